What follows belongs to an exercise in optimizing a design on an open flow for small area; a production flow would make more cautious choices.
The RTL was checked by simulation tests, not by an equivalence proof against the original design.
Runs are listed by start time; runs that overlapped did not see each other's results, and the first one shown may already differ from the original design.
The series may have gaps, and a smaller design here may also do less where the tests do not look.
Power is estimated from default activity; no workload was simulated.

==> flow/design.v <==
module debounce #(parameter SIZE = 1) (
				       input 		 clk,
				       input 		 rst,
				       input [SIZE-1:0]  in,
				       output [SIZE-1:0] out
				       );
   reg [SIZE-1:0] 					 q1,q2;
   always @(posedge clk or posedge rst) begin
      if(rst) begin
	 q1 <= 'b0;
	 q2 <= 'b0;
      end
      else begin
	 q1 <= in;
	 q2 <= q1;
      end
   end
   assign out = q2;
endmodule  
module chronometer_control #( parameter SIZE = 32, parameter VALUE = 5000000, 
parameter ADDR_SIZE = 10, parameter DATA_SIZE = 16) (
									       input 	     rst,
									       input 	     clk,
									       input 	     start_d,
									       input 	     stop_d,
									       input 	     restart_d,
											 input blink,
									       output [15:0] value,
											 output [ADDR_SIZE-1 : 0]  rd_addr,
											 input  [DATA_SIZE-1 : 0] rd_data,
											 output [ADDR_SIZE-1 : 0]  wr_addr,
											 output [DATA_SIZE-1 : 0]      wr_data,
											 output 			      wr_en,
											 output rd_en,
											 output cs,
											 input rd_done
									       );
   localparam IDLE = 3'b000;
   localparam RUN = 3'b001;
   localparam STOP = 3'b010;
   localparam START = 3'b011;
	localparam PRE_START = 3'b100;
   reg [2:0] 										     state_nxt, state_reg;
   reg [15:0] 										     value_nxt, value_reg;
   reg [SIZE-1:0] 									     cnt_nxt,cnt_reg;
   wire 										     start,stop,restart;
   reg [DATA_SIZE-1:0] 											     wr_data_nxt,wr_data_reg;
   reg [ADDR_SIZE-1:0] 											     wr_addr_reg,wr_addr_nxt,rd_addr_reg,rd_addr_nxt;
   reg 													     wr_en_reg,wr_en_nxt,rd_en_nxt,rd_en_reg;
   reg cs_nxt,cs_reg;
	assign wr_en = wr_en_reg;
	assign wr_data = wr_data_reg;
	assign rd_addr = rd_addr_reg;
	assign wr_addr = wr_addr_reg;
   assign rd_en = rd_en_reg;
   assign start = start_d & ~restart_d & ~stop_d;
   assign stop = ~start_d & ~restart_d & stop_d;
   assign restart = ~start_d & restart_d & ~stop_d;
	assign cs = cs_reg;
   assign value = value_reg;
   always @(*) begin
      value_nxt = value_reg;
      state_nxt = state_reg;
      cnt_nxt = cnt_reg;
      rd_addr_nxt = rd_addr_reg;
      wr_en_nxt = wr_en_reg;
      wr_addr_nxt = wr_addr_reg;
		wr_data_nxt = wr_data_reg;
		rd_en_nxt = rd_en_reg;
		cs_nxt = cs_reg;
      case(state_nxt)
	IDLE : begin
		value_nxt = 'b0;
		cnt_nxt = 'b0;
		wr_en_nxt = 1'b1;
		cs_nxt = 1'b1;
		wr_data_nxt = value_nxt;
	   if(start == 1'b1) begin
			wr_en_nxt = 1'b0;
		 state_nxt = RUN;		 
	   end
	end
	START: begin
		rd_en_nxt = 1'b0;
		if(rd_done) begin
			state_nxt = RUN;
			value_nxt = rd_data;
		end
	end
	RUN : begin
	   if(stop) begin
	      state_nxt = STOP;
	      wr_en_nxt = 1'b1;
	      wr_data_nxt = value_reg;
	      cs_nxt = 1'b0;
	      rd_addr_nxt = wr_addr_reg;  
	   end
	   else if(restart) begin
	      state_nxt = IDLE;	      
	   end
	   else begin
			state_nxt = RUN;
			cnt_nxt = cnt_reg+1;
			wr_en_nxt = 1'b0;
	      if(cnt_reg == VALUE) begin
				 value_nxt = value_reg + 1;
				 cnt_nxt = 'b1;
				 wr_en_nxt = 1'b1;
				 wr_data_nxt = value_nxt;
				 cs_nxt = 1'b1;
	      end
	   end
	end  
	STOP: begin
		wr_en_nxt = 1'b0;
		if(start) begin
			state_nxt = START;
			wr_addr_nxt = wr_addr_reg + 1;
			rd_en_nxt = 1'b1;
			cs_nxt = 1'b0;
		end
		else if(restart) begin
			state_nxt = IDLE;
			wr_addr_nxt = wr_addr_reg + 1;
		end
	end	
      endcase  
   end  
   always @(posedge clk or posedge rst) begin
      if(rst) begin
	 state_reg <= IDLE;
	 value_reg <= 'b0;
	 cnt_reg <= 'b0;
	 wr_en_reg <= 1'b0;
	 rd_en_reg <= 1'b0;
	 rd_addr_reg <= 'b0;
	 wr_addr_reg <= 'b0;
	 wr_data_reg <= 'b0;
	 cs_reg <= 1'b0;
      end
      else begin
		wr_data_reg <= wr_data_nxt;
	 state_reg <= state_nxt;
	 value_reg <= value_nxt;
	 wr_en_reg <= wr_en_nxt;
	 wr_addr_reg <= wr_addr_nxt;
	 rd_addr_reg <= rd_addr_nxt;
	 rd_en_reg <= rd_en_nxt;
	 cnt_reg <= cnt_nxt;
	 cs_reg <= cs_nxt;
      end
   end
endmodule  
module led_chronometer #( parameter CLK_FPGA = 100000000, parameter CLK_DIV = 5000000, parameter ADDR_SIZE = 4, parameter DATA_SIZE = 16) (
											  input 	rst,
											  input 	clk,
											  input 	start,
											  input 	stop,
											  input 	restart,
											  output [ADDR_SIZE-1 : 0]  rd_addr,
											 input  [DATA_SIZE-1 : 0] rd_data,
											 output [ADDR_SIZE-1 : 0]  wr_addr,
											 output [DATA_SIZE-1 : 0]      wr_data,
											 output 			      wr_en,
											 output rd_en,
											 output cs,
											 input rd_done,
											 output [15:0] value
											  );
   wire 			     blink;
   wire 			     clk_out,clk_int;
   chronometer_control #( .SIZE(32), .VALUE(CLK_DIV), .DATA_SIZE(DATA_SIZE), .ADDR_SIZE(ADDR_SIZE)) control (
				.clk(clk),
				.rst(rst),
				.start_d(start),
				.stop_d(stop),
				.restart_d(restart),
				.wr_data(wr_data),
			  .rd_data(rd_data),
			  .rd_addr(rd_addr),
			  .wr_addr(wr_addr),
			  .wr_en(wr_en),
			  .rd_en(rd_en),
			  .cs(cs),
			  .rd_done(rd_done),
			  .value(value)
				);
endmodule  
`timescale 1ns / 1ps
module master_interface #(parameter WB_DATA_WIDTH=32, parameter WB_ADDR_WIDTH=11,parameter GRANULARITY = 8,
	parameter CLK_FPGA=100000000, parameter CLK_DIV = 5000000,parameter DATA_SIZE=16,parameter ADDR_SIZE= 10) (
	input clk_i,
	input rst_i,
	output [WB_ADDR_WIDTH-1:0] addr_o,
	input [WB_DATA_WIDTH-1:0] data_i,
	output [WB_DATA_WIDTH-1:0] data_o,
	output stb_o,
	output [WB_DATA_WIDTH/GRANULARITY-1:0] sel_o,
	input ack_i,
	output cyc_o,
	output we_o,
	input start,
	input restart,
	input stop,
	output [15:0] value
    );
localparam IDLE = 2'b00;
localparam ACK_PHASE = 2'b01;
localparam DATA_PHASE = 2'b10;
reg [1:0] state_nxt ,state_reg;
wire rd_en,wr_en;
wire [ADDR_SIZE-1:0] rd_addr,wr_addr;
wire [DATA_SIZE-1:0] wr_data;
reg [DATA_SIZE-1:0] rd_data_reg,rd_data_nxt;
reg stb_reg,stb_nxt;
reg cyc_reg, cyc_nxt;
reg we_reg,we_nxt;
reg [WB_ADDR_WIDTH-1:0] addr_reg,addr_nxt;
reg [WB_DATA_WIDTH-1:0] data_reg,data_nxt;
reg [WB_DATA_WIDTH/GRANULARITY-1:0] sel_nxt,sel_reg;
wire en;
led_chronometer #( .CLK_FPGA(CLK_FPGA), .CLK_DIV(CLK_DIV), .DATA_SIZE(DATA_SIZE), .ADDR_SIZE(ADDR_SIZE)) led (
			  .clk(clk_i),
			  .rst(rst_i),
			  .start(start),
			  .stop(stop),
			  .restart(restart),
			  .wr_data(wr_data),
			  .rd_data(rd_data_reg),
			  .rd_addr(rd_addr),
			  .wr_addr(wr_addr),
			  .wr_en(wr_en),
			  .rd_en(rd_en),
			  .cs(en),
			  .rd_done(ack_i),
			  .value(value)
			  );
assign addr_o = addr_reg;
assign data_o = data_reg;
assign we_o = we_reg;
assign cyc_o = cyc_reg;
assign stb_o = stb_reg;
assign sel_o = sel_reg;
always @(*) begin
	state_nxt = state_reg;
	cyc_nxt = cyc_reg;
	sel_nxt = sel_reg;
	addr_nxt = addr_reg;
	data_nxt = data_reg;
	stb_nxt = stb_reg;
	we_nxt = we_reg;
	rd_data_nxt = rd_data_reg;
	case(state_nxt)
	IDLE:begin
		if(wr_en) begin
			state_nxt = ACK_PHASE;
			addr_nxt = {en,{(WB_ADDR_WIDTH-1-ADDR_SIZE){1'b0}},wr_addr};
			data_nxt = wr_data;
			cyc_nxt = 1'b1;
			stb_nxt = 1'b1;
			we_nxt = 1'b1;
			sel_nxt = 4'b0011;
		end
		else if(rd_en) begin
			state_nxt = ACK_PHASE;
			addr_nxt = {en,{(WB_ADDR_WIDTH-1-ADDR_SIZE){1'b0}},rd_addr};
			cyc_nxt = 1'b1;
			stb_nxt = 1'b1;
			we_nxt = 1'b0;
			sel_nxt = 4'b0011;
		end
	end
	ACK_PHASE: begin
		if(ack_i) begin
			state_nxt = IDLE;
			cyc_nxt = 1'b0;
			stb_nxt = 1'b0;
			rd_data_nxt = data_i;
		end
	end
	endcase
end
always @(posedge clk_i or posedge rst_i) begin
	if(rst_i) begin
		stb_reg <= 1'b0;
		cyc_reg <= 1'b0;
		addr_reg <= 'b0;
		data_reg <= 'b0;
		sel_reg <= 'b0;
		we_reg <= 1'b0;
		state_reg <= IDLE;
		rd_data_reg <= 'b0;
	end
	else begin
		rd_data_reg <= rd_data_nxt;
		stb_reg <= stb_nxt;
		cyc_reg <=cyc_nxt;
		addr_reg <= addr_nxt;
		data_reg <= data_nxt;
		sel_reg <= sel_nxt;
		state_reg <= state_nxt;
		we_reg <= we_nxt;
	end
end
endmodule
`timescale 1ns / 1ps
module wb_conbus_top(
	clk_i, rst_i,
	m0_dat_i, m0_dat_o, m0_adr_i, m0_sel_i, m0_we_i, m0_cyc_i,
	m0_stb_i, m0_ack_o, m0_err_o, m0_rty_o, m0_cab_i,
	s0_dat_i, s0_dat_o, s0_adr_o, s0_sel_o, s0_we_o, s0_cyc_o,
	s0_stb_o, s0_ack_i, s0_err_i, s0_rty_i, s0_cab_o,
	s1_dat_i, s1_dat_o, s1_adr_o, s1_sel_o, s1_we_o, s1_cyc_o,
	s1_stb_o, s1_ack_i, s1_err_i, s1_rty_i, s1_cab_o,
	value
    );
parameter		s0_addr_w = 1 ;			 
parameter		s0_addr = 1'b0;			 
parameter		s1_addr_w = 1 ;			 
parameter		s1_addr = 1'b1;			 
input		clk_i, rst_i;
input		[32-1 : 0]		m0_dat_i;
output	[32-1:0]		m0_dat_o;
input		[11-1 : 0]		m0_adr_i; 
input		[32 / 8-1 : 0]		m0_sel_i; 
input							m0_we_i; 
input							m0_cyc_i;
input							m0_stb_i;
input							m0_cab_i;
output						m0_ack_o;
output						m0_err_o;
output						m0_rty_o;
input [15:0] value;
input		[32-1:0]		s0_dat_i;
output	[32-1:0]		s0_dat_o;
output	[11-1:0]		s0_adr_o;
output	[32 / 8-1:0]		s0_sel_o;
output						s0_we_o;
output						s0_cyc_o;
output						s0_stb_o;
output						s0_cab_o;
input							s0_ack_i;
input							s0_err_i;
input							s0_rty_i;
input		[32-1:0]		s1_dat_i;
output	[32-1:0]		s1_dat_o;
output	[11-1:0]		s1_adr_o;
output	[32 / 8-1:0]		s1_sel_o;
output						s1_we_o;
output						s1_cyc_o;
output						s1_stb_o;
output						s1_cab_o;
input							s1_ack_i;
input							s1_err_i;
input							s1_rty_i;
wire	[2 -1:0]	i_ssel_dec;
		wire		[11 + 32 / 8 + 32 +4 -1:0]	i_bus_m;		 
wire	[32 -1:0]		i_dat_s;	 
wire	[3 -1:0]	i_bus_s;	 
assign	m0_dat_o = i_dat_s;
assign  {m0_ack_o, m0_err_o, m0_rty_o} = i_bus_s;  
assign  i_bus_s = {s0_ack_i | s1_ack_i, s0_err_i | s1_err_i, s0_rty_i | s1_rty_i};
assign  {s0_adr_o, s0_sel_o, s0_dat_o, s0_we_o, s0_cab_o,s0_cyc_o} = i_bus_m[11 + 32 / 8 + 32 +4 -1:1];
assign	 s0_stb_o = i_bus_m[0] & i_ssel_dec[0];     
assign  {s1_adr_o, s1_sel_o, s1_dat_o, s1_we_o, s1_cab_o, s1_cyc_o} = i_bus_m[11 + 32 / 8 + 32 +4 -1:1];
assign	s1_stb_o = i_bus_m[0] & i_ssel_dec[1];
	assign i_bus_m = {m0_adr_i, m0_sel_i, m0_dat_i, m0_we_i, m0_cab_i, m0_cyc_i,m0_stb_i};
	assign	i_dat_s = i_ssel_dec[0] ? s0_dat_i :
				  i_ssel_dec[1] ? s1_dat_i : 0; 
wire [1:0]	m0_ssel_dec;
assign i_ssel_dec = m0_ssel_dec;
assign m0_ssel_dec[0] = (m0_adr_i[11 -1 : 11 - s0_addr_w ] == s0_addr);
assign m0_ssel_dec[1] = (m0_adr_i[11 -1 : 11 - s1_addr_w ] == s1_addr);
endmodule
module bram_inf  #(parameter RAM_WIDTH = 16,    parameter RAM_ADDR_BITS = 9)   (
											       input 			      clk,
											       input 			      rst,
											       input [RAM_ADDR_BITS-1 : 0]  rd_addr,
											       output reg [RAM_WIDTH-1 : 0] rd_data,
											       input [RAM_ADDR_BITS-1 : 0]  wr_addr,
											       input [RAM_WIDTH-1 : 0]      wr_data,
											       input 			      wr_en
											       );
   reg [RAM_WIDTH- 1 : 0] 												      ram [2**RAM_ADDR_BITS-1:0];
   integer i;
				       											      always @(posedge clk or posedge rst)
																begin
																   if(rst) begin
																      for(i = 0; i < 2**RAM_ADDR_BITS; i = i + 1)
																	ram[i] <= 'b0;
																      rd_data <= 'b0;
																   end
																   else begin
																      if(wr_en)
																	ram[wr_addr] <= wr_data;
																      rd_data<= ram[rd_addr];
																   end
																end
endmodule
`timescale 1ns / 1ps
module wb_slave #(parameter WB_DATA_WIDTH=32, parameter WB_ADDR_WIDTH=11,parameter GRANULARITY = 8,
parameter SLAVE_ADDR_WIDTH = 1, parameter SLAVE_ADDR = 0) (
	input clk_i,
	input rst_i,
	input [WB_ADDR_WIDTH-1:0] addr_i,
	input [WB_DATA_WIDTH-1:0] data_i,
	output [WB_DATA_WIDTH-1:0] data_o,
	input stb_i,
	input [WB_DATA_WIDTH/GRANULARITY-1:0] sel_i,
	output ack_o,
	input cyc_i,
	input we_i,
	output start,
	output wr_rd,
	output [WB_DATA_WIDTH-1:0] interface_data_o,
	input [WB_DATA_WIDTH-1:0] interface_data_i,
	input [15:0] value
    );
localparam IDLE = 2'b00;
localparam RUN = 2'b01;
reg state_nxt,state_reg;
reg [WB_DATA_WIDTH-1:0] data_reg,data_nxt;
reg ack_reg,ack_nxt;
reg start_nxt,start_reg;
reg [WB_DATA_WIDTH-1:0] tmp_data;
assign ack_o = ack_reg;
assign data_o = data_reg;
assign start = start_reg;
assign wr_rd = we_i;
assign interface_data_o = data_i;
always @(*) begin
	state_nxt= state_reg;
	start_nxt = start_reg;
	data_nxt = data_reg;
	ack_nxt = ack_reg;
	case(state_nxt)
	IDLE:begin
		ack_nxt = 1'b0;
		if(cyc_i & stb_i & (addr_i[WB_ADDR_WIDTH-1:WB_ADDR_WIDTH-SLAVE_ADDR_WIDTH] == SLAVE_ADDR)) begin
			state_nxt = RUN;
			start_nxt = 1'b1;
		end
	end
	RUN:begin
		start_nxt = 1'b0;
		if(cyc_i & stb_i & (addr_i[WB_ADDR_WIDTH-1:WB_ADDR_WIDTH-SLAVE_ADDR_WIDTH] == SLAVE_ADDR)) begin
			state_nxt = IDLE;
			ack_nxt = 1'b1;
			if(we_i) begin
				data_nxt = data_i;
			end
			else begin
				data_nxt = interface_data_i;
			end
		end
	end	
	endcase
end
always @(posedge clk_i or posedge rst_i) begin
	if(rst_i) begin
		state_reg <= IDLE;
		start_reg <= 'b0;
		data_reg <= 'b0;
		ack_reg <= 'b0;
	end
	else begin
		state_reg <= state_nxt;
		start_reg <= start_nxt;
		data_reg <= data_nxt;
		ack_reg <= ack_nxt;
	end
end
endmodule
`timescale 1ns / 1ps
module slave_interface #(parameter WB_DATA_WIDTH=32, parameter WB_ADDR_WIDTH=11,parameter GRANULARITY = 8,
	parameter CLK_FPGA=100000000, parameter CLK_DIV = 5000000,parameter DATA_SIZE=16,parameter ADDR_SIZE= 10,
	parameter SLAVE_ADDR_WIDTH = 1) (
	input clk_i,
	input rst_i,
	input [WB_ADDR_WIDTH-1:0] addr_i,
	input [WB_DATA_WIDTH-1:0] data_i,
	output [WB_DATA_WIDTH-1:0] data_o,
	input stb_i,
	input [WB_DATA_WIDTH/GRANULARITY-1:0] sel_i,
	output ack_o,
	input cyc_i,
	input we_i,
	input [15:0] value
    );
wire start, wr_rd;
wire [WB_DATA_WIDTH-1:0] interface_data_o,interface_data_i;
wire [DATA_SIZE-1:0] ram_rd_data;
assign interface_data_i = {{(WB_DATA_WIDTH-DATA_SIZE){1'b0}},ram_rd_data};
wire wr_en;
wire [WB_DATA_WIDTH-1:0] tmp_data;
assign wr_en = (start == 1'b1 && wr_rd == 1'b1);
wb_slave slave (
	.clk_i(clk_i),
	.rst_i(rst_i),
	.addr_i(addr_i),
	.data_i(data_i),
	.data_o(data_o),
	.stb_i(stb_i),
	.sel_i(sel_i),
	.ack_o(ack_o),
	.cyc_i(cyc_i),
	.we_i(we_i),
	.start(start),
	.interface_data_o(interface_data_o),
	.interface_data_i(interface_data_i),
	.wr_rd(wr_rd),
	.value(value)
);
bram_inf #( .RAM_WIDTH(DATA_SIZE), .RAM_ADDR_BITS(ADDR_SIZE)) ram (
								     .clk(clk_i),
								     .rst(rst_i),
								     .wr_data(interface_data_o[DATA_SIZE-1:0]),
									  .rd_data(ram_rd_data),
									  .rd_addr(addr_i[ADDR_SIZE-1:0]),
									  .wr_addr(addr_i[ADDR_SIZE-1:0]),
									  .wr_en(wr_en)
								     );
endmodule
module display_7_seg (
		      input 	   clk,
		      input 	   rst,
		      input [15:0] data,
		      output [7:0] hex_display,
		      output [3:0] an
		      );
   localparam N = 18;
   reg [N-1:0] 		     count;  
   always @ (posedge clk or posedge rst)
     begin
	if (rst)
	  count <= 0;
	else
	  count <= count + 1;
     end
   reg [6:0]sseg;  
   reg [3:0] an_temp;  
   always @ (*)
     begin
	case(count[N-6:N-7])  
	  2'b00 :   
	    begin
	       sseg = data[3:0];
	       an_temp = 4'b1110;
	    end
	  2'b01:   
	    begin
	       sseg = data[7:4];
	       an_temp = 4'b1101;
	    end
	  2'b10:   
	    begin
	       sseg = data[11:8];
	       an_temp = 4'b1011;
	    end
	  2'b11:   
	    begin
	       sseg = data[15:12];
	       an_temp = 4'b0111;
	    end
	endcase
     end
   assign an = an_temp;
   reg [6:0] sseg_temp;  
   always @ (*)
		      begin
			 case(sseg)
			   4'd0 : sseg_temp = 7'b1000000;  
			   4'd1 : sseg_temp = 7'b1111001;  
			   4'd2 : sseg_temp = 7'b0100100;  
			   4'd3 : sseg_temp = 7'b0110000;  
			   4'd4 : sseg_temp = 7'b0011001;  
			   4'd5 : sseg_temp = 7'b0010010;  
			   4'd6 : sseg_temp = 7'b0000010;  
			   4'd7 : sseg_temp = 7'b1111000;  
			   4'd8 : sseg_temp = 7'b0000000;  
			   4'd9 : sseg_temp = 7'b0010000;  
			   4'ha: sseg_temp = 7'b0001000; 
			   4'hb: sseg_temp = 7'b0000011; 
			   4'hc: sseg_temp = 7'b1000110; 
			   4'hd: sseg_temp = 7'b0100001; 
			   4'he: sseg_temp = 7'b0000110; 
			   4'hf: sseg_temp = 7'b0001110; 
			   default : sseg_temp = 7'b0111111;  
			 endcase
		      end
   assign hex_display = {1'b1,sseg_temp};  
endmodule
`timescale 1ns / 1ps
module display_slave #(parameter WB_DATA_WIDTH=32, parameter WB_ADDR_WIDTH=11,parameter GRANULARITY = 8,
	parameter CLK_FPGA=100000000, parameter CLK_DIV = 5000000,parameter DATA_SIZE=16,parameter ADDR_SIZE= 10,
	parameter SLAVE_ADDR_WIDTH = 1) (
	input clk_i,
	input rst_i,
	input [WB_ADDR_WIDTH-1:0] addr_i,
	input [WB_DATA_WIDTH-1:0] data_i,
	output [WB_DATA_WIDTH-1:0] data_o,
	input stb_i,
	input [WB_DATA_WIDTH/GRANULARITY-1:0] sel_i,
	output ack_o,
	input cyc_i,
	input we_i,
	output [3:0] an,
	output [7:0] hex_display
    );
	wire [15:0] value;
	wire [WB_DATA_WIDTH-1:0] interface_data_o;
	wire start,wr_rd;
	assign value = interface_data_o;
	display_7_seg display (
			  .clk(clk_i),
			  .rst(rst_i),
			  .data(value),
			  .hex_display(hex_display),
			  .an(an)
			  );
	wb_slave #( .SLAVE_ADDR(1'b1)) slave (
	.clk_i(clk_i),
	.rst_i(rst_i),
	.addr_i(addr_i),
	.data_i(data_i),
	.data_o(data_o),
	.stb_i(stb_i),
	.sel_i(sel_i),
	.ack_o(ack_o),
	.cyc_i(cyc_i),
	.we_i(we_i),
	.start(start),
	.interface_data_o(interface_data_o),
	.interface_data_i({WB_DATA_WIDTH{1'b0}}),
	.wr_rd(wr_rd)
);
endmodule
module display_chronometer #( parameter WB_DATA_WIDTH=32, parameter WB_ADDR_WIDTH=11,parameter GRANULARITY = 8,
parameter CLK_FPGA = 100000000, 
parameter CLK_DIV=100, parameter CLK_DISPLAY = 1000, 
parameter ADDR_SIZE = 4, parameter DATA_SIZE = 16) (
			    input clk,
			    input rst,
			    input start,
			    input stop,
			    input restart,
			    output [7:0] hex_display,
			    output [3:0] an
			    );
   wire 				 start_d; 
   wire [WB_ADDR_WIDTH-1:0] m_addr,s1_addr,s0_addr;
	wire [WB_DATA_WIDTH-1:0] m_data_o,m_data_i,s0_data_o,s0_data_i,s1_data_i,s1_data_o;
	wire m_ack,m_cyc,m_stb,m_we,s0_ack,s0_cyc,s0_stb,s0_we,s1_we,s1_cyc,s1_stb,s1_ack;
	wire [WB_DATA_WIDTH/GRANULARITY-1:0] m_sel,s0_sel,s1_sel;
	wire clk_int, clk_i;
	wire [15:0] value;  
   debounce sta (
		 .clk(clk_i),
		 .rst(rst),
		 .in(start),
		 .out(start_d)
		 );
	assign clk_i = clk;
   master_interface #( .CLK_DIV(CLK_DIV), .DATA_SIZE(DATA_SIZE), .ADDR_SIZE(ADDR_SIZE)) m (
		.clk_i(clk_i),
		.rst_i(rst),
		.addr_o(m_addr),
		.data_i(m_data_i),
		.data_o(m_data_o),
		.sel_o(m_sel),
		.stb_o(m_stb),
		.cyc_o(m_cyc),
		.we_o(m_we),
		.ack_i(m_ack),
		.start(start_d),
		.restart(restart),
		.stop(stop),
		.value(value)  
		);
	wb_conbus_top w(
		.clk_i(clk_i),
		.rst_i(rst),
		.m0_dat_i(m_data_o),
		.m0_dat_o(m_data_i),
		.m0_adr_i(m_addr), 
		.m0_sel_i(m_sel), 
		.m0_we_i(m_we), 
		.m0_cyc_i(m_cyc),
		.m0_stb_i(m_stb), 
		.m0_ack_o(m_ack), 
		.m0_err_o(),
		.m0_rty_o(),
		.m0_cab_i(1'b0),
		.value(value),  
		.s0_dat_i(s0_data_o),
		.s0_dat_o(s0_data_i),
		.s0_adr_o(s0_addr),
		.s0_sel_o(s0_sel),
		.s0_we_o(s0_we),
		.s0_cyc_o(s0_cyc),
		.s0_stb_o(s0_stb),
		.s0_ack_i(s0_ack),
		.s0_err_i(1'b0),
		.s0_rty_i(1'b0), 
		.s0_cab_o(),
		.s1_dat_i(s1_data_o),
		.s1_dat_o(s1_data_i),
		.s1_adr_o(s1_addr),
		.s1_sel_o(s1_sel),
		.s1_we_o(s1_we),
		.s1_cyc_o(s1_cyc),
		.s1_stb_o(s1_stb),
		.s1_ack_i(s1_ack),
		.s1_err_i(1'b0),
		.s1_rty_i(1'b0), 
		.s1_cab_o()
		);
	slave_interface #( .DATA_SIZE(DATA_SIZE), .ADDR_SIZE(ADDR_SIZE)) s0(
		.clk_i(clk_i),
		.rst_i(rst),
		.addr_i(s0_addr),
		.data_i(s0_data_i),
		.data_o(s0_data_o),
		.sel_i(s0_sel),
		.stb_i(s0_stb),
		.cyc_i(s0_cyc),
		.ack_o(s0_ack),
		.we_i(s0_we),
		.value(value)  
		);
		display_slave s1(
		.clk_i(clk_i),
		.rst_i(rst),
		.addr_i(s1_addr),
		.data_i(s1_data_i),
		.data_o(s1_data_o),
		.sel_i(s1_sel),
		.stb_i(s1_stb),
		.cyc_i(s1_cyc),
		.ack_o(s1_ack),
		.we_i(s1_we),
		.an(an),
		.hex_display(hex_display)
		);
endmodule  
==> flow/run.sh <==
#!/bin/bash
# synth_recipe.tcl (not shown) runs the flow's synth.tcl, then flattens the netlist and writes it again
# the make line also repeats each setting of config.mk as NAME=value (left out here)
make -C /OpenROAD-flow-scripts/flow DESIGN_CONFIG=/design/flow/config.mk WORK_HOME=/design/flow/orfs CLKGATE_MAP_FILE= SYNTH_SCRIPT=/design/flow/synth_recipe.tcl finish
==> flow/config.mk <==
export PLATFORM = sky130hd
export DESIGN_NAME = display_chronometer
export DESIGN_NICKNAME = display_chronometer
export VERILOG_FILES = /design/flow/design.v
export SDC_FILE = /design/flow/constraint.sdc
export NUM_CORES = 4
export LEC_CHECK = 0
export CAP_MARGIN = 20
export CORE_MARGIN = 2
export CORE_UTILIZATION = 40
export SLEW_MARGIN = 20
==> flow/constraint.sdc <==
create_clock -name core_clock -period 10.0 [get_ports {clk}]
set_input_delay 2.0000 -clock core_clock [delete_from_list [all_inputs] [get_ports {clk}]]
set_output_delay 2.0000 -clock core_clock [all_outputs]
set_load 0.01 [all_outputs]
==> results.cfg, run 1 <==
[run_status]
outcome = complete, no violations

[global_routing]
grt.overflow.total = 0
groute.layer.met2.usage_pct = 32.4
total_routing_resource_utilization_after_global_routing_pct = 21.0
use_met1_pct = 30.4
grt_start_max_net_pins = 187
global_route.usage.met3_pct = 3.68
grt_first_pass_wirelength_um = 85700
gr-max-usage-layer = met2
grt_pass1_vias = 14100
grt_antenna_before_repair = 0

[sta]
max_slew.worst_pin.slew_ns = 1.15
timing.slew.headroom_pct = 23.0
hold_ws_ns = 0.347
maxSlewViolCount = 0
clock-skew-final_ns = 0.0366
setup-tns-final_ns = 0
min_period_over_period_pct = 53.6
final.min_clock_period_ns = 5.36
max_freq_mhz = 187
finalSetupViolations = 0
unrepaired_setup_endpoints_after_global_routing = false
final-hold-violation-count = 0

[placed_design]
count_of_buffers_from_port_buffering = 15
dpl_hpwl_um = 34600
routabilityCongestion = 0.846
place_area_mm2 = 0.0213

[layout]
largest_register_ff_count = 256
mostFrequentLayoutCell = sky130_fd_sc_hd__dfrtp_1
fraction_of_final_layout_cells_sized_beyond_drive_strength_1_pct = 25.6
nFillCells = 4578
flow.area_growth_from_synthesis_pct = 12.3
num-nets-final = 1752
sequential_cell_area_mm2 = 0.0110
final_cell_area_mm2 = 0.0230
antenna_cells = 0
postLayoutCoreUtil_pct = 45.7
layout.cells.most_common_list = sky130_fd_sc_hd__dfrtp_1, sky130_fd_sc_hd__mux2_2, sky130_fd_sc_hd__nor2_1
multi_input_gate_area_in_the_final_layout_mm2 = 0.00870

[synthesis]
synth_nets = 1773
synth.cell_area_mm2 = 0.0205
synth-main-ff-cell = sky130_fd_sc_hd__dfrtp_1
synth_area_per_inst_um2 = 11.7
async_reset_ff_share_pct = 100
synth.yosys.seq_area_share_pct = 53.8
synth_edf_count = 0
syn_inst = 1748
unique_cell_type_count_in_the_yosys_netlist = 65
yosys_register_bits = 440
yosysWarningCount = 8

[floorplanning]
initial_utilization_pct = 40.7
dieHeight_um = 230
die_area_mm2 = 0.0530
coreArea_mm2 = 0.0503
placementRows = 82
design.portCount = 17
die_w_um = 230

[critical_path]
criticalPathCategory = flop to primary output
cp.arrival_ns = 3.36
worst_path_max_delay_cell = sky130_fd_sc_hd__dfrtp_1
cp-end-kind = primary output
path_max_fanout = 20
cp_slowest_stage_delay_ns = 0.84
critical_path.cell_chain = mux4_2, inv_1, ha_1, inv_1, mux4_2, clkdlybuf4s50_1
critical_path.startpoint_type = flop
cp_data_required_time_ns = 8.00

[routing]
drt_antenna_net_count = 0
pre_antenna_drt_iters = 5
via_count = 13900
remaining_drc_errors = 0
drt_first_iter_violations = 1246
detail_route.wl_per_cell_um = 22.5
vias_per_cell = 5.71
totalWireLength_um = 54700

[clocking]
cts_buffer_depth = 3
htree_levels = 2
tritoncts.num_buffers = 47
worst_setup_hold_path_clk_slew_ns = 0.07
cts-resized-gates = 0
tritoncts = built
cts.sinks = 440
cts.repair_timing.setup_buffer_count = 0
ctsHoldBuffers = 0
clk_latency_ns = 0.60
clock-root-buffer = sky130_fd_sc_hd__clkbuf_16

[pwr]
p_per_area_mw_per_mm2 = 236
peakVddDrop_mv = 0.117
clkPwrFrac_pct = 33.0
p_sw_uw = 1820
power_leakage_uw = 0.0104
switching_portion_of_total_power_pct = 33.6
power.share.combinational_pct = 23.4
power.sequential.fraction_pct = 43.6
p_int_uw = 3590

[worst_hold_path]
hold_path.class = flop to flop

[flow_run]
maxCapViolations = 0
cell type report:
cell class / instances / area share (%)
well taps: 672 / 3.66
clock inverters: 25 / 1.24
multi-input cells: 1112 / 37.9
repair buffers: 61 / 2.50
inverters: 65 / 1.08
flip-flops and latches: 440 / 48.0
clock buffers: 61 / 5.66
stage by stage:
step / instances / worst slack, ns / power [uW]
final: 2436 / 4.64 / 5410
after global placement: 2346 / 5.22 / 3610
after detailed placement: 2347 / 5.12 / 3650
after CTS: 2433 / 4.64 / 5450
after global routing: 2436 / 4.52 / 5690
after floorplan: 1748 / 2.05 / 3200
cell families (layout without fill, tap and decap cells):
logic type / count (synthesis) / after routing / synth area share, %
flip-flops: 440 / 440 / 53.8
AND/OR/NAND/NOR: 387 / 387 / 9.70
AO/OA/AOI/OAI: 310 / 310 / 10.2
other: 1 / 1 / 0.0183
XOR/XNOR: 55 / 55 / 2.36
buffers and inverters: 196 / 212 / 3.96
multiplexers: 339 / 339 / 18.7
adder cells (fa/ha/maj): 20 / 20 / 1.22
Yosys cell counts (all sizes together) (15+ instances only):
cell / instances / share of area, %
nand2: 90 / 1.7
nor3: 22 / 0.76
inv: 65 / 1.2
and3: 16 / 0.49
dfrtp: 440 / 54
clkbuf: 83 / 1.5
a22oi: 59 / 2.2
xor2: 27 / 1.2
buf: 48 / 1.2
nand2b: 16 / 0.49
xnor2: 28 / 1.2
mux2: 287 / 16
nand4: 17 / 0.52
nor2: 102 / 1.9
nand3: 74 / 1.8
mux2i: 47 / 2.3
o22ai: 15 / 0.46
o21ai: 74 / 1.8
ha: 20 / 1.2
a21oi: 60 / 1.5
power groups by stage:
stage,Combinational [uW],Clock [uW],Sequential [uW]
final,1270,1790,2360
after global routing,1400,1890,2400
after CTS,1270,1820,2350
after detailed placement,1260,0,2390
after global placement,1240,0,2370
after floorplan,994,0,2200
worst paths after layout:
| kind | startpoint | endpoint | slack, ns | cells after the start |
|---|---|---|---|---|
| worst max-delay path | m.data_reg[1] | hex_display[3] | 4.64 | 6 |
| worst min-delay path | sta.q1 | sta.q2 | 0.35 | 0 |
| worst max register to register | m.we_reg | s0.ram.ram[10][4] | 6.59 | 5 |
| worst min register to register | sta.q1 | sta.q2 | 0.35 | 0 |
| max in group asynchronous | rst | s0.ram.ram[3][13] | 6.59 | 4 |
| min in group asynchronous | rst | sta.q2 | 1.97 | 2 |
worst max-delay path, delay by kind of cell, from the launching register on:
family | cells | cell delay (ns)
buf+inv | 3 | 0.65
fa+ha+maj | 1 | 0.31
mux | 2 | 0.95
flops | 1 | 0.84
routing by layer:
layer  vias to the layer above  part of all wire, %
met3                        94                  6.0
met2                       379                   45
met4                         0                  2.5
met1                      7206                   46
li1                       6222                    -
met5                         -                    0
==> run 2, diff against run 1 <==
==> flow/design.v (replaced) <==
module display_chronometer #(parameter CLK_DIV = 100) (
    input            clk,
    input            rst,
    input            start,
    input            stop,
    input            restart,
    output [7:0]     hex_display,
    output [3:0]     an
);
   localparam IDLE = 2'd0, RUN = 2'd1, STOP = 2'd2, START = 2'd3;
   reg q1, q2;
   always @(posedge clk or posedge rst)
     if (rst) begin q1 <= 1'b0; q2 <= 1'b0; end
     else begin q1 <= start; q2 <= q1; end
   wire b_start   =  q2 & ~restart & ~stop;
   wire b_stop    = ~q2 & ~restart &  stop;
   wire b_restart = ~q2 &  restart & ~stop;
   reg [1:0]  st;
   reg [15:0] value;
   reg [6:0]  cnt;
   reg        wen, ren;
   reg [3:0]  wa;
   reg        busy, a10, we, ack;
   reg [3:0]  a;
   reg [15:0] data;
   reg [15:0] rdata;
   reg        warm0, warm1, pulse0;
   reg [15:0] mem [0:15];
   wire [15:0] mem_rd = mem[a];
   wire warm_sel = a10 ? warm1 : warm0;
   wire take_wr  = ~busy & wen;
   wire take_rd  = ~busy & ~wen & ren;
   wire ack_now  = busy & ack;
   wire rd_load  = (take_rd & warm0) | (busy & ~ack & ~we & ~a10 & ~warm0);
   wire [15:0] rdata_nxt = (ack_now & we) ? data : rd_load ? mem_rd : rdata;
   integer i;
   always @(posedge clk or posedge rst) begin
      if (rst) begin
         st <= IDLE; value <= 16'd0; cnt <= 7'd0; wen <= 1'b0; ren <= 1'b0; wa <= 4'd0;
         busy <= 1'b0; a10 <= 1'b0; we <= 1'b0; ack <= 1'b0; a <= 4'd0; data <= 16'd0;
         rdata <= 16'd0; warm0 <= 1'b0; warm1 <= 1'b0; pulse0 <= 1'b0;
         for (i = 0; i < 16; i = i + 1) mem[i] <= 16'd0;
      end else begin
         case (st)
           IDLE: begin
              value <= 16'd0;
              cnt <= 7'd0;
              wen <= ~b_start;
              if (b_start) st <= RUN;
           end
           RUN: begin
              if (b_stop) begin
                 st <= STOP;
                 wen <= 1'b1;
              end else if (b_restart) begin
                 st <= IDLE;
              end else begin
                 if (cnt == CLK_DIV) begin
                    value <= value + 16'd1;
                    cnt <= 7'd1;
                    wen <= 1'b1;
                 end else begin
                    cnt <= cnt + 7'd1;
                    wen <= 1'b0;
                 end
              end
           end
           STOP: begin
              wen <= 1'b0;
              if (b_start) begin
                 st <= START;
                 wa <= wa + 4'd1;
                 ren <= 1'b1;
                 value <= rdata_nxt;
              end else if (b_restart) begin
                 st <= IDLE;
                 wa <= wa + 4'd1;
              end
           end
           START: begin
              ren <= 1'b0;
              if (ack_now) st <= RUN;
           end
         endcase
         if (take_wr) begin
            busy <= 1'b1;
            a10 <= (st != STOP);
            a <= wa;
            data <= value;
            we <= 1'b1;
         end else if (take_rd) begin
            busy <= 1'b1;
            a10 <= 1'b0;
            a <= wa - 4'd1;
            we <= 1'b0;
         end else if (ack_now) begin
            busy <= 1'b0;
         end
         rdata <= rdata_nxt;
         if (busy & ~ack) begin
            if (warm_sel) ack <= 1'b1;
            else if (a10) warm1 <= 1'b1;
            else warm0 <= 1'b1;
         end else begin
            ack <= 1'b0;
         end
         pulse0 <= busy & ~a10 & (ack | ~warm0);
         if (pulse0 & we) mem[a] <= data;
      end
   end
   reg [12:0] dcnt;
   always @(posedge clk or posedge rst)
     if (rst) dcnt <= 13'd0;
     else dcnt <= dcnt + 13'd1;
   reg [3:0] digit;
   reg [3:0] an_r;
   always @(*) begin
      case (dcnt[12:11])
        2'b00: begin digit = data[3:0];   an_r = 4'b1110; end
        2'b01: begin digit = data[7:4];   an_r = 4'b1101; end
        2'b10: begin digit = data[11:8];  an_r = 4'b1011; end
        default: begin digit = data[15:12]; an_r = 4'b0111; end
      endcase
   end
   assign an = an_r;
   reg [6:0] seg;
   always @(*) begin
      case (digit)
        4'h0: seg = 7'b1000000;
        4'h1: seg = 7'b1111001;
        4'h2: seg = 7'b0100100;
        4'h3: seg = 7'b0110000;
        4'h4: seg = 7'b0011001;
        4'h5: seg = 7'b0010010;
        4'h6: seg = 7'b0000010;
        4'h7: seg = 7'b1111000;
        4'h8: seg = 7'b0000000;
        4'h9: seg = 7'b0010000;
        4'ha: seg = 7'b0001000;
        4'hb: seg = 7'b0000011;
        4'hc: seg = 7'b1000110;
        4'hd: seg = 7'b0100001;
        4'he: seg = 7'b0000110;
        default: seg = 7'b0001110;
      endcase
   end
   assign hex_display = {1'b1, seg};
endmodule
--- a/flow/config.mk
+++ b/flow/config.mk
@@ -5,7 +5,9 @@
 export SDC_FILE = /design/flow/constraint.sdc
 export NUM_CORES = 4
 export LEC_CHECK = 0
+export ABC_AREA = 1
 export CAP_MARGIN = 20
 export CORE_MARGIN = 2
 export CORE_UTILIZATION = 40
+export CTS_BUF_LIST = sky130_fd_sc_hd__clkbuf_4 sky130_fd_sc_hd__clkbuf_8
 export SLEW_MARGIN = 20
==> run 2 against run 1 <==
  * Global-route usage is 2.7 points higher
  * Design area fell by 22%
  * Cell count rose by 6.4%
  * Largest cell class unchanged
  * Clock power shrank 25%
  * Synthesized cell count up 17%
  * Via count is 1.3% lower
  * Combinational power shrank 16%
  * Still clean
==> results.cfg, run 2 <==
[run_status]
outcome = complete, no violations

[global_routing]
total_routing_resource_utilization_after_global_routing_pct = 23.8
grt_antenna_before_repair = 1
grt_first_pass_wirelength_um = 77000
grt_pass1_vias = 13300
grt_start_max_net_pins = 185
grt.overflow.total = 0

[pwr]
p_per_area_mw_per_mm2 = 222
power.sequential.fraction_pct = 39.4
power_leakage_uw = 0.00871
switching_portion_of_total_power_pct = 36.5
clkPwrFrac_pct = 33.7
power.share.combinational_pct = 26.9
p_int_uw = 2530
p_sw_uw = 1460
peakVddDrop_mv = 0.193

[routing]
totalWireLength_um = 48200
remaining_drc_errors = 0
via_count = 13700
detail_route.wl_per_cell_um = 18.6
vias_per_cell = 5.29
drt_antenna_net_count = 0
pre_antenna_drt_iters = 5
drt_first_iter_violations = 1209

[layout]
layout.cells.most_common_list = sky130_fd_sc_hd__nand2_1, sky130_fd_sc_hd__dfrtp_1, sky130_fd_sc_hd__o21ai_0
antenna_cells = 0
flow.area_growth_from_synthesis_pct = 11.3
num-nets-final = 2050
fraction_of_final_layout_cells_sized_beyond_drive_strength_1_pct = 7.64
nFillCells = 4102
postLayoutCoreUtil_pct = 45.2
sequential_cell_area_mm2 = 0.00863
largest_register_ff_count = 256
multi_input_gate_area_in_the_final_layout_mm2 = 0.00677
top_register = mem
mostFrequentLayoutCell = sky130_fd_sc_hd__nand2_1

[critical_path]
cp-end-kind = primary output
worst_path_max_delay_cell = sky130_fd_sc_hd__clkdlybuf4s50_1
path_max_fanout = 19
cp_data_required_time_ns = 8.00
criticalPathCategory = flop to primary output
critical_path.startpoint_type = flop
cp.arrival_ns = 3.24
most_frequent_cell_on_the_critical_path = sky130_fd_sc_hd__o21ai_0
cp_slowest_stage_delay_ns = 0.56
critical_path.cell_chain = inv_1, o221ai_1, o21ai_0, clkinv_1, o21ai_0, nand2_1, o21ai_0, clkdlybuf4s50_1

[synthesis]
syn_inst = 2038
synth.cell_area_mm2 = 0.0162
yosysWarningCount = 2
synth_simple_gate_area_share_pct = 28.0
main_combinational_cell_family_by_area_after_synthesis = simple AND/OR/NAND/NOR gates
yosys-mux-area-fraction_pct = 0
unique_cell_type_count_in_the_yosys_netlist = 44
synth-adder-area-share_pct = 1.31
yosys_register_bits = 345
yosys.area.top_type = sky130_fd_sc_hd__dfrtp_1
synth.yosys.seq_area_share_pct = 53.3
synth_top_cell_area_share_pct = 53.3
synthTopCellsByArea = sky130_fd_sc_hd__dfrtp_1, sky130_fd_sc_hd__nand2_1, sky130_fd_sc_hd__o21ai_0
synth_compound_gate_area_share_pct = 11.3
synth_area_per_inst_um2 = 7.94
synth_nets = 2060
synth_edf_count = 0
synthMostInstantiatedCell = sky130_fd_sc_hd__nand2_1
synth-main-ff-cell = sky130_fd_sc_hd__dfrtp_1
synth_commonest_cells = sky130_fd_sc_hd__nand2_1, sky130_fd_sc_hd__dfrtp_1, sky130_fd_sc_hd__o21ai_0
async_reset_ff_share_pct = 100
yosys.area_share.xor_xnor_pct = 0.920

[clocking]
clk_latency_ns = 0.64
tritoncts = built
cts.repair_timing.setup_buffer_count = 0
cts_buffer_depth = 3
cts-resized-gates = 0
ctsHoldBuffers = 0
tritoncts.num_buffers = 59
clock-root-buffer = sky130_fd_sc_hd__clkbuf_8
worst_setup_hold_path_clk_slew_ns = 0.06
htree_levels = 2
cts.sinks = 345

[placed_design]
routabilityCongestion = 0.857
placement.setup.worst_slack_ns = 5.20
count_of_buffers_from_port_buffering = 15
dpl_hpwl_um = 28700

[floorplanning]
dieHeight_um = 205
die_area_mm2 = 0.0421
placementRows = 73
coreArea_mm2 = 0.0398
initial_utilization_pct = 40.7
design.portCount = 17
die_w_um = 205

[sta]
postLayoutSetupSlackWorst_ns = 4.76
setup-tns-final_ns = 0
finalSetupViolations = 0
maxSlewViolCount = 0
max_freq_mhz = 191
timing.slew.headroom_pct = 24.2
clock-skew-final_ns = 0.0199
final-hold-violation-count = 0
min_period_over_period_pct = 52.4
final.min_clock_period_ns = 5.24
max_slew.worst_pin.slew_ns = 1.13
unrepaired_setup_endpoints_after_global_routing = false

[flow_run]
maxCapViolations = 0

[worst_hold_path]
hold_path.class = flop to flop
## run 2: changes by cell type in the layout (fill, tap and decap cells not counted), sizes merged, moves of 25 or more
cell	before	now
nand3	74	200
dfrtp	440	345
nor2	102	144
mux2	287	0
a21oi	60	6
clkbuf	62	91
o21ai	74	315
inv	65	90
a22oi	59	1
nand2	90	717
mux2i	47	0
## run 2: worst max-delay path: cells and delay by family, from the launching register on
family	cells	cell delay (ns)
AOI/OAI and AO/OA	4	0.86
buffers and inverters	3	1.32
and+or+nand+nor	1	0.06
DFF	1	0.35
## run 2: kinds of logic after synthesis
family | after synthesis
AND/OR/NAND/NOR | 1103
buffers and inverters | 205
other | 1
adder cells (fa/ha/maj) | 17
XOR/XNOR | 17
AO/OA/AOI/OAI | 350
flip-flops | 345
## run 2: layout make-up
cell class | count | share of cell area (%)
timing repair buffer | 43 | 2.07
multi-input combinational | 1488 | 37.5
tap | 525 | 3.65
clock buffer | 91 | 6.47
inverter | 91 | 1.92
sequential | 345 | 47.9
clock inverter | 9 | 0.437
## run 2: routing by layer
metal | up-vias | track usage [%] | part of all wire, %
li1 | 6589 | - | -
met1 | 6595 | 31.7 | 44
met2 | 453 | 39.1 | 47
met3 | 85 | 4.17 | 6.9
met4 | 0 | 8.30 | 2.4
met5 | - | 0 | 0
## run 2: final timing paths
check                        start              to  slack [ns]  depth (start not counted)
max                        data[2]  hex_display[6]        4.76                          8
min                             q1              q2        0.36                          0
max reg2reg                  st[1]       value[13]        6.89                          9
min reg2reg                     q1              q2        0.36                          0
max in group asynchronous      rst       mem[4][3]        6.71                          3
min in group asynchronous      rst      mem[8][14]        1.84                          2
## run 2: metrics by stage
step                hold WS [ns]  instance area [um^2]  std cells  total power [uW]
finish                     0.362                 18000       2592              3990
CTS                        0.361                 18000       2592              4020
floorplan                  0.331                 16200       2038              2290
global route               0.375                 18000       2592              4210
detailed placement         0.336                 16800       2492              2660
global placement           0.343                 16800       2492              2650
## run 2: power groups by stage
stage	clock network (uW)	registers [uW]	logic (uW)
2_1_floorplan	0	1570	719
3_3_place_gp	0	1600	1060
3_5_place_dp	0	1600	1060
4_1_cts	1370	1570	1070
5_1_grt	1430	1590	1190
6_report	1340	1570	1070
==> run 3, diff against run 2 <==
--- a/flow/design.v
+++ b/flow/design.v
@@ -21,30 +21,78 @@
    reg        wen, ren;
    reg [3:0]  wa;
    reg        busy, a10, we, ack;
-   reg [3:0]  a;
    reg [15:0] data;
    reg [15:0] rdata;
-   reg        warm0, warm1, pulse0;
-   reg [15:0] mem [0:15];
-   wire [15:0] mem_rd = mem[a];
-   wire warm_sel = a10 ? warm1 : warm0;
+   reg        warm0, warm1;
+   reg [12:0] dcnt;
+   wire [1:0] ph = dcnt[1:0];
+   reg        init;                
+   reg        cv, cpt, csr;         
+   reg [1:0]  cage;
+   reg [3:0]  ca;
+   reg        ov;                  
+   reg [3:0]  oa;
+   reg        rp;                  
+   reg [15:0] ring0 [0:3];
+   reg [15:0] ring1 [0:3];
+   reg [15:0] ring2 [0:3];
+   reg [15:0] ring3 [0:3];
    wire take_wr  = ~busy & wen;
    wire take_rd  = ~busy & ~wen & ren;
+   wire take_wr0 = take_wr & (st == STOP);
    wire ack_now  = busy & ack;
-   wire rd_load  = (take_rd & warm0) | (busy & ~ack & ~we & ~a10 & ~warm0);
-   wire [15:0] rdata_nxt = (ack_now & we) ? data : rd_load ? mem_rd : rdata;
-   integer i;
+   wire busy_nxt = take_wr | take_rd | (busy & ~ack);
+   wire warm_sel = a10 ? warm1 : warm0;
+   wire [3:0] ta = wa - 4'd1;      
+   wire [1:0] ev_c = ca[1:0] + ph;
+   wire [1:0] ev_o = oa[1:0] + ph;
+   wire [1:0] ev_t = ta[1:0] + ph;
+   wire stay_stop = (st == STOP) & ~b_start & ~b_restart;
+   wire tp        = (st == STOP) & b_start & ~busy_nxt;
+   wire c_elig    = (cage == 2'd1) ? ~stay_stop : (cage == 2'd2) ? ~tp : 1'b1;
+   wire commit_c  = cv & (ev_c == 2'd3) & c_elig;
+   wire commit_o  = ov & (ev_o == 2'd3);
+   wire [15:0] wsrc = (commit_o | csr) ? rdata : data;
+   wire [3:0] wp;
+   assign wp[0] = ~init | (commit_c & (ca[3:2] == 2'd0)) | (commit_o & (oa[3:2] == 2'd0));
+   assign wp[1] = ~init | (commit_c & (ca[3:2] == 2'd1)) | (commit_o & (oa[3:2] == 2'd1));
+   assign wp[2] = ~init | (commit_c & (ca[3:2] == 2'd2)) | (commit_o & (oa[3:2] == 2'd2));
+   assign wp[3] = ~init | (commit_c & (ca[3:2] == 2'd3)) | (commit_o & (oa[3:2] == 2'd3));
+   reg [15:0] tail;
+   always @(*) begin
+      case (ta[3:2])
+        2'd0: tail = ring0[3];
+        2'd1: tail = ring1[3];
+        2'd2: tail = ring2[3];
+        default: tail = ring3[3];
+      endcase
+   end
+   wire rd_take_w = take_rd & warm0;
+   wire rd_now    = (rd_take_w | rp) & (ev_t == 2'd3);
+   wire byp       = (commit_c & ~cpt & (ca == ta)) | (commit_o & (oa == ta));
+   wire [15:0] sample = byp ? wsrc : tail;
+   integer k;
+   always @(posedge clk) begin
+      ring0[0] <= wp[0] ? wsrc : ring0[3];
+      ring1[0] <= wp[1] ? wsrc : ring1[3];
+      ring2[0] <= wp[2] ? wsrc : ring2[3];
+      ring3[0] <= wp[3] ? wsrc : ring3[3];
+      for (k = 1; k < 4; k = k + 1) begin
+         ring0[k] <= ring0[k-1];
+         ring1[k] <= ring1[k-1];
+         ring2[k] <= ring2[k-1];
+         ring3[k] <= ring3[k-1];
+      end
+   end
    always @(posedge clk or posedge rst) begin
       if (rst) begin
-         st <= IDLE; value <= 16'd0; cnt <= 7'd0; wen <= 1'b0; ren <= 1'b0; wa <= 4'd0;
-         busy <= 1'b0; a10 <= 1'b0; we <= 1'b0; ack <= 1'b0; a <= 4'd0; data <= 16'd0;
-         rdata <= 16'd0; warm0 <= 1'b0; warm1 <= 1'b0; pulse0 <= 1'b0;
-         for (i = 0; i < 16; i = i + 1) mem[i] <= 16'd0;
+         st <= IDLE; wen <= 1'b0; ren <= 1'b0;
+         busy <= 1'b0; ack <= 1'b0; data <= 16'd0;
+         warm0 <= 1'b0; warm1 <= 1'b0;
+         init <= 1'b0; cv <= 1'b0; csr <= 1'b0; ov <= 1'b0; rp <= 1'b0;
       end else begin
          case (st)
            IDLE: begin
-              value <= 16'd0;
-              cnt <= 7'd0;
               wen <= ~b_start;
               if (b_start) st <= RUN;
            end
@@ -55,26 +103,16 @@
               end else if (b_restart) begin
                  st <= IDLE;
               end else begin
-                 if (cnt == CLK_DIV) begin
-                    value <= value + 16'd1;
-                    cnt <= 7'd1;
-                    wen <= 1'b1;
-                 end else begin
-                    cnt <= cnt + 7'd1;
-                    wen <= 1'b0;
-                 end
+                 wen <= (cnt == CLK_DIV);
               end
            end
            STOP: begin
               wen <= 1'b0;
               if (b_start) begin
                  st <= START;
-                 wa <= wa + 4'd1;
                  ren <= 1'b1;
-                 value <= rdata_nxt;
               end else if (b_restart) begin
                  st <= IDLE;
-                 wa <= wa + 4'd1;
               end
            end
            START: begin
@@ -84,19 +122,12 @@
          endcase
          if (take_wr) begin
             busy <= 1'b1;
-            a10 <= (st != STOP);
-            a <= wa;
             data <= value;
-            we <= 1'b1;
          end else if (take_rd) begin
             busy <= 1'b1;
-            a10 <= 1'b0;
-            a <= wa - 4'd1;
-            we <= 1'b0;
          end else if (ack_now) begin
             busy <= 1'b0;
          end
-         rdata <= rdata_nxt;
          if (busy & ~ack) begin
             if (warm_sel) ack <= 1'b1;
             else if (a10) warm1 <= 1'b1;
@@ -104,11 +135,62 @@
          end else begin
             ack <= 1'b0;
          end
-         pulse0 <= busy & ~a10 & (ack | ~warm0);
-         if (pulse0 & we) mem[a] <= data;
-      end
-   end
-   reg [12:0] dcnt;
+         if (ph == 2'd3) init <= 1'b1;
+         if (rd_now) rp <= 1'b0;
+         else if (rd_take_w) rp <= 1'b1;
+         if (commit_o) ov <= 1'b0;
+         if (take_wr0) begin
+            if (cv & ~commit_c) ov <= 1'b1;
+            cv <= 1'b1;
+            csr <= 1'b0;
+         end else if (cv) begin
+            if (commit_c) cv <= 1'b0;
+            if (take_wr) csr <= 1'b1;
+         end
+      end
+   end
+   always @(posedge clk) begin
+      case (st)
+        IDLE: begin
+           value <= 16'd0;
+           cnt <= 7'd0;
+        end
+        RUN: begin
+           if (~b_stop & ~b_restart) begin
+              if (cnt == CLK_DIV) begin
+                 value <= value + 16'd1;
+                 cnt <= 7'd1;
+              end else begin
+                 cnt <= cnt + 7'd1;
+              end
+           end
+        end
+        STOP: begin
+           if (b_start | b_restart) wa <= wa + 4'd1;
+           if (b_start) value <= (ack_now & we) ? data : rdata;
+        end
+        default: ;
+      endcase
+      if (take_wr) begin
+         a10 <= (st != STOP);
+         we <= 1'b1;
+      end else if (take_rd) begin
+         a10 <= 1'b0;
+         we <= 1'b0;
+      end
+      if (ack_now & we) rdata <= data;
+      else if (take_rd & ~warm0) rdata <= 16'd0;    
+      else if (rd_now) rdata <= sample;
+      if (take_wr0) begin
+         if (cv & ~commit_c) oa <= ca;
+         ca <= wa;
+         cage <= 2'd1;
+         cpt <= 1'b0;
+      end else if (cv) begin
+         if (cage != 2'd3) cage <= cage + 2'd1;
+         if (cage == 2'd2 && tp) cpt <= 1'b1;
+      end
+   end
    always @(posedge clk or posedge rst)
      if (rst) dcnt <= 13'd0;
      else dcnt <= dcnt + 13'd1;
--- a/flow/config.mk
+++ b/flow/config.mk
@@ -5,7 +5,6 @@
 export SDC_FILE = /design/flow/constraint.sdc
 export NUM_CORES = 4
 export LEC_CHECK = 0
-export ABC_AREA = 1
 export CAP_MARGIN = 20
 export CORE_MARGIN = 2
 export CORE_UTILIZATION = 40
==> run 3 against run 2 <==
  * Synthesized cell count is 56% lower
  * Wire length decreased by 54%
  * Global-route usage down 9.5 points
  * Critical endpoint is now hex_display[3]
  * Sequential power increased by 34%
  * First-iteration DRC count is 67% lower
  * Largest cell class unchanged
==> results.cfg, run 3 <==
[run_status]
outcome = complete, no violations

[routing]
pre_antenna_drt_iters = 5
detail_route.wl_per_cell_um = 16.1
remaining_drc_errors = 0
vias_per_cell = 4.85
via_count = 6677
drt_antenna_net_count = 0
drt_first_iter_violations = 401
totalWireLength_um = 22100

[clocking]
cts_buffer_depth = 3
worst_setup_hold_path_clk_slew_ns = 0.06
cts-resized-gates = 0
htree_levels = 2
clock-root-buffer = sky130_fd_sc_hd__clkbuf_8
tritoncts = built
cts.sinks = 356
clk_latency_ns = 0.61
ctsHoldBuffers = 0
tritoncts.num_buffers = 54
cts.repair_timing.setup_buffer_count = 0

[sta]
hold_ws_ns = 0.303
min_period_over_period_pct = 50.7
maxSlewViolCount = 0
finalSetupViolations = 0
unrepaired_setup_endpoints_after_global_routing = false
clock-skew-final_ns = 0.0356
max_freq_mhz = 197
max_slew.worst_pin.slew_ns = 1.05
final-hold-violation-count = 0
setup-tns-final_ns = 0
timing.slew.headroom_pct = 29.7
final.min_clock_period_ns = 5.07

[layout]
nFillCells = 2674
mostFrequentLayoutCell = sky130_fd_sc_hd__dfxtp_1
postLayoutCoreUtil_pct = 46.1
multi_input_gate_area_in_the_final_layout_mm2 = 0.00413
flow.area_growth_from_synthesis_pct = 14.3
layout.cells.most_common_list = sky130_fd_sc_hd__dfxtp_1, sky130_fd_sc_hd__nand2_1, sky130_fd_sc_hd__mux2_2
sequential_cell_area_mm2 = 0.00787
fraction_of_final_layout_cells_sized_beyond_drive_strength_1_pct = 22.8
num-nets-final = 967
antenna_cells = 0

[pwr]
peakVddDrop_mv = 0.116
p_int_uw = 3010
power.sequential.fraction_pct = 49.2
p_per_area_mw_per_mm2 = 305
power_leakage_uw = 0.00573
p_sw_uw = 1250
clkPwrFrac_pct = 30.3
power.share.combinational_pct = 20.6
switching_portion_of_total_power_pct = 29.3

[global_routing]
grt_start_max_net_pins = 45
grt_pass1_vias = 6619
grt_first_pass_wirelength_um = 35900
grt.overflow.total = 0
grt_antenna_before_repair = 0
total_routing_resource_utilization_after_global_routing_pct = 14.3

[synthesis]
synth.yosys.seq_area_share_pct = 64.2
synthTopCellsByArea = sky130_fd_sc_hd__dfxtp_1, sky130_fd_sc_hd__edfxtp_1, sky130_fd_sc_hd__dfrtp_1
synth.cell_area_mm2 = 0.0123
synth_edf_count = 52
yosysWarningCount = 5
yosys.area.top_type = sky130_fd_sc_hd__dfxtp_1
yosys_register_bits = 356
synth_nets = 921
synthMostInstantiatedCell = sky130_fd_sc_hd__dfxtp_1
async_reset_ff_share_pct = 12.4
synth_area_per_inst_um2 = 13.7
synth-main-ff-cell = sky130_fd_sc_hd__dfxtp_1
unique_cell_type_count_in_the_yosys_netlist = 65
syn_inst = 894
synth_commonest_cells = sky130_fd_sc_hd__dfxtp_1, sky130_fd_sc_hd__nand2_1, sky130_fd_sc_hd__mux2_2
synth_top_cell_area_share_pct = 42.5

[critical_path]
cp_slowest_stage_delay_ns = 0.64
cp_data_required_time_ns = 8.00
critical_path_buf_inv_count = 3
most_frequent_cell_on_the_critical_path = sky130_fd_sc_hd__inv_1
path_max_fanout = 10
worst_path_max_delay_cell = sky130_fd_sc_hd__mux4_2
critical_path.startpoint_type = flop
gate_family_responsible_for_the_most_delay_along_the_worst_path = buffers and inverters
criticalPathCategory = flop to primary output
cp.arrival_ns = 3.07
critical_path.cell_chain = mux4_2, inv_1, ha_1, inv_1, nor2_1, a211oi_1, a31oi_1, clkdlybuf4s50_1
cp-end-kind = primary output

[flow_run]
maxCapViolations = 0

[floorplanning]
dieHeight_um = 179
die_w_um = 179
placementRows = 64
design.portCount = 17
initial_utilization_pct = 40.4
die_area_mm2 = 0.0321
coreArea_mm2 = 0.0303

[placed_design]
routabilityCongestion = 0.765
count_of_buffers_from_port_buffering = 15
dpl_hpwl_um = 14000

[worst_hold_path]
hold_path.class = flop to flop
==> run 3: power groups by stage <==
stage	Sequential, uW	Clock [uW]	Combinational (uW)
finish	2100	1290	877
global route	2150	1390	978
CTS	2100	1330	879
detailed placement	2120	0	874
global placement	2120	0	865
floorplan	2040	0	666
==> run 3: path summary, 6_finish.rpt <==
path / from / endpoint / slack [ns] / cells past startpoint
setup / recovery: dcnt[11] / hex_display[3] / 4.93 / 8
hold / removal: ring0[0][15] / ring0[1][15] / 0.30 / 0
max in group asynchronous: rst / data[13] / 7.66 / 2
hold reg to reg: ring0[0][15] / ring0[1][15] / 0.30 / 0
setup reg to reg: st[0] / ring2[0][12] / 6.71 / 7
min in group asynchronous: rst / q2 / 1.85 / 2
==> run 3: metrics by stage <==
stage	setup slack, ns	cells	total power (uW)	instance area, um^2
2_1_floorplan	6.18	894	2700	12300
3_3_place_gp	5.21	1279	2980	12700
3_5_place_dp	5.15	1279	3000	12700
4_1_cts	4.87	1377	4310	14000
5_1_grt	4.69	1378	4520	14000
6_report	4.93	1378	4270	14000
==> run 3: logic make-up after synthesis <==
family	count (synthesis)	share of synthesized area, %
other	1	0.0306
buffers and inverters	51	2.15
DFF	356	64.2
xor gates and xnor gates	49	3.96
muxes	134	14.1
AOI/OAI and AO/OA	101	6.31
and+or+nand+nor	180	6.95
adders and majority gates	22	2.25
==> run 3: per-layer routing <==
| layer | global-route usage, % | vias up | part of all wire (%) | wire length (um) |
|---|---|---|---|---|
| met3 | 2.91 | 34 | 4.1 | 905 |
| met4 | 4.44 | 0 | 1.7 | 380 |
| met1 | 20.2 | 3273 | 49 | 10900 |
| li1 | - | 3262 | - | - |
| met5 | 0 | - | 0 | 0 |
| met2 | 22.1 | 108 | 45 | 9930 |
==> run 3: area by class of cell <==
type / count / share of cell area, %
Sequential cell: 356 / 56.2
Multi-Input combinational cell: 487 / 29.5
Clock buffer: 84 / 7.59
Tap cell: 396 / 3.54
Timing Repair Buffer: 21 / 1.54
Clock inverter: 14 / 1.13
Inverter: 20 / 0.545
==> run 4, diff against run 3 <==
==> flow/flow/run.sh (new file) <==
#!/bin/bash
# Standard ORFS layout (standard.sh, unchanged synthesis), with a
# lighter clock tree: clkbuf_4 leaf buffers, clusters of at most 10 sinks and
# no dummy loads.  Tool output goes to flow_make.log in the work folder; ORFS
# keeps each step's own log under orfs/logs/.
set -euo pipefail
export CTS_ARGS="-sink_clustering_enable -repair_clock_nets -dont_use_dummy_load -buf_list sky130_fd_sc_hd__clkbuf_4 -sink_clustering_size 10 -sink_clustering_max_diameter 35"
bash standard.sh > flow_make.log 2>&1
==> flow/standard.sh (new file) <==
#!/bin/bash
# synth_recipe.tcl (not shown) runs the flow's synth.tcl, then flattens the netlist and writes it again
# the make line also repeats each setting of config.mk as NAME=value (left out here)
make -C /OpenROAD-flow-scripts/flow DESIGN_CONFIG=/design/flow/config.mk WORK_HOME=/design/flow/orfs CLKGATE_MAP_FILE= SYNTH_SCRIPT=/design/flow/synth_recipe.tcl "${@:-finish}"
--- a/flow/config.mk
+++ b/flow/config.mk
@@ -8,5 +8,4 @@
 export CAP_MARGIN = 20
 export CORE_MARGIN = 2
 export CORE_UTILIZATION = 40
-export CTS_BUF_LIST = sky130_fd_sc_hd__clkbuf_4 sky130_fd_sc_hd__clkbuf_8
 export SLEW_MARGIN = 20
removed: flow/run.sh
==> run 4 against run 3 <==
  * Clock power decreased by about 50%
  * Setup slack worse by 0.061 ns
  * Via count decreased by 1.4%
  * Critical path type unchanged
  * Critical endpoint unchanged
  * Highest routed layer unchanged
==> results.cfg, run 4 <==
[global_routing]
grt_first_pass_wirelength_um = 35000
grt_antenna_before_repair = 1
grt.overflow.total = 0
total_routing_resource_utilization_after_global_routing_pct = 14.0
grt_pass1_vias = 6478
grt_start_max_net_pins = 45

[routing]
via_count = 6585
drt_first_iter_violations = 361
totalWireLength_um = 21500
drt_antenna_net_count = 0
vias_per_cell = 4.95
detail_route.wl_per_cell_um = 16.2
pre_antenna_drt_iters = 4
remaining_drc_errors = 0

[synthesis]
async_reset_ff_share_pct = 12.4
syn_inst = 894
synth_top_cell_area_share_pct = 42.5
synth_area_per_inst_um2 = 13.7
synth_edf_count = 52
yosysWarningCount = 5
synth-main-ff-cell = sky130_fd_sc_hd__dfxtp_1
unique_cell_type_count_in_the_yosys_netlist = 65
yosys.area.top_type = sky130_fd_sc_hd__dfxtp_1
yosys_register_bits = 356
synthTopCellsByArea = sky130_fd_sc_hd__dfxtp_1, sky130_fd_sc_hd__edfxtp_1, sky130_fd_sc_hd__dfrtp_1
synthMostInstantiatedCell = sky130_fd_sc_hd__dfxtp_1
synth_commonest_cells = sky130_fd_sc_hd__dfxtp_1, sky130_fd_sc_hd__nand2_1, sky130_fd_sc_hd__mux2_2
synth_nets = 921
synth.yosys.seq_area_share_pct = 64.2
synth.cell_area_mm2 = 0.0123

[sta]
min_period_over_period_pct = 51.3
unrepaired_setup_endpoints_after_global_routing = false
finalSetupViolations = 0
max_slew.worst_pin.slew_ns = 1.04
setup-tns-final_ns = 0
max_freq_mhz = 195
postLayoutSetupSlackWorst_ns = 4.87
final.min_clock_period_ns = 5.13
clock-skew-final_ns = 0.0900
maxSlewViolCount = 0
final-hold-violation-count = 0
timing.slew.headroom_pct = 30.3
hold_ws_ns = 0.271

[critical_path]
critical_path.reg2reg.endpoint = ring2[0][6]
critical_path.startpoint_type = flop
setup.reg_to_reg.worst_slack_ns = 6.76
r2r_start = st[0]
cp_data_required_time_ns = 8.00
r2r.worst_path.cells = 7
path_max_fanout = 10
most_frequent_cell_on_the_critical_path = sky130_fd_sc_hd__inv_1
critical_path.cell_chain = mux4_2, inv_1, ha_1, inv_1, nor2_1, a211oi_1, a31oi_1, clkdlybuf4s50_1
cp.arrival_ns = 3.13
criticalPathCategory = flop to primary output
cp_slowest_stage_delay_ns = 0.64
worst_path_max_delay_cell = sky130_fd_sc_hd__mux4_2
cp-end-kind = primary output

[placed_design]
dpl_hpwl_um = 14000
count_of_buffers_from_port_buffering = 15
place_area_mm2 = 0.0127
placement.setup.worst_slack_ns = 5.15
routabilityCongestion = 0.765

[worst_hold_path]
worst_hold_startpoint = ring1[1][12]
min_delay_path_depth = 0
hold_path.class = flop to flop
worst_hold_path.endpoint = ring1[2][12]

[floorplanning]
die_w_um = 179
initial_utilization_pct = 40.4
design.portCount = 17
dieHeight_um = 179
die_area_mm2 = 0.0321
placementRows = 64
coreArea_mm2 = 0.0303

[pwr]
peakVddDrop_mv = 0.0743
p_per_area_mw_per_mm2 = 275
power_leakage_uw = 0.00530

[clocking]
cts.repair_timing.setup_buffer_count = 0
tritoncts = built
cts_buffer_depth = 3
tritoncts.num_buffers = 48
ctsHoldBuffers = 0
clk_latency_ns = 0.70
clock-root-buffer = sky130_fd_sc_hd__clkbuf_4
cts-resized-gates = 0
cts.sinks = 356
htree_levels = 2
worst_setup_hold_path_clk_slew_ns = 0.09

[layout]
fraction_of_final_layout_cells_sized_beyond_drive_strength_1_pct = 18.7
final_cell_area_mm2 = 0.0131
flow.area_growth_from_synthesis_pct = 7.28
mostFrequentLayoutCell = sky130_fd_sc_hd__dfxtp_1
num-nets-final = 961
layout.cells.most_common_list = sky130_fd_sc_hd__dfxtp_1, sky130_fd_sc_hd__nand2_1, sky130_fd_sc_hd__mux2_2

[run_status]
outcome = complete, no violations

[flow_run]
maxCapViolations = 0
==> run 4: cell counts after synthesis <==
No cell type changed its count.
==> run 4: power breakdown <==
group / internal [uW] / switching (uW)
sequential: 1870 / 220
clock: 221 / 422
combinational: 401 / 475
==> run 4: layout make-up <==
| type | count | area (um^2) |
|---|---|---|
| Tap cell | 396 | 495 |
| Fill cell | 2748 | 17200 |
| Multi-Input combinational cell | 487 | 4130 |
| Inverter | 20 | 76.3 |
| Timing Repair Buffer | 21 | 215 |
| Antenna cell | 1 | 2.50 |
| Clock buffer | 48 | 360 |
| Sequential cell | 356 | 7870 |
==> run 4: cell families after synthesis <==
group | synth area share, %
compound gates | 6.31
xor+xnor | 3.96
fa+ha+maj | 2.25
buf+inv | 2.15
flops | 64.2
mux | 14.1
other cells | 0.0306
simple gates | 6.95
==> run 4: how the worst max path moves through the flow <==
stage / from / to / slack [ns] / depth (start not counted)
after floorplan: dcnt[11] / hex_display[3] / 6.18 / 8
after global placement: stop / ring2[0][5] / 5.21 / 6
after detailed placement: stop / ring2[0][12] / 5.15 / 6
after CTS: dcnt[11] / hex_display[3] / 4.79 / 8
after global routing: dcnt[11] / hex_display[3] / 4.61 / 8
final: dcnt[11] / hex_display[3] / 4.87 / 8
==> run 4: critical path: cells and delay by family (launching register included) <==
kind | cells | cell delay [ns]
buffers and inverters | 3 | 0.76
AND/OR/NAND/NOR | 1 | 0.11
adder cells (fa/ha/maj) | 1 | 0.17
multiplexers | 1 | 0.64
AO/OA/AOI/OAI | 2 | 0.20
flip-flops | 1 | 0.62
==> run 4: layer usage <==
metal | wire length, um | vias to the layer above | track usage (%)
met2 | 9450 | 117 | 21.5
li1 | - | 3229 | -
met5 | 0 | - | 0
met1 | 10700 | 3211 | 19.8
met3 | 965 | 28 | 2.86
met4 | 359 | 0 | 4.23
==> run 4: stage by stage <==
stage	total power [uW]	util (%)	instances
after CTS	3650	43.2	1327
after global routing	3850	43.3	1329
after floorplan	2700	-	894
after detailed placement	3000	42.0	1279
final	3610	43.3	1329
after global placement	2980	42.0	1279
==> run 5, diff against run 4 <==
--- a/flow/design.v
+++ b/flow/design.v
@@ -8,6 +8,7 @@
     output [3:0]     an
 );
    localparam IDLE = 2'd0, RUN = 2'd1, STOP = 2'd2, START = 2'd3;
+   localparam [6:0] CNT_0 = 7'b0000001, CNT_1 = 7'b0000010, CNT_TICK = 7'b0111011;
    reg q1, q2;
    always @(posedge clk or posedge rst)
      if (rst) begin q1 <= 1'b0; q2 <= 1'b0; end
@@ -103,7 +104,7 @@
               end else if (b_restart) begin
                  st <= IDLE;
               end else begin
-                 wen <= (cnt == CLK_DIV);
+                 wen <= (cnt == CNT_TICK);
               end
            end
            STOP: begin
@@ -153,15 +154,15 @@
       case (st)
         IDLE: begin
            value <= 16'd0;
-           cnt <= 7'd0;
+           cnt <= CNT_0;
         end
         RUN: begin
            if (~b_stop & ~b_restart) begin
-              if (cnt == CLK_DIV) begin
+              if (cnt == CNT_TICK) begin
                  value <= value + 16'd1;
-                 cnt <= 7'd1;
+                 cnt <= CNT_1;
               end else begin
-                 cnt <= cnt + 7'd1;
+                 cnt <= {cnt[5:0], cnt[6] ^ cnt[5]};
               end
            end
         end
==> flow/flow/run.sh (replaced) <==
#!/bin/bash
# Layout flow: the standard layout (standard.sh) with two changes:
#  * synthesis runs synth_recipe.tcl with an area-oriented abc mapping script
#    (flow/synth.tcl, flow/area.abc); everything else in it is unchanged;
#  * clock tree: clkbuf_4 buffers, clusters of at most 10 sinks, no dummy
#    loads.
# Each tool's output: flow_synth.log and flow_make.log here, and ORFS's own
# per-step logs under orfs/logs/.
set -euo pipefail
W=$(pwd)
export FLOW_WORK=$W
export FLOW_ABC_SCRIPT=$W/flow/area.abc
# synthesis only, with our script; standard.sh then finds it done
make -C "$FLOW_HOME" DESIGN_CONFIG="$FLOW_CONFIG" WORK_HOME="$W/orfs" CLKGATE_MAP_FILE= \
  SYNTH_SCRIPT="$W/flow/synth.tcl" synth > flow_synth.log 2>&1
export CTS_ARGS="-sink_clustering_enable -repair_clock_nets -dont_use_dummy_load -buf_list sky130_fd_sc_hd__clkbuf_4 -sink_clustering_size 10 -sink_clustering_max_diameter 35"
bash standard.sh > flow_make.log 2>&1
==> flow/flow/area.abc (new file) <==
&get -n
&st
&dch
&nf -C 32 -p -R 100 -F 10 -A 10 -a
&put
==> flow/flow/synth.tcl (new file) <==
# The standard synthesis (synth_recipe.tcl, unchanged), with only the abc
# technology-mapping script swapped for an area-oriented one (flow/area.abc).
# Registers are mapped before abc runs, so they come out as in the standard
# synthesis.
proc abc {args} {
  set i [lsearch -exact $args -script]
  if {$i >= 0} { lset args [expr {$i + 1}] $::env(FLOW_ABC_SCRIPT) }
  yosys abc {*}$args
}
source $::env(FLOW_WORK)/synth_recipe.tcl
==> run 5 against run 4 <==
  * Non-clock buffer count is 6 higher
  * First-iteration DRC count up 32%
  * Largest power group unchanged
  * Maximum frequency fell by 7.9%
  * Total power is 2.0% lower
  * Sequential share of layout area rose by 3.6 points
  * Sequential cell count did not move
  * Clock power rose by 1%
  * Core utilization rose by 1.3 points
  * Synthesized area is 7.9% lower
==> results.cfg, run 5 <==
[synthesis]
async_reset_ff_share_pct = 12.4
synth_commonest_cells = sky130_fd_sc_hd__dfxtp_1, sky130_fd_sc_hd__nand2_1, sky130_fd_sc_hd__a21oi_1
yosysWarningCount = 5
yosys.area.top_type = sky130_fd_sc_hd__dfxtp_1
yosys_register_bits = 356
synthMostInstantiatedCell = sky130_fd_sc_hd__dfxtp_1
unique_cell_type_count_in_the_yosys_netlist = 49
synth_area_per_inst_um2 = 12.2
synth_edf_count = 52
synth-main-ff-cell = sky130_fd_sc_hd__dfxtp_1
syn_inst = 924
synthTopCellsByArea = sky130_fd_sc_hd__dfxtp_1, sky130_fd_sc_hd__edfxtp_1, sky130_fd_sc_hd__dfrtp_1
synth.cell_area_mm2 = 0.0113
synth_nets = 949
synth_top_cell_area_share_pct = 46.1
synth.yosys.seq_area_share_pct = 69.7

[global_routing]
total_routing_resource_utilization_after_global_routing_pct = 16.0
grt_first_pass_wirelength_um = 36800
grt_start_max_net_pins = 45
grt.overflow.total = 0
grt_pass1_vias = 6711
grt_antenna_before_repair = 1

[critical_path]
path_max_fanout = 10
r2r_start = busy
cp-end-kind = primary output
cp.arrival_ns = 3.57
critical_path.startpoint_type = flop
criticalPathCategory = flop to primary output
critical_path.reg2reg.endpoint = rdata[12]
cp_data_required_time_ns = 8.00
r2r.worst_path.cells = 10
setup.reg_to_reg.worst_slack_ns = 6.55
worstSetupStartpoint = dcnt[11]

[clocking]
cts_buffer_depth = 3
cts-resized-gates = 0
worst_setup_hold_path_clk_slew_ns = 0.10
tritoncts.num_buffers = 48
cts.repair_timing.setup_buffer_count = 0
clock-root-buffer = sky130_fd_sc_hd__clkbuf_4
ctsHoldBuffers = 0
cts.sinks = 356
clk_latency_ns = 0.68
tritoncts = built
htree_levels = 2

[pwr]
p_int_uw = 2390
power.share.combinational_pct = 23.8
power_leakage_uw = 0.00505
power.total_uw = 3540
p_sw_uw = 1150
p_per_area_mw_per_mm2 = 285
peakVddDrop_mv = 0.0983
clkPwrFrac_pct = 18.4
power.sequential.fraction_pct = 57.8
switching_portion_of_total_power_pct = 32.4

[routing]
via_count = 6921
drt_antenna_net_count = 0
totalWireLength_um = 22900
vias_per_cell = 5.03
remaining_drc_errors = 0
drt_first_iter_violations = 476
pre_antenna_drt_iters = 6
detail_route.wl_per_cell_um = 16.6

[worst_hold_path]
min_delay_path_depth = 0
hold_path.class = flop to flop
worst_hold_path.endpoint = ring0[3][7]
worst_hold_startpoint = ring0[2][7]

[layout]
fraction_of_final_layout_cells_sized_beyond_drive_strength_1_pct = 7.41
mostFrequentLayoutCell = sky130_fd_sc_hd__dfxtp_1
layout.cells.most_common_list = sky130_fd_sc_hd__dfxtp_1, sky130_fd_sc_hd__nand2_1, sky130_fd_sc_hd__a21oi_1
num-nets-final = 1025
flow.area_growth_from_synthesis_pct = 9.96
nFillCells = 2599
postLayoutCoreUtil_pct = 44.7

[placed_design]
count_of_buffers_from_port_buffering = 15
routabilityCongestion = 0.828
dpl_hpwl_um = 14400

[sta]
clock-skew-final_ns = 0.0693
maxSlewViolCount = 0
max_slew.worst_pin.slew_ns = 1.06
min_period_over_period_pct = 55.7
timing.slew.headroom_pct = 29.4
finalSetupViolations = 0
final-hold-violation-count = 0
max_freq_mhz = 180
setup-tns-final_ns = 0
unrepaired_setup_endpoints_after_global_routing = false
final.min_clock_period_ns = 5.57

[run_status]
outcome = complete, no violations

[floorplanning]
coreArea_mm2 = 0.0278
initial_utilization_pct = 40.6
design.portCount = 17
die_w_um = 172
dieHeight_um = 172
placementRows = 61
die_area_mm2 = 0.0296

[flow_run]
maxCapViolations = 0
run 5: cell types whose count changed after synthesis, sizes merged, moves of 20 or more:
cell   change
nand2     +25
inv       -20
mux2      -83
nor2      +56
a21oi     +87
o21ai     +24
a22oi     -31
run 5: critical path, cell delays in order, from the launching register on:
cell and delay (ns):
sky130_fd_sc_hd__dfrtp_1 0.70, sky130_fd_sc_hd__mux4_2 0.65, sky130_fd_sc_hd__clkinv_1 0.14, sky130_fd_sc_hd__ha_1 0.26
sky130_fd_sc_hd__o32ai_1 0.51, sky130_fd_sc_hd__clkdlybuf4s50_1 0.64
run 5: worst max-delay path by stage:
stage | depth (start not counted) | slack, ns | endpoint
finish | 5 | 4.43 | hex_display[1]
detailed placement | 10 | 4.76 | rdata[3]
global route | 5 | 4.28 | hex_display[1]
global placement | 10 | 4.87 | rdata[9]
floorplan | 6 | 3.86 | ring0[0][0]
CTS | 5 | 4.36 | hex_display[1]
run 5: routing by layer:
layer / global-route usage (%) / part of all wire, %
met3: 3.09 / 4.2
met5: 0 / 0
met1: 23.0 / 49
met4: 6.21 / 2.7
met2: 23.9 / 44
run 5: layout make-up:
cell class              count  area [um^2]  area share, %
flip-flops and latches    356         7870           63.4
clock buffers              48          360           2.90
inverters                  15         57.6          0.464
repair buffers             27          240           1.94
diodes                      1         2.50         0.0202
multi-input cells         552         3410           27.5
well taps                 378          473           3.81
run 5: cell families (layout without fill, tap and decap cells):
| group | count (synthesis) | after routing | share of synthesized area (%) |
|---|---|---|---|
| AOI/OAI and AO/OA | 213 | 213 | 12.0 |
| xor gates and xnor gates | 30 | 30 | 2.33 |
| adders and majority gates | 20 | 20 | 2.22 |
| buffers and inverters | 16 | 90 | 0.566 |
| DFF | 356 | 356 | 69.7 |
| muxes | 28 | 28 | 3.04 |
| other | 1 | 2 | 0.0332 |
| and+or+nand+nor | 260 | 260 | 10.1 |
run 5: power by group through the flow:
stage          Combinational, uW  Clock [uW]  Sequential [uW]
2_1_floorplan                578           0             2000
3_5_place_dp                 842           0             2070
4_1_cts                      846         679             2050
5_1_grt                      930         742             2090
6_report                     842         650             2050
3_3_place_gp                 828           0             2060
run 5: stage by stage:
stage	hold WS, ns	setup slack (ns)	area [um^2]	cells
floorplan	0.310	3.86	11300	924
global placement	0.310	4.87	12000	1328
detailed placement	0.312	4.76	12000	1328
CTS	0.268	4.36	12400	1376
global route	0.254	4.28	12400	1377
finish	0.262	4.43	12400	1377
==> run 6, diff against run 5 <==
--- a/flow/design.v
+++ b/flow/design.v
@@ -32,7 +32,7 @@
    reg [1:0]  cage;
    reg [3:0]  ca;
    reg        ov;                  
-   reg [3:0]  oa;
+   wire [3:0] oa = ca - 4'd1;
    reg        rp;                  
    reg [15:0] ring0 [0:3];
    reg [15:0] ring1 [0:3];
@@ -183,7 +183,6 @@
       else if (take_rd & ~warm0) rdata <= 16'd0;    
       else if (rd_now) rdata <= sample;
       if (take_wr0) begin
-         if (cv & ~commit_c) oa <= ca;
          ca <= wa;
          cage <= 2'd1;
          cpt <= 1'b0;
==> run 6 against run 5 <==
  * Via count decreased by 2.4%
  * Largest cell class unchanged
  * Critical path type unchanged
  * Sequential cell count decreased by 4
  * Core utilization decreased by 0.17 points
  * Clock power about the same
  * Die area decreased by 0.82%
  * Cell count decreased by 2.3%
==> results.cfg, run 6 <==
[run_status]
outcome = complete, no violations

[critical_path]
critical_path.startpoint_type = flop
cp_slowest_stage_delay_ns = 0.66
critical_path.cell_chain = mux4_2, clkinv_1, ha_1, mux4_2, clkdlybuf4s50_1
critical_path_buf_inv_count = 2
criticalPathCategory = flop to primary output
setup.reg_to_reg.worst_slack_ns = 6.42
gate_family_responsible_for_the_most_delay_along_the_worst_path = multiplexers
worst_path_max_delay_cell = sky130_fd_sc_hd__mux4_2
cp.arrival_ns = 3.31
cp-end-kind = primary output
cp_data_required_time_ns = 8.00
path_max_fanout = 10
worstSetupPathDepth = 5
r2r.worst_path.cells = 10
most_frequent_cell_on_the_critical_path = sky130_fd_sc_hd__mux4_2

[floorplanning]
die_area_mm2 = 0.0293
coreArea_mm2 = 0.0276
dieHeight_um = 171
design.portCount = 17
die_w_um = 171
initial_utilization_pct = 40.5
placementRows = 61

[synthesis]
synth-main-ff-cell = sky130_fd_sc_hd__dfxtp_1
synth.cell_area_mm2 = 0.0112
synth.yosys.seq_area_share_pct = 69.2
synthTopCellsByArea = sky130_fd_sc_hd__dfxtp_1, sky130_fd_sc_hd__edfxtp_1, sky130_fd_sc_hd__dfrtp_1
synth_top_cell_area_share_pct = 46.5
yosysWarningCount = 5
yosys_register_bits = 352
synth_edf_count = 48
yosys.area_share.xor_xnor_pct = 2.43
yosys-mux-area-fraction_pct = 4.76
synth_area_per_inst_um2 = 12.5
synth_simple_gate_area_share_pct = 8.81
synth_nets = 918
yosys.area.top_type = sky130_fd_sc_hd__dfxtp_1
synth_compound_gate_area_share_pct = 11.8
unique_cell_type_count_in_the_yosys_netlist = 47
main_combinational_cell_family_by_area_after_synthesis = compound AO/OA/AOI/OAI gates
synth_commonest_cells = sky130_fd_sc_hd__dfxtp_1, sky130_fd_sc_hd__nand2_1, sky130_fd_sc_hd__o21ai_0
synthMostInstantiatedCell = sky130_fd_sc_hd__dfxtp_1
syn_inst = 892
async_reset_ff_share_pct = 12.5
synth-adder-area-share_pct = 2.35

[sta]
min_period_over_period_pct = 53.1
maxSlewViolCount = 0
clock-skew-final_ns = 0.0689
max_slew.worst_pin.slew_ns = 1.08
final.min_clock_period_ns = 5.31
unrepaired_setup_endpoints_after_global_routing = false
max_freq_mhz = 188
finalSetupViolations = 0
timing.slew.headroom_pct = 27.3
hold_ws_ns = 0.294
setup-tns-final_ns = 0
final-hold-violation-count = 0

[global_routing]
grt_antenna_before_repair = 1
total_routing_resource_utilization_after_global_routing_pct = 15.1
grt_pass1_vias = 6519
grt.overflow.total = 0
grt_start_max_net_pins = 45
grt_first_pass_wirelength_um = 34600

[routing]
drt_antenna_net_count = 0
drt_first_iter_violations = 567
vias_per_cell = 5.02
pre_antenna_drt_iters = 7
detail_route.wl_per_cell_um = 16.2
remaining_drc_errors = 0
via_count = 6757
totalWireLength_um = 21800

[clocking]
cts_buffer_depth = 3
tritoncts.num_buffers = 49
worst_setup_hold_path_clk_slew_ns = 0.10
clk_latency_ns = 0.67
ctsHoldBuffers = 0
clock-root-buffer = sky130_fd_sc_hd__clkbuf_4
tritoncts = built
cts-resized-gates = 0
cts.repair_timing.setup_buffer_count = 0
htree_levels = 2
cts.sinks = 352

[layout]
fraction_of_final_layout_cells_sized_beyond_drive_strength_1_pct = 7.65
num-nets-final = 995
postLayoutCoreUtil_pct = 44.5
nFillCells = 2578
flow.area_growth_from_synthesis_pct = 9.86
layout.cells.most_common_list = sky130_fd_sc_hd__dfxtp_1, sky130_fd_sc_hd__nand2_1, sky130_fd_sc_hd__o21ai_0
mostFrequentLayoutCell = sky130_fd_sc_hd__dfxtp_1

[placed_design]
dpl_hpwl_um = 13600
count_of_buffers_from_port_buffering = 15
routabilityCongestion = 0.788

[pwr]
power_leakage_uw = 0.00515
p_per_area_mw_per_mm2 = 294
peakVddDrop_mv = 0.0880

[worst_hold_path]
hold_path.class = flop to flop
min_delay_path_depth = 0

[flow_run]
maxCapViolations = 0
run 6: changes by cell type after synthesis, sizes merged, moves of 5 or more:
cell / change
nor2: -55
o21ai: +50
a221o: -5
mux2: +16
nand2b: +5
a21oi: -51
run 6: per-layer routing:
layer / up-vias / wire length (um) / GRT usage [%]
met5: - / 0 / 0
met4: 0 / 597 / 5.90
met3: 58 / 1100 / 3.11
met2: 134 / 9420 / 23.0
met1: 3221 / 10700 / 21.3
li1: 3344 / - / -
run 6: area by class of cell:
class,instances,area [um^2],area share [%]
inverter,16,60.1,0.489
tap,378,473,3.85
antenna,1,2.50,0.0204
clock buffer,49,368,2.99
timing repair buffer,27,240,1.95
multi-input combinational,523,3400,27.7
sequential,352,7750,63.0
run 6: report_power, final:
group          internal [uW]  switching (uW)
sequential              1910             218
clock                    225             423
combinational            344             494
run 6: path summary, 6_finish.rpt:
kind	from	to
worst max-delay path	dcnt[11]	hex_display[3]
worst min-delay path	ring3[2][12]	ring3[3][12]
worst max register to register	st[0]	rdata[2]
worst min register to register	ring3[2][12]	ring3[3][12]
max in group asynchronous	rst	data[4]
min in group asynchronous	rst	data[9]
run 6: cells by family (layout without fill, tap and decap cells):
kind of cell               count (synthesis)  in the layout
muxes                                     45             45
and+or+nand+nor                          215            215
other                                      1              2
DFF                                      352            352
AOI/OAI and AO/OA                        210            210
xor gates and xnor gates                  31             31
buffers and inverters                     17             92
adders and majority gates                 21             21
run 6: worst register-to-register path, stage by stage, from the launching register on:
cell                       delay, ns
sky130_fd_sc_hd__dfrtp_1        0.41
sky130_fd_sc_hd__clkinv_1       0.13
sky130_fd_sc_hd__ha_1           0.44
sky130_fd_sc_hd__nand4b_1       0.23
sky130_fd_sc_hd__o32ai_1        0.10
sky130_fd_sc_hd__nor4b_1        0.91
sky130_fd_sc_hd__a32o_1         0.28
sky130_fd_sc_hd__buf_4          0.34
sky130_fd_sc_hd__a21oi_1        0.09
sky130_fd_sc_hd__a221o_1        0.37
sky130_fd_sc_hd__a21oi_1        0.13
run 6: through the flow:
step           setup slack (ns)  total power [uW]  instance area, um^2  std cells
2_1_floorplan              5.21              2660                11200        892
3_3_place_gp               4.44              2970                11900       1296
3_5_place_dp               4.36              2990                11900       1296
4_1_cts                    4.59              3650                12300       1345
5_1_grt                    4.53              3840                12300       1346
6_report                   4.69              3610                12300       1346
==> run 7, diff against run 6 <==
--- a/flow/flow/run.sh
+++ b/flow/flow/run.sh
@@ -3,7 +3,9 @@
 #  * synthesis runs synth_recipe.tcl with an area-oriented abc mapping script
 #    (flow/synth.tcl, flow/area.abc); everything else in it is unchanged;
 #  * clock tree: clkbuf_4 buffers, clusters of at most 10 sinks, no dummy
-#    loads.
+#    loads;
+#  * port buffers (every input and output still gets one) are buf_1 cells
+#    instead of the default clkdlybuf4s50_1.
 # Each tool's output: flow_synth.log and flow_make.log here, and ORFS's own
 # per-step logs under orfs/logs/.
 set -euo pipefail
@@ -14,4 +16,5 @@
 make -C "$FLOW_HOME" DESIGN_CONFIG="$FLOW_CONFIG" WORK_HOME="$W/orfs" CLKGATE_MAP_FILE= \
   SYNTH_SCRIPT="$W/flow/synth.tcl" synth > flow_synth.log 2>&1
 export CTS_ARGS="-sink_clustering_enable -repair_clock_nets -dont_use_dummy_load -buf_list sky130_fd_sc_hd__clkbuf_4 -sink_clustering_size 10 -sink_clustering_max_diameter 35"
+export BUFFER_PORTS_ARGS="-buffer_cell sky130_fd_sc_hd__buf_1"
 bash standard.sh > flow_make.log 2>&1
--- a/flow/config.mk
+++ b/flow/config.mk
@@ -5,7 +5,7 @@
 export SDC_FILE = /design/flow/constraint.sdc
 export NUM_CORES = 4
 export LEC_CHECK = 0
-export CAP_MARGIN = 20
+export CAP_MARGIN = 0
 export CORE_MARGIN = 2
 export CORE_UTILIZATION = 40
-export SLEW_MARGIN = 20
+export SLEW_MARGIN = 0
==> run 7 against run 6 <==
  * Still clean
  * Non-clock buffer count stayed put
  * Sequential cell count is the same
  * Maximum frequency rose by 7.0%
  * Combinational power shrank 3.8%
  * Clock-buffer cell count rose by 1
  * Total power shrank 0.66%
  * Clock power is essentially flat
  * Via count is 0.64% lower
  * Sequential share of layout area rose by 0.45 points
  * Sequential power about the same
  * Cell count is essentially flat
  * Critical endpoint unchanged
  * Largest cell class unchanged
  * Largest power group unchanged
==> results.cfg, run 7 <==
[synthesis]
main_combinational_cell_family_by_area_after_synthesis = compound AO/OA/AOI/OAI gates
synth_nets = 918
synthMostInstantiatedCell = sky130_fd_sc_hd__dfxtp_1
synth_simple_gate_area_share_pct = 8.81
yosys_register_bits = 352
async_reset_ff_share_pct = 12.5
synth_compound_gate_area_share_pct = 11.8
synth_area_per_inst_um2 = 12.5
yosysWarningCount = 5
synth_edf_count = 48
synth_top_cell_area_share_pct = 46.5
synth-main-ff-cell = sky130_fd_sc_hd__dfxtp_1
synth-adder-area-share_pct = 2.35
unique_cell_type_count_in_the_yosys_netlist = 47
yosys.area.top_type = sky130_fd_sc_hd__dfxtp_1
synth_commonest_cells = sky130_fd_sc_hd__dfxtp_1, sky130_fd_sc_hd__nand2_1, sky130_fd_sc_hd__o21ai_0
yosys.area_share.xor_xnor_pct = 2.43
yosys-mux-area-fraction_pct = 4.76
synth.cell_area_mm2 = 0.0112
synthTopCellsByArea = sky130_fd_sc_hd__dfxtp_1, sky130_fd_sc_hd__edfxtp_1, sky130_fd_sc_hd__dfrtp_1
syn_inst = 892
synth.yosys.seq_area_share_pct = 69.2

[floorplanning]
die_area_mm2 = 0.0293
dieHeight_um = 171
design.portCount = 17
placementRows = 61
die_w_um = 171
initial_utilization_pct = 40.5
coreArea_mm2 = 0.0276

[sta]
max_freq_mhz = 201
min_period_over_period_pct = 49.7
max_slew.worst_pin.slew_ns = 1.10
unrepaired_setup_endpoints_after_global_routing = false
clock-skew-final_ns = 0.0738
final.min_clock_period_ns = 4.97
timing.slew.headroom_pct = 25.7
setup-tns-final_ns = 0
finalSetupViolations = 0
maxSlewViolCount = 0
final-hold-violation-count = 0

[clocking]
cts_buffer_depth = 3
clk_latency_ns = 0.68
cts.sinks = 352
ctsHoldBuffers = 0
worst_setup_hold_path_clk_slew_ns = 0.10
tritoncts = built
cts-resized-gates = 0
tritoncts.num_buffers = 50
cts.repair_timing.setup_buffer_count = 0
clock-root-buffer = sky130_fd_sc_hd__clkbuf_4
htree_levels = 2

[routing]
drt_antenna_net_count = 0
vias_per_cell = 4.98
pre_antenna_drt_iters = 6
remaining_drc_errors = 0
drt_first_iter_violations = 498
detail_route.wl_per_cell_um = 16.3
via_count = 6714
totalWireLength_um = 21900

[global_routing]
grt.overflow.total = 0
total_routing_resource_utilization_after_global_routing_pct = 15.3
grt_pass1_vias = 6519
grt_first_pass_wirelength_um = 35100
grt_antenna_before_repair = 1
grt_start_max_net_pins = 45

[layout]
nFillCells = 2592
mostFrequentLayoutCell = sky130_fd_sc_hd__dfxtp_1
num-nets-final = 996
fraction_of_final_layout_cells_sized_beyond_drive_strength_1_pct = 7.75
postLayoutCoreUtil_pct = 44.2
layout.cells.most_common_list = sky130_fd_sc_hd__dfxtp_1, sky130_fd_sc_hd__nand2_1, sky130_fd_sc_hd__o21ai_0
flow.area_growth_from_synthesis_pct = 9.09

[placed_design]
routabilityCongestion = 0.802
dpl_hpwl_um = 14000
count_of_buffers_from_port_buffering = 15

[critical_path]
criticalPathCategory = flop to primary output
path_max_fanout = 10
critical_path.startpoint_type = flop
cp-end-kind = primary output
most_frequent_cell_on_the_critical_path = sky130_fd_sc_hd__mux4_2
cp.arrival_ns = 2.97
cp_slowest_stage_delay_ns = 0.66
cp_data_required_time_ns = 8.00
worst_path_max_delay_cell = sky130_fd_sc_hd__dfrtp_1
critical_path.cell_chain = mux4_2, clkinv_1, ha_1, mux4_2, buf_1

[pwr]
p_per_area_mw_per_mm2 = 294
power_leakage_uw = 0.00511
peakVddDrop_mv = 0.0870

[run_status]
outcome = complete, no violations

[worst_hold_path]
hold_path.class = flop to flop

[flow_run]
maxCapViolations = 0
[run 7: cell types whose count changed in the layout (fill, tap and decap cells not counted)]
cell                              previous run  this run
sky130_fd_sc_hd__buf_1                       0        15
sky130_fd_sc_hd__clkbuf_4                   49        50
sky130_fd_sc_hd__clkdlybuf4s50_1            15         0
[run 7: area by class of cell]
type	count	area, um^2	area share [%]
Antenna cell	1	2.50	0.0205
Tap cell	378	473	3.87
Multi-Input combinational cell	523	3400	27.9
Timing Repair Buffer	27	146	1.20
Sequential cell	352	7750	63.5
Inverter	16	60.1	0.492
Clock buffer	50	375	3.08
[run 7: where the power goes]
group | switching [uW] | internal [uW]
Clock | 421 | 229
Combinational | 494 | 312
Sequential | 223 | 1910
Total | 1140 | 2450
[run 7: final timing paths]
kind	endpoint	slack (ns)	start	cells after the start
max in group asynchronous	dcnt[10]	7.78	rst	2
worst max register to register	rdata[10]	6.39	q2	8
worst min-delay path	ring0[1][6]	0.28	ring0[0][6]	0
min in group asynchronous	data[14]	1.56	rst	2
worst min register to register	ring0[1][6]	0.28	ring0[0][6]	0
worst max-delay path	hex_display[3]	5.03	dcnt[11]	5
[run 7: critical path: cells and delay by family (launching register included)]
family	cells	cell delay, ns
mux	2	1.10
flops	1	0.66
buf+inv	2	0.29
fa+ha+maj	1	0.25
[run 7: kinds of logic (layout without fill, tap and decap cells)]
group / after synthesis / count (layout)
DFF: 352 / 352
AOI/OAI and AO/OA: 210 / 210
adders and majority gates: 21 / 21
xor gates and xnor gates: 31 / 31
other: 1 / 2
buffers and inverters: 17 / 93
and+or+nand+nor: 215 / 215
muxes: 45 / 45
[run 7: routing by layer]
metal	track usage [%]	part of all wire, %	vias to the layer above
li1	-	-	3347
met1	21.0	48	3178
met2	24.0	45	145
met3	3.77	5.7	44
met4	4.97	2.2	0
met5	0	0	-
[run 7: per-stage QoR]
stage / instance area, um^2 / hold WS [ns] / instances / setup slack, ns / power [uW]
4_1_cts: 12200 / 0.277 / 1346 / 4.93 / 3630
6_report: 12200 / 0.278 / 1347 / 5.03 / 3590
3_3_place_gp: 11800 / 0.310 / 1296 / 4.82 / 2950
5_1_grt: 12200 / 0.272 / 1347 / 4.86 / 3830
3_5_place_dp: 11800 / 0.312 / 1296 / 4.69 / 2970
2_1_floorplan: 11200 / 0.310 / 892 / 5.21 / 2660
==> run 8, diff against run 7 <==
--- a/flow/design.v
+++ b/flow/design.v
@@ -87,7 +87,7 @@
    end
    always @(posedge clk or posedge rst) begin
       if (rst) begin
-         st <= IDLE; wen <= 1'b0; ren <= 1'b0;
+         st <= IDLE; wen <= 1'b0; ren <= 1'b0; wa <= 4'd0;
          busy <= 1'b0; ack <= 1'b0; data <= 16'd0;
          warm0 <= 1'b0; warm1 <= 1'b0;
          init <= 1'b0; cv <= 1'b0; csr <= 1'b0; ov <= 1'b0; rp <= 1'b0;
@@ -109,6 +109,7 @@
            end
            STOP: begin
               wen <= 1'b0;
+              if (b_start | b_restart) wa <= wa + 4'd1;
               if (b_start) begin
                  st <= START;
                  ren <= 1'b1;
@@ -167,7 +168,6 @@
            end
         end
         STOP: begin
-           if (b_start | b_restart) wa <= wa + 4'd1;
            if (b_start) value <= (ack_now & we) ? data : rdata;
         end
         default: ;
--- a/flow/flow/run.sh
+++ b/flow/flow/run.sh
@@ -1,5 +1,5 @@
 #!/bin/bash
-# Layout flow: the standard layout (standard.sh) with two changes:
+# Layout flow: the standard layout (standard.sh) with these changes:
 #  * synthesis runs synth_recipe.tcl with an area-oriented abc mapping script
 #    (flow/synth.tcl, flow/area.abc); everything else in it is unchanged;
 #  * clock tree: clkbuf_4 buffers, clusters of at most 10 sinks, no dummy
==> run 8 against run 7 <==
  * Still clean
  * Non-clock buffer count up 2
  * Wire length down 0.52%
  * Setup slack worse by 0.048 ns
  * Critical path type unchanged
  * Largest power group unchanged
==> results.cfg, run 8 <==
[synthesis]
yosysWarningCount = 5
yosys.area.top_type = sky130_fd_sc_hd__dfxtp_1
synth_commonest_cells = sky130_fd_sc_hd__dfxtp_1, sky130_fd_sc_hd__nand2_1, sky130_fd_sc_hd__a21oi_1
synth.cell_area_mm2 = 0.0112
synth_top_cell_area_share_pct = 46.4
async_reset_ff_share_pct = 13.6
synthTopCellsByArea = sky130_fd_sc_hd__dfxtp_1, sky130_fd_sc_hd__edfxtp_1, sky130_fd_sc_hd__dfrtp_1
yosys_register_bits = 352
synth_nets = 958
synth.yosys.seq_area_share_pct = 68.9
synth_edf_count = 44
unique_cell_type_count_in_the_yosys_netlist = 50
syn_inst = 932
synthMostInstantiatedCell = sky130_fd_sc_hd__dfxtp_1
synth_area_per_inst_um2 = 12.0
synth-main-ff-cell = sky130_fd_sc_hd__dfxtp_1

[pwr]
peakVddDrop_mv = 0.102
p_per_area_mw_per_mm2 = 311
power_leakage_uw = 0.00505
power.total_uw = 3800

[routing]
drt_first_iter_violations = 590
vias_per_cell = 4.95
remaining_drc_errors = 0
detail_route.wl_per_cell_um = 15.7
drt_antenna_net_count = 0
via_count = 6869
pre_antenna_drt_iters = 5
totalWireLength_um = 21800

[floorplanning]
placementRows = 61
initial_utilization_pct = 40.5
design.portCount = 17
die_area_mm2 = 0.0294
dieHeight_um = 172
coreArea_mm2 = 0.0277
die_w_um = 172

[sta]
max_freq_mhz = 199
min_period_over_period_pct = 50.1
max_slew.worst_pin.slew_ns = 1.01
final.min_clock_period_ns = 5.01
finalSetupViolations = 0
maxSlewViolCount = 0
setup-tns-final_ns = 0
clock-skew-final_ns = 0.0485
unrepaired_setup_endpoints_after_global_routing = false
timing.slew.headroom_pct = 32.3
final-hold-violation-count = 0

[clocking]
cts.sinks = 352
ctsHoldBuffers = 0
tritoncts = built
htree_levels = 2
worst_setup_hold_path_clk_slew_ns = 0.09
cts_buffer_depth = 3
clk_latency_ns = 0.67
tritoncts.num_buffers = 48
cts.repair_timing.setup_buffer_count = 0
clock-root-buffer = sky130_fd_sc_hd__clkbuf_4
cts-resized-gates = 0

[critical_path]
worstSetupPathDepth = 5
r2r_start = busy
cp_slowest_stage_delay_ns = 0.70
critical_path.reg2reg.endpoint = rdata[12]
setup.reg_to_reg.worst_slack_ns = 6.44
critical_path.cell_chain = mux4_2, clkinv_1, ha_1, mux4_2, buf_1
cp.arrival_ns = 3.01
critical_path_buf_inv_count = 2
worst_path_max_delay_cell = sky130_fd_sc_hd__dfrtp_1
most_frequent_cell_on_the_critical_path = sky130_fd_sc_hd__mux4_2
path_max_fanout = 10
criticalPathCategory = flop to primary output
cp_data_required_time_ns = 8.00
cp-end-kind = primary output
r2r.worst_path.cells = 9
critical_path.startpoint_type = flop
gate_family_responsible_for_the_most_delay_along_the_worst_path = multiplexers

[worst_hold_path]
min_delay_path_depth = 0
worst_hold_startpoint = ring0[2][8]
worst_hold_path.endpoint = ring0[3][8]
hold_path.class = flop to flop

[global_routing]
total_routing_resource_utilization_after_global_routing_pct = 15.3
grt.overflow.total = 0
grt_pass1_vias = 6774
grt_start_max_net_pins = 49
grt_first_pass_wirelength_um = 35400
grt_antenna_before_repair = 1

[layout]
num-nets-final = 1036
final_cell_area_mm2 = 0.0122
fraction_of_final_layout_cells_sized_beyond_drive_strength_1_pct = 7.54
flow.area_growth_from_synthesis_pct = 9.12
layout.cells.most_common_list = sky130_fd_sc_hd__dfxtp_1, sky130_fd_sc_hd__nand2_1, sky130_fd_sc_hd__a21oi_1
mostFrequentLayoutCell = sky130_fd_sc_hd__dfxtp_1

[placed_design]
routabilityCongestion = 0.828
place_area_mm2 = 0.0119
dpl_hpwl_um = 13900
count_of_buffers_from_port_buffering = 15

[flow_run]
maxCapViolations = 0

[run_status]
outcome = complete, no violations
## run 8: power by group
group          total [uW]  internal (uW)  switching, uW  leakage (uW)
sequential           2110           1890            216       0.00318
combinational        1060            397            663       0.00165
clock                 638            221            418      0.000221
total                3800           2510           1300       0.00505
## run 8: cells by family after synthesis
family / after synthesis / synth area share (%)
flops: 352 / 68.9
simple gates: 257 / 10.1
compound gates: 216 / 11.8
mux: 37 / 3.90
xor+xnor: 30 / 2.34
fa+ha+maj: 21 / 2.34
buf+inv: 18 / 0.635
other cells: 1 / 0.0334
## run 8: layout make-up
type | count | area [um^2]
Antenna cell | 1 | 2.50
Clock buffer | 48 | 360
Fill cell | 2568 | 15500
Inverter | 17 | 63.8
Multi-Input combinational cell | 562 | 3460
Sequential cell | 352 | 7730
Tap cell | 378 | 473
Timing Repair Buffer | 29 | 161
## run 8: metrics by stage
stage,util [%],worst slack [ns],hold slack [ns],cells
after floorplan,-,4.02,0.310,932
after global placement,42.9,5.23,0.310,1338
after detailed placement,42.9,5.04,0.312,1338
after CTS,44.2,4.90,0.283,1386
after global routing,44.2,4.82,0.277,1387
final,44.2,4.99,0.280,1387
## run 8: routing by layer
metal / up-vias / part of all wire (%) / track usage [%]
li1: 3449 / - / -
met1: 3238 / 49 / 21.5
met2: 135 / 44 / 23.4
met3: 47 / 4.6 / 2.95
met4: 0 / 2.4 / 6.15
met5: - / 0 / 0
## run 8: how the worst max path moves through the flow
stage	startpoint	end	slack (ns)
after floorplan	restart	ring0[0][0]	4.02
after global placement	stop	rdata[12]	5.23
after detailed placement	stop	rdata[12]	5.04
after CTS	dcnt[11]	hex_display[3]	4.90
after global routing	dcnt[11]	hex_display[3]	4.82
final	dcnt[11]	hex_display[3]	4.99
==> run 9, diff against run 8 <==
--- a/flow/design.v
+++ b/flow/design.v
@@ -29,7 +29,7 @@
    wire [1:0] ph = dcnt[1:0];
    reg        init;                
    reg        cv, cpt, csr;         
-   reg [1:0]  cage;
+   reg        cage1, cage2;        
    reg [3:0]  ca;
    reg        ov;                  
    wire [3:0] oa = ca - 4'd1;
@@ -50,7 +50,7 @@
    wire [1:0] ev_t = ta[1:0] + ph;
    wire stay_stop = (st == STOP) & ~b_start & ~b_restart;
    wire tp        = (st == STOP) & b_start & ~busy_nxt;
-   wire c_elig    = (cage == 2'd1) ? ~stay_stop : (cage == 2'd2) ? ~tp : 1'b1;
+   wire c_elig    = cage1 ? ~stay_stop : cage2 ? ~tp : 1'b1;
    wire commit_c  = cv & (ev_c == 2'd3) & c_elig;
    wire commit_o  = ov & (ev_o == 2'd3);
    wire [15:0] wsrc = (commit_o | csr) ? rdata : data;
@@ -70,7 +70,7 @@
    end
    wire rd_take_w = take_rd & warm0;
    wire rd_now    = (rd_take_w | rp) & (ev_t == 2'd3);
-   wire byp       = (commit_c & ~cpt & (ca == ta)) | (commit_o & (oa == ta));
+   wire byp       = (commit_c & ~cpt & (ca[3:2] == ta[3:2])) | (commit_o & (oa[3:2] == ta[3:2]));
    wire [15:0] sample = byp ? wsrc : tail;
    integer k;
    always @(posedge clk) begin
@@ -184,11 +184,13 @@
       else if (rd_now) rdata <= sample;
       if (take_wr0) begin
          ca <= wa;
-         cage <= 2'd1;
+         cage1 <= 1'b1;
+         cage2 <= 1'b0;
          cpt <= 1'b0;
       end else if (cv) begin
-         if (cage != 2'd3) cage <= cage + 2'd1;
-         if (cage == 2'd2 && tp) cpt <= 1'b1;
+         cage1 <= 1'b0;
+         cage2 <= cage1;
+         if (cage2 && tp) cpt <= 1'b1;
       end
    end
    always @(posedge clk or posedge rst)
==> run 9 against run 8 <==
  * Sequential power about the same
  * Synthesized area down 0.86%
  * Setup slack got worse by 0.012 ns
  * Critical path depth unchanged
  * Sequential share of layout area increased by 0.65 points
  * Register-to-register slack lost 0.03 ns
  * First-iteration DRC count shrank 22%
  * Wire length rose by 2.2%
  * Total power decreased by 2.2%
  * Maximum frequency down 0.24%
  * Largest cell class unchanged
  * Highest routed layer unchanged
==> results.cfg, run 9 <==
[layout]
mostFrequentLayoutCell = sky130_fd_sc_hd__dfxtp_1
num-nets-final = 1019
postLayoutCoreUtil_pct = 44.0
finalNonFillerCells = 1373
fraction_of_final_layout_cells_sized_beyond_drive_strength_1_pct = 7.04
flow.area_growth_from_synthesis_pct = 8.94
layout.cells.most_common_list = sky130_fd_sc_hd__dfxtp_1, sky130_fd_sc_hd__nand2_1, sky130_fd_sc_hd__o21ai_0

[global_routing]
grt_first_pass_wirelength_um = 36500
grt.overflow.total = 0
grt_pass1_vias = 6816
grt_start_max_net_pins = 49
grt_antenna_before_repair = 1
total_routing_resource_utilization_after_global_routing_pct = 15.9

[floorplanning]
initial_utilization_pct = 40.4
die_area_mm2 = 0.0292
coreArea_mm2 = 0.0276
placementRows = 61
design.portCount = 17
die_w_um = 171
dieHeight_um = 171

[clocking]
htree_levels = 2
cts_buffer_depth = 3
clock-root-buffer = sky130_fd_sc_hd__clkbuf_4
cts-resized-gates = 0
tritoncts.num_buffers = 46
cts.repair_timing.setup_buffer_count = 0
worst_setup_hold_path_clk_slew_ns = 0.10
clk_latency_ns = 0.66
tritoncts = built
ctsHoldBuffers = 0
cts.sinks = 352

[critical_path]
gate_family_responsible_for_the_most_delay_along_the_worst_path = multiplexers
cp.arrival_ns = 3.03
critical_path.startpoint_type = flop
criticalPathCategory = flop to primary output
r2r_start = st[0]
cp_data_required_time_ns = 8.00
cp-end-kind = primary output
path_max_fanout = 10
critical_path.cell_chain = mux4_2, clkinv_1, ha_1, mux4_2, buf_1
worst_path_max_delay_cell = sky130_fd_sc_hd__dfrtp_1
most_frequent_cell_on_the_critical_path = sky130_fd_sc_hd__mux4_2
worstSetupStartpoint = dcnt[11]
cp_slowest_stage_delay_ns = 0.69
critical_path_buf_inv_count = 2

[routing]
drt_first_iter_violations = 461
totalWireLength_um = 22300
remaining_drc_errors = 0
drt_antenna_net_count = 0
detail_route.wl_per_cell_um = 16.2
vias_per_cell = 4.98
pre_antenna_drt_iters = 5
via_count = 6836

[flow_run]
maxCapViolations = 0

[placed_design]
place_inst = 1326
routabilityCongestion = 0.774
dpl_hpwl_um = 14200
count_of_buffers_from_port_buffering = 15

[pwr]
p_per_area_mw_per_mm2 = 307
power_leakage_uw = 0.00487
peakVddDrop_mv = 0.108

[synthesis]
syn_inst = 921
synth.cell_area_mm2 = 0.0111
synth.yosys.seq_area_share_pct = 69.4
yosys.area.top_type = sky130_fd_sc_hd__dfxtp_1
synthTopCellsByArea = sky130_fd_sc_hd__dfxtp_1, sky130_fd_sc_hd__edfxtp_1, sky130_fd_sc_hd__dfrtp_1
synth_top_cell_area_share_pct = 46.8
synth_commonest_cells = sky130_fd_sc_hd__dfxtp_1, sky130_fd_sc_hd__nand2_1, sky130_fd_sc_hd__o21ai_0
synth_nets = 944
yosysWarningCount = 5
synth-main-ff-cell = sky130_fd_sc_hd__dfxtp_1
synth_area_per_inst_um2 = 12.1
yosys_register_bits = 352
unique_cell_type_count_in_the_yosys_netlist = 44
synth_edf_count = 44
synthMostInstantiatedCell = sky130_fd_sc_hd__dfxtp_1
async_reset_ff_share_pct = 13.6

[sta]
timing.slew.headroom_pct = 7.55
setup-tns-final_ns = 0
min_period_over_period_pct = 50.3
final-hold-violation-count = 0
final.min_clock_period_ns = 5.03
unrepaired_setup_endpoints_after_global_routing = false
hold_ws_ns = 0.280
maxSlewViolCount = 0
max_slew.worst_pin.slew_ns = 1.39
finalSetupViolations = 0
max_freq_mhz = 199
clock-skew-final_ns = 0.0665

[run_status]
outcome = complete, no violations

[worst_hold_path]
hold_path.class = flop to flop
worst_hold_startpoint = ring1[2][7]
-- run 9: cell types whose count changed after synthesis, sizes merged, moves of 6 or more --
| cell | change |
|---|---|
| nand2 | -10 |
| a31oi | +11 |
| a21oi | -31 |
| nand3 | +7 |
| mux2 | +11 |
| o21ai | +15 |
| nor2 | +11 |
| a21boi | +6 |
| mux2i | -10 |
| a221oi | -9 |
| a21o | -8 |
-- run 9: final timing paths --
kind	to	slack, ns	cells after the start
setup / recovery	hex_display[3]	4.97	5
hold / removal	ring1[3][7]	0.28	0
setup reg to reg	rdata[12]	6.41	12
hold reg to reg	ring1[3][7]	0.28	0
max in group asynchronous	csr	8.03	3
min in group asynchronous	dcnt[5]	1.49	3
-- run 9: worst register-to-register path: stages, from the launching register on --
cell and delay, ns:
sky130_fd_sc_hd__dfrtp_1 0.42, sky130_fd_sc_hd__clkinv_1 0.10, sky130_fd_sc_hd__ha_1 0.46, sky130_fd_sc_hd__nand2_1 0.20
sky130_fd_sc_hd__nor2_1 0.19, sky130_fd_sc_hd__nand2_1 0.07, sky130_fd_sc_hd__o21ai_0 0.60, sky130_fd_sc_hd__nor4_1 0.15
sky130_fd_sc_hd__a31oi_2 0.46, sky130_fd_sc_hd__buf_4 0.36, sky130_fd_sc_hd__nand3_1 0.12, sky130_fd_sc_hd__a31oi_1 0.18
sky130_fd_sc_hd__nor2_1 0.05
-- run 9: layout make-up --
class | instances | area [um^2]
clock buffer | 46 | 345
tap | 378 | 473
antenna | 1 | 2.50
timing repair buffer | 28 | 154
sequential | 352 | 7730
fill | 2574 | 15400
multi-input combinational | 550 | 3350
inverter | 18 | 67.6
-- run 9: routing by layer --
layer	GRT usage (%)	vias up	part of all wire, %
met5	0	-	0
met2	24.7	135	44
met1	22.4	3265	49
met4	5.20	0	2.3
met3	3.17	45	4.7
li1	-	3391	-
-- run 9: where the power goes --
part	switching [uW]	leakage, uW	internal, uW
logic	656	0.00150	362
clock network	412	0.000212	212
registers	207	0.00316	1870
total	1270	0.00487	2450
-- run 9: logic make-up (layout without fill, tap and decap cells) --
| family | after synthesis | count (layout) | synth area share (%) |
|---|---|---|---|
| DFF | 352 | 352 | 69.4 |
| other | 1 | 2 | 0.0337 |
| AOI/OAI and AO/OA | 199 | 199 | 10.8 |
| muxes | 38 | 38 | 4.15 |
| and+or+nand+nor | 264 | 264 | 10.5 |
| xor gates and xnor gates | 30 | 30 | 2.36 |
| adders and majority gates | 18 | 18 | 2.02 |
| buffers and inverters | 19 | 92 | 0.675 |
-- run 9: through the flow --
stage,setup slack [ns],instance area (um^2),total power (uW)
after floorplan,3.91,11100,2730
after global placement,4.95,11800,3110
after detailed placement,4.82,11800,3130
after CTS,4.87,12100,3760
after global routing,4.81,12100,3980
final,4.97,12100,3720
==> run 10, diff against run 9 <==
--- a/flow/design.v
+++ b/flow/design.v
@@ -68,7 +68,7 @@
         default: tail = ring3[3];
       endcase
    end
-   wire rd_take_w = take_rd & warm0;
+   wire rd_take_w = take_rd;
    wire rd_now    = (rd_take_w | rp) & (ev_t == 2'd3);
    wire byp       = (commit_c & ~cpt & (ca[3:2] == ta[3:2])) | (commit_o & (oa[3:2] == ta[3:2]));
    wire [15:0] sample = byp ? wsrc : tail;
@@ -167,8 +167,8 @@
               end
            end
         end
-        STOP: begin
-           if (b_start) value <= (ack_now & we) ? data : rdata;
+        START: begin
+           if (ren) value <= rdata;
         end
         default: ;
       endcase
@@ -180,7 +180,6 @@
          we <= 1'b0;
       end
       if (ack_now & we) rdata <= data;
-      else if (take_rd & ~warm0) rdata <= 16'd0;    
       else if (rd_now) rdata <= sample;
       if (take_wr0) begin
          ca <= wa;
==> run 10 against run 9 <==
  * Cell count down 4.2%
  * Sequential cell count did not move
  * Clock-buffer cell count is 4 higher
  * Still clean on timing, DRC and antenna
  * Wire length is 4.7% lower
  * Combinational power is essentially flat
==> results.cfg, run 10 <==
[clocking]
tritoncts = built
cts.repair_timing.setup_buffer_count = 0
ctsHoldBuffers = 0
cts_buffer_depth = 3
clk_latency_ns = 0.71
cts-resized-gates = 0
cts.sinks = 352
clock-root-buffer = sky130_fd_sc_hd__clkbuf_4
tritoncts.num_buffers = 50
worst_setup_hold_path_clk_slew_ns = 0.10
htree_levels = 2

[run_status]
outcome = complete, no violations

[synthesis]
synth_nets = 919
yosys_register_bits = 352
yosys.area.top_type = sky130_fd_sc_hd__dfxtp_1
synth_commonest_cells = sky130_fd_sc_hd__dfxtp_1, sky130_fd_sc_hd__nand2_1, sky130_fd_sc_hd__o21ai_0
syn_inst = 895
synth.yosys.seq_area_share_pct = 70.5
unique_cell_type_count_in_the_yosys_netlist = 45
synth_area_per_inst_um2 = 12.2
yosysWarningCount = 5
async_reset_ff_share_pct = 13.6
synthMostInstantiatedCell = sky130_fd_sc_hd__dfxtp_1
synthTopCellsByArea = sky130_fd_sc_hd__dfxtp_1, sky130_fd_sc_hd__edfxtp_1, sky130_fd_sc_hd__dfrtp_1
synth-main-ff-cell = sky130_fd_sc_hd__dfxtp_1
synth_edf_count = 44
synth_top_cell_area_share_pct = 47.5
synth.cell_area_mm2 = 0.0110

[worst_hold_path]
hold_path.class = flop to flop
min_delay_path_depth = 0
worst_hold_startpoint = ring2[2][12]

[routing]
vias_per_cell = 5.03
pre_antenna_drt_iters = 6
drt_antenna_net_count = 0
remaining_drc_errors = 0
via_count = 6619
totalWireLength_um = 21300
detail_route.wl_per_cell_um = 16.2
drt_first_iter_violations = 583

[sta]
unrepaired_setup_endpoints_after_global_routing = false
finalSetupViolations = 0
setup-tns-final_ns = 0
min_period_over_period_pct = 49.4
max_slew.worst_pin.slew_ns = 0.983
clock-skew-final_ns = 0.117
max_freq_mhz = 203
final-hold-violation-count = 0
final.min_clock_period_ns = 4.94
timing.slew.headroom_pct = 34.5
maxSlewViolCount = 0

[critical_path]
critical_path.startpoint_type = flop
criticalPathCategory = flop to primary output
cp-end-kind = primary output
worst_path_max_delay_cell = sky130_fd_sc_hd__mux4_2
cp.arrival_ns = 2.94
worstSetupStartpoint = dcnt[11]
worstSetupPathDepth = 6
r2r_start = busy
gate_family_responsible_for_the_most_delay_along_the_worst_path = multiplexers
cp_slowest_stage_delay_ns = 0.70
path_max_fanout = 10
r2r.worst_path.cells = 8
critical_path.cell_chain = mux4_2, ha_1, nand2_1, o21ai_0, o21ai_0, buf_1
most_frequent_cell_on_the_critical_path = sky130_fd_sc_hd__o21ai_0
critical_path_buf_inv_count = 1
cp_data_required_time_ns = 8.00

[pwr]
power_leakage_uw = 0.00501
p_per_area_mw_per_mm2 = 317
peakVddDrop_mv = 0.0907

[layout]
layout.cells.most_common_list = sky130_fd_sc_hd__dfxtp_1, sky130_fd_sc_hd__nand2_1, sky130_fd_sc_hd__o21ai_0
fraction_of_final_layout_cells_sized_beyond_drive_strength_1_pct = 7.81
postLayoutCoreUtil_pct = 44.3
flow.area_growth_from_synthesis_pct = 9.05
num-nets-final = 999
final_cell_area_mm2 = 0.0119
mostFrequentLayoutCell = sky130_fd_sc_hd__dfxtp_1

[global_routing]
grt_first_pass_wirelength_um = 34500
use_met1_pct = 21.0
total_routing_resource_utilization_after_global_routing_pct = 15.2
groute.layer.met2.usage_pct = 24.0
gr-max-usage-layer = met2
global_route.usage.met3_pct = 3.03
grt_antenna_before_repair = 1
grt_pass1_vias = 6513
grt_start_max_net_pins = 49
grt.overflow.total = 0

[floorplanning]
design.portCount = 17
initial_utilization_pct = 40.6
die_w_um = 169
placementRows = 60
coreArea_mm2 = 0.0270
die_area_mm2 = 0.0287
dieHeight_um = 169

[flow_run]
maxCapViolations = 0

[placed_design]
place_area_mm2 = 0.0116
count_of_buffers_from_port_buffering = 15
routabilityCongestion = 0.829
dpl_hpwl_um = 13400
-- run 10: final cells by class --
type	instances	area (um^2)
repair buffers	29	161
diodes	1	2.50
flip-flops and latches	352	7730
multi-input cells	525	3190
clock buffers	50	375
fillers	2500	15000
inverters	17	63.8
well taps	341	427
-- run 10: per-stage QoR --
step	instances	total power [uW]	setup WS, ns	hold slack, ns
global route	1315	4040	4.83	0.300
detailed placement	1264	3170	5.02	0.312
global placement	1264	3140	5.14	0.310
CTS	1314	3820	4.92	0.290
finish	1315	3790	5.06	0.289
floorplan	895	2780	3.86	0.310
-- run 10: cells by family after synthesis --
| logic type | count (synthesis) | share of synthesized area, % |
|---|---|---|
| AOI/OAI and AO/OA | 201 | 11.3 |
| adders and majority gates | 19 | 2.17 |
| xor gates and xnor gates | 36 | 2.88 |
| buffers and inverters | 18 | 0.651 |
| DFF | 352 | 70.5 |
| and+or+nand+nor | 243 | 9.70 |
| muxes | 25 | 2.74 |
| other | 1 | 0.0342 |
-- run 10: path summary, 6_finish.rpt --
path                             endpoint  slack, ns
setup / recovery           hex_display[4]       5.06
hold / removal               ring2[3][12]       0.29
setup reg to reg             ring1[0][11]       6.43
hold reg to reg              ring2[3][12]       0.29
max in group asynchronous           st[0]       8.01
min in group asynchronous         dcnt[6]       1.46
-- run 10: power breakdown --
| part | internal (uW) | leakage [uW] | switching (uW) |
|---|---|---|---|
| logic | 387 | 0.00159 | 625 |
| registers | 1900 | 0.00319 | 220 |
| clock network | 229 | 0.000230 | 421 |
| total | 2520 | 0.00501 | 1270 |
-- run 10: per-layer routing --
layer,vias to the layer above,part of all wire (%)
met5,-,0
met4,0,2.3
met3,41,4.5
met2,152,44
met1,3137,49
li1,3289,-
==> run 11, diff against run 10 <==
--- a/flow/design.v
+++ b/flow/design.v
@@ -73,7 +73,15 @@
    wire byp       = (commit_c & ~cpt & (ca[3:2] == ta[3:2])) | (commit_o & (oa[3:2] == ta[3:2]));
    wire [15:0] sample = byp ? wsrc : tail;
    integer k;
-   always @(posedge clk) begin
+   always @(posedge clk or posedge rst) begin
+     if (rst) begin
+      for (k = 0; k < 4; k = k + 1) begin
+         ring0[k] <= 16'd0;
+         ring1[k] <= 16'd0;
+         ring2[k] <= 16'd0;
+         ring3[k] <= 16'd0;
+      end
+     end else begin
       ring0[0] <= wp[0] ? wsrc : ring0[3];
       ring1[0] <= wp[1] ? wsrc : ring1[3];
       ring2[0] <= wp[2] ? wsrc : ring2[3];
@@ -84,6 +92,7 @@
          ring2[k] <= ring2[k-1];
          ring3[k] <= ring3[k-1];
       end
+     end
    end
    always @(posedge clk or posedge rst) begin
       if (rst) begin
@@ -151,7 +160,11 @@
          end
       end
    end
-   always @(posedge clk) begin
+   always @(posedge clk or posedge rst) begin
+     if (rst) begin
+      value <= 16'd0; cnt <= CNT_0; a10 <= 1'b0; we <= 1'b0; rdata <= 16'd0;
+      ca <= 4'd0; cage1 <= 1'b0; cage2 <= 1'b0; cpt <= 1'b0;
+     end else begin
       case (st)
         IDLE: begin
            value <= 16'd0;
@@ -191,6 +204,7 @@
          cage2 <= cage1;
          if (cage2 && tp) cpt <= 1'b1;
       end
+     end
    end
    always @(posedge clk or posedge rst)
      if (rst) dcnt <= 13'd0;
==> run 11 against run 10 <==
  * Still clean
  * Die area is 13% higher
  * Sequential power is 13% lower
  * Design area is 13% higher
  * Clock-buffer cell count stayed put
  * Combinational power is 7% higher
  * Clock skew is 0.038 ns lower
  * Cell count is 9.0% higher
  * Clock power is 2% higher
  * Setup slack better by 0.087 ns
  * Sequential share of layout area is 0.66 points higher
  * Sequential cell count stayed put
  * Critical path type unchanged
  * Highest routed layer unchanged
==> results.cfg, run 11 <==
[run_status]
outcome = complete, no violations

[sta]
clock-skew-final_ns = 0.0795
min_period_over_period_pct = 48.5
timing.slew.headroom_pct = 28.7
finalSetupViolations = 0
maxSlewViolCount = 0
postLayoutSetupSlackWorst_ns = 5.15
unrepaired_setup_endpoints_after_global_routing = false
final.min_clock_period_ns = 4.85
max_slew.worst_pin.slew_ns = 1.07
max_freq_mhz = 206
final-hold-violation-count = 0
setup-tns-final_ns = 0

[clocking]
clock-root-buffer = sky130_fd_sc_hd__clkbuf_4
cts_buffer_depth = 3
worst_setup_hold_path_clk_slew_ns = 0.10
htree_levels = 2
cts.repair_timing.setup_buffer_count = 0
tritoncts = built
clk_latency_ns = 0.71
cts.sinks = 352
cts-resized-gates = 0
ctsHoldBuffers = 0
tritoncts.num_buffers = 50

[worst_hold_path]
min_delay_path_depth = 0
hold_path.class = flop to flop

[global_routing]
grt_first_pass_wirelength_um = 40800
grt_antenna_before_repair = 1
total_routing_resource_utilization_after_global_routing_pct = 15.6
grt.overflow.total = 0
grt_start_max_net_pins = 178
grt_pass1_vias = 7539

[critical_path]
cp.arrival_ns = 2.85
setup.reg_to_reg.worst_slack_ns = 6.49
path_max_fanout = 10
r2r.worst_path.cells = 9
cp-end-kind = primary output
cp_data_required_time_ns = 8.00
criticalPathCategory = flop to primary output
critical_path.startpoint_type = flop

[layout]
mostFrequentLayoutCell = sky130_fd_sc_hd__dfrtp_1
final_cell_area_mm2 = 0.0135
flow.area_growth_from_synthesis_pct = 8.92
finalNonFillerCells = 1434
sequential_cell_area_mm2 = 0.00881
num-nets-final = 1063
fraction_of_final_layout_cells_sized_beyond_drive_strength_1_pct = 7.81
postLayoutCoreUtil_pct = 44.2
nFillCells = 2769
multi_input_gate_area_in_the_final_layout_mm2 = 0.00354
layout.cells.most_common_list = sky130_fd_sc_hd__dfrtp_1, sky130_fd_sc_hd__nand2_1, sky130_fd_sc_hd__o21ai_0

[synthesis]
synth-main-ff-cell = sky130_fd_sc_hd__dfrtp_1
synth_nets = 982
synth.cell_area_mm2 = 0.0124
synthMostInstantiatedCell = sky130_fd_sc_hd__dfrtp_1
synthTopCellsByArea = sky130_fd_sc_hd__dfrtp_1, sky130_fd_sc_hd__nand2_1, sky130_fd_sc_hd__o21ai_0
async_reset_ff_share_pct = 100
synth.yosys.seq_area_share_pct = 71.2
synth_area_per_inst_um2 = 12.9
synth_edf_count = 0
yosysWarningCount = 5
unique_cell_type_count_in_the_yosys_netlist = 46
yosys_register_bits = 352
synth_commonest_cells = sky130_fd_sc_hd__dfrtp_1, sky130_fd_sc_hd__nand2_1, sky130_fd_sc_hd__o21ai_0
yosys.area.top_type = sky130_fd_sc_hd__dfrtp_1
syn_inst = 958
synth_top_cell_area_share_pct = 71.0

[floorplanning]
initial_utilization_pct = 40.6
design.portCount = 17
placementRows = 64
die_w_um = 180
die_area_mm2 = 0.0324
dieHeight_um = 180
coreArea_mm2 = 0.0305

[placed_design]
placement.setup.worst_slack_ns = 4.88
count_of_buffers_from_port_buffering = 15
place_inst = 1383
place_area_mm2 = 0.0131
routabilityCongestion = 0.780
dpl_hpwl_um = 14900

[routing]
vias_per_cell = 5.16
detail_route.wl_per_cell_um = 17.0
via_count = 7403
totalWireLength_um = 24400
pre_antenna_drt_iters = 6
drt_antenna_net_count = 0
drt_first_iter_violations = 505
remaining_drc_errors = 0

[flow_run]
maxCapViolations = 0

[pwr]
peakVddDrop_mv = 0.143
p_per_area_mw_per_mm2 = 267
power_leakage_uw = 0.00538
-- run 11: cell count changes after synthesis, moves of 16 or more --
| cell | change |
|---|---|
| sky130_fd_sc_hd__dfrtp_1 | +303 |
| sky130_fd_sc_hd__dfxtp_1 | -260 |
| sky130_fd_sc_hd__edfxtp_1 | -44 |
| sky130_fd_sc_hd__nand2_1 | +30 |
| sky130_fd_sc_hd__nor2_1 | +23 |
| sky130_fd_sc_hd__a2111oi_0 | +16 |
| sky130_fd_sc_hd__a221o_1 | +16 |
-- run 11: final cells by class --
class,instances,area share (%)
Timing Repair Buffer,30,1.35
Sequential cell,352,65.4
Tap cell,396,3.68
Antenna cell,1,0.0186
Inverter,17,0.529
Clock buffer,50,2.78
Multi-Input combinational cell,588,26.3
-- run 11: final timing paths --
path,start,to
min in group asynchronous,rst,ring2[2][13]
worst max-delay path,dcnt[11],hex_display[3]
worst min-delay path,q1,q2
worst min register to register,q1,q2
worst max register to register,q2,rdata[15]
max in group asynchronous,rst,ring2[0][4]
-- run 11: metrics by stage --
stage          total power [uW]  hold WS, ns
3_3_place_gp               2930        0.331
3_5_place_dp               2960        0.335
2_1_floorplan              2600        0.331
5_1_grt                    3860        0.306
6_report                   3600        0.286
4_1_cts                    3640        0.300
-- run 11: layer usage --
layer	part of all wire [%]	track usage, %
met2	44	23.3
met1	50	23.3
met3	4.3	3.08
met4	2.1	4.13
met5	0	0
-- run 11: critical path, cell delays in order, from the launching register on --
cell and delay, ns:
sky130_fd_sc_hd__dfrtp_1 0.66, sky130_fd_sc_hd__mux4_2 0.65, sky130_fd_sc_hd__clkinv_1 0.13, sky130_fd_sc_hd__ha_1 0.24, sky130_fd_sc_hd__a21oi_1 0.15, sky130_fd_sc_hd__o21ai_0 0.11
sky130_fd_sc_hd__nand2_1 0.08, sky130_fd_sc_hd__buf_1 0.15
-- run 11: report_power, final --
part           switching (uW)  total [uW]  internal, uW
Clock                     437         666           229
Combinational             659        1080           419
Sequential                191        1850          1660
Total                    1290        3600          2310
-- run 11: kinds of logic (layout without fill, tap and decap cells) --
kind of cell,count (synthesis),count (layout),share of synthesized area (%)
XOR/XNOR,36,36,2.55
AND/OR/NAND/NOR,311,311,10.9
AO/OA/AOI/OAI,199,199,10.7
multiplexers,22,22,2.18
adder cells (fa/ha/maj),19,19,1.92
buffers and inverters,18,97,0.576
other,1,2,0.0303
flip-flops,352,352,71.2
==> run 12, diff against run 11 <==
--- a/flow/design.v
+++ b/flow/design.v
@@ -73,15 +73,7 @@
    wire byp       = (commit_c & ~cpt & (ca[3:2] == ta[3:2])) | (commit_o & (oa[3:2] == ta[3:2]));
    wire [15:0] sample = byp ? wsrc : tail;
    integer k;
-   always @(posedge clk or posedge rst) begin
-     if (rst) begin
-      for (k = 0; k < 4; k = k + 1) begin
-         ring0[k] <= 16'd0;
-         ring1[k] <= 16'd0;
-         ring2[k] <= 16'd0;
-         ring3[k] <= 16'd0;
-      end
-     end else begin
+   always @(posedge clk) begin
       ring0[0] <= wp[0] ? wsrc : ring0[3];
       ring1[0] <= wp[1] ? wsrc : ring1[3];
       ring2[0] <= wp[2] ? wsrc : ring2[3];
@@ -92,7 +84,6 @@
          ring2[k] <= ring2[k-1];
          ring3[k] <= ring3[k-1];
       end
-     end
    end
    always @(posedge clk or posedge rst) begin
       if (rst) begin
@@ -160,11 +151,7 @@
          end
       end
    end
-   always @(posedge clk or posedge rst) begin
-     if (rst) begin
-      value <= 16'd0; cnt <= CNT_0; a10 <= 1'b0; we <= 1'b0; rdata <= 16'd0;
-      ca <= 4'd0; cage1 <= 1'b0; cage2 <= 1'b0; cpt <= 1'b0;
-     end else begin
+   always @(posedge clk) begin
       case (st)
         IDLE: begin
            value <= 16'd0;
@@ -204,7 +191,6 @@
          cage2 <= cage1;
          if (cage2 && tp) cpt <= 1'b1;
       end
-     end
    end
    always @(posedge clk or posedge rst)
      if (rst) dcnt <= 13'd0;
==> flow/flow/run.sh (replaced) <==
#!/bin/bash
# Layout flow: the standard layout (standard.sh) with these changes:
#  * synthesis runs synth_recipe.tcl with an area-oriented abc mapping script
#    (flow/synth.tcl, flow/area.abc); everything else in it is unchanged;
#  * clock tree: clkbuf_4 buffers, clusters of at most 10 sinks within 70 um, no dummy
#    loads;
#  * port buffers (every input and output still gets one) are buf_1 cells
#    instead of the default clkdlybuf4s50_1.
# Each tool's output: flow_synth.log and flow_make.log here, and ORFS's own
# per-step logs under orfs/logs/.
set -euo pipefail
W=$(pwd)
export FLOW_WORK=$W
export FLOW_ABC_SCRIPT=$W/flow/area.abc
# synthesis only, with our script; standard.sh then finds it done
make -C "$FLOW_HOME" DESIGN_CONFIG="$FLOW_CONFIG" WORK_HOME="$W/orfs" CLKGATE_MAP_FILE= \
  SYNTH_SCRIPT="$W/flow/synth.tcl" synth > flow_synth.log 2>&1
export CTS_ARGS="-sink_clustering_enable -repair_clock_nets -dont_use_dummy_load -buf_list sky130_fd_sc_hd__clkbuf_4 -sink_clustering_size 10 -sink_clustering_max_diameter 70"
export BUFFER_PORTS_ARGS="-buffer_cell sky130_fd_sc_hd__buf_1"
bash standard.sh > flow_make.log 2>&1
==> run 12 against run 11 <==
  * Setup slack got worse by 0.076 ns
  * Cell count fell by 8.9%
  * Global-route usage fell by 0.45 points
  * Synthesized area fell by 11%
==> results.cfg, run 12 <==
[run_status]
outcome = complete, no violations

[pwr]
peakVddDrop_mv = 0.0821
p_per_area_mw_per_mm2 = 315
power_leakage_uw = 0.00497
power.total_uw = 3740

[sta]
max_freq_mhz = 203
max_slew.worst_pin.slew_ns = 0.980
unrepaired_setup_endpoints_after_global_routing = false
final.min_clock_period_ns = 4.92
finalSetupViolations = 0
min_period_over_period_pct = 49.2
clock-skew-final_ns = 0.0635
hold_ws_ns = 0.311
timing.slew.headroom_pct = 34.6
final-hold-violation-count = 0
setup-tns-final_ns = 0
maxSlewViolCount = 0

[floorplanning]
die_w_um = 169
dieHeight_um = 169
placementRows = 60
coreArea_mm2 = 0.0270
design.portCount = 17
die_area_mm2 = 0.0287
initial_utilization_pct = 40.6

[clocking]
cts_buffer_depth = 3
cts.repair_timing.setup_buffer_count = 0
tritoncts.num_buffers = 41
clock-root-buffer = sky130_fd_sc_hd__clkbuf_4
tritoncts = built
clk_latency_ns = 0.66
worst_setup_hold_path_clk_slew_ns = 0.10
cts-resized-gates = 0
ctsHoldBuffers = 0
cts.sinks = 352
htree_levels = 2

[routing]
drt_antenna_net_count = 0
via_count = 6600
vias_per_cell = 5.05
remaining_drc_errors = 0
drt_first_iter_violations = 581
detail_route.wl_per_cell_um = 16.2
totalWireLength_um = 21100
pre_antenna_drt_iters = 5

[critical_path]
critical_path.startpoint_type = flop
cp-end-kind = primary output
path_max_fanout = 10
criticalPathCategory = flop to primary output
setup.reg_to_reg.worst_slack_ns = 6.44
cp.arrival_ns = 2.92
cp_data_required_time_ns = 8.00

[global_routing]
grt.overflow.total = 0
total_routing_resource_utilization_after_global_routing_pct = 15.1
grt_first_pass_wirelength_um = 34300
grt_pass1_vias = 6481
grt_start_max_net_pins = 49
grt_antenna_before_repair = 1

[placed_design]
count_of_buffers_from_port_buffering = 15
dpl_hpwl_um = 13400
routabilityCongestion = 0.829
place_inst = 1264

[synthesis]
synth_commonest_cells = sky130_fd_sc_hd__dfxtp_1, sky130_fd_sc_hd__nand2_1, sky130_fd_sc_hd__o21ai_0
synthTopCellsByArea = sky130_fd_sc_hd__dfxtp_1, sky130_fd_sc_hd__edfxtp_1, sky130_fd_sc_hd__dfrtp_1
synth.cell_area_mm2 = 0.0110
synth-main-ff-cell = sky130_fd_sc_hd__dfxtp_1
synthMostInstantiatedCell = sky130_fd_sc_hd__dfxtp_1
yosys_register_bits = 352
unique_cell_type_count_in_the_yosys_netlist = 45
synth_nets = 919
async_reset_ff_share_pct = 13.6
synth_edf_count = 44
syn_inst = 895
synth.yosys.seq_area_share_pct = 70.5
synth_area_per_inst_um2 = 12.2
synth_top_cell_area_share_pct = 47.5
yosys.area.top_type = sky130_fd_sc_hd__dfxtp_1
yosysWarningCount = 5

[worst_hold_path]
hold_path.class = flop to flop

[layout]
finalNonFillerCells = 1306
layout.cells.most_common_list = sky130_fd_sc_hd__dfxtp_1, sky130_fd_sc_hd__nand2_1, sky130_fd_sc_hd__o21ai_0
nFillCells = 2492
mostFrequentLayoutCell = sky130_fd_sc_hd__dfxtp_1
num-nets-final = 990
flow.area_growth_from_synthesis_pct = 8.43
fraction_of_final_layout_cells_sized_beyond_drive_strength_1_pct = 6.95

[flow_run]
maxCapViolations = 0
-- run 12: cell types whose count changed after synthesis, sizes merged, moves of 10 or more --
cell and delta:
dfrtp -303, dfxtp +260, edfxtp +44, nand2 -30
nor2 -23, a2111oi -16, a221o -16, a21o +14
a221oi +14, and3 -14, o21ai +14, a31oi -12
a21oi +10
-- run 12: cells by family (layout without fill, tap and decap cells) --
kind of cell,Yosys count,in the layout,share of synthesized area (%)
DFF,352,352,70.5
and+or+nand+nor,243,243,9.70
AOI/OAI and AO/OA,201,201,11.3
xor gates and xnor gates,36,36,2.88
muxes,25,25,2.74
adders and majority gates,19,19,2.17
buffers and inverters,18,87,0.651
other,1,2,0.0342
-- run 12: stage by stage --
stage | worst slack, ns | util (%) | instance area [um^2]
after floorplan | 3.86 | - | 11000
after global placement | 5.14 | 42.9 | 11600
after detailed placement | 5.02 | 42.9 | 11600
after CTS | 4.93 | 44.1 | 11900
after global routing | 4.85 | 44.1 | 11900
final | 5.08 | 44.1 | 11900
-- run 12: routing by layer --
metal	share of wire, %	global-route usage (%)	vias up
li1	-	-	3272
met1	49	21.2	3163
met2	44	24.0	121
met3	4.3	2.43	44
met4	2.8	5.24	0
met5	0	0	-
-- run 12: layout make-up --
type                            instances  area, um^2  area share (%)
Multi-Input combinational cell        525        3190            26.8
Antenna cell                            1        2.50          0.0211
Tap cell                              341         427            3.59
Sequential cell                       352        7730            65.1
Inverter                               17        63.8           0.537
Timing Repair Buffer                   29         161            1.36
Clock buffer                           41         308            2.59
-- run 12: report_power, final --
group,switching (uW),leakage (uW),total (uW),internal (uW)
Clock,410,0.000189,600,190
Sequential,218,0.00319,2120,1900
Combinational,628,0.00159,1020,387
Total,1260,0.00497,3740,2480
-- run 12: final timing paths --
kind                             endpoint         start  cells past startpoint
max                        hex_display[4]      dcnt[11]                      6
min                          ring1[2][13]  ring1[1][13]                      0
max reg2reg                   ring1[0][9]          busy                      8
min reg2reg                  ring1[2][13]  ring1[1][13]                      0
max in group asynchronous         data[9]           rst                      3
min in group asynchronous        data[14]           rst                      3
-- run 12: critical path, stage by stage (launching register included) --
cell and delay, ns:
sky130_fd_sc_hd__dfrtp_1 0.69, sky130_fd_sc_hd__mux4_2 0.70, sky130_fd_sc_hd__ha_1 0.25, sky130_fd_sc_hd__nand2_1 0.05, sky130_fd_sc_hd__o21ai_0 0.07, sky130_fd_sc_hd__o21ai_0 0.33
sky130_fd_sc_hd__buf_1 0.21
==> run 13, diff against run 12 <==
--- a/flow/design.v
+++ b/flow/design.v
@@ -30,7 +30,9 @@
    reg        init;                
    reg        cv, cpt, csr;         
    reg        cage1, cage2;        
-   reg [3:0]  ca;
+   reg        xs;                  
+   wire       exit_now = (st == STOP) & (b_start | b_restart);
+   wire [3:0] ca = xs ? wa - 4'd1 : wa;    
    reg        ov;                  
    wire [3:0] oa = ca - 4'd1;
    reg        rp;                  
@@ -182,13 +184,14 @@
       if (ack_now & we) rdata <= data;
       else if (rd_now) rdata <= sample;
       if (take_wr0) begin
-         ca <= wa;
+         xs <= exit_now;
          cage1 <= 1'b1;
          cage2 <= 1'b0;
          cpt <= 1'b0;
       end else if (cv) begin
          cage1 <= 1'b0;
          cage2 <= cage1;
+         if (exit_now) xs <= 1'b1;
          if (cage2 && tp) cpt <= 1'b1;
       end
    end
==> run 13 against run 12 <==
  * Still clean
  * Sequential cell count shrank 3
  * Sequential power decreased by 9.9%
  * Sequential share of layout area decreased by 0.095 points
  * Clock-buffer cell count decreased by 1
  * Clock skew is 0.018 ns lower
  * Cell count rose by 0.15%
  * Wire length is 1.1% lower
  * Combinational power shrank 14%
==> results.cfg, run 13 <==
[run_status]
outcome = complete, no violations

[clocking]
cts-resized-gates = 0
cts_buffer_depth = 3
cts.sinks = 349
htree_levels = 2
clk_latency_ns = 0.64
worst_setup_hold_path_clk_slew_ns = 0.10
clock-root-buffer = sky130_fd_sc_hd__clkbuf_4
cts.repair_timing.setup_buffer_count = 0
tritoncts = built
ctsHoldBuffers = 0
tritoncts.num_buffers = 40

[synthesis]
synthMostInstantiatedCell = sky130_fd_sc_hd__dfxtp_1
synth_area_per_inst_um2 = 12.1
yosys.area.top_type = sky130_fd_sc_hd__dfxtp_1
synthTopCellsByArea = sky130_fd_sc_hd__dfxtp_1, sky130_fd_sc_hd__edfxtp_1, sky130_fd_sc_hd__dfrtp_1
synth_top_cell_area_share_pct = 47.8
synth_edf_count = 41
synth.cell_area_mm2 = 0.0109
yosys_register_bits = 349
synth_commonest_cells = sky130_fd_sc_hd__dfxtp_1, sky130_fd_sc_hd__nand2_1, sky130_fd_sc_hd__o21ai_0
synth-main-ff-cell = sky130_fd_sc_hd__dfxtp_1
async_reset_ff_share_pct = 13.8
synth.yosys.seq_area_share_pct = 70.2
unique_cell_type_count_in_the_yosys_netlist = 44
syn_inst = 903
yosysWarningCount = 5
synth_nets = 926

[floorplanning]
initial_utilization_pct = 40.6
coreArea_mm2 = 0.0268
die_w_um = 169
dieHeight_um = 169
placementRows = 60
design.portCount = 17
die_area_mm2 = 0.0285

[critical_path]
worst_path_max_delay_cell = sky130_fd_sc_hd__dfrtp_1
setup.reg_to_reg.worst_slack_ns = 6.43
gate_family_responsible_for_the_most_delay_along_the_worst_path = multiplexers
critical_path.startpoint_type = flop
cp.arrival_ns = 2.93
cp_data_required_time_ns = 8.00
path_max_fanout = 10
critical_path.cell_chain = mux4_2, ha_1, mux2_1, nand2_1, o21ai_0, buf_1
r2r.worst_path.cells = 12
criticalPathCategory = flop to primary output
critical_path_buf_inv_count = 1
cp_slowest_stage_delay_ns = 0.74
cp-end-kind = primary output
r2r_start = wa[0]
critical_path.reg2reg.endpoint = rdata[0]

[pwr]
power.share.combinational_pct = 26.0
switching_portion_of_total_power_pct = 34.1
power_leakage_uw = 0.00451
power.sequential.fraction_pct = 56.4
p_int_uw = 2230
peakVddDrop_mv = 0.138
p_sw_uw = 1150
clkPwrFrac_pct = 17.6
p_per_area_mw_per_mm2 = 288

[global_routing]
grt_first_pass_wirelength_um = 34200
grt_antenna_before_repair = 1
grt_start_max_net_pins = 49
total_routing_resource_utilization_after_global_routing_pct = 15.0
grt_pass1_vias = 6446
grt.overflow.total = 0

[sta]
setup-tns-final_ns = 0
unrepaired_setup_endpoints_after_global_routing = false
max_slew.worst_pin.slew_ns = 1.15
timing.slew.headroom_pct = 23.4
final-hold-violation-count = 0
final.min_clock_period_ns = 4.93
finalSetupViolations = 0
maxSlewViolCount = 0
max_freq_mhz = 203
clock-skew-final_ns = 0.0458
min_period_over_period_pct = 49.3

[layout]
num-nets-final = 991
fraction_of_final_layout_cells_sized_beyond_drive_strength_1_pct = 6.31
final_cell_area_mm2 = 0.0118
layout.cells.most_common_list = sky130_fd_sc_hd__dfxtp_1, sky130_fd_sc_hd__nand2_1, sky130_fd_sc_hd__o21ai_0
flow.area_growth_from_synthesis_pct = 8.01
mostFrequentLayoutCell = sky130_fd_sc_hd__dfxtp_1
nFillCells = 2494

[worst_hold_path]
worst_hold_path.endpoint = ring0[2][5]
hold_path.class = flop to flop
min_delay_path_depth = 0
worst_hold_startpoint = ring0[1][5]

[placed_design]
place_area_mm2 = 0.0115
count_of_buffers_from_port_buffering = 15
routabilityCongestion = 0.802
dpl_hpwl_um = 12700

[routing]
remaining_drc_errors = 0
via_count = 6541
totalWireLength_um = 20900
pre_antenna_drt_iters = 6
vias_per_cell = 5.00
drt_first_iter_violations = 528
drt_antenna_net_count = 0
detail_route.wl_per_cell_um = 15.9

[flow_run]
maxCapViolations = 0
==> run 13: metrics by stage <==
step | hold slack (ns) | util [%] | setup slack (ns) | total power, uW | std cells
2_1_floorplan | 0.310 | - | 4.98 | 2490 | 903
3_3_place_gp | 0.310 | 42.7 | 5.33 | 2800 | 1267
3_5_place_dp | 0.312 | 42.7 | 5.24 | 2820 | 1267
4_1_cts | 0.317 | 43.9 | 5.03 | 3420 | 1307
5_1_grt | 0.310 | 43.9 | 4.89 | 3600 | 1308
6_report | 0.311 | 43.9 | 5.07 | 3380 | 1308
==> run 13: routing by layer <==
layer  global-route usage, %  share of wire [%]  vias up  wire (um)
li1                        -                  -     3286          -
met1                    21.4                 50     3094      10400
met2                    22.9                 44      121       9100
met3                    3.09                4.4       40        917
met4                    5.06                2.3        0        474
met5                       0                  0        -          0
==> run 13: cell families (layout without fill, tap and decap cells) <==
logic type      count (synthesis)  count (layout)  synth area share (%)
compound gates                210             210                  11.7
buf+inv                        18              81                 0.655
simple gates                  249             249                  9.93
other cells                     1               2                0.0345
mux                            26              26                  2.86
flops                         349             349                  70.2
fa+ha+maj                      18              18                  2.07
xor+xnor                       32              32                  2.58
==> run 13: worst max-delay path by stage <==
stage / to / depth (start not counted) / from
global placement: ring1[0][15] / 10 / restart
detailed placement: ring1[0][15] / 10 / restart
CTS: hex_display[0] / 6 / dcnt[11]
global route: hex_display[3] / 7 / dcnt[11]
finish: hex_display[0] / 6 / dcnt[11]
floorplan: ring0[0][15] / 9 / restart
==> run 13: power groups by stage <==
stage / registers (uW) / clock network [uW] / logic, uW
after floorplan: 1870 / 0 / 619
after global placement: 1930 / 0 / 868
after detailed placement: 1930 / 0 / 886
after CTS: 1910 / 623 / 887
after global routing: 1940 / 676 / 985
final: 1910 / 595 / 879
==> run 13: cell type report <==
cell class	instances	area, um^2	area share [%]
Sequential cell	349	7640	65.0
Tap cell	341	427	3.63
Multi-Input combinational cell	536	3200	27.2
Inverter	17	63.8	0.543
Timing Repair Buffer	24	124	1.05
Antenna cell	1	2.50	0.0213
Clock buffer	40	300	2.55
==> run 14, diff against run 13 <==
==> flow/flow/run.sh (replaced) <==
#!/bin/bash
# Layout flow: the standard layout (standard.sh) with these changes:
#  * synthesis runs synth_recipe.tcl with an area-oriented abc mapping script
#    (flow/synth.tcl, flow/area.abc); everything else in it is unchanged;
#  * clock tree: clkbuf_4 buffers, clusters of at most 10 sinks within 35 um, no dummy
#    loads;
#  * port buffers (every input and output still gets one) are buf_1 cells
#    instead of the default clkdlybuf4s50_1.
# Each tool's output: flow_synth.log and flow_make.log here, and ORFS's own
# per-step logs under orfs/logs/.
set -euo pipefail
W=$(pwd)
export FLOW_WORK=$W
export FLOW_ABC_SCRIPT=$W/flow/area.abc
# synthesis only, with our script; standard.sh then finds it done
make -C "$FLOW_HOME" DESIGN_CONFIG="$FLOW_CONFIG" WORK_HOME="$W/orfs" CLKGATE_MAP_FILE= \
  SYNTH_SCRIPT="$W/flow/synth.tcl" synth > flow_synth.log 2>&1
export CTS_ARGS="-sink_clustering_enable -repair_clock_nets -dont_use_dummy_load -buf_list sky130_fd_sc_hd__clkbuf_4 -sink_clustering_size 10 -sink_clustering_max_diameter 35"
export BUFFER_PORTS_ARGS="-buffer_cell sky130_fd_sc_hd__buf_1"
bash standard.sh > flow_make.log 2>&1
==> run 14 against run 13 <==
  * Clock-buffer cell count grew 8
  * Synthesized cell count is the same
  * Setup slack lost 0.011 ns
  * Highest routed layer unchanged
==> results.cfg, run 14 <==
[pwr]
power.total_uw = 3430
power_leakage_uw = 0.00455
p_per_area_mw_per_mm2 = 290
peakVddDrop_mv = 0.117

[global_routing]
total_routing_resource_utilization_after_global_routing_pct = 15.2
grt.overflow.total = 0
grt_start_max_net_pins = 49
grt_pass1_vias = 6576
grt_first_pass_wirelength_um = 34400
grt_antenna_before_repair = 1

[synthesis]
unique_cell_type_count_in_the_yosys_netlist = 44
synth.cell_area_mm2 = 0.0109
synth_top_cell_area_share_pct = 47.8
async_reset_ff_share_pct = 13.8
synth_commonest_cells = sky130_fd_sc_hd__dfxtp_1, sky130_fd_sc_hd__nand2_1, sky130_fd_sc_hd__o21ai_0
synthTopCellsByArea = sky130_fd_sc_hd__dfxtp_1, sky130_fd_sc_hd__edfxtp_1, sky130_fd_sc_hd__dfrtp_1
synth_nets = 926
synth_area_per_inst_um2 = 12.1
syn_inst = 903
yosysWarningCount = 5
yosys.area.top_type = sky130_fd_sc_hd__dfxtp_1
yosys_register_bits = 349
synth.yosys.seq_area_share_pct = 70.2
synthMostInstantiatedCell = sky130_fd_sc_hd__dfxtp_1
synth_edf_count = 41
synth-main-ff-cell = sky130_fd_sc_hd__dfxtp_1

[critical_path]
path_max_fanout = 10
cp_slowest_stage_delay_ns = 0.72
worst_path_max_delay_cell = sky130_fd_sc_hd__dfrtp_1
criticalPathCategory = flop to primary output
critical_path.cell_chain = mux4_2, ha_1, mux2_1, nand2_1, o21ai_0, buf_1
critical_path.startpoint_type = flop
cp_data_required_time_ns = 8.00
cp.arrival_ns = 2.94
cp-end-kind = primary output

[floorplanning]
die_w_um = 169
die_area_mm2 = 0.0285
design.portCount = 17
coreArea_mm2 = 0.0268
initial_utilization_pct = 40.6
placementRows = 60
dieHeight_um = 169

[run_status]
outcome = complete, no violations

[layout]
sequential_cell_area_mm2 = 0.00764
fraction_of_final_layout_cells_sized_beyond_drive_strength_1_pct = 7.08
num-nets-final = 999
flow.area_growth_from_synthesis_pct = 8.59
layout.cells.most_common_list = sky130_fd_sc_hd__dfxtp_1, sky130_fd_sc_hd__nand2_1, sky130_fd_sc_hd__o21ai_0
nFillCells = 2492
multi_input_gate_area_in_the_final_layout_mm2 = 0.00320
mostFrequentLayoutCell = sky130_fd_sc_hd__dfxtp_1

[sta]
unrepaired_setup_endpoints_after_global_routing = false
max_freq_mhz = 203
clock-skew-final_ns = 0.0791
maxSlewViolCount = 0
final.min_clock_period_ns = 4.94
min_period_over_period_pct = 49.4
timing.slew.headroom_pct = 22.4
finalSetupViolations = 0
max_slew.worst_pin.slew_ns = 1.16
setup-tns-final_ns = 0
final-hold-violation-count = 0

[clocking]
cts.sinks = 349
cts.repair_timing.setup_buffer_count = 0
cts_buffer_depth = 3
clock-root-buffer = sky130_fd_sc_hd__clkbuf_4
htree_levels = 2
cts-resized-gates = 0
clk_latency_ns = 0.67
tritoncts.num_buffers = 48
tritoncts = built
worst_setup_hold_path_clk_slew_ns = 0.10
ctsHoldBuffers = 0

[routing]
pre_antenna_drt_iters = 5
drt_first_iter_violations = 451
totalWireLength_um = 20900
remaining_drc_errors = 0
via_count = 6607
detail_route.wl_per_cell_um = 15.9
vias_per_cell = 5.02
drt_antenna_net_count = 0

[flow_run]
maxCapViolations = 0

[placed_design]
count_of_buffers_from_port_buffering = 15
routabilityCongestion = 0.802
dpl_hpwl_um = 12700

[worst_hold_path]
hold_path.class = flop to flop
==> run 14: changes by cell type in the layout (fill, tap and decap cells not counted), sizes merged <==
cell / change
diode: +1
clkbuf: +8
==> run 14: report_power, final <==
part	switching (uW)	internal, uW	total [uW]
registers	169	1740	1910
logic	576	305	881
clock network	419	220	639
==> run 14: layout make-up <==
class	instances	share of cell area, %
clock buffer	48	3.05
timing repair buffer	24	1.05
inverter	17	0.540
multi-input combinational	536	27.1
tap	341	3.61
antenna	2	0.0423
sequential	349	64.6
==> run 14: routing by layer <==
layer,global-route usage (%),wire (um),vias to the layer above
li1,-,-,3310
met1,21.3,10100,3117
met3,3.20,1040,45
met4,5.73,551,0
met2,23.1,9170,135
met5,0,0,-
==> run 14: critical path, delay by kind of cell (launching register included) <==
kind / cells / cell delay, ns
multiplexers: 2 / 0.98
flip-flops: 1 / 0.72
adder cells (fa/ha/maj): 1 / 0.29
buffers and inverters: 1 / 0.14
AO/OA/AOI/OAI: 1 / 0.09
AND/OR/NAND/NOR: 1 / 0.06
==> run 14: logic make-up after synthesis <==
family / Yosys count / share of synthesized area (%)
buffers and inverters: 18 / 0.655
and+or+nand+nor: 249 / 9.93
muxes: 26 / 2.86
AOI/OAI and AO/OA: 210 / 11.7
DFF: 349 / 70.2
adders and majority gates: 18 / 2.07
other: 1 / 0.0345
xor gates and xnor gates: 32 / 2.58
==> run 14: path summary, 6_finish.rpt <==
path | startpoint | to | slack, ns | cells past startpoint
worst max register to register | wa[0] | rdata[0] | 6.44 | 12
max in group asynchronous | rst | data[0] | 7.72 | 2
min in group asynchronous | rst | ren | 1.57 | 2
worst min register to register | ring2[1][1] | ring2[2][1] | 0.28 | 0
worst max-delay path | dcnt[11] | hex_display[0] | 5.06 | 6
worst min-delay path | ring2[1][1] | ring2[2][1] | 0.28 | 0
==> run 14: metrics by stage <==
step,util [%],cell area (um^2),cells,setup WS (ns),hold slack [ns]
finish,44.1,11800,1317,5.06,0.285
global placement,42.7,11500,1267,5.33,0.310
CTS,44.1,11800,1315,5.00,0.279
detailed placement,42.7,11500,1267,5.24,0.312
global route,44.1,11800,1317,4.87,0.290
floorplan,-,10900,903,4.98,0.310
==> run 15, diff against run 14 <==
--- a/flow/design.v
+++ b/flow/design.v
@@ -30,9 +30,7 @@
    reg        init;                
    reg        cv, cpt, csr;         
    reg        cage1, cage2;        
-   reg        xs;                  
-   wire       exit_now = (st == STOP) & (b_start | b_restart);
-   wire [3:0] ca = xs ? wa - 4'd1 : wa;    
+   reg [3:0]  ca;
    reg        ov;                  
    wire [3:0] oa = ca - 4'd1;
    reg        rp;                  
@@ -46,7 +44,10 @@
    wire ack_now  = busy & ack;
    wire busy_nxt = take_wr | take_rd | (busy & ~ack);
    wire warm_sel = a10 ? warm1 : warm0;
-   wire [3:0] ta = wa - 4'd1;      
+   reg        lt;                  
+   reg        sk;                  
+   wire       exit_now = (st == STOP) & (b_start | b_restart);
+   wire [3:0] ta = wa - {2'b00, sk, ~sk};    
    wire [1:0] ev_c = ca[1:0] + ph;
    wire [1:0] ev_o = oa[1:0] + ph;
    wire [1:0] ev_t = ta[1:0] + ph;
@@ -93,6 +94,7 @@
          busy <= 1'b0; ack <= 1'b0; data <= 16'd0;
          warm0 <= 1'b0; warm1 <= 1'b0;
          init <= 1'b0; cv <= 1'b0; csr <= 1'b0; ov <= 1'b0; rp <= 1'b0;
+         lt <= 1'b0; sk <= 1'b0;
       end else begin
          case (st)
            IDLE: begin
@@ -140,6 +142,12 @@
             ack <= 1'b0;
          end
          if (ph == 2'd3) init <= 1'b1;
+         if (exit_now) begin
+            sk <= ~(lt | take_wr | take_rd);
+            lt <= 1'b0;
+         end else if (take_wr | take_rd) begin
+            lt <= 1'b1;
+         end
          if (rd_now) rp <= 1'b0;
          else if (rd_take_w) rp <= 1'b1;
          if (commit_o) ov <= 1'b0;
@@ -184,14 +192,13 @@
       if (ack_now & we) rdata <= data;
       else if (rd_now) rdata <= sample;
       if (take_wr0) begin
-         xs <= exit_now;
+         ca <= wa;
          cage1 <= 1'b1;
          cage2 <= 1'b0;
          cpt <= 1'b0;
       end else if (cv) begin
          cage1 <= 1'b0;
          cage2 <= cage1;
-         if (exit_now) xs <= 1'b1;
          if (cage2 && tp) cpt <= 1'b1;
       end
    end
==> run 15 against run 14 <==
  * Critical endpoint is now hex_display[3]
  * Global-route usage increased by 0.13 points
  * Die area up 1.8%
  * Highest routed layer unchanged
  * First-iteration DRC count shrank 3.3%
  * Maximum frequency rose by 0.76%
  * Non-clock buffer count up 6
  * Sequential share of layout area down 0.46 points
  * Critical path type unchanged
  * Clock power rose by 0.6%
  * Synthesized area increased by 1.8%
  * Via count down 0.47%
  * Hold slack gained 0.0043 ns
  * Cell count rose by 0.61%
==> results.cfg, run 15 <==
[run_status]
outcome = complete, no violations

[synthesis]
synth_compound_gate_area_share_pct = 11.5
yosys-mux-area-fraction_pct = 4.44
synth_area_per_inst_um2 = 12.7
main_combinational_cell_family_by_area_after_synthesis = compound AO/OA/AOI/OAI gates
unique_cell_type_count_in_the_yosys_netlist = 50
synth_top_cell_area_share_pct = 47.0
async_reset_ff_share_pct = 14.1
synth_commonest_cells = sky130_fd_sc_hd__dfxtp_1, sky130_fd_sc_hd__nand2_1, sky130_fd_sc_hd__o21ai_0
synth_edf_count = 44
synthMostInstantiatedCell = sky130_fd_sc_hd__dfxtp_1
synth_nets = 900
synth-adder-area-share_pct = 2.44
yosys_register_bits = 354
synth.cell_area_mm2 = 0.0111
yosysWarningCount = 5
synth-main-ff-cell = sky130_fd_sc_hd__dfxtp_1
yosys.area_share.xor_xnor_pct = 2.61
synthTopCellsByArea = sky130_fd_sc_hd__dfxtp_1, sky130_fd_sc_hd__edfxtp_1, sky130_fd_sc_hd__dfrtp_1
syn_inst = 874
synth.yosys.seq_area_share_pct = 70.2
yosys.area.top_type = sky130_fd_sc_hd__dfxtp_1
synth_simple_gate_area_share_pct = 8.03

[pwr]
power.total_uw = 3960
p_per_area_mw_per_mm2 = 327
power_leakage_uw = 0.00504
peakVddDrop_mv = 0.137

[floorplanning]
coreArea_mm2 = 0.0271
design.portCount = 17
die_w_um = 170
placementRows = 60
initial_utilization_pct = 40.9
die_area_mm2 = 0.0291
dieHeight_um = 170

[routing]
remaining_drc_errors = 0
detail_route.wl_per_cell_um = 15.9
drt_first_iter_violations = 436
drt_antenna_net_count = 0
pre_antenna_drt_iters = 5
totalWireLength_um = 21100
vias_per_cell = 4.96
via_count = 6576

[critical_path]
worst_path_max_delay_cell = sky130_fd_sc_hd__dfrtp_1
critical_path.cell_chain = mux4_2, clkinv_1, ha_1, a21oi_1, o21ai_0, nand2_1, buf_1
worstSetupStartpoint = dcnt[11]
cp_slowest_stage_delay_ns = 0.70
worstSetupPathDepth = 7
setup.reg_to_reg.worst_slack_ns = 6.20
critical_path_buf_inv_count = 2
criticalPathCategory = flop to primary output
critical_path.endpoint = hex_display[3]
critical_path.reg2reg.endpoint = ring1[0][2]
critical_path.startpoint_type = flop
cp.arrival_ns = 2.90
r2r_start = busy
cp_data_required_time_ns = 8.00
gate_family_responsible_for_the_most_delay_along_the_worst_path = flip-flops
r2r.worst_path.cells = 10
cp-end-kind = primary output
path_max_fanout = 10

[global_routing]
grt_start_max_net_pins = 51
total_routing_resource_utilization_after_global_routing_pct = 15.3
grt_pass1_vias = 6442
grt_first_pass_wirelength_um = 34500
grt_antenna_before_repair = 1
grt.overflow.total = 0

[clocking]
tritoncts.num_buffers = 49
cts.sinks = 354
cts_buffer_depth = 3
cts.repair_timing.setup_buffer_count = 0
clock-root-buffer = sky130_fd_sc_hd__clkbuf_4
clk_latency_ns = 0.69
tritoncts = built
ctsHoldBuffers = 0
cts-resized-gates = 0
htree_levels = 2
worst_setup_hold_path_clk_slew_ns = 0.10

[sta]
final.min_clock_period_ns = 4.90
clock-skew-final_ns = 0.0959
final-hold-violation-count = 0
setup-tns-final_ns = 0
maxSlewViolCount = 0
min_period_over_period_pct = 49.0
unrepaired_setup_endpoints_after_global_routing = false
timing.slew.headroom_pct = 28.3
finalSetupViolations = 0
postLayoutSetupSlackWorst_ns = 5.10
max_freq_mhz = 204
max_slew.worst_pin.slew_ns = 1.07

[placed_design]
routabilityCongestion = 0.798
count_of_buffers_from_port_buffering = 15
dpl_hpwl_um = 13300
placement.setup.worst_slack_ns = 4.70

[layout]
flow.area_growth_from_synthesis_pct = 9.39
postLayoutCoreUtil_pct = 44.7
num-nets-final = 980
layout.cells.most_common_list = sky130_fd_sc_hd__dfxtp_1, sky130_fd_sc_hd__nand2_1, sky130_fd_sc_hd__o21ai_0
mostFrequentLayoutCell = sky130_fd_sc_hd__dfxtp_1
fraction_of_final_layout_cells_sized_beyond_drive_strength_1_pct = 8.30

[flow_run]
maxCapViolations = 0

[worst_hold_path]
hold_path.class = flop to flop
## run 15: cell types whose count changed in the layout (fill, tap and decap cells not counted), moves of 6 or more
cell,delta
sky130_fd_sc_hd__o22a_1,-15
sky130_fd_sc_hd__mux2_1,+16
sky130_fd_sc_hd__a21o_1,+15
sky130_fd_sc_hd__nand2_1,-70
sky130_fd_sc_hd__a21oi_1,+9
sky130_fd_sc_hd__buf_4,+6
sky130_fd_sc_hd__a221oi_1,+13
sky130_fd_sc_hd__o21ai_0,-28
sky130_fd_sc_hd__nor2_1,+21
## run 15: per-stage QoR
step                hold WS (ns)  instance area (um^2)  std cells
floorplan                  0.310                 11100        874
global placement           0.310                 11800       1275
detailed placement         0.312                 11800       1275
CTS                        0.280                 12100       1324
global route               0.296                 12100       1325
finish                     0.289                 12100       1325
## run 15: cell type report
cell class | count | area, um^2
Tap cell | 372 | 465
Multi-Input combinational cell | 498 | 3260
Antenna cell | 1 | 2.50
Sequential cell | 354 | 7780
Fill cell | 2508 | 15000
Timing Repair Buffer | 30 | 169
Inverter | 21 | 78.8
Clock buffer | 49 | 368
## run 15: power by group
group          total [uW]  leakage, uW  internal, uW  switching [uW]
Clock                 643     0.000225           225             418
Sequential           2020      0.00323          1830             182
Combinational        1300      0.00158           548             756
## run 15: cells by family (layout without fill, tap and decap cells)
family                   Yosys count  after routing
flip-flops                       354            354
other                              1              2
AO/OA/AOI/OAI                    203            203
XOR/XNOR                          33             33
AND/OR/NAND/NOR                  198            198
adder cells (fa/ha/maj)           21             21
multiplexers                      42             42
buffers and inverters             22            100
## run 15: worst register-to-register path, cell delays in order, from the launching register on
cell	delay (ns)
sky130_fd_sc_hd__dfrtp_1	0.43
sky130_fd_sc_hd__nor2b_2	0.06
sky130_fd_sc_hd__buf_4	0.23
sky130_fd_sc_hd__or2_0	0.32
sky130_fd_sc_hd__nand2b_1	0.21
sky130_fd_sc_hd__or3b_1	0.38
sky130_fd_sc_hd__o21ai_0	0.61
sky130_fd_sc_hd__o21ai_0	0.23
sky130_fd_sc_hd__a31oi_2	0.65
sky130_fd_sc_hd__buf_4	0.39
sky130_fd_sc_hd__o21ai_0	0.12
## run 15: worst min-delay path by stage
stage | startpoint | to | slack (ns) | depth (start not counted)
2_1_floorplan | ring0[0][0] | ring0[1][0] | 0.31 | 0
6_report | ring0[1][3] | ring0[2][3] | 0.29 | 0
4_1_cts | ring3[0][3] | ring3[1][3] | 0.28 | 0
3_5_place_dp | ring0[0][0] | ring0[1][0] | 0.31 | 0
5_1_grt | ring3[0][3] | ring3[1][3] | 0.30 | 0
3_3_place_gp | ring1[2][15] | ring1[3][15] | 0.31 | 0
## run 15: routing by layer
layer  up-vias  global-route usage (%)  share of wire (%)
met5         -                   0.870                  0
met4         0                    5.61                2.5
met3        51                    3.30                5.3
met2       149                    22.8                 43
met1      3122                    21.8                 50
li1       3254                       -                  -
==> run 16, diff against run 15 <==
--- a/flow/design.v
+++ b/flow/design.v
@@ -76,7 +76,15 @@
    wire byp       = (commit_c & ~cpt & (ca[3:2] == ta[3:2])) | (commit_o & (oa[3:2] == ta[3:2]));
    wire [15:0] sample = byp ? wsrc : tail;
    integer k;
-   always @(posedge clk) begin
+   always @(posedge clk or posedge rst) begin
+     if (rst) begin
+      for (k = 0; k < 4; k = k + 1) begin
+         ring0[k] <= 16'd0;
+         ring1[k] <= 16'd0;
+         ring2[k] <= 16'd0;
+         ring3[k] <= 16'd0;
+      end
+     end else begin
       ring0[0] <= wp[0] ? wsrc : ring0[3];
       ring1[0] <= wp[1] ? wsrc : ring1[3];
       ring2[0] <= wp[2] ? wsrc : ring2[3];
@@ -87,6 +95,7 @@
          ring2[k] <= ring2[k-1];
          ring3[k] <= ring3[k-1];
       end
+     end
    end
    always @(posedge clk or posedge rst) begin
       if (rst) begin
@@ -161,7 +170,11 @@
          end
       end
    end
-   always @(posedge clk) begin
+   always @(posedge clk or posedge rst) begin
+     if (rst) begin
+      value <= 16'd0; cnt <= CNT_0; a10 <= 1'b0; we <= 1'b0; rdata <= 16'd0;
+      ca <= 4'd0; cage1 <= 1'b0; cage2 <= 1'b0; cpt <= 1'b0;
+     end else begin
       case (st)
         IDLE: begin
            value <= 16'd0;
@@ -201,6 +214,7 @@
          cage2 <= cage1;
          if (cage2 && tp) cpt <= 1'b1;
       end
+     end
    end
    always @(posedge clk or posedge rst)
      if (rst) dcnt <= 13'd0;
==> run 16 against run 15 <==
  * Core utilization is 0.26 points lower
  * Critical path depth unchanged
  * Clock power grew 9.2%
  * Sequential power is 9% lower
  * First-iteration DRC count grew 11%
  * Die area grew 12%
  * Wire length grew 16%
  * Combinational power shrank 8%
  * Sequential cell count did not move
  * Via count increased by 13%
  * Largest cell class unchanged
  * Still clean on timing, DRC and antenna
==> results.cfg, run 16 <==
[placed_design]
count_of_buffers_from_port_buffering = 15
placement.setup.worst_slack_ns = 5.07
dpl_hpwl_um = 15300
place_inst = 1383
routabilityCongestion = 0.767

[critical_path]
critical_path.startpoint_type = flop
cp-end-kind = primary output
cp.arrival_ns = 3.10
criticalPathCategory = flop to primary output
path_max_fanout = 10
cp_data_required_time_ns = 8.00

[worst_hold_path]
hold_path.class = flop to flop

[global_routing]
total_routing_resource_utilization_after_global_routing_pct = 15.8
grt.overflow.total = 0
grt_first_pass_wirelength_um = 41200
grt_pass1_vias = 7582
grt_antenna_before_repair = 1
grt_start_max_net_pins = 169

[synthesis]
unique_cell_type_count_in_the_yosys_netlist = 51
synth-adder-area-share_pct = 2.16
synth.yosys.seq_area_share_pct = 70.9
synthTopCellsByArea = sky130_fd_sc_hd__dfrtp_1, sky130_fd_sc_hd__nand2_1, sky130_fd_sc_hd__o21ai_0
synthMostInstantiatedCell = sky130_fd_sc_hd__dfrtp_1
synth_simple_gate_area_share_pct = 9.22
main_combinational_cell_family_by_area_after_synthesis = compound AO/OA/AOI/OAI gates
synth_compound_gate_area_share_pct = 10.6
synth_top_cell_area_share_pct = 70.7
synth.cell_area_mm2 = 0.0125
async_reset_ff_share_pct = 100
yosys.area_share.xor_xnor_pct = 2.38
synth-main-ff-cell = sky130_fd_sc_hd__dfrtp_1
synth_area_per_inst_um2 = 13.0
yosys.area.top_type = sky130_fd_sc_hd__dfrtp_1
syn_inst = 958
synth_nets = 984
synth_commonest_cells = sky130_fd_sc_hd__dfrtp_1, sky130_fd_sc_hd__nand2_1, sky130_fd_sc_hd__o21ai_0
synth_edf_count = 0
yosysWarningCount = 5
yosys_register_bits = 354
yosys-mux-area-fraction_pct = 4.04

[pwr]
p_per_area_mw_per_mm2 = 273
p_sw_uw = 1360
p_int_uw = 2370
switching_portion_of_total_power_pct = 36.5
power.share.combinational_pct = 32.0
power.sequential.fraction_pct = 49.2
power_leakage_uw = 0.00578
clkPwrFrac_pct = 18.8
peakVddDrop_mv = 0.102

[clocking]
cts_buffer_depth = 3
ctsHoldBuffers = 0
clock-root-buffer = sky130_fd_sc_hd__clkbuf_4
clk_latency_ns = 0.69
cts.repair_timing.setup_buffer_count = 0
worst_setup_hold_path_clk_slew_ns = 0.10
tritoncts = built
tritoncts.num_buffers = 57
htree_levels = 2
cts-resized-gates = 0
cts.sinks = 354

[floorplanning]
dieHeight_um = 181
die_w_um = 181
initial_utilization_pct = 40.7
coreArea_mm2 = 0.0307
die_area_mm2 = 0.0327
design.portCount = 17
placementRows = 64

[sta]
max_freq_mhz = 196
setup-tns-final_ns = 0
final-hold-violation-count = 0
maxSlewViolCount = 0
max_slew.worst_pin.slew_ns = 0.998
finalSetupViolations = 0
unrepaired_setup_endpoints_after_global_routing = false
min_period_over_period_pct = 51.0
clock-skew-final_ns = 0.0728
postLayoutSetupSlackWorst_ns = 4.90
final.min_clock_period_ns = 5.10
timing.slew.headroom_pct = 33.5

[run_status]
outcome = complete, no violations

[layout]
flow.area_growth_from_synthesis_pct = 9.16
nFillCells = 2784
fraction_of_final_layout_cells_sized_beyond_drive_strength_1_pct = 8.24
num-nets-final = 1072
mostFrequentLayoutCell = sky130_fd_sc_hd__dfrtp_1
finalNonFillerCells = 1441
layout.cells.most_common_list = sky130_fd_sc_hd__dfrtp_1, sky130_fd_sc_hd__nand2_1, sky130_fd_sc_hd__o21ai_0

[flow_run]
maxCapViolations = 0

[routing]
detail_route.wl_per_cell_um = 17.0
totalWireLength_um = 24500
vias_per_cell = 5.15
remaining_drc_errors = 0
drt_first_iter_violations = 483
drt_antenna_net_count = 0
pre_antenna_drt_iters = 5
via_count = 7428
==> run 16: changes by cell type in the layout (fill, tap and decap cells not counted), moves of 12 or more <==
cell,change
sky130_fd_sc_hd__a21o_1,-16
sky130_fd_sc_hd__a21oi_1,+15
sky130_fd_sc_hd__a221oi_1,-13
sky130_fd_sc_hd__a22oi_1,+14
sky130_fd_sc_hd__a31oi_1,+12
sky130_fd_sc_hd__dfrtp_1,+303
sky130_fd_sc_hd__dfxtp_1,-260
sky130_fd_sc_hd__edfxtp_1,-44
sky130_fd_sc_hd__nand2_1,+38
sky130_fd_sc_hd__nor2_1,+30
==> run 16: final timing paths <==
kind | startpoint | endpoint | slack [ns] | cells past startpoint
setup / recovery | dcnt[11] | hex_display[3] | 4.90 | 7
hold / removal | ring1[2][9] | ring1[3][9] | 0.29 | 0
setup reg to reg | wa[0] | rdata[4] | 6.56 | 12
hold reg to reg | ring1[2][9] | ring1[3][9] | 0.29 | 0
max in group asynchronous | rst | wen | 7.02 | 3
min in group asynchronous | rst | ring2[1][12] | 1.50 | 2
==> run 16: logic make-up (layout without fill, tap and decap cells) <==
group                    Yosys count  after routing
flip-flops                       354            354
AND/OR/NAND/NOR                  268            268
buffers and inverters             21            107
AO/OA/AOI/OAI                    216            216
adder cells (fa/ha/maj)           21             21
multiplexers                      43             43
other                              1              2
XOR/XNOR                          34             34
==> run 16: layer usage <==
| metal | vias up | GRT usage (%) | share of wire [%] |
|---|---|---|---|
| met4 | 0 | 5.00 | 2.3 |
| met2 | 148 | 23.2 | 44 |
| met5 | - | 0 | 0 |
| met3 | 58 | 3.10 | 4.5 |
| met1 | 3688 | 23.6 | 49 |
| li1 | 3534 | - | - |
==> run 16: layout make-up <==
type,instances,area [um^2],area share (%)
diodes,1,2.50,0.0183
clock buffers,57,428,3.14
inverters,20,82.6,0.605
multi-input cells,583,3590,26.3
flip-flops and latches,354,8860,65.0
well taps,396,495,3.63
repair buffers,30,181,1.33
==> run 16: critical path, stage by stage, from the launching register on <==
cell and delay (ns):
sky130_fd_sc_hd__dfrtp_1 0.67, sky130_fd_sc_hd__mux4_2 0.67, sky130_fd_sc_hd__clkinv_1 0.13, sky130_fd_sc_hd__ha_1 0.23
sky130_fd_sc_hd__a21oi_1 0.28, sky130_fd_sc_hd__o21ai_0 0.16, sky130_fd_sc_hd__nand2_1 0.09, sky130_fd_sc_hd__buf_1 0.14
==> run 16: power by group through the flow <==
stage               combinational [uW]  clock [uW]  sequential, uW
floorplan                          858           0            1800
detailed placement                1210           0            1860
finish                            1190         702            1830
CTS                               1210         742            1830
global placement                  1190           0            1850
global route                      1350         812            1870
==> run 16: through the flow <==
| step | power (uW) | instance area (um^2) | hold slack [ns] | utilization (%) |
|---|---|---|---|---|
| 6_report | 3730 | 13600 | 0.293 | 44.5 |
| 5_1_grt | 4030 | 13600 | 0.293 | 44.5 |
| 4_1_cts | 3790 | 13600 | 0.292 | 44.5 |
| 3_5_place_dp | 3070 | 13200 | 0.335 | 43.1 |
| 3_3_place_gp | 3040 | 13200 | 0.331 | 43.1 |
| 2_1_floorplan | 2660 | 12500 | 0.331 | - |
==> run 17, diff against run 16 <==
--- a/flow/design.v
+++ b/flow/design.v
@@ -76,15 +76,7 @@
    wire byp       = (commit_c & ~cpt & (ca[3:2] == ta[3:2])) | (commit_o & (oa[3:2] == ta[3:2]));
    wire [15:0] sample = byp ? wsrc : tail;
    integer k;
-   always @(posedge clk or posedge rst) begin
-     if (rst) begin
-      for (k = 0; k < 4; k = k + 1) begin
-         ring0[k] <= 16'd0;
-         ring1[k] <= 16'd0;
-         ring2[k] <= 16'd0;
-         ring3[k] <= 16'd0;
-      end
-     end else begin
+   always @(posedge clk) begin
       ring0[0] <= wp[0] ? wsrc : ring0[3];
       ring1[0] <= wp[1] ? wsrc : ring1[3];
       ring2[0] <= wp[2] ? wsrc : ring2[3];
@@ -95,7 +87,6 @@
          ring2[k] <= ring2[k-1];
          ring3[k] <= ring3[k-1];
       end
-     end
    end
    always @(posedge clk or posedge rst) begin
       if (rst) begin
@@ -170,11 +161,7 @@
          end
       end
    end
-   always @(posedge clk or posedge rst) begin
-     if (rst) begin
-      value <= 16'd0; cnt <= CNT_0; a10 <= 1'b0; we <= 1'b0; rdata <= 16'd0;
-      ca <= 4'd0; cage1 <= 1'b0; cage2 <= 1'b0; cpt <= 1'b0;
-     end else begin
+   always @(posedge clk) begin
       case (st)
         IDLE: begin
            value <= 16'd0;
@@ -214,7 +201,6 @@
          cage2 <= cage1;
          if (cage2 && tp) cpt <= 1'b1;
       end
-     end
    end
    always @(posedge clk or posedge rst)
      if (rst) dcnt <= 13'd0;
--- a/flow/config.mk
+++ b/flow/config.mk
@@ -7,5 +7,5 @@
 export LEC_CHECK = 0
 export CAP_MARGIN = 0
 export CORE_MARGIN = 2
-export CORE_UTILIZATION = 40
+export CORE_UTILIZATION = 60
 export SLEW_MARGIN = 0
==> run 17 against run 16 <==
  * Still clean on timing, DRC and antenna
  * Wire length decreased by 12%
  * Sequential power is about 10% higher
  * Die area shrank 40%
  * Sequential share of layout area rose by 0.43 points
  * Sequential cell count did not move
  * Register-to-register slack worse by 0.35 ns
  * Total power rose by 6.3%
==> results.cfg, run 17 <==
[placed_design]
dpl_hpwl_um = 13900
placement.setup.worst_slack_ns = 4.57
count_of_buffers_from_port_buffering = 15
routabilityCongestion = 0.827
place_inst = 1128

[routing]
drt-met1-wl_um = 10000
vias_per_cell = 5.68
totalWireLength_um = 21600
drt_first_iter_violations = 401
pre_antenna_drt_iters = 5
drt_antenna_net_count = 0
dr.max_layer_used = met4
met2WireLength_um = 10200
detail_route.wl_per_cell_um = 18.4
met3_wirelength_um = 962
remaining_drc_errors = 0
via_count = 6673

[critical_path]
path_max_fanout = 10
criticalPathCategory = flop to primary output
cp_data_required_time_ns = 8.00
cp.arrival_ns = 2.93
critical_path.startpoint_type = flop
cp-end-kind = primary output

[sta]
clock-skew-final_ns = 0.0646
finalSetupViolations = 0
postLayoutSetupSlackWorst_ns = 5.07
maxSlewViolCount = 0
setup-tns-final_ns = 0
final-hold-violation-count = 0
timing.slew.headroom_pct = 5.27
min_period_over_period_pct = 49.3
final.min_clock_period_ns = 4.93
max_freq_mhz = 203
max_slew.worst_pin.slew_ns = 1.42
unrepaired_setup_endpoints_after_global_routing = false

[global_routing]
grt_antenna_before_repair = 1
grt_start_max_net_pins = 51
total_routing_resource_utilization_after_global_routing_pct = 22.8
grt_first_pass_wirelength_um = 35500
grt_pass1_vias = 6827
grt.overflow.total = 0

[pwr]
p_per_area_mw_per_mm2 = 333
peakVddDrop_mv = 0.172
power_leakage_uw = 0.00500

[clocking]
clk_latency_ns = 0.66
htree_levels = 2
cts.repair_timing.setup_buffer_count = 0
ctsHoldBuffers = 0
cts_buffer_depth = 3
cts.sinks = 354
cts-resized-gates = 0
worst_setup_hold_path_clk_slew_ns = 0.09
clock-root-buffer = sky130_fd_sc_hd__clkbuf_4
tritoncts.num_buffers = 46
tritoncts = built

[synthesis]
synthTopCellsByArea = sky130_fd_sc_hd__dfxtp_1, sky130_fd_sc_hd__edfxtp_1, sky130_fd_sc_hd__dfrtp_1
synth-main-ff-cell = sky130_fd_sc_hd__dfxtp_1
synth.yosys.seq_area_share_pct = 70.2
synth_commonest_cells = sky130_fd_sc_hd__dfxtp_1, sky130_fd_sc_hd__nand2_1, sky130_fd_sc_hd__o21ai_0
yosys_register_bits = 354
syn_inst = 874
synth_edf_count = 44
synth_area_per_inst_um2 = 12.7
synth_top_cell_area_share_pct = 47.0
synth.cell_area_mm2 = 0.0111
unique_cell_type_count_in_the_yosys_netlist = 50
synthMostInstantiatedCell = sky130_fd_sc_hd__dfxtp_1
yosys.area.top_type = sky130_fd_sc_hd__dfxtp_1
synth_nets = 900
yosysWarningCount = 5
async_reset_ff_share_pct = 14.1

[layout]
finalNonFillerCells = 1175
flow.area_growth_from_synthesis_pct = 7.33
num-nets-final = 973
layout.cells.most_common_list = sky130_fd_sc_hd__dfxtp_1, sky130_fd_sc_hd__nand2_1, sky130_fd_sc_hd__o21ai_0
fraction_of_final_layout_cells_sized_beyond_drive_strength_1_pct = 7.41
nFillCells = 1432
multi_input_gate_area_in_the_final_layout_mm2 = 0.00326
mostFrequentLayoutCell = sky130_fd_sc_hd__dfxtp_1
sequential_cell_area_mm2 = 0.00778

[floorplanning]
design.portCount = 17
placementRows = 49
die_w_um = 140
coreArea_mm2 = 0.0180
dieHeight_um = 140
initial_utilization_pct = 61.5
die_area_mm2 = 0.0196

[run_status]
outcome = complete, no violations

[flow_run]
maxCapViolations = 0

[worst_hold_path]
hold_path.class = flop to flop
run 17: critical path: stages, from the launching register on:
cell                       delay, ns
sky130_fd_sc_hd__dfrtp_1        0.66
sky130_fd_sc_hd__mux4_2         0.67
sky130_fd_sc_hd__clkinv_1       0.12
sky130_fd_sc_hd__ha_1           0.24
sky130_fd_sc_hd__nand2b_1       0.15
sky130_fd_sc_hd__o211ai_1       0.09
sky130_fd_sc_hd__o21ai_0        0.13
sky130_fd_sc_hd__buf_1          0.24
run 17: power by group:
part / leakage, uW / internal, uW / switching (uW) / total, uW
registers: 0.00323 / 1830 / 190 / 2020
logic: 0.00156 / 547 / 765 / 1310
clock network: 0.000212 / 212 / 413 / 625
total: 0.00500 / 2590 / 1370 / 3960
run 17: area by class of cell:
type	count	share of cell area (%)
flip-flops and latches	354	65.4
multi-input cells	498	27.4
clock buffers	46	2.90
well taps	229	2.41
repair buffers	26	1.17
inverters	21	0.663
diodes	1	0.0210
run 17: per-stage QoR:
stage	hold WS [ns]	utilization (%)	power, uW	area, um^2
final	0.294	66.0	3960	11900
after global routing	0.297	66.0	4210	11900
after CTS	0.297	65.9	4000	11900
after detailed placement	0.312	64.0	3380	11500
after global placement	0.310	64.0	3320	11500
after floorplan	0.310	-	2910	11100
run 17: kinds of logic after synthesis:
| family | synth area share, % |
|---|---|
| DFF | 70.2 |
| AOI/OAI and AO/OA | 11.5 |
| and+or+nand+nor | 8.03 |
| muxes | 4.44 |
| xor gates and xnor gates | 2.61 |
| buffers and inverters | 0.779 |
| adders and majority gates | 2.44 |
| other | 0.0338 |
run 17: path summary, 6_finish.rpt:
| path | slack, ns | endpoint | cells after the start | from |
|---|---|---|---|---|
| max | 5.07 | hex_display[0] | 7 | dcnt[11] |
| min | 0.29 | ring3[2][15] | 0 | ring3[1][15] |
| max reg2reg | 6.21 | rdata[0] | 11 | wa[0] |
| min reg2reg | 0.29 | ring3[2][15] | 0 | ring3[1][15] |
| max in group asynchronous | 7.70 | dcnt[12] | 2 | rst |
| min in group asynchronous | 1.59 | data[13] | 2 | rst |
run 17: layer usage:
layer,up-vias,GRT usage (%)
met1,3260,31.6
met5,-,0
met4,0,7.00
li1,3229,-
met2,148,36.7
met3,36,4.65

separate check: timing with driven ports:
The flow's constraints put no driver on any port. The routed layouts listed below were extracted and timed again, unchanged, in two steps. Step 1: set_driving_cell puts a clkbuf_16 on clk and a buf_2 on each other input, an assumption about the parent block. Step 2 also shifts input and output timing later by t, the mid clock arrival at the registers, as if the neighbouring blocks saw the same clock. a / b / c = ideal ports / drivers / drivers and shift; a / b = the first two.
run	shift t [ns]	setup WS [ns]	worst hold slack (ns)	latest minus earliest clock arrival (ns)
run 1	0.641	4.639 / 4.578 / 5.119	0.347 / 0.347 / 0.347	0.040 / 0.039
run 2	0.683	4.763 / 4.711 / 5.394	0.362 / 0.362 / 0.362	0.023 / 0.022
run 3	0.636	4.933 / 4.889 / 5.179	0.303 / 0.303 / 0.303	0.036 / 0.036
run 4	0.691	4.872 / 4.832 / 5.194	0.271 / 0.271 / 0.271	0.090 / 0.091
run 5	0.683	4.432 / 4.394 / 4.739	0.262 / 0.262 / 0.262	0.069 / 0.069
run 6	0.676	4.689 / 4.649 / 4.371	0.294 / 0.294 / 0.294	0.069 / 0.069
run 7	0.681	5.035 / 4.996 / 4.591	0.278 / 0.278 / 0.278	0.084 / 0.083
run 8	0.682	4.986 / 4.947 / 5.026	0.280 / 0.280 / 0.280	0.051 / 0.051
run 9	0.666	4.974 / 4.933 / 4.866	0.280 / 0.280 / 0.280	0.069 / 0.069
run 10	0.690	5.065 / 5.023 / 5.001	0.289 / 0.289 / 0.289	0.117 / 0.117
run 11	0.703	5.152 / 5.111 / 4.802	0.286 / 0.286 / 0.286	0.086 / 0.086
run 12	0.668	5.076 / 5.035 / 5.009	0.311 / 0.311 / 0.311	0.063 / 0.064
run 13	0.657	5.074 / 5.029 / 5.201	0.311 / 0.311 / 0.311	0.046 / 0.046
run 14	0.661	5.062 / 5.023 / 5.228	0.285 / 0.285 / 0.285	0.095 / 0.094
run 15	0.686	5.100 / 5.058 / 4.607	0.289 / 0.289 / 0.289	0.096 / 0.096
run 16	0.707	4.898 / 4.858 / 5.078	0.293 / 0.293 / 0.293	0.092 / 0.092
run 17	0.667	5.067 / 5.030 / 4.974	0.294 / 0.294 / 0.294	0.064 / 0.065
After both steps every run listed still meets setup and hold. The setup slack of run 15, which loses most, moves by -0.042 ns with the drivers and by -0.493 ns with both steps.
